Background: an optimization exercise with open tools, aiming at small area. Do not read the settings as production practice.
Where RTL was checked, it was by simulation tests only, not by an equivalence proof against the original.
Runs are listed by start time; runs that overlapped did not see each other's results, and the first one shown may already differ from the original design.
Some runs may be left out. An edit can pass the tests and still lose a function that they never use.
The RTL of runs 4 to 6 was laid out without a check of its function.
No activity file was given, so power comes from the tool's default toggle rates.

**config.mk**
```make
export PLATFORM = sky130hd
export DESIGN_NAME = catTrap
export DESIGN_NICKNAME = catTrap
export VERILOG_FILES = /design/flow/design.v
export SDC_FILE = /design/flow/constraint.sdc
export NUM_CORES = 4
export LEC_CHECK = 0
export CAP_MARGIN = 20
export CORE_MARGIN = 2
export CORE_UTILIZATION = 30
export SLEW_MARGIN = 20
```
**constraint.sdc**
```tcl
create_clock -name core_clock -period 10.0 [get_ports {Clk}]
set_input_delay 2.0000 -clock core_clock [delete_from_list [all_inputs] [get_ports {Clk}]]
set_output_delay 2.0000 -clock core_clock [all_outputs]
set_load 0.01 [all_outputs]
```
**design.v**
```verilog
`timescale 1ns / 1ps
module catTrap(Clk, Reset, Down_b, hCount, vCount, rgb, bright, Block_col, Block_row);
	input	Clk, Reset, Down_b;
	input [7:0] Block_col, Block_row;
	reg btn_flag;
	integer i, j;
	reg [6:0] state;
	input [9:0] hCount, vCount;
	reg [83:0] board_map;    
	output reg [11:0] rgb;
	input bright;
	reg [1:0] cat_flag;
	reg [2:0] block_col;
  reg [2:0] block_row;
	reg [2:0] cat_col;
	reg [2:0] cat_row;
	localparam
		START =    7'b1000000,
		PLAY =   7'b0100000,
		GAMEOVER =   7'b0010000,
		GAMEWIN =  7'b0001000,
	WHITE = 12'b1111_1111_1111;
	parameter GRAY = 12'b1010_1010_1010;
	parameter BLACK = 12'b0000_0000_0000;
	parameter RED = 12'b1111_0000_0000;
	parameter ORANGE = 12'b1111_1000_0000;
	parameter GREEN = 12'b0000_1111_0000;
	wire [11:0] color [0:3];
	wire inbound;
	wire box00, box01, box02, box03, box04, box05, box06;
	wire box10, box11, box12, box13, box14, box15, box16;
	wire box20, box21, box22, box23, box24, box25, box26;
	wire box30, box31, box32, box33, box34, box35, box36;
	wire box40, box41, box42, box43, box44, box45, box46;
	wire box50, box51, box52, box53, box54, box55, box56;
	assign color[0] = WHITE;
	assign color[1] = GRAY;
	assign color[2] = ORANGE;
	assign color[3] = BLACK;
	always@ (*)
	begin
    	if(~bright )	 
			rgb = BLACK;
		else if (inbound)
		begin
			if(box00)
				rgb = color[board_map[70 +: 2]];
			else if (box01)
				rgb = color[board_map[72 +: 2]];
			else if (box02)
				rgb = color[board_map[74 +: 2]];
			else if (box03)
				rgb = color[board_map[76 +: 2]];
			else if (box04)
				rgb = color[board_map[78 +: 2]];
			else if (box05)
				rgb = color[board_map[80 +: 2]];
			else if (box06)
				rgb = color[board_map[82 +: 2]];
			else if (box10)
				rgb = color[board_map[56 +: 2]];
			else if (box11)
				rgb = color[board_map[58 +: 2]];
			else if (box12)
				rgb = color[board_map[60 +: 2]];
			else if (box13)
				rgb = color[board_map[62 +: 2]];
			else if (box14)
				rgb = color[board_map[64 +: 2]];
			else if (box15)
				rgb = color[board_map[66 +: 2]];
			else if (box16)
				rgb = color[board_map[68 +: 2]];
			else if (box20)
				rgb = color[board_map[42 +: 2]];
			else if (box21)
				rgb = color[board_map[44 +: 2]];
			else if (box22)
				rgb = color[board_map[46 +: 2]];
			else if (box23)
				rgb = color[board_map[48 +: 2]];
			else if (box24)
				rgb = color[board_map[50 +: 2]];
			else if (box25)
				rgb = color[board_map[52 +: 2]];
			else if (box26)
				rgb = color[board_map[54 +: 2]];
			else if (box30)
				rgb = color[board_map[28 +: 2]];
			else if (box31)
				rgb = color[board_map[30 +: 2]];
			else if (box32)
				rgb = color[board_map[32 +: 2]];
			else if (box33)
				rgb = color[board_map[34 +: 2]];
			else if (box34)
				rgb = color[board_map[36 +: 2]];
			else if (box35)
				rgb = color[board_map[38 +: 2]];
			else if (box36)
				rgb = color[board_map[40 +: 2]];
			else if (box40)
				rgb = color[board_map[14 +: 2]];
			else if (box41)
				rgb = color[board_map[16 +: 2]];
			else if (box42)
				rgb = color[board_map[18 +: 2]];
			else if (box43)
				rgb = color[board_map[20 +: 2]];
			else if (box44)
				rgb = color[board_map[22 +: 2]];
			else if (box45)
				rgb = color[board_map[24 +: 2]];
			else if (box46)
				rgb = color[board_map[26 +: 2]];
			else if (box50)
				rgb = color[board_map[0 +: 2]];
			else if (box51)
				rgb = color[board_map[2 +: 2]];
			else if (box52)
				rgb = color[board_map[4 +: 2]];
			else if (box53)
				rgb = color[board_map[6 +: 2]];
			else if (box54)
				rgb = color[board_map[8 +: 2]];
			else if (box55)
				rgb = color[board_map[10 +: 2]];
			else if (box56)
				rgb = color[board_map[12 +: 2]];
			else
				rgb = 12'b0000_0111_1111;
		end
		else
		begin
			if (state == GAMEOVER)
				rgb = RED;
			else if (state == GAMEWIN)
				rgb = GREEN;
			else if (state == START)
			     rgb = ORANGE;
			else
				rgb = 12'b1010_1111_1111;
	     end
	end
	assign inbound = ((hCount >= 190)&&(hCount <= 550)&&(vCount >= 140)&&(vCount <= 450));
	assign box00 = ((hCount >= 200)&&(hCount <= 250)&&(vCount >= 150)&&(vCount <= 200));
	assign box01 = ((hCount >= 250)&&(hCount <= 300)&&(vCount >= 150)&&(vCount <= 200));
	assign box02 = ((hCount >= 300)&&(hCount <= 350)&&(vCount >= 150)&&(vCount <= 200));
	assign box03 = ((hCount >= 350)&&(hCount <= 400)&&(vCount >= 150)&&(vCount <= 200));
	assign box04 = ((hCount >= 400)&&(hCount <= 450)&&(vCount >= 150)&&(vCount <= 200));
	assign box05 = ((hCount >= 450)&&(hCount <= 500)&&(vCount >= 150)&&(vCount <= 200));
	assign box06 = ((hCount >= 500)&&(hCount <= 550)&&(vCount >= 150)&&(vCount <= 200));
	assign box10 = ((hCount >= 200)&&(hCount <= 250)&&(vCount >= 200)&&(vCount <= 250));
	assign box11 = ((hCount >= 250)&&(hCount <= 300)&&(vCount >= 200)&&(vCount <= 250));
	assign box12 = ((hCount >= 300)&&(hCount <= 350)&&(vCount >= 200)&&(vCount <= 250));
	assign box13 = ((hCount >= 350)&&(hCount <= 400)&&(vCount >= 200)&&(vCount <= 250));
	assign box14 = ((hCount >= 400)&&(hCount <= 450)&&(vCount >= 200)&&(vCount <= 250));
	assign box15 = ((hCount >= 450)&&(hCount <= 500)&&(vCount >= 200)&&(vCount <= 250));
	assign box16 = ((hCount >= 500)&&(hCount <= 550)&&(vCount >= 200)&&(vCount <= 250));
	assign box20 = ((hCount >= 200)&&(hCount <= 250)&&(vCount >= 250)&&(vCount <= 300));
	assign box21 = ((hCount >= 250)&&(hCount <= 300)&&(vCount >= 250)&&(vCount <= 300));
	assign box22 = ((hCount >= 300)&&(hCount <= 350)&&(vCount >= 250)&&(vCount <= 300));
	assign box23 = ((hCount >= 350)&&(hCount <= 400)&&(vCount >= 250)&&(vCount <= 300));
	assign box24 = ((hCount >= 400)&&(hCount <= 450)&&(vCount >= 250)&&(vCount <= 300));
	assign box25 = ((hCount >= 450)&&(hCount <= 500)&&(vCount >= 250)&&(vCount <= 300));
	assign box26 = ((hCount >= 500)&&(hCount <= 550)&&(vCount >= 250)&&(vCount <= 300));
	assign box30 = ((hCount >= 200)&&(hCount <= 250)&&(vCount >= 300)&&(vCount <= 350));
	assign box31 = ((hCount >= 250)&&(hCount <= 300)&&(vCount >= 300)&&(vCount <= 350));
	assign box32 = ((hCount >= 300)&&(hCount <= 350)&&(vCount >= 300)&&(vCount <= 350));
	assign box33 = ((hCount >= 350)&&(hCount <= 400)&&(vCount >= 300)&&(vCount <= 350));
	assign box34 = ((hCount >= 400)&&(hCount <= 450)&&(vCount >= 300)&&(vCount <= 350));
	assign box35 = ((hCount >= 450)&&(hCount <= 500)&&(vCount >= 300)&&(vCount <= 350));
	assign box36 = ((hCount >= 500)&&(hCount <= 550)&&(vCount >= 300)&&(vCount <= 350));
	assign box40 = ((hCount >= 200)&&(hCount <= 250)&&(vCount >= 350)&&(vCount <= 400));
	assign box41 = ((hCount >= 250)&&(hCount <= 300)&&(vCount >= 350)&&(vCount <= 400));
	assign box42 = ((hCount >= 300)&&(hCount <= 350)&&(vCount >= 350)&&(vCount <= 400));
	assign box43 = ((hCount >= 350)&&(hCount <= 400)&&(vCount >= 350)&&(vCount <= 400));
	assign box44 = ((hCount >= 400)&&(hCount <= 450)&&(vCount >= 350)&&(vCount <= 400));
	assign box45 = ((hCount >= 450)&&(hCount <= 500)&&(vCount >= 350)&&(vCount <= 400));
	assign box46 = ((hCount >= 500)&&(hCount <= 550)&&(vCount >= 350)&&(vCount <= 400));
	assign box50 = ((hCount >= 200)&&(hCount <= 250)&&(vCount >= 400)&&(vCount <= 450));
	assign box51 = ((hCount >= 250)&&(hCount <= 300)&&(vCount >= 400)&&(vCount <= 450));
	assign box52 = ((hCount >= 300)&&(hCount <= 350)&&(vCount >= 400)&&(vCount <= 450));
	assign box53 = ((hCount >= 350)&&(hCount <= 400)&&(vCount >= 400)&&(vCount <= 450));
	assign box54 = ((hCount >= 400)&&(hCount <= 450)&&(vCount >= 400)&&(vCount <= 450));
	assign box55 = ((hCount >= 450)&&(hCount <= 500)&&(vCount >= 400)&&(vCount <= 450));
	assign box56 = ((hCount >= 500)&&(hCount <= 550)&&(vCount >= 400)&&(vCount <= 450));
	reg [83:0] next_map;
	reg [6:0] next_state;
	reg [2:0] next_cat_col;
	reg [2:0] next_cat_row;
	always @ (*)
	begin
		next_state = state;
		next_cat_col = cat_col;
		next_cat_row = cat_row;
		block_row = 3'b000;
		block_col = 3'b000;
		cat_flag = 1;
		for (i = 0; i < 6; i = i + 1)
			for (j = 0; j < 7; j = j + 1)
				next_map[2*((i)*7+(j)) +: 2] = board_map[2*((i)*7+(j)) +: 2];
			case(state)
				START:
				begin
						if (Down_b)
							begin
								 next_state = PLAY;
							end
				end
				PLAY:
				begin
	        if (Down_b)
	            begin
	            case(Block_row)
	               8'b00000000: block_row = 3'b000;
	               8'b00000001: block_row = 3'b001;
	               8'b00000010: block_row = 3'b010;
	               8'b00000100: block_row = 3'b011;
	               8'b00001000: block_row = 3'b100;
	               8'b00010000: block_row = 3'b101;
	               8'b00100000: block_row = 3'b110;
	               8'b01000000: block_row = 3'b111;
	               default: block_row = 3'b000;
	              endcase
	              case(Block_col)
	               8'b00000000: block_col = 3'b000;
	               8'b00000001: block_col = 3'b001;
	               8'b00000010: block_col = 3'b010;
	               8'b00000100: block_col = 3'b011;
	               8'b00001000: block_col = 3'b100;
	               8'b00010000: block_col = 3'b101;
	               8'b00100000: block_col = 3'b110;
	               8'b01000000: block_col = 3'b111;
	               default: block_col = 3'b000;
	              endcase
                    if ((block_row <= 3'd5)&&(block_col <= 3'd6))
                      next_map[2*((block_row)*7+(block_col)) +: 2] = 3;
                    cat_flag = 1;
                    if ((next_map[2*((next_cat_row+1)*7+(next_cat_col)) +: 2] != 3)&&(cat_flag==1))
                      begin
                        next_map[2*((next_cat_row+1)*7+(next_cat_col)) +: 2] = 2;
                        next_map[2*((next_cat_row)*7+(next_cat_col)) +: 2] = 0;
                        next_cat_row = next_cat_row + 1;
                        cat_flag = 0;
                      end
                    else if ((next_map[2*((next_cat_row)*7+(next_cat_col+1)) +: 2] != 3)&&(cat_flag==1))
                      begin
                        next_map[2*((next_cat_row)*7+(next_cat_col+1)) +: 2] = 2;
                        next_map[2*((next_cat_row)*7+(next_cat_col)) +: 2] = 0;
                        next_cat_col = next_cat_col + 1;
                        cat_flag = 0;
                      end
                    else if ((next_map[2*((next_cat_row-1)*7+(next_cat_col)) +: 2] != 3)&&(cat_flag==1))
                      begin
                        next_map[2*((next_cat_row-1)*7+(next_cat_col)) +: 2] = 2;
                        next_map[2*((next_cat_row)*7+(next_cat_col)) +: 2] = 0;
                        next_cat_row = next_cat_row - 1;
                        cat_flag = 0;
                      end
                    else if ((next_map[2*((next_cat_row)*7+(next_cat_col-1)) +: 2] != 3)&&(cat_flag==1))
                      begin
                        next_map[2*((next_cat_row)*7+(next_cat_col-1)) +: 2] = 2;
                        next_map[2*((next_cat_row)*7+(next_cat_col)) +: 2] = 0;
                        next_cat_col = next_cat_col - 1;
                        cat_flag = 0;
                      end
                    else
                      next_state = GAMEWIN;
	            end
								 if ((next_cat_row > 4)||(next_cat_col > 5)||(next_cat_col < 1)||(next_cat_row < 1))
									 next_state = GAMEOVER;
	           end
				GAMEOVER:
				begin
	      end
				GAMEWIN:
				begin
	      end
				default: ;
		  endcase
	end
	always @ (posedge Clk, posedge Reset)
	begin
		if(Reset)
		begin
			state <= START;
			cat_col <= 3'd3;
			cat_row <= 3'd3;
			for (i = 0; i < 6; i = i + 1)
				for (j = 0; j < 7; j = j + 1)
					board_map[2*((i)*7+(j)) +: 2] <= ((i + j) % 2 == 1) ? 2'd1 : 2'd0;
			board_map[48 +: 2] <= 2;  
		end
		else
		begin
			state <= next_state;
			cat_col <= next_cat_col;
			cat_row <= next_cat_row;
			for (i = 0; i < 6; i = i + 1)
				for (j = 0; j < 7; j = j + 1)
					board_map[2*((i)*7+(j)) +: 2] <= next_map[2*((i)*7+(j)) +: 2];
	   end 
    end
endmodule
```
**run.sh**
```bash
#!/bin/bash
# synth_recipe.tcl (not shown) runs the flow's synth.tcl, then flattens the netlist and writes it again
# the make line also repeats each setting of config.mk as NAME=value (left out here)
make -C /OpenROAD-flow-scripts/flow DESIGN_CONFIG=/design/flow/config.mk WORK_HOME=/design/flow/orfs CLKGATE_MAP_FILE= SYNTH_SCRIPT=/design/flow/synth_recipe.tcl finish
```
==> notes.md, run 1 <==
STATUS
--------------------------------------------------------------------------------------
Run status                                                    timing/DRC/antenna clean

FLOORPLANNING
--------------------------------------------------------------------------------------
Die height                                                                      234 um
Die outline area                                                           54,800 um^2
Core Area                                                                  52,400 um^2
Die width                                                                       234 um
Total number of placement rows                                                      84
Ports                                                                               52
Initial core utilization                                                         30.3%

CLOCKING
--------------------------------------------------------------------------------------
Clk buf depth                                                                        2
Library cell used as clock root buffer                                       clkbuf_16
Clock transition at the registers of the reported paths                        0.07 ns
# hold bufs at CTS                                                                   0
Clock latency at the later pin of the worst-skew pair                          0.40 ns
Number of buffers created by CTS                                                     9
Number of H-tree levels                                                              3
Postcts setup bufs                                                                   0
CTS tree                                                                          done
Number of clock sinks seen by CTS                                                   94
Resized cells post-CTS                                                               0

YOSYS
--------------------------------------------------------------------------------------
Flip-flop and latch count after synthesis                                           94
Share of the yosys chip area belonging to registers                              15.0%
Synthesized area per cell                                                    6.69 um^2
Number of synthesis warnings                                                         1
Number of distinct standard cells referenced by the synthesized netlist            107
Leading cell type by number of instances after synthesis                       a21oi_1
Synth top area share                                                             10.6%
Number of synthesized flops with an enable pin                                       0
Leading post-synthesis cells by instance count                            a21oi_1 (313), nand2_1 (277), nor2_1 (271)
Flip-flop cell with the highest count after synthesis                          dfrtp_1
Total standard cell area after synthesis                                   15,900 um^2
Gate Count Post-Synth                                                            2,371
Net count of the mapped netlist                                                  2,499
Most area-consuming cells after synthesis                                 dfrtp_1 (11%), a21oi_1 (9.9%), nand2_1 (6.6%), nor2_1 (6.4%), ha_1 (5.6%)
Async SR Flop Fraction                                                            100%
Synth area leader                                                              dfrtp_1

MIN PATH
--------------------------------------------------------------------------------------
Endpoint with the worst hold slack                                        board_map[30]$_DFFE_PP1P_
WHS Path Cells                                                                       2
Critical hold path startpoint                                             board_map[30]$_DFFE_PP1P_
Hold/Removal Path Class                                                   flop to flop

GRT
--------------------------------------------------------------------------------------
Number of global-route vias before repair                                       19,400
Global route overflow                                                                0
Wire length of the first global-routing pass                                137,000 um
Number of antenna violations at the first check in global routing                    1
Largest net degree at the start of global routing                                   62
Overall routing resource usage                                                   34.4%

FINAL LAYOUT
--------------------------------------------------------------------------------------
Multi-input combinational cell area                                        12,600 um^2
Design Area, Final                                                         17,900 um^2
Final cell utilization of the core                                               34.1%
Layout overhead on the synthesized area                                          12.5%
Layout Cells excl Fill                                                           3,090
Fraction of final layout cells sized beyond drive strength 1                     9.45%
Layout Nets                                                                      2,524
FILL cells                                                                       5,678
Area of all sequential standard cells                                        2390 um^2

DRT
--------------------------------------------------------------------------------------
Vias per inst                                                                     6.69
Routed length per instance                                                     31.0 um
Wire length after detailed routing                                           95,700 um
First-pass DRT Iterations                                                            6
DRC Markers                                                                          0
DR iter-0 viols                                                                  2,952
ANT nets after route                                                                 0
Via total after detailed routing                                                20,700

STA
--------------------------------------------------------------------------------------
Fin crit period                                                                9.36 ns
Period Utilization, post-route                                                   93.6%
Final Hold Viols                                                                     0
Slew at the pin with the worst max-slew slack                                  1.22 ns
Worst-case hold slack                                                         0.536 ns
Unrepaired setup endpoints after global routing                                  false
Setup total negative slack                                                        0 ns
Slew Limit Headroom                                                              18.3%
Clock skew                                                                   0.0109 ns
Final setup violation count                                                          0
Peak Freq                                                                      107 MHz
Max Transition Viols Final                                                           0

POWER
--------------------------------------------------------------------------------------
Static leakage                                                                 6.61 nW
Worst supply voltage drop on vdd                                             0.0618 mV
Power density cells                                                       53.0 nW/um^2

SETUP PATH
--------------------------------------------------------------------------------------
CP arrival                                                                     9.64 ns
Sort of element at the end of the critical path                                   flop
Nature of the critical path startpoint                                       input pin
Worst Reg-to-Reg Cells                                                              23
Critical R2R Capture                                                      board_map[78]$_DFFE_PP1P_
Category of the critical setup timing path                                input pin to flop
Data required time of the worst path                                          10.28 ns
Critical path fanouts, max                                                          17
Launching point of the worst reg2reg path                                 cat_row[0]$_DFFE_PP1P_
R2R Setup Slk                                                                  2.12 ns

PLACE
--------------------------------------------------------------------------------------
Count of port buffers added during placement                                        51
Global placement routability congestion                                           1.10
Total instance count after detailed placement                                    3,072
DPL Wire Length                                                              75,000 um
Total placed instance area                                                 17,500 um^2

RUN
--------------------------------------------------------------------------------------
Max-cap violation count                                                              0

## sequential cells by signal, summed over array words and instances (netlist names)
name       cells
cat_row        3
board_map     84
cat_col        3
state          4
## layer usage
metal	track usage [%]	wire, um	part of all wire, %	up-vias
met3	7.87	10200	11	286
met1	45.1	38900	41	10100
met5	0	0	0	-
li1	-	-	-	8962
met2	51.4	40100	42	1380
met4	20.0	6590	6.9	0
## metrics by stage
step | setup slack [ns] | power [mW]
detailed placement | 0.446 | 0.546
floorplan | 1.96 | 0.479
global route | 0.367 | 0.978
global placement | 0.504 | 0.545
finish | 0.639 | 0.947
CTS | 0.828 | 0.948
## cell type report
type / count / area share [%]
multi-input cells: 2064 / 70.5
flip-flops and latches: 94 / 13.4
repair buffers: 176 / 8.38
well taps: 688 / 4.82
clock buffers: 10 / 1.34
inverters: 51 / 1.09
clock inverters: 6 / 0.504
diodes: 1 / 0.0140
## placed cells by master (no fill, tap or decap), drive strengths merged, types with 10 or more instances in the layout
master,count
a21oi,314
nand2,279
nor2,274
o21ai,157
buf,125
nor3,120
nand3,102
ha,71
dfrtp,67
a31oi,65
inv,52
clkdlybuf4s50,51
o211ai,38
a211oi,36
o22ai,34
xnor2,33
nand2b,27
a21o,27
dfstp,27
nor4,26
and3,25
xor2,22
nand4,22
and2,21
nor2b,20
a221oi,19
a22oi,18
a311oi,18
or3,17
fa,17
mux2i,16
o21a,16
a2111oi,14
a32oi,12
o22a,11
or2,11
a21boi,11
o2111ai,10
clkbuf,10
## report_power, final
group	leakage, nW	switching [mW]	internal (mW)
clock network	0.159	0.177	0.227
logic	5.27	0.103	0.0596
registers	1.19	0	0.380
## cell families after synthesis
logic type | count (synthesis) | synth area share [%]
other | 1 | 0.0236
XOR/XNOR | 55 | 3.08
buffers and inverters | 213 | 5.96
AO/OA/AOI/OAI | 908 | 36.9
flip-flops | 94 | 15.0
multiplexers | 20 | 1.36
AND/OR/NAND/NOR | 992 | 29.9
adder cells (fa/ha/maj) | 88 | 7.74
## critical path, stage by stage
cell and delay (ns):
clkdlybuf4s50_1 0.51, or2_2 0.35, a211o_1 0.30, a211o_1 0.30, inv_1 0.20, fa_1 0.47, fa_1 0.52, fa_1 0.50
nand2b_1 0.18, a21oi_1 0.30, xnor2_2 0.22, nor3_1 0.11, buf_4 0.19, a31oi_1 0.49, nor4b_1 0.12, or4_1 0.48
or4_4 0.61, and2_2 0.35, nand2_1 0.23, nor2b_2 0.13, a222oi_1 0.70, a21oi_1 0.16, o22a_1 0.20
## worst max-delay path by stage
stage	endpoint	depth (start not counted)	startpoint
2_1_floorplan	state[4]$_DFFE_PP0P_	23	Block_row[3]
3_3_place_gp	board_map[47]$_DFFE_PP0P_	21	Block_row[5]
3_5_place_dp	board_map[47]$_DFFE_PP0P_	23	Block_row[5]
4_1_cts	board_map[47]$_DFFE_PP0P_	23	Block_row[5]
5_1_grt	board_map[47]$_DFFE_PP0P_	23	Block_row[6]
6_report	board_map[47]$_DFFE_PP0P_	23	Block_row[5]
==> run 2, diff against run 1 <==
==> design.v (replaced) <==
`timescale 1ns / 1ps
module catTrap(Clk, Reset, Down_b, hCount, vCount, rgb, bright, Block_col, Block_row);
	input	Clk, Reset, Down_b;
	input [7:0] Block_col, Block_row;
	input [9:0] hCount, vCount;
	input bright;
	output reg [11:0] rgb;
	localparam S_START = 2'd0, S_PLAY = 2'd1, S_LOST = 2'd2, S_WON = 2'd3;
	integer r, c, i;
	function gtk(input [9:0] x, input [9:0] K);
		reg g;
		begin
			g = 1'b0;
			for (i = 0; i < 10; i = i + 1)
				g = K[i] ? (x[i] & g) : (x[i] | g);
			gtk = g;
		end
	endfunction
	reg [1:0] state;
	reg [2:0] cr, cc;           
	reg [41:0] blk;             
	reg [41:0] vis_r;
	wire start = ~state[1] & ~state[0];
	wire go = ~state[1] & state[0] & Down_b;
	function is_vsq(input integer k);
		is_vsq = (k / 7 >= 1) && (k / 7 <= 4) && (k % 7 >= 1) && (k % 7 <= 5) && (((k / 7) + (k % 7)) % 2 == 1);
	endfunction
	wire [41:0] vis;
	genvar g;
	generate
		for (g = 0; g < 42; g = g + 1) begin : vmask
			if (is_vsq(g)) begin : v
				assign vis[g] = vis_r[g];
			end else begin : n
				assign vis[g] = 1'b0;
			end
		end
	endgenerate
	function [7:0] dec1h(input [7:0] code);
		reg [7:0] s;
		begin
			for (i = 1; i < 8; i = i + 1)
				s[i] = (code == (8'd1 << (i - 1)));
			s[0] = ~|s[7:1];
			dec1h = s;
		end
	endfunction
	wire [7:0] rsel = dec1h(Block_row);
	wire [7:0] csel = dec1h(Block_col);
	wire bvalid = go & ~rsel[6] & ~rsel[7] & ~csel[7];
	reg [5:0] crh;
	reg [6:0] cch;
	always @(*) begin
		for (r = 0; r < 6; r = r + 1) crh[r] = (cr == r);
		for (c = 0; c < 7; c = c + 1) cch[c] = (cc == c);
	end
	reg [6:0] colD, colU, colM;
	reg b_dn, b_up, b_rt, b_lt;
	always @(*) begin
		for (c = 0; c < 7; c = c + 1) begin
			colD[c] = 1'b0; colU[c] = 1'b0; colM[c] = 1'b0;
			for (r = 1; r < 5; r = r + 1) begin
				colD[c] = colD[c] | (crh[r] & blk[(r+1)*7+c]);
				colU[c] = colU[c] | (crh[r] & blk[(r-1)*7+c]);
				colM[c] = colM[c] | (crh[r] & blk[r*7+c]);
			end
		end
		b_dn = 1'b0; b_up = 1'b0; b_rt = 1'b0; b_lt = 1'b0;
		for (c = 1; c < 6; c = c + 1) begin
			b_dn = b_dn | (cch[c] & colD[c]);
			b_up = b_up | (cch[c] & colU[c]);
			b_rt = b_rt | (cch[c] & colM[c+1]);
			b_lt = b_lt | (cch[c] & colM[c-1]);
		end
	end
	reg m_r0, m_rp, m_rm, m_c0, m_cp, m_cm;
	always @(*) begin
		m_r0 = 1'b0; m_rp = 1'b0; m_rm = 1'b0;
		for (r = 1; r < 5; r = r + 1) begin
			m_r0 = m_r0 | (crh[r] & rsel[r]);
			m_rp = m_rp | (crh[r] & rsel[r+1]);
			m_rm = m_rm | (crh[r] & rsel[r-1]);
		end
		m_c0 = 1'b0; m_cp = 1'b0; m_cm = 1'b0;
		for (c = 1; c < 6; c = c + 1) begin
			m_c0 = m_c0 | (cch[c] & csel[c]);
			m_cp = m_cp | (cch[c] & csel[c+1]);
			m_cm = m_cm | (cch[c] & csel[c-1]);
		end
	end
	wire n_dn = b_dn | (bvalid & m_rp & m_c0);
	wire n_rt = b_rt | (bvalid & m_r0 & m_cp);
	wire n_up = b_up | (bvalid & m_rm & m_c0);
	wire n_lt = b_lt | (bvalid & m_r0 & m_cm);
	wire trapped = n_dn & n_rt & n_up & n_lt;
	wire moved = go & ~trapped;
	wire mv_dn = ~n_dn;
	wire mv_rt = n_dn & ~n_rt;
	wire mv_up = n_dn & n_rt & ~n_up;
	wire mv_lt = n_dn & n_rt & n_up & ~n_lt;
	reg [2:0] ncr, ncc;
	always @(*) begin
		case (cr)
			3'd1: ncr = mv_dn ? 3'd2 : mv_up ? 3'd0 : 3'd1;
			3'd2: ncr = mv_dn ? 3'd3 : mv_up ? 3'd1 : 3'd2;
			3'd3: ncr = mv_dn ? 3'd4 : mv_up ? 3'd2 : 3'd3;
			3'd4: ncr = mv_dn ? 3'd5 : mv_up ? 3'd3 : 3'd4;
			default: ncr = cr;
		endcase
		case (cc)
			3'd1: ncc = mv_rt ? 3'd2 : mv_lt ? 3'd0 : 3'd1;
			3'd2: ncc = mv_rt ? 3'd3 : mv_lt ? 3'd1 : 3'd2;
			3'd3: ncc = mv_rt ? 3'd4 : mv_lt ? 3'd2 : 3'd3;
			3'd4: ncc = mv_rt ? 3'd5 : mv_lt ? 3'd3 : 3'd4;
			3'd5: ncc = mv_rt ? 3'd6 : mv_lt ? 3'd4 : 3'd5;
			default: ncc = cc;
		endcase
	end
	wire edge_hit = (mv_dn & crh[4]) | (mv_up & crh[1]) | (mv_rt & cch[5]) | (mv_lt & cch[1]);
	reg [41:0] blk_n, vis_n;
	reg [5:0] rs, rk;
	reg [6:0] ck;
	always @(*) begin
		for (r = 0; r < 6; r = r + 1) begin
			rs[r] = bvalid & rsel[r];
			rk[r] = start | (moved & crh[r]);
		end
		for (c = 0; c < 7; c = c + 1)
			ck[c] = start | cch[c];
		for (r = 0; r < 6; r = r + 1)
			for (c = 0; c < 7; c = c + 1) begin
				blk_n[r*7+c] = (blk[r*7+c] | (rs[r] & csel[c])) & ~(rk[r] & ck[c]);
				vis_n[r*7+c] = (vis[r*7+c] & ~start) | (moved & crh[r] & cch[c]);
			end
	end
	always @(posedge Clk) begin
		blk <= blk_n;
		vis_r <= vis_n;
	end
	always @(posedge Clk, posedge Reset) begin
		if (Reset) begin
			state <= S_START;
			cr <= 3'd3;
			cc <= 3'd3;
		end else begin
			if (start) begin
				if (Down_b) state <= S_PLAY;
			end else if (go) begin
				if (moved) begin
					cr <= ncr;
					cc <= ncc;
					if (edge_hit) state <= S_LOST;
				end else
					state <= S_WON;
			end
		end
	end
	wire h_frame = gtk(hCount, 10'd189) & ~gtk(hCount, 10'd550);
	wire v_frame = gtk(vCount, 10'd139) & ~gtk(vCount, 10'd450);
	wire in_sq = gtk(hCount, 10'd199) & gtk(vCount, 10'd149);
	wire [6:0] hgt;
	wire [5:0] vgt;
	assign hgt[0] = 1'b0;
	assign hgt[1] = gtk(hCount, 10'd250);
	assign hgt[2] = gtk(hCount, 10'd300);
	assign hgt[3] = gtk(hCount, 10'd350);
	assign hgt[4] = gtk(hCount, 10'd400);
	assign hgt[5] = gtk(hCount, 10'd450);
	assign hgt[6] = gtk(hCount, 10'd500);
	assign vgt[0] = 1'b0;
	assign vgt[1] = gtk(vCount, 10'd200);
	assign vgt[2] = gtk(vCount, 10'd250);
	assign vgt[3] = gtk(vCount, 10'd300);
	assign vgt[4] = gtk(vCount, 10'd350);
	assign vgt[5] = gtk(vCount, 10'd400);
	reg [6:0] pch;
	reg [5:0] prh;
	always @(*) begin
		for (c = 0; c < 6; c = c + 1) pch[c] = ~hgt[c+1] & hgt[c] | (c == 0 && ~hgt[1]);
		pch[6] = hgt[6];
		for (r = 0; r < 5; r = r + 1) prh[5-r] = ~vgt[r+1] & vgt[r] | (r == 0 && ~vgt[1]);
		prh[0] = vgt[5];
	end
	reg p_blk, p_vis, p_odd;
	reg [6:0] pb_col, pv_col;
	always @(*) begin
		for (c = 0; c < 7; c = c + 1) begin
			pb_col[c] = 1'b0; pv_col[c] = 1'b0;
			for (r = 0; r < 6; r = r + 1) begin
				pb_col[c] = pb_col[c] | (prh[r] & blk[r*7+c]);
				pv_col[c] = pv_col[c] | (prh[r] & vis[r*7+c]);
			end
		end
		p_blk = 1'b0; p_vis = 1'b0;
		for (c = 0; c < 7; c = c + 1) begin
			p_blk = p_blk | (pch[c] & pb_col[c]);
			p_vis = p_vis | (pch[c] & pv_col[c]);
		end
		p_odd = (prh[1] | prh[3] | prh[5]) ^ (pch[1] | pch[3] | pch[5]);
	end
	wire p_cat = |(prh & crh) & |(pch & cch);
	always @(*) begin
		if (!bright)
			rgb = 12'h000;
		else if (h_frame && v_frame) begin
			if (!in_sq)
				rgb = 12'h07F;
			else if (p_blk & ~start)
				rgb = 12'h000;
			else if (p_cat)
				rgb = 12'hF80;
			else if (p_odd && !(p_vis & ~start))
				rgb = 12'hAAA;
			else
				rgb = 12'hFFF;
		end else begin
			case (state)
				S_LOST: rgb = 12'hF00;
				S_WON: rgb = 12'h0F0;
				S_START: rgb = 12'hF80;
				default: rgb = 12'hAFF;
			endcase
		end
	end
endmodule
--- a/config.mk
+++ b/config.mk
@@ -5,7 +5,9 @@
 export SDC_FILE = /design/flow/constraint.sdc
 export NUM_CORES = 4
 export LEC_CHECK = 0
+export ABC_AREA = 1
 export CAP_MARGIN = 20
 export CORE_MARGIN = 2
-export CORE_UTILIZATION = 30
+export CORE_UTILIZATION = 60
+export PLACE_DENSITY = 0.75
 export SLEW_MARGIN = 20
==> run 2 against run 1 <==
Against the previous run:
- still clean
- synthesized cell count shrank 62%
- combinational power decreased by 54%
- flip-flop and latch count decreased by 34
- wire length decreased by 80%
- worst setup slack improved by 2.3 ns
- critical endpoint is now rgb[10]
- largest cell class unchanged
- largest power group is now registers
==> notes.md, run 2 <==
DRT
-----------------------------------------------------------------------------------------------------------------
ANT nets after route                                                                                            0
Vias per inst                                                                                                6.25
First-pass DRT Iterations                                                                                       7
DRC Markers                                                                                                     0
Via total after detailed routing                                                                            6,561
Wire length after detailed routing                                                                      19,400 um
DR iter-0 viols                                                                                             1,018
Routed length per instance                                                                                18.5 um

STA
-----------------------------------------------------------------------------------------------------------------
Fin crit period                                                                                           7.05 ns
Peak Freq                                                                                                 142 MHz
Max Transition Viols Final                                                                                      0
Setup total negative slack                                                                                   0 ns
Worst-case hold slack                                                                                    0.500 ns
Slew at the pin with the worst max-slew slack                                                             1.07 ns
Final Hold Viols                                                                                                0
Clock skew                                                                                              0.0130 ns
Period Utilization, post-route                                                                              70.5%
Final setup violation count                                                                                     0
Smallest setup slack after layout                                                                         2.95 ns
Unrepaired setup endpoints after global routing                                                             false
Slew Limit Headroom                                                                                         28.2%

SETUP PATH
-----------------------------------------------------------------------------------------------------------------
Category of the critical setup timing path                                                           input pin to output port
Critical R2R Capture                                                                                 blk[41]$_DFF_P_
Cell-by-cell listing of the critical path                                                            clkdlybuf4s50_1 > nor2_1 > a21oi_1 > nand2_1 > nand2_1 > nand2_1 > nor2_1 > nor2_1 > nand2_1 > nand2_1 > nand2_1 > nor2_1 > nand2_1 > nand2_1 > nand2_1 > nand2_1 > nand2_1 > nor2_1 > clkdlybuf4s50_1
Most used cell, CP                                                                                        nand2_1
Launching point of the worst reg2reg path                                                            cr[2]$_DFFE_PP0P_
Critical path fanouts, max                                                                                     13
Data required time of the worst path                                                                      8.00 ns
Sort of element at the end of the critical path                                                       output port
Worst Reg-to-Reg Cells                                                                                         13
R2R Setup Slk                                                                                             5.88 ns
CP arrival                                                                                                5.05 ns
Cell with the largest stage delay on the worst path                                                  clkdlybuf4s50_1
Nature of the critical path startpoint                                                                  input pin
Delay of the slowest cell on the worst path                                                               0.57 ns

POWER
-----------------------------------------------------------------------------------------------------------------
Part of the power in the clock network                                                                      42.0%
Internal Dissipation                                                                                       387 uW
Switching share of power                                                                                    28.6%
Net load switching power                                                                                   155 uW
Sequential share of power                                                                                   44.1%
Static leakage                                                                                            2.95 nW
Power density cells                                                                                  93.9 nW/um^2
Worst supply voltage drop on vdd                                                                         0.118 mV
Total power draw                                                                                           542 uW
Combinational share of power                                                                                13.9%

FLOORPLANNING
-----------------------------------------------------------------------------------------------------------------
Core Area                                                                                               8220 um^2
Total number of placement rows                                                                                 33
Die outline area                                                                                        9220 um^2
Initial core utilization                                                                                    61.8%
Die height                                                                                                96.0 um
Ports                                                                                                          52
Die width                                                                                                 96.0 um

YOSYS
-----------------------------------------------------------------------------------------------------------------
Flip-flop cell with the highest count after synthesis                                                     dfxtp_1
Area share of xor/xnor cells in the synthesized design                                                     0.172%
Arithmetic-cell share of the synthesized area counting full adders, half adders and majority gates             0%
Number of distinct standard cells referenced by the synthesized netlist                                        39
Number of synthesis warnings                                                                                    1
Net count of the mapped netlist                                                                               945
Portion of netlist area occupied by mux cells                                                                  0%
Gate Count Post-Synth                                                                                         905
Most area-consuming cells after synthesis                                                            dfxtp_1 (20%), nand2_1 (18%), nand3_1 (10%), inv_1 (9.7%), o21ai_0 (8.9%)
Share of the yosys chip area belonging to registers                                                         24.5%
Async SR Flop Fraction                                                                                      13.3%
Leading post-synthesis cells by instance count                                                       nand2_1 (241), inv_1 (131), nor2_1 (118)
Leading cell type by number of instances after synthesis                                                  nand2_1
Synth area leader                                                                                         dfxtp_1
Area fraction in and, or, nand and nor cells after synthesis                                                41.4%
Number of synthesized flops with an enable pin                                                                  0
Synth top area share                                                                                        20.5%
Synthesized area per cell                                                                               5.61 um^2
Dominant combinational cell family by area after synthesis                                           simple AND/OR/NAND/NOR gates
Post-synthesis compound-gate area fraction                                                                  20.9%
Total standard cell area after synthesis                                                                5080 um^2
Flip-flop and latch count after synthesis                                                                      60

FINAL LAYOUT
-----------------------------------------------------------------------------------------------------------------
Total inserted antenna cells                                                                                    0
Layout Nets                                                                                                   980
Most frequent cells in the layout                                                                    nand2_1 (241), inv_1 (131), nor2_1 (118)
Most common cell after layout, fill and taps aside                                                        nand2_1
Design Area, Final                                                                                      5780 um^2
Number of flip-flops in the largest register                                                                   42
Final cell utilization of the core                                                                          70.3%
Largest register by flop count                                                                                blk
Layout Cells excl Fill                                                                                      1,050
Layout overhead on the synthesized area                                                                     13.7%
Fraction of final layout cells sized beyond drive strength 1                                                4.34%

CLOCKING
-----------------------------------------------------------------------------------------------------------------
Postcts setup bufs                                                                                              0
Number of clock sinks seen by CTS                                                                              60
Clock latency at the later pin of the worst-skew pair                                                     0.36 ns
# hold bufs at CTS                                                                                              0
Resized cells post-CTS                                                                                          0
Number of buffers created by CTS                                                                                9
Library cell used as clock root buffer                                                                   clkbuf_8
Clock transition at the registers of the reported paths                                                   0.07 ns
Clk buf depth                                                                                                   2
Number of H-tree levels                                                                                         3
CTS tree                                                                                                     done

MIN PATH
-----------------------------------------------------------------------------------------------------------------
Endpoint with the worst hold slack                                                                   vis_r[31]$_DFF_P_
Hold/Removal Path Class                                                                              flop to flop
Critical hold path startpoint                                                                        vis_r[31]$_DFF_P_
WHS Path Cells                                                                                                  2

RUN
-----------------------------------------------------------------------------------------------------------------
Max-cap violation count                                                                                         0

GRT
-----------------------------------------------------------------------------------------------------------------
Number of antenna violations at the first check in global routing                                               0
Overall routing resource usage                                                                              42.8%
Largest net degree at the start of global routing                                                              25
Wire length of the first global-routing pass                                                            29,700 um
Number of global-route vias before repair                                                                   6,030
Global route overflow                                                                                           0

PLACE
-----------------------------------------------------------------------------------------------------------------
Global placement routability congestion                                                                      1.16
Count of port buffers added during placement                                                                   51
Worst slack at placement                                                                                  3.01 ns
Total placed instance area                                                                              5580 um^2
Total instance count after detailed placement                                                               1,034
DPL Wire Length                                                                                         14,300 um

STATUS
-----------------------------------------------------------------------------------------------------------------
Run status                                                                               timing/DRC/antenna clean

[run 2: changes by cell type in the layout (fill, tap and decap cells not counted), sizes merged, moves of 36 or more]
cell and change:
dfrtp -63, ha -71, inv +84, a21oi -281
nor2 -153, a31oi -61, nor3 -108, dfxtp +52
o211ai -36, buf -124, o21ai -60, nand2 -36
a211oi -36
[run 2: power by group through the flow]
stage	registers [mW]	clock network, mW	logic [mW]
after CTS	0.239	0.225	0.0734
after detailed placement	0.245	0	0.0730
after global routing	0.239	0.233	0.0829
after floorplan	0.245	0	0.0403
after global placement	0.245	0	0.0704
final	0.239	0.228	0.0752
[run 2: cells by family after synthesis]
| logic type | after synthesis |
|---|---|
| compound gates | 182 |
| flops | 60 |
| xor+xnor | 1 |
| simple gates | 499 |
| buf+inv | 163 |
[run 2: layout make-up]
type | instances | area, um^2
repair buffers | 52 | 518
clock inverters | 5 | 61.3
flip-flops and latches | 60 | 1250
multi-input cells | 682 | 3180
fillers | 707 | 2440
clock buffers | 11 | 131
inverters | 135 | 507
well taps | 105 | 131
[run 2: worst max-delay path by stage]
stage / from / end / slack [ns]
finish: vCount[5] / rgb[10] / 2.95
global route: vCount[5] / rgb[10] / 2.66
CTS: vCount[5] / rgb[10] / 2.99
detailed placement: vCount[5] / rgb[10] / 3.01
global placement: vCount[5] / rgb[11] / 3.14
floorplan: vCount[4] / rgb[11] / 4.25
[run 2: critical path, delay by kind of cell]
| kind | cells | cell delay (ns) |
|---|---|---|
| compound gates | 1 | 0.11 |
| buf+inv | 2 | 1.04 |
| simple gates | 16 | 1.91 |
[run 2: layer usage]
layer | vias up | GRT usage [%] | share of wire, %
met5 | - | 0 | 0
met4 | 0 | 26.8 | 6.1
met2 | 566 | 65.5 | 43
li1 | 3007 | - | -
met3 | 140 | 12.5 | 15
met1 | 2848 | 52.6 | 37
==> run 3, diff against run 2 <==
==> flow/run.sh (new file) <==
#!/bin/bash
# The standard layout (standard.sh), with two changes:
#  - synthesis maps the logic with an area-oriented ABC script (flow/area.abc)
#    instead of ORFS's abc_area.script; everything else in the synthesis
#    script (synth_recipe.tcl) is unchanged, so the registers are the same;
#  - ports are buffered with sky130_fd_sc_hd__buf_1 cells.
set -euo pipefail
W=$(pwd)
export MY_ABC_SCRIPT=$W/flow/area.abc
{
  echo 'proc abc {args} {'
  echo '  set i [lsearch -exact $args -script]'
  echo '  if { $i >= 0 } { lset args [expr {$i + 1}] $::env(MY_ABC_SCRIPT) }'
  echo '  yosys abc {*}$args'
  echo '}'
  cat "$W/synth_recipe.tcl"
} > "$W/flow_synth.tcl"
bash "$W/standard.sh" SYNTH_SCRIPT="$W/flow_synth.tcl" \
  "BUFFER_PORTS_ARGS=-buffer_cell sky130_fd_sc_hd__buf_1" finish > "$W/standard.log" 2>&1
==> flow/area.abc (new file) <==
&get -n
&st
&dch -f
&nf -R 1000 -p -C 32 -F 10 -A 10
&put
==> standard.sh (new file) <==
#!/bin/bash
# synth_recipe.tcl (not shown) runs the flow's synth.tcl, then flattens the netlist and writes it again
# the make line also repeats each setting of config.mk as NAME=value (left out here)
make -C /OpenROAD-flow-scripts/flow DESIGN_CONFIG=/design/flow/config.mk WORK_HOME=/design/flow/orfs CLKGATE_MAP_FILE= SYNTH_SCRIPT=/design/flow/synth_recipe.tcl "${@:-finish}"
removed: run.sh
==> run 3 against run 2 <==
Against the previous run:
- still clean on timing, DRC and antenna
- register-to-register slack gained 0.09 ns
- first-iteration DRC count shrank 3.5%
- hold slack lost 0.027 ns
- synthesized cell count shrank 43%
- clock-buffer cell count shrank 1
- area after synthesis shrank 24%
- via count shrank 27%
- core utilization shrank 0.47 points
- critical path type unchanged
- largest power group unchanged
- highest routed layer unchanged
==> notes.md, run 3 <==
STA
-----------------------------------------------------------------------------------------------------------------
Setup total negative slack                                                                                   0 ns
Fin crit period                                                                                           7.20 ns
Slew at the pin with the worst max-slew slack                                                             1.07 ns
Final setup violation count                                                                                     0
Unrepaired setup endpoints after global routing                                                             false
Max Transition Viols Final                                                                                      0
Worst-case hold slack                                                                                    0.473 ns
Clock skew                                                                                              0.0123 ns
Peak Freq                                                                                                 139 MHz
Smallest setup slack after layout                                                                         2.80 ns
Slew Limit Headroom                                                                                         28.0%
Final Hold Viols                                                                                                0
Period Utilization, post-route                                                                              72.0%

YOSYS
-----------------------------------------------------------------------------------------------------------------
Share of the yosys chip area belonging to registers                                                         32.4%
Gate Count Post-Synth                                                                                         514
Leading post-synthesis cells by instance count                                                       a21oi_1 (121), nand2_1 (79), dfxtp_1 (52)
Area fraction in and, or, nand and nor cells after synthesis                                                24.5%
Post-synthesis compound-gate area fraction                                                                  40.4%
Most area-consuming cells after synthesis                                                            dfxtp_1 (27%), a21oi_1 (16%), a222oi_1 (9.9%), nand2_1 (7.7%), nor2_1 (3.8%)
Number of distinct standard cells referenced by the synthesized netlist                                        54
Number of synthesis warnings                                                                                    1
Total standard cell area after synthesis                                                                3850 um^2
Leading cell type by number of instances after synthesis                                                  a21oi_1
Area share of xor/xnor cells in the synthesized design                                                     0.682%
Synthesized area per cell                                                                               7.49 um^2
Flip-flop and latch count after synthesis                                                                      60
Dominant combinational cell family by area after synthesis                                           compound AO/OA/AOI/OAI gates
Net count of the mapped netlist                                                                               554
Portion of netlist area occupied by mux cells                                                                  0%
Synth area leader                                                                                         dfxtp_1
Number of synthesized flops with an enable pin                                                                  0
Async SR Flop Fraction                                                                                      13.3%
Arithmetic-cell share of the synthesized area counting full adders, half adders and majority gates             0%
Synth top area share                                                                                        27.0%
Flip-flop cell with the highest count after synthesis                                                     dfxtp_1

FINAL LAYOUT
-----------------------------------------------------------------------------------------------------------------
Fraction of final layout cells sized beyond drive strength 1                                                5.29%
Layout overhead on the synthesized area                                                                     13.8%
Area of all sequential standard cells                                                                   1250 um^2
FILL cells                                                                                                    552
Total inserted antenna cells                                                                                    0
Most frequent cells in the layout                                                                    a21oi_1 (121), nand2_1 (79), dfxtp_1 (52)
Largest register by flop count                                                                                blk
Number of flip-flops in the largest register                                                                   42
Multi-input combinational cell area                                                                     2530 um^2
Layout Nets                                                                                                   621
Most common cell after layout, fill and taps aside                                                        a21oi_1
Layout Cells excl Fill                                                                                        663

PLACE
-----------------------------------------------------------------------------------------------------------------
DPL Wire Length                                                                                           9560 um
Worst slack at placement                                                                                  2.91 ns
Global placement routability congestion                                                                     0.964
Total instance count after detailed placement                                                                 647
Count of port buffers added during placement                                                                   51

SETUP PATH
-----------------------------------------------------------------------------------------------------------------
CP arrival                                                                                                5.20 ns
Launching point of the worst reg2reg path                                                            cr[2]$_DFFE_PP0P_
Data required time of the worst path                                                                      8.00 ns
Sort of element at the end of the critical path                                                       output port
Startpoint of the most critical setup path                                                              vCount[7]
Delay of the slowest cell on the worst path                                                               0.52 ns
Critical path fanouts, max                                                                                     11
Nature of the critical path startpoint                                                                  input pin
Category of the critical setup timing path                                                           input pin to output port
Cell-by-cell listing of the critical path                                                            buf_1 > nand2_1 > o31a_1 > and2_0 > a222oi_1 > a21oi_1 > or4_1 > o21ai_0 > nand2_1 > nand3_1 > o211a_1 > nor2b_1 > buf_1
Cell with the largest stage delay on the worst path                                                         or4_1

GRT
-----------------------------------------------------------------------------------------------------------------
Wire length of the first global-routing pass                                                            21,500 um
Global route overflow                                                                                           0
Largest net degree at the start of global routing                                                              26
Number of global-route vias before repair                                                                   4,367
Overall routing resource usage                                                                              37.8%
Number of antenna violations at the first check in global routing                                               0

CLOCKING
-----------------------------------------------------------------------------------------------------------------
CTS tree                                                                                                     done
Clock latency at the later pin of the worst-skew pair                                                     0.36 ns
Library cell used as clock root buffer                                                                   clkbuf_8
Resized cells post-CTS                                                                                          0
Clk buf depth                                                                                                   2
Number of H-tree levels                                                                                         3
Clock transition at the registers of the reported paths                                                   0.08 ns
Number of buffers created by CTS                                                                                9
Number of clock sinks seen by CTS                                                                              60
Postcts setup bufs                                                                                              0
# hold bufs at CTS                                                                                              0

POWER
-----------------------------------------------------------------------------------------------------------------
Net load switching power                                                                                   149 uW
Switching share of power                                                                                    27.6%
Internal Dissipation                                                                                       392 uW
Combinational share of power                                                                                11.1%
Static leakage                                                                                            1.52 nW
Worst supply voltage drop on vdd                                                                         0.186 mV
Part of the power in the clock network                                                                      41.7%
Sequential share of power                                                                                   47.2%
Power density cells                                                                                   123 nW/um^2

DRT
-----------------------------------------------------------------------------------------------------------------
First-pass DRT Iterations                                                                                      11
Routed length per instance                                                                                20.2 um
DR iter-0 viols                                                                                               982
DRC Markers                                                                                                     0
Vias per inst                                                                                                7.22
Wire length after detailed routing                                                                      13,400 um
ANT nets after route                                                                                            0
Via total after detailed routing                                                                            4,784

FLOORPLANNING
-----------------------------------------------------------------------------------------------------------------
Die height                                                                                                84.1 um
Total number of placement rows                                                                                 29
Die outline area                                                                                        7080 um^2
Die width                                                                                                 84.1 um
Core Area                                                                                               6280 um^2
Initial core utilization                                                                                    61.4%
Ports                                                                                                          52

MIN PATH
-----------------------------------------------------------------------------------------------------------------
Hold/Removal Path Class                                                                              flop to flop
Critical hold path startpoint                                                                        vis_r[29]$_DFF_P_

RUN
-----------------------------------------------------------------------------------------------------------------
Max-cap violation count                                                                                         0

STATUS
-----------------------------------------------------------------------------------------------------------------
Run status                                                                               timing/DRC/antenna clean

==> run 3: cell families after synthesis <==
group / count (synthesis)
XOR/XNOR: 3
flip-flops: 60
AO/OA/AOI/OAI: 241
AND/OR/NAND/NOR: 194
buffers and inverters: 16
==> run 3: final timing paths <==
path	to	slack [ns]	depth (start not counted)
worst min register to register	vis_r[29]$_DFF_P_	0.47	2
worst max-delay path	rgb[2]	2.80	13
min in group asynchronous	state[0]$_DFFE_PP0P_	1.51	2
worst min-delay path	vis_r[29]$_DFF_P_	0.47	2
max in group asynchronous	cc[0]$_DFFE_PP1P_	8.25	2
worst max register to register	blk[30]$_DFF_P_	5.97	12
==> run 3: per-layer routing <==
layer / wire, um / share of wire, % / track usage [%] / up-vias
met5: 0 / 0 / 0 / -
met4: 584 / 4.4 / 24.2 / 0
met3: 1790 / 13 / 9.20 / 60
met2: 5790 / 43 / 56.4 / 371
met1: 5210 / 39 / 48.8 / 2170
li1: - / - / - / 2183
==> run 3: final cells by class <==
| type | instances | area share [%] |
|---|---|---|
| tap | 77 | 2.20 |
| sequential | 60 | 28.4 |
| clock inverter | 6 | 1.46 |
| clock buffer | 10 | 3.14 |
| timing repair buffer | 61 | 6.08 |
| multi-input combinational | 438 | 57.8 |
| inverter | 11 | 0.942 |
==> run 3: through the flow <==
| stage | utilization (%) | power [mW] | cell area, um^2 |
|---|---|---|---|
| floorplan | - | 0.296 | 3850 |
| global placement | 66.6 | 0.316 | 4180 |
| detailed placement | 66.6 | 0.319 | 4180 |
| CTS | 69.8 | 0.538 | 4380 |
| global route | 69.8 | 0.558 | 4380 |
| finish | 69.8 | 0.541 | 4380 |
==> run 3: power groups by stage <==
stage          sequential, mW  clock, mW  combinational (mW)
6_report                0.255      0.225              0.0599
5_1_grt                 0.256      0.235              0.0673
4_1_cts                 0.255      0.225              0.0586
3_5_place_dp            0.260          0              0.0584
3_3_place_gp            0.260          0              0.0561
2_1_floorplan           0.258          0              0.0379
==> run 3: critical path, delay by kind of cell <==
kind | cells | cell delay [ns]
AO/OA/AOI/OAI | 5 | 1.41
AND/OR/NAND/NOR | 6 | 1.38
buffers and inverters | 2 | 0.40
==> run 4, diff against run 3 <==
==> design.v (replaced) <==
`timescale 1ns / 1ps
module catTrap(Clk, Reset, Down_b, hCount, vCount, rgb, bright, Block_col, Block_row);
	input	Clk, Reset, Down_b;
	input [7:0] Block_col, Block_row;
	input [9:0] hCount, vCount;
	input bright;
	output reg [11:0] rgb;
	reg started;
	reg [2:0] cr, cc;
	reg [41:0] blk;
	reg [41:0] vis_r;
	wire [41:0] vis;
	function gtk(input [9:0] x, input [9:0] K);
		integer i;
		reg g;
		begin
			g = 1'b0;
			for (i = 0; i < 10; i = i + 1)
				g = K[i] ? (x[i] & g) : (x[i] | g);
			gtk = g;
		end
	endfunction
	function [7:0] dec1h(input [7:0] code);
		integer i;
		reg [7:0] s;
		begin
			for (i = 1; i < 8; i = i + 1)
				s[i] = (code == (8'd1 << (i - 1)));
			s[0] = ~|s[7:1];
			dec1h = s;
		end
	endfunction
	function is_vsq(input integer k);
		is_vsq = (k / 7 >= 1) && (k / 7 <= 4) && (k % 7 >= 1) && (k % 7 <= 5) && (((k / 7) + (k % 7)) % 2 == 1);
	endfunction
	wire [5:0] crh;
	wire [6:0] cch;
	genvar gr, gc;
	generate
		for (gr = 0; gr < 6; gr = gr + 1) begin : crdec
			assign crh[gr] = (cr == gr);
		end
		for (gc = 0; gc < 7; gc = gc + 1) begin : ccdec
			assign cch[gc] = (cc == gc);
		end
	endgenerate
	reg [5:0] rowC, rowL, rowR;
	reg b_dn, b_up, b_rt, b_lt;
	always @(*) begin : nbr
		integer r, c;
		for (r = 0; r < 6; r = r + 1) begin
			rowC[r] = 1'b0; rowL[r] = 1'b0; rowR[r] = 1'b0;
			for (c = 1; c < 6; c = c + 1) begin
				rowC[r] = rowC[r] | (cch[c] & blk[r*7+c]);
				rowL[r] = rowL[r] | (cch[c] & blk[r*7+c-1]);
				rowR[r] = rowR[r] | (cch[c] & blk[r*7+c+1]);
			end
		end
		b_dn = 1'b0; b_up = 1'b0; b_rt = 1'b0; b_lt = 1'b0;
		for (r = 1; r < 5; r = r + 1) begin
			b_dn = b_dn | (crh[r] & rowC[r+1]);
			b_up = b_up | (crh[r] & rowC[r-1]);
			b_rt = b_rt | (crh[r] & rowR[r]);
			b_lt = b_lt | (crh[r] & rowL[r]);
		end
	end
	wire on_edge = crh[0] | crh[5] | cch[0] | cch[6];
	wire trapped = b_dn & b_rt & b_up & b_lt;
	wire start = ~started;
	wire lost = started & on_edge;
	wire won = started & trapped;
	wire go = started & ~on_edge & ~trapped & Down_b;
	wire [7:0] rsel = dec1h(Block_row);
	wire [7:0] csel = dec1h(Block_col);
	wire bvalid = go & ~rsel[6] & ~rsel[7] & ~csel[7];
	reg m_r0, m_rp, m_rm, m_c0, m_cp, m_cm;
	always @(*) begin : match
		integer r, c;
		m_r0 = 1'b0; m_rp = 1'b0; m_rm = 1'b0;
		for (r = 1; r < 5; r = r + 1) begin
			m_r0 = m_r0 | (crh[r] & rsel[r]);
			m_rp = m_rp | (crh[r] & rsel[r+1]);
			m_rm = m_rm | (crh[r] & rsel[r-1]);
		end
		m_c0 = 1'b0; m_cp = 1'b0; m_cm = 1'b0;
		for (c = 1; c < 6; c = c + 1) begin
			m_c0 = m_c0 | (cch[c] & csel[c]);
			m_cp = m_cp | (cch[c] & csel[c+1]);
			m_cm = m_cm | (cch[c] & csel[c-1]);
		end
	end
	wire n_dn = b_dn | (bvalid & m_rp & m_c0);
	wire n_rt = b_rt | (bvalid & m_r0 & m_cp);
	wire n_up = b_up | (bvalid & m_rm & m_c0);
	wire n_lt = b_lt | (bvalid & m_r0 & m_cm);
	wire moved = go & ~(n_dn & n_rt & n_up & n_lt);
	wire mv_dn = ~n_dn;
	wire mv_rt = n_dn & ~n_rt;
	wire mv_up = n_dn & n_rt & ~n_up;
	wire mv_lt = n_dn & n_rt & n_up & ~n_lt;
	reg [2:0] ncr, ncc;
	always @(*) begin
		case (cr)
			3'd1: ncr = mv_dn ? 3'd2 : mv_up ? 3'd0 : 3'd1;
			3'd2: ncr = mv_dn ? 3'd3 : mv_up ? 3'd1 : 3'd2;
			3'd3: ncr = mv_dn ? 3'd4 : mv_up ? 3'd2 : 3'd3;
			3'd4: ncr = mv_dn ? 3'd5 : mv_up ? 3'd3 : 3'd4;
			default: ncr = cr;
		endcase
		case (cc)
			3'd1: ncc = mv_rt ? 3'd2 : mv_lt ? 3'd0 : 3'd1;
			3'd2: ncc = mv_rt ? 3'd3 : mv_lt ? 3'd1 : 3'd2;
			3'd3: ncc = mv_rt ? 3'd4 : mv_lt ? 3'd2 : 3'd3;
			3'd4: ncc = mv_rt ? 3'd5 : mv_lt ? 3'd3 : 3'd4;
			3'd5: ncc = mv_rt ? 3'd6 : mv_lt ? 3'd4 : 3'd5;
			default: ncc = cc;
		endcase
	end
	wire [5:0] rs, rk, mk;
	wire [6:0] ck;
	generate
		for (gr = 0; gr < 6; gr = gr + 1) begin : rowsig
			assign rs[gr] = bvalid & rsel[gr];
			assign mk[gr] = moved & crh[gr];
			assign rk[gr] = start | mk[gr];
		end
		for (gc = 0; gc < 7; gc = gc + 1) begin : colsig
			assign ck[gc] = start | cch[gc];
		end
		for (gr = 0; gr < 6; gr = gr + 1) begin : sqr
			for (gc = 0; gc < 7; gc = gc + 1) begin : sqc
				always @(posedge Clk)
					blk[gr*7+gc] <= (blk[gr*7+gc] | (rs[gr] & csel[gc])) & ~(rk[gr] & ck[gc]);
				if (is_vsq(gr*7+gc)) begin : v
					always @(posedge Clk)
						vis_r[gr*7+gc] <= (vis_r[gr*7+gc] & started) | (mk[gr] & cch[gc]);
					assign vis[gr*7+gc] = vis_r[gr*7+gc];
				end else begin : nv
					assign vis[gr*7+gc] = 1'b0;
				end
			end
		end
	endgenerate
	always @(posedge Clk, posedge Reset) begin
		if (Reset) begin
			started <= 1'b0;
			cr <= 3'd3;
			cc <= 3'd3;
		end else begin
			if (Down_b) started <= 1'b1;
			if (moved) begin
				cr <= ncr;
				cc <= ncc;
			end
		end
	end
	wire h_frame = gtk(hCount, 10'd189) & ~gtk(hCount, 10'd550);
	wire v_frame = gtk(vCount, 10'd139) & ~gtk(vCount, 10'd450);
	wire in_sq = gtk(hCount, 10'd199) & gtk(vCount, 10'd149);
	wire [6:0] hgt;
	wire [5:0] vgt;
	assign hgt[0] = 1'b1;
	assign hgt[1] = gtk(hCount, 10'd250);
	assign hgt[2] = gtk(hCount, 10'd300);
	assign hgt[3] = gtk(hCount, 10'd350);
	assign hgt[4] = gtk(hCount, 10'd400);
	assign hgt[5] = gtk(hCount, 10'd450);
	assign hgt[6] = gtk(hCount, 10'd500);
	assign vgt[0] = 1'b0;
	assign vgt[1] = gtk(vCount, 10'd200);
	assign vgt[2] = gtk(vCount, 10'd250);
	assign vgt[3] = gtk(vCount, 10'd300);
	assign vgt[4] = gtk(vCount, 10'd350);
	assign vgt[5] = gtk(vCount, 10'd400);
	wire [6:0] pch = {hgt[6], hgt[5:0] & ~hgt[6:1]};
	wire [5:0] prh = {~vgt[1], vgt[1] & ~vgt[2], vgt[2] & ~vgt[3], vgt[3] & ~vgt[4], vgt[4] & ~vgt[5], vgt[5]};
	reg p_blk, p_vis;
	reg [6:0] pb_col, pv_col;
	always @(*) begin : dmux
		integer r, c;
		for (c = 0; c < 7; c = c + 1) begin
			pb_col[c] = 1'b0; pv_col[c] = 1'b0;
			for (r = 0; r < 6; r = r + 1) begin
				pb_col[c] = pb_col[c] | (prh[r] & blk[r*7+c]);
				pv_col[c] = pv_col[c] | (prh[r] & vis[r*7+c]);
			end
		end
		p_blk = 1'b0; p_vis = 1'b0;
		for (c = 0; c < 7; c = c + 1) begin
			p_blk = p_blk | (pch[c] & pb_col[c]);
			p_vis = p_vis | (pch[c] & pv_col[c]);
		end
	end
	wire p_odd = (prh[1] | prh[3] | prh[5]) ^ (pch[1] | pch[3] | pch[5]);
	wire p_cat = |(prh & crh) & |(pch & cch);
	always @(*) begin
		if (!bright)
			rgb = 12'h000;
		else if (h_frame && v_frame) begin
			if (!in_sq)
				rgb = 12'h07F;
			else if (p_blk & started)
				rgb = 12'h000;
			else if (p_cat)
				rgb = 12'hF80;
			else if (p_odd && !(p_vis & started))
				rgb = 12'hAAA;
			else
				rgb = 12'hFFF;
		end else if (start)
			rgb = 12'hF80;
		else if (lost)
			rgb = 12'hF00;
		else if (won)
			rgb = 12'h0F0;
		else
			rgb = 12'hAFF;
	end
endmodule
--- a/config.mk
+++ b/config.mk
@@ -8,6 +8,9 @@
 export ABC_AREA = 1
 export CAP_MARGIN = 20
 export CORE_MARGIN = 2
-export CORE_UTILIZATION = 60
-export PLACE_DENSITY = 0.75
+export CORE_UTILIZATION = 40
+export CTS_BUF_LIST = sky130_fd_sc_hd__clkbuf_4
+export CTS_CLUSTER_DIAMETER = 60
+export CTS_CLUSTER_SIZE = 20
+export PLACE_DENSITY = 0.6
 export SLEW_MARGIN = 20
==> run 4 against run 3 <==
Against the previous run:
- still clean on timing, DRC and antenna
- total power shrank 10%
- non-clock buffer count shrank 5
- die area grew 47%
- critical path type unchanged
- largest cell class unchanged
==> notes.md, run 4 <==
STATUS
--------------------------------------------------------------------------------------
Run status                                                    timing/DRC/antenna clean

SETUP PATH
--------------------------------------------------------------------------------------
Cell-by-cell listing of the critical path                                 buf_1 > or3_1 > or4_1 > a31o_1 > nor3_2 > a222oi_1 > a21oi_1 > a2111oi_0 > a21boi_0 > nor2_1 > o21ai_0 > nor3_1 > buf_1
R2R Setup Slk                                                                  4.94 ns
Count of buffering cells on the critical path with inverters included                2
CP arrival                                                                     5.55 ns
Data required time of the worst path                                           8.00 ns
Most used cell, CP                                                               buf_1
Cell class contributing the biggest share of worst-path delay             simple AND/OR/NAND/NOR gates
Logic depth of the worst setup path including buffers                               13
Nature of the critical path startpoint                                       input pin
Delay of the slowest cell on the worst path                                    0.64 ns
Critical path fanouts, max                                                          11
Cell with the largest stage delay on the worst path                             nor3_2
Category of the critical setup timing path                                input pin to output port
Sort of element at the end of the critical path                            output port
Worst Reg-to-Reg Cells                                                              17

POWER
--------------------------------------------------------------------------------------
Internal Dissipation                                                            356 uW
Switching share of power                                                         26.8%
Combinational share of power                                                      9.9%
Power density cells                                                        111 nW/um^2
Sequential share of power                                                        49.5%
Part of the power in the clock network                                           40.6%
Worst supply voltage drop on vdd                                             0.0792 mV
Static leakage                                                                 1.55 nW
Net load switching power                                                        130 uW

YOSYS
--------------------------------------------------------------------------------------
Number of synthesis warnings                                                         1
Share of the yosys chip area belonging to registers                              31.7%
Flip-flop cell with the highest count after synthesis                          dfxtp_1
Number of distinct standard cells referenced by the synthesized netlist             50
Total standard cell area after synthesis                                     3850 um^2
Most area-consuming cells after synthesis                                 dfxtp_1 (27%), a222oi_1 (11%), a21oi_1 (8.8%), nand2_1 (8.2%), nor2b_1 (4.9%)
Leading post-synthesis cells by instance count                            nand2_1 (84), a21oi_1 (68), dfxtp_1 (52)
Async SR Flop Fraction                                                           11.9%
Net count of the mapped netlist                                                    543
Synth area leader                                                              dfxtp_1
Synthesized area per cell                                                    7.65 um^2
Gate Count Post-Synth                                                              503
Number of synthesized flops with an enable pin                                       0
Flip-flop and latch count after synthesis                                           59
Synth top area share                                                             27.0%
Leading cell type by number of instances after synthesis                       nand2_1

GRT
--------------------------------------------------------------------------------------
Met2 routing resource usage after global routing                                 41.3%
GR met3 Demand/Resource                                                          5.54%
Largest net degree at the start of global routing                                   49
Top Usage Layer GRT                                                               met2
Wire length of the first global-routing pass                                 21,400 um
Number of global-route vias before repair                                        4,131
Overall routing resource usage                                                   26.3%
Met1 GRT Util                                                                    34.7%
Global route overflow                                                                0
Number of antenna violations at the first check in global routing                    0

PLACE
--------------------------------------------------------------------------------------
Global placement routability congestion                                           1.03
DPL Wire Length                                                                9800 um
Count of port buffers added during placement                                        51

FINAL LAYOUT
--------------------------------------------------------------------------------------
Most frequent cells in the layout                                         nand2_1 (84), a21oi_1 (68), dfxtp_1 (52)
Largest register by flop count                                                     blk
Number of flip-flops in the largest register                                        42
Layout Nets                                                                        605
Fraction of final layout cells sized beyond drive strength 1                     4.74%
Layout overhead on the synthesized area                                          13.8%
Total inserted antenna cells                                                         0
Most common cell after layout, fill and taps aside                             nand2_1

CLOCKING
--------------------------------------------------------------------------------------
Clock latency at the later pin of the worst-skew pair                          0.42 ns
CTS tree                                                                          done
# hold bufs at CTS                                                                   0
Number of buffers created by CTS                                                     9
Clock transition at the registers of the reported paths                        0.09 ns
Number of clock sinks seen by CTS                                                   59
Number of H-tree levels                                                              3
Clk buf depth                                                                        2
Postcts setup bufs                                                                   0
Resized cells post-CTS                                                               0
Library cell used as clock root buffer                                        clkbuf_4

DRT
--------------------------------------------------------------------------------------
First-pass DRT Iterations                                                           13
Vias per inst                                                                     6.41
Routed length per instance                                                     19.1 um
Wire length after detailed routing                                           13,300 um
ANT nets after route                                                                 0
DRC Markers                                                                          0
DR iter-0 viols                                                                    884
Via total after detailed routing                                                 4,480

FLOORPLANNING
--------------------------------------------------------------------------------------
Core Area                                                                    9280 um^2
Total number of placement rows                                                      35
Ports                                                                               52
Die width                                                                       102 um
Die height                                                                      102 um
Initial core utilization                                                         41.5%
Die outline area                                                           10,400 um^2

RUN
--------------------------------------------------------------------------------------
Max-cap violation count                                                              0

STA
--------------------------------------------------------------------------------------
Final setup violation count                                                          0
Slew Limit Headroom                                                              24.8%
Setup total negative slack                                                        0 ns
Slew at the pin with the worst max-slew slack                                  1.12 ns
Period Utilization, post-route                                                   75.5%
Peak Freq                                                                      132 MHz
Worst-case hold slack                                                         0.464 ns
Max Transition Viols Final                                                           0
Fin crit period                                                                7.55 ns
Final Hold Viols                                                                     0
Clock skew                                                                   0.0207 ns
Unrepaired setup endpoints after global routing                                  false

MIN PATH
--------------------------------------------------------------------------------------
Hold/Removal Path Class                                                   flop to flop
WHS Path Cells                                                                       2

## run 4: changes by cell type after synthesis, sizes merged, moves of 6 or more
cell,change
clkinv,-6
a21oi,-53
o21ai,+7
o21a,+12
nor2b,+21
o22ai,-6
a22oi,+12
## run 4: power by group through the flow
stage          registers [mW]  clock network [mW]  logic, mW
2_1_floorplan           0.245                   0     0.0284
3_3_place_gp            0.246                   0     0.0454
3_5_place_dp            0.246                   0     0.0473
4_1_cts                 0.240               0.200     0.0475
5_1_grt                 0.241               0.209     0.0546
6_report                0.241               0.197     0.0482
## run 4: cells by family (layout without fill, tap and decap cells)
kind of cell / after synthesis / in the layout / share of synthesized area, %
AOI/OAI and AO/OA: 208 / 208 / 37.3
xor gates and xnor gates: 4 / 4 / 0.910
buffers and inverters: 10 / 77 / 1.46
DFF: 59 / 59 / 31.7
and+or+nand+nor: 222 / 222 / 28.6
## run 4: worst paths after layout
path                                   start                  end
hold / removal               vis[15]$_DFF_P_      vis[15]$_DFF_P_
hold reg to reg              vis[15]$_DFF_P_      vis[15]$_DFF_P_
setup reg to reg           cc[1]$_DFFE_PP1P_      blk[32]$_DFF_P_
max in group asynchronous              Reset    cr[1]$_DFFE_PP1P_
setup / recovery                   vCount[2]               rgb[2]
min in group asynchronous              Reset  started$_DFFE_PP0P_
## run 4: metal layers
| metal | wire length, um | part of all wire, % |
|---|---|---|
| met1 | 5780 | 43 |
| met2 | 5840 | 44 |
| met3 | 1270 | 9.5 |
| met4 | 457 | 3.4 |
| met5 | 0 | 0 |
## run 4: final cells by class
type / instances / area, um^2
Sequential cell: 59 / 1220
Timing Repair Buffer: 56 / 229
Multi-Input combinational cell: 434 / 2590
Inverter: 5 / 18.8
Tap cell: 129 / 161
Clock buffer: 9 / 67.6
Clock inverter: 7 / 92.6
Fill cell: 981 / 4900
## run 4: worst min-delay path, delay by kind of cell (launching register included)
| kind | cells | cell delay [ns] |
|---|---|---|
| AOI/OAI and AO/OA | 1 | 0.05 |
| DFF | 1 | 0.33 |
| and+or+nand+nor | 1 | 0.05 |
## run 4: stage by stage
stage	cell area (um^2)	std cells	setup slack (ns)	power, mW	utilization [%]
2_1_floorplan	3850	503	2.94	0.274	-
3_3_place_gp	4220	683	2.43	0.291	45.4
3_5_place_dp	4220	683	2.21	0.293	45.4
4_1_cts	4380	699	2.13	0.488	47.1
5_1_grt	4380	699	2.12	0.504	47.2
6_report	4380	699	2.45	0.486	47.2
==> run 5, diff against run 4 <==
--- a/config.mk
+++ b/config.mk
@@ -9,8 +9,5 @@
 export CAP_MARGIN = 20
 export CORE_MARGIN = 2
 export CORE_UTILIZATION = 40
-export CTS_BUF_LIST = sky130_fd_sc_hd__clkbuf_4
-export CTS_CLUSTER_DIAMETER = 60
-export CTS_CLUSTER_SIZE = 20
 export PLACE_DENSITY = 0.6
 export SLEW_MARGIN = 20
==> run 5 against run 4 <==
Against the previous run:
- via count up 0.94%
- critical path depth unchanged
- combinational power about the same
- die area stayed put
- area after synthesis unchanged
- global-route usage decreased by 0.057 points
- final area up 1.7%
- core utilization up 0.82 points
- flip-flop and latch count unchanged
- first-iteration DRC count is 8.5% lower
- clock power rose by 31%
- critical endpoint unchanged
- highest routed layer unchanged
==> notes.md, run 5 <==
FINAL LAYOUT
--------------------------------------------------------------------------------------
Design Area, Final                                                           4460 um^2
FILL cells                                                                         976
Most frequent cells in the layout                                         nand2_1 (84), a21oi_1 (68), dfxtp_1 (52)
Most common cell after layout, fill and taps aside                             nand2_1
Number of flip-flops in the largest register                                        42
Layout Cells excl Fill                                                             699
Fraction of final layout cells sized beyond drive strength 1                     5.09%
Multi-input combinational cell area                                          2590 um^2
Final cell utilization of the core                                               48.0%
Total inserted antenna cells                                                         0
Area of all sequential standard cells                                        1220 um^2
Layout overhead on the synthesized area                                          15.8%
Largest register by flop count                                                     blk
Layout Nets                                                                        605

CLOCKING
--------------------------------------------------------------------------------------
Clock transition at the registers of the reported paths                        0.07 ns
Number of buffers created by CTS                                                     9
Number of H-tree levels                                                              3
Number of clock sinks seen by CTS                                                   59
CTS tree                                                                          done
Library cell used as clock root buffer                                        clkbuf_8
Resized cells post-CTS                                                               0
Clk buf depth                                                                        2
Clock latency at the later pin of the worst-skew pair                          0.35 ns
Postcts setup bufs                                                                   0
# hold bufs at CTS                                                                   0

YOSYS
--------------------------------------------------------------------------------------
Number of distinct standard cells referenced by the synthesized netlist             50
Synthesized area per cell                                                    7.65 um^2
Flip-flop cell with the highest count after synthesis                          dfxtp_1
Synth top area share                                                             27.0%
Leading post-synthesis cells by instance count                            nand2_1 (84), a21oi_1 (68), dfxtp_1 (52)
Number of synthesis warnings                                                         1
Synth area leader                                                              dfxtp_1
Async SR Flop Fraction                                                           11.9%
Flip-flop and latch count after synthesis                                           59
Share of the yosys chip area belonging to registers                              31.7%
Number of synthesized flops with an enable pin                                       0
Leading cell type by number of instances after synthesis                       nand2_1
Most area-consuming cells after synthesis                                 dfxtp_1 (27%), a222oi_1 (11%), a21oi_1 (8.8%), nand2_1 (8.2%), nor2b_1 (4.9%)
Gate Count Post-Synth                                                              503
Total standard cell area after synthesis                                     3850 um^2
Net count of the mapped netlist                                                    543

POWER
--------------------------------------------------------------------------------------
Power density cells                                                        123 nW/um^2
Worst supply voltage drop on vdd                                             0.0822 mV
Sequential share of power                                                        43.9%
Internal Dissipation                                                            410 uW
Net load switching power                                                        137 uW
Switching share of power                                                         25.1%
Total power draw                                                                547 uW
Part of the power in the clock network                                           47.2%
Static leakage                                                                 1.59 nW
Combinational share of power                                                      8.8%

SETUP PATH
--------------------------------------------------------------------------------------
Delay of the slowest cell on the worst path                                    0.64 ns
Cell with the largest stage delay on the worst path                             nor3_2
Nature of the critical path startpoint                                       input pin
Category of the critical setup timing path                                input pin to output port
Cell-by-cell listing of the critical path                                 buf_1 > or3_1 > or4_1 > a31o_1 > nor3_2 > a222oi_1 > a21oi_1 > a2111oi_0 > a21boi_0 > nor2_1 > o21ai_0 > nor3_1 > buf_1
Sort of element at the end of the critical path                            output port
CP arrival                                                                     5.55 ns
Most used cell, CP                                                               buf_1
Critical path fanouts, max                                                          11
Data required time of the worst path                                           8.00 ns

STATUS
--------------------------------------------------------------------------------------
Run status                                                    timing/DRC/antenna clean

STA
--------------------------------------------------------------------------------------
Fin crit period                                                                7.55 ns
Slew Limit Headroom                                                              23.7%
Setup total negative slack                                                        0 ns
Worst-case hold slack                                                         0.463 ns
Clock skew                                                                   0.0123 ns
Slew at the pin with the worst max-slew slack                                  1.14 ns
Max Transition Viols Final                                                           0
Peak Freq                                                                      132 MHz
Unrepaired setup endpoints after global routing                                  false
Final Hold Viols                                                                     0
Final setup violation count                                                          0
Period Utilization, post-route                                                   75.5%
Smallest setup slack after layout                                              2.45 ns

FLOORPLANNING
--------------------------------------------------------------------------------------
Die outline area                                                           10,400 um^2
Die height                                                                      102 um
Ports                                                                               52
Die width                                                                       102 um
Initial core utilization                                                         41.5%
Total number of placement rows                                                      35
Core Area                                                                    9280 um^2

DRT
--------------------------------------------------------------------------------------
Wire length after detailed routing                                           13,400 um
Vias per inst                                                                     6.47
Routed length per instance                                                     19.2 um
Via total after detailed routing                                                 4,522
ANT nets after route                                                                 0
First-pass DRT Iterations                                                           11
DR iter-0 viols                                                                    809
DRC Markers                                                                          0

PLACE
--------------------------------------------------------------------------------------
Count of port buffers added during placement                                        51
Global placement routability congestion                                           1.03
Total instance count after detailed placement                                      683
Total placed instance area                                                   4220 um^2
Worst slack at placement                                                       2.21 ns
DPL Wire Length                                                                9800 um

GRT
--------------------------------------------------------------------------------------
Global route overflow                                                                0
Largest net degree at the start of global routing                                   49
Wire length of the first global-routing pass                                 21,400 um
Number of global-route vias before repair                                        4,137
Overall routing resource usage                                                   26.2%
Number of antenna violations at the first check in global routing                    0

MIN PATH
--------------------------------------------------------------------------------------
Hold/Removal Path Class                                                   flop to flop

RUN
--------------------------------------------------------------------------------------
Max-cap violation count                                                              0

-- run 5: cell types whose count changed in the layout (fill, tap and decap cells not counted), sizes merged --
cell / before / now
clkbuf: 9 / 11
clkinv: 9 / 7
-- run 5: layout make-up --
class                      instances  share of cell area (%)
clock buffer                      11                    3.40
clock inverter                     5                    1.91
inverter                           5                   0.421
multi-input combinational        434                    58.1
sequential                        59                    27.4
tap                              129                    3.62
timing repair buffer              56                    5.13
-- run 5: routing by layer --
layer / vias up / wire [um] / global-route usage (%)
met3: 49 / 1350 / 5.88
li1: 2118 / - / -
met2: 300 / 5770 / 41.9
met4: 0 / 472 / 10.5
met1: 2055 / 5830 / 34.3
met5: - / 0 / 0
-- run 5: worst max-delay path, delay by kind of cell --
kind	cells	cell delay, ns
and+or+nand+nor	5	1.66
buffers and inverters	2	0.28
AOI/OAI and AO/OA	6	1.62
-- run 5: logic make-up (layout without fill, tap and decap cells) --
kind of cell    Yosys count  in the layout  share of synthesized area [%]
xor+xnor                  4              4                          0.910
simple gates            222            222                           28.6
flops                    59             59                           31.7
compound gates          208            208                           37.3
buf+inv                  10             77                           1.46
-- run 5: worst paths after layout --
| check | from | to | slack (ns) | depth (start not counted) |
|---|---|---|---|---|
| max in group asynchronous | Reset | cr[1]$_DFFE_PP1P_ | 8.25 | 2 |
| min | vis[33]$_DFF_P_ | vis[33]$_DFF_P_ | 0.46 | 2 |
| min reg2reg | vis[33]$_DFF_P_ | vis[33]$_DFF_P_ | 0.46 | 2 |
| max reg2reg | cc[1]$_DFFE_PP1P_ | blk[32]$_DFF_P_ | 4.92 | 17 |
| min in group asynchronous | Reset | started$_DFFE_PP0P_ | 1.51 | 2 |
| max | vCount[2] | rgb[2] | 2.45 | 13 |
-- run 5: power by group through the flow --
stage               sequential (mW)  clock [mW]  combinational (mW)
floorplan                     0.245           0              0.0284
global placement              0.246           0              0.0454
detailed placement            0.246           0              0.0473
CTS                           0.240       0.261              0.0476
global route                  0.241       0.269              0.0546
finish                        0.241       0.258              0.0484
==> run 6, diff against run 5 <==
--- a/design.v
+++ b/design.v
@@ -6,6 +6,7 @@
 	input bright;
 	output reg [11:0] rgb;
 	reg started;
+	reg won;
 	reg [2:0] cr, cc;
 	reg [41:0] blk;
 	reg [41:0] vis_r;
@@ -33,66 +34,64 @@
 	function is_vsq(input integer k);
 		is_vsq = (k / 7 >= 1) && (k / 7 <= 4) && (k % 7 >= 1) && (k % 7 <= 5) && (((k / 7) + (k % 7)) % 2 == 1);
 	endfunction
+	assign crh[0] = cr[2] & cr[0];
+	assign crh[1] = cr[1] & ~cr[0];
+	assign crh[2] = cr[2] & ~cr[1];
+	assign crh[3] = ~cr[2] & ~cr[0];
+	assign crh[4] = cr[0] & ~cr[1];
+	assign crh[5] = cr[1] & ~cr[2];
 	wire [5:0] crh;
 	wire [6:0] cch;
 	genvar gr, gc;
 	generate
-		for (gr = 0; gr < 6; gr = gr + 1) begin : crdec
-			assign crh[gr] = (cr == gr);
-		end
 		for (gc = 0; gc < 7; gc = gc + 1) begin : ccdec
 			assign cch[gc] = (cc == gc);
 		end
 	endgenerate
-	reg [5:0] rowC, rowL, rowR;
+	wire [7:0] rsel = dec1h(Block_row);
+	wire [7:0] csel = dec1h(Block_col);
+	wire bvalid = go & ~rsel[6] & ~rsel[7] & ~csel[7];
+	wire [41:0] bs;
+	generate
+		for (gr = 0; gr < 6; gr = gr + 1) begin : bsr
+			for (gc = 0; gc < 7; gc = gc + 1) begin : bsc
+				assign bs[gr*7+gc] = blk[gr*7+gc] | (bvalid & rsel[gr] & csel[gc]);
+			end
+		end
+	endgenerate
+	reg [5:0] colv;
+	reg [6:0] rowv;
 	reg b_dn, b_up, b_rt, b_lt;
 	always @(*) begin : nbr
 		integer r, c;
 		for (r = 0; r < 6; r = r + 1) begin
-			rowC[r] = 1'b0; rowL[r] = 1'b0; rowR[r] = 1'b0;
-			for (c = 1; c < 6; c = c + 1) begin
-				rowC[r] = rowC[r] | (cch[c] & blk[r*7+c]);
-				rowL[r] = rowL[r] | (cch[c] & blk[r*7+c-1]);
-				rowR[r] = rowR[r] | (cch[c] & blk[r*7+c+1]);
-			end
+			colv[r] = 1'b0;
+			for (c = 1; c < 6; c = c + 1)
+				colv[r] = colv[r] | (cch[c] & bs[r*7+c]);
+		end
+		for (c = 0; c < 7; c = c + 1) begin
+			rowv[c] = 1'b0;
+			for (r = 1; r < 5; r = r + 1)
+				rowv[c] = rowv[c] | (crh[r] & bs[r*7+c]);
 		end
 		b_dn = 1'b0; b_up = 1'b0; b_rt = 1'b0; b_lt = 1'b0;
 		for (r = 1; r < 5; r = r + 1) begin
-			b_dn = b_dn | (crh[r] & rowC[r+1]);
-			b_up = b_up | (crh[r] & rowC[r-1]);
-			b_rt = b_rt | (crh[r] & rowR[r]);
-			b_lt = b_lt | (crh[r] & rowL[r]);
+			b_dn = b_dn | (crh[r] & colv[r+1]);
+			b_up = b_up | (crh[r] & colv[r-1]);
+		end
+		for (c = 1; c < 6; c = c + 1) begin
+			b_rt = b_rt | (cch[c] & rowv[c+1]);
+			b_lt = b_lt | (cch[c] & rowv[c-1]);
 		end
 	end
 	wire on_edge = crh[0] | crh[5] | cch[0] | cch[6];
-	wire trapped = b_dn & b_rt & b_up & b_lt;
 	wire start = ~started;
 	wire lost = started & on_edge;
-	wire won = started & trapped;
-	wire go = started & ~on_edge & ~trapped & Down_b;
-	wire [7:0] rsel = dec1h(Block_row);
-	wire [7:0] csel = dec1h(Block_col);
-	wire bvalid = go & ~rsel[6] & ~rsel[7] & ~csel[7];
-	reg m_r0, m_rp, m_rm, m_c0, m_cp, m_cm;
-	always @(*) begin : match
-		integer r, c;
-		m_r0 = 1'b0; m_rp = 1'b0; m_rm = 1'b0;
-		for (r = 1; r < 5; r = r + 1) begin
-			m_r0 = m_r0 | (crh[r] & rsel[r]);
-			m_rp = m_rp | (crh[r] & rsel[r+1]);
-			m_rm = m_rm | (crh[r] & rsel[r-1]);
-		end
-		m_c0 = 1'b0; m_cp = 1'b0; m_cm = 1'b0;
-		for (c = 1; c < 6; c = c + 1) begin
-			m_c0 = m_c0 | (cch[c] & csel[c]);
-			m_cp = m_cp | (cch[c] & csel[c+1]);
-			m_cm = m_cm | (cch[c] & csel[c-1]);
-		end
-	end
-	wire n_dn = b_dn | (bvalid & m_rp & m_c0);
-	wire n_rt = b_rt | (bvalid & m_r0 & m_cp);
-	wire n_up = b_up | (bvalid & m_rm & m_c0);
-	wire n_lt = b_lt | (bvalid & m_r0 & m_cm);
+	wire go = started & ~on_edge & ~won & Down_b;
+	wire n_dn = b_dn;
+	wire n_rt = b_rt;
+	wire n_up = b_up;
+	wire n_lt = b_lt;
 	wire moved = go & ~(n_dn & n_rt & n_up & n_lt);
 	wire mv_dn = ~n_dn;
 	wire mv_rt = n_dn & ~n_rt;
@@ -100,13 +99,7 @@
 	wire mv_lt = n_dn & n_rt & n_up & ~n_lt;
 	reg [2:0] ncr, ncc;
 	always @(*) begin
-		case (cr)
-			3'd1: ncr = mv_dn ? 3'd2 : mv_up ? 3'd0 : 3'd1;
-			3'd2: ncr = mv_dn ? 3'd3 : mv_up ? 3'd1 : 3'd2;
-			3'd3: ncr = mv_dn ? 3'd4 : mv_up ? 3'd2 : 3'd3;
-			3'd4: ncr = mv_dn ? 3'd5 : mv_up ? 3'd3 : 3'd4;
-			default: ncr = cr;
-		endcase
+		ncr = mv_dn ? {cr[1:0], ~cr[2]} : mv_up ? {~cr[0], cr[2:1]} : cr;
 		case (cc)
 			3'd1: ncc = mv_rt ? 3'd2 : mv_lt ? 3'd0 : 3'd1;
 			3'd2: ncc = mv_rt ? 3'd3 : mv_lt ? 3'd1 : 3'd2;
@@ -121,16 +114,16 @@
 	generate
 		for (gr = 0; gr < 6; gr = gr + 1) begin : rowsig
 			assign rs[gr] = bvalid & rsel[gr];
-			assign mk[gr] = moved & crh[gr];
+			assign mk[gr] = (gr == 0 || gr == 5) ? 1'b0 : moved & crh[gr];
 			assign rk[gr] = start | mk[gr];
 		end
 		for (gc = 0; gc < 7; gc = gc + 1) begin : colsig
-			assign ck[gc] = start | cch[gc];
+			assign ck[gc] = (gc == 0 || gc == 6) ? start : start | cch[gc];
 		end
 		for (gr = 0; gr < 6; gr = gr + 1) begin : sqr
 			for (gc = 0; gc < 7; gc = gc + 1) begin : sqc
 				always @(posedge Clk)
-					blk[gr*7+gc] <= (blk[gr*7+gc] | (rs[gr] & csel[gc])) & ~(rk[gr] & ck[gc]);
+					blk[gr*7+gc] <= bs[gr*7+gc] & ~(rk[gr] & ck[gc]);
 				if (is_vsq(gr*7+gc)) begin : v
 					always @(posedge Clk)
 						vis_r[gr*7+gc] <= (vis_r[gr*7+gc] & started) | (mk[gr] & cch[gc]);
@@ -144,10 +137,12 @@
 	always @(posedge Clk, posedge Reset) begin
 		if (Reset) begin
 			started <= 1'b0;
-			cr <= 3'd3;
+			won <= 1'b0;
+			cr <= 3'b000;
 			cc <= 3'd3;
 		end else begin
 			if (Down_b) started <= 1'b1;
+			if (go & ~moved) won <= 1'b1;
 			if (moved) begin
 				cr <= ncr;
 				cc <= ncc;
--- a/config.mk
+++ b/config.mk
@@ -9,5 +9,8 @@
 export CAP_MARGIN = 20
 export CORE_MARGIN = 2
 export CORE_UTILIZATION = 40
+export CTS_BUF_LIST = sky130_fd_sc_hd__clkbuf_4
+export CTS_CLUSTER_DIAMETER = 150
+export CTS_CLUSTER_SIZE = 30
 export PLACE_DENSITY = 0.6
 export SLEW_MARGIN = 20
==> run 6 against run 5 <==
Against the previous run:
- core utilization is 1.2 points lower
- clock power is 33% lower
- highest routed layer unchanged
- still clean
- hold slack better by 0.0088 ns
- largest cell class unchanged
==> notes.md, run 6 <==
YOSYS
--------------------------------------------------------------------------------------
Async SR Flop Fraction                                                           13.3%
Number of synthesized flops with an enable pin                                       0
Net count of the mapped netlist                                                    514
Synthesized area per cell                                                    7.68 um^2
Leading cell type by number of instances after synthesis                       a21oi_1
Leading post-synthesis cells by instance count                            a21oi_1 (73), nand2_1 (59), dfxtp_1 (52)
Gate Count Post-Synth                                                              474
Most area-consuming cells after synthesis                                 dfxtp_1 (29%), a21oi_1 (10%), nand2_1 (6.1%), a222oi_1 (4.7%), o22ai_1 (4.6%)
Flip-flop and latch count after synthesis                                           60
Number of distinct standard cells referenced by the synthesized netlist             50
Synth top area share                                                             28.6%
Flip-flop cell with the highest count after synthesis                          dfxtp_1
Share of the yosys chip area belonging to registers                              34.2%
Number of synthesis warnings                                                         1
Synth area leader                                                              dfxtp_1
Total standard cell area after synthesis                                     3640 um^2

FLOORPLANNING
--------------------------------------------------------------------------------------
Initial core utilization                                                         41.5%
Die outline area                                                             9880 um^2
Ports                                                                               52
Total number of placement rows                                                      34
Core Area                                                                    8760 um^2
Die height                                                                     99.4 um
Die width                                                                      99.4 um

FINAL LAYOUT
--------------------------------------------------------------------------------------
Layout Nets                                                                        576
Fraction of final layout cells sized beyond drive strength 1                     4.07%
Final cell utilization of the core                                               46.8%
Number of flip-flops in the largest register                                        42
Largest register by flop count                                                     blk
Layout Cells excl Fill                                                             649
Most frequent cells in the layout                                         a21oi_1 (73), nand2_1 (59), dfxtp_1 (52)
Total inserted antenna cells                                                         0
Most common cell after layout, fill and taps aside                             a21oi_1
FILL cells                                                                         899
Layout overhead on the synthesized area                                          12.7%

GRT
--------------------------------------------------------------------------------------
Largest net degree at the start of global routing                                   47
Number of antenna violations at the first check in global routing                    0
Wire length of the first global-routing pass                                 19,300 um
Overall routing resource usage                                                   24.7%
Global route overflow                                                                0
Number of global-route vias before repair                                        3,938

RUN
--------------------------------------------------------------------------------------
Max-cap violation count                                                              0

SETUP PATH
--------------------------------------------------------------------------------------
Data required time of the worst path                                           8.00 ns
Category of the critical setup timing path                                input pin to output port
Nature of the critical path startpoint                                       input pin
Critical path fanouts, max                                                          11
Worst Reg-to-Reg Cells                                                              20
Launching point of the worst reg2reg path                                 cc[0]$_DFFE_PP1P_
Sort of element at the end of the critical path                            output port
CP arrival                                                                     4.97 ns
Critical R2R Capture                                                      blk[31]$_DFF_P_
R2R Setup Slk                                                                  4.59 ns

CLOCKING
--------------------------------------------------------------------------------------
Postcts setup bufs                                                                   0
Resized cells post-CTS                                                               0
Clk buf depth                                                                        2
Number of buffers created by CTS                                                     9
Library cell used as clock root buffer                                        clkbuf_4
CTS tree                                                                          done
Number of clock sinks seen by CTS                                                   60
Clock transition at the registers of the reported paths                        0.11 ns
Clock latency at the later pin of the worst-skew pair                          0.43 ns
# hold bufs at CTS                                                                   0
Number of H-tree levels                                                              3

DRT
--------------------------------------------------------------------------------------
Routed length per instance                                                     18.9 um
DRC Markers                                                                          0
ANT nets after route                                                                 0
Total routed wire length on the met1 layer                                     5030 um
Max Used Layer                                                                    met4
Wire length after detailed routing                                           12,300 um
Via total after detailed routing                                                 4,326
Met2 WL post-DR                                                                5420 um
First-pass DRT Iterations                                                            6
Met3 wire len                                                                  1370 um
Vias per inst                                                                     6.67
DR iter-0 viols                                                                    654

STA
--------------------------------------------------------------------------------------
Clock skew                                                                   0.0176 ns
Unrepaired setup endpoints after global routing                                  false
Max Transition Viols Final                                                           0
Period Utilization, post-route                                                   69.7%
Peak Freq                                                                      143 MHz
Setup total negative slack                                                        0 ns
Fin crit period                                                                6.97 ns
Final Hold Viols                                                                     0
Final setup violation count                                                          0
Slew Limit Headroom                                                              29.9%
Slew at the pin with the worst max-slew slack                                  1.04 ns

PLACE
--------------------------------------------------------------------------------------
Total instance count after detailed placement                                      633
Count of port buffers added during placement                                        51
DPL Wire Length                                                                9010 um
Global placement routability congestion                                           1.01

POWER
--------------------------------------------------------------------------------------
Internal Dissipation                                                            334 uW
Power density cells                                                        113 nW/um^2
Part of the power in the clock network                                           37.1%
Net load switching power                                                        130 uW
Sequential share of power                                                        52.8%
Static leakage                                                                 1.48 nW
Switching share of power                                                         28.0%
Worst supply voltage drop on vdd                                             0.0787 mV
Combinational share of power                                                     10.2%

STATUS
--------------------------------------------------------------------------------------
Run status                                                    timing/DRC/antenna clean

MIN PATH
--------------------------------------------------------------------------------------
Critical hold path startpoint                                             vis[11]$_DFF_P_
Endpoint with the worst hold slack                                        vis[11]$_DFF_P_
Hold/Removal Path Class                                                   flop to flop
WHS Path Cells                                                                       2

[run 6: cells by family (layout without fill, tap and decap cells)]
group	after synthesis	after routing	synth area share, %
XOR/XNOR	1	1	0.241
multiplexers	4	4	1.20
flip-flops	60	60	34.2
AO/OA/AOI/OAI	201	201	35.4
buffers and inverters	12	79	1.75
AND/OR/NAND/NOR	196	196	27.2
[run 6: power groups by stage]
stage / Clock (mW) / Sequential, mW / Combinational, mW
final: 0.172 / 0.245 / 0.0472
after global routing: 0.183 / 0.245 / 0.0530
after CTS: 0.173 / 0.245 / 0.0466
after detailed placement: 0 / 0.250 / 0.0464
after global placement: 0 / 0.250 / 0.0447
after floorplan: 0 / 0.249 / 0.0276
[run 6: worst max-delay path, stage by stage]
cell and delay (ns):
buf_1 0.15, or3_1 0.44, a41o_1 0.37, nor2b_1 0.73
a222oi_1 0.20, a21oi_1 0.22, a21oi_1 0.06, nand3_1 0.13
nand2_1 0.08, nand2_1 0.09, nand2_1 0.05, nand2_1 0.09
a21oi_1 0.06, and2_0 0.16, buf_1 0.13
[run 6: worst max-delay path by stage]
| stage | startpoint | to | slack, ns |
|---|---|---|---|
| after floorplan | vCount[6] | rgb[2] | 3.54 |
| after global placement | vCount[6] | rgb[2] | 3.32 |
| after detailed placement | vCount[6] | rgb[0] | 3.13 |
| after CTS | vCount[6] | rgb[0] | 3.11 |
| after global routing | vCount[6] | rgb[0] | 2.81 |
| final | vCount[6] | rgb[0] | 3.03 |
[run 6: per-layer routing]
layer / GRT usage, % / vias up
li1: - / 1969
met1: 32.2 / 1997
met2: 38.5 / 307
met3: 7.24 / 53
met4: 9.69 / 0
met5: 0 / -
[run 6: stage by stage]
stage	worst slack [ns]	hold slack [ns]	power [mW]	area, um^2
after detailed placement	3.13	0.445	0.296	3970
after global placement	3.32	0.445	0.295	3970
after floorplan	3.54	0.429	0.277	3640
after global routing	2.81	0.513	0.481	4100
after CTS	3.11	0.473	0.464	4100
final	3.03	0.472	0.464	4100
[run 6: final cells by class]
type                    instances  area (um^2)  area share (%)
clock buffers                   9         67.6            1.65
clock inverters                 7         67.6            1.65
inverters                       7         26.3           0.641
multi-input cells             402         2330            56.9
flip-flops and latches         60         1240            30.3
well taps                     108          135            3.30
repair buffers                 56          229            5.58
==> run 7, diff against run 6 <==
--- a/design.v
+++ b/design.v
@@ -21,14 +21,14 @@
 			gtk = g;
 		end
 	endfunction
-	function [7:0] dec1h(input [7:0] code);
-		integer i;
-		reg [7:0] s;
+	function [7:0] dec1h(input [7:0] b);
+		reg m_lo, m_hi, multi;
 		begin
-			for (i = 1; i < 8; i = i + 1)
-				s[i] = (code == (8'd1 << (i - 1)));
-			s[0] = ~|s[7:1];
-			dec1h = s;
+			m_lo = (b[0] & b[1]) | (b[2] & b[3]) | ((b[0] | b[1]) & (b[2] | b[3]));
+			m_hi = (b[4] & b[5]) | (b[6] & b[7]) | ((b[4] | b[5]) & (b[6] | b[7]));
+			multi = m_lo | m_hi | (|b[3:0] & |b[7:4]);
+			dec1h[7:1] = b[6:0] & {7{~multi}};
+			dec1h[0] = ~|b[6:0] | multi;
 		end
 	endfunction
 	function is_vsq(input integer k);
@@ -51,28 +51,29 @@
 	wire [7:0] rsel = dec1h(Block_row);
 	wire [7:0] csel = dec1h(Block_col);
 	wire bvalid = go & ~rsel[6] & ~rsel[7] & ~csel[7];
-	wire [41:0] bs;
+	wire [5:0] rs;
+	wire [41:0] fr;       
 	generate
 		for (gr = 0; gr < 6; gr = gr + 1) begin : bsr
 			for (gc = 0; gc < 7; gc = gc + 1) begin : bsc
-				assign bs[gr*7+gc] = blk[gr*7+gc] | (bvalid & rsel[gr] & csel[gc]);
+				assign fr[gr*7+gc] = ~(blk[gr*7+gc] | (rs[gr] & csel[gc]));
 			end
 		end
 	endgenerate
 	reg [5:0] colv;
 	reg [6:0] rowv;
-	reg b_dn, b_up, b_rt, b_lt;
+	reg b_dn, b_up, b_rt, b_lt;    
 	always @(*) begin : nbr
 		integer r, c;
 		for (r = 0; r < 6; r = r + 1) begin
 			colv[r] = 1'b0;
 			for (c = 1; c < 6; c = c + 1)
-				colv[r] = colv[r] | (cch[c] & bs[r*7+c]);
+				colv[r] = colv[r] | (cch[c] & fr[r*7+c]);
 		end
 		for (c = 0; c < 7; c = c + 1) begin
 			rowv[c] = 1'b0;
 			for (r = 1; r < 5; r = r + 1)
-				rowv[c] = rowv[c] | (crh[r] & bs[r*7+c]);
+				rowv[c] = rowv[c] | (crh[r] & fr[r*7+c]);
 		end
 		b_dn = 1'b0; b_up = 1'b0; b_rt = 1'b0; b_lt = 1'b0;
 		for (r = 1; r < 5; r = r + 1) begin
@@ -88,10 +89,10 @@
 	wire start = ~started;
 	wire lost = started & on_edge;
 	wire go = started & ~on_edge & ~won & Down_b;
-	wire n_dn = b_dn;
-	wire n_rt = b_rt;
-	wire n_up = b_up;
-	wire n_lt = b_lt;
+	wire n_dn = ~b_dn;
+	wire n_rt = ~b_rt;
+	wire n_up = ~b_up;
+	wire n_lt = ~b_lt;
 	wire moved = go & ~(n_dn & n_rt & n_up & n_lt);
 	wire mv_dn = ~n_dn;
 	wire mv_rt = n_dn & ~n_rt;
@@ -109,7 +110,7 @@
 			default: ncc = cc;
 		endcase
 	end
-	wire [5:0] rs, rk, mk;
+	wire [5:0] rk, mk;
 	wire [6:0] ck;
 	generate
 		for (gr = 0; gr < 6; gr = gr + 1) begin : rowsig
@@ -123,7 +124,7 @@
 		for (gr = 0; gr < 6; gr = gr + 1) begin : sqr
 			for (gc = 0; gc < 7; gc = gc + 1) begin : sqc
 				always @(posedge Clk)
-					blk[gr*7+gc] <= bs[gr*7+gc] & ~(rk[gr] & ck[gc]);
+					blk[gr*7+gc] <= ~(fr[gr*7+gc] | (rk[gr] & ck[gc]));
 				if (is_vsq(gr*7+gc)) begin : v
 					always @(posedge Clk)
 						vis_r[gr*7+gc] <= (vis_r[gr*7+gc] & started) | (mk[gr] & cch[gc]);
--- a/config.mk
+++ b/config.mk
@@ -9,8 +9,5 @@
 export CAP_MARGIN = 20
 export CORE_MARGIN = 2
 export CORE_UTILIZATION = 40
-export CTS_BUF_LIST = sky130_fd_sc_hd__clkbuf_4
-export CTS_CLUSTER_DIAMETER = 150
-export CTS_CLUSTER_SIZE = 30
 export PLACE_DENSITY = 0.6
 export SLEW_MARGIN = 20
==> run 7 against run 6 <==
Against the previous run:
- register-to-register slack worse by 0.42 ns
- largest power group unchanged
- wire length is 2.1% higher
- synthesized cell count is 1.7% lower
- sequential share of layout area is 0.23 points lower
- first-iteration DRC count is 5.5% lower
- clock power is 31% higher
- hold slack worse by 0.0040 ns
- flip-flop and latch count stayed put
- via count is 4.3% lower
- clock-buffer cell count stayed put
- still clean on timing, DRC and antenna
- largest cell class unchanged
==> notes.md, run 7 <==
SETUP PATH
--------------------------------------------------------------------------------------
CP arrival                                                                     5.55 ns
Sort of element at the end of the critical path                            output port
Launching point of the worst reg2reg path                                 cc[0]$_DFFE_PP1P_
Worst Reg-to-Reg Cells                                                              20
Critical R2R Capture                                                      blk[19]$_DFF_P_
Nature of the critical path startpoint                                       input pin
Startpoint of the most critical setup path                                   vCount[6]
Data required time of the worst path                                           8.00 ns
Category of the critical setup timing path                                input pin to output port
Critical path fanouts, max                                                          11
R2R Setup Slk                                                                  4.17 ns
Critical path destination                                                       rgb[2]

STA
--------------------------------------------------------------------------------------
Final setup violation count                                                          0
Setup total negative slack                                                        0 ns
Max Transition Viols Final                                                           0
Peak Freq                                                                      132 MHz
Unrepaired setup endpoints after global routing                                  false
Fin crit period                                                                7.55 ns
Final Hold Viols                                                                     0
Worst-case hold slack                                                         0.468 ns
Period Utilization, post-route                                                   75.5%
Slew at the pin with the worst max-slew slack                                 0.983 ns
Clock skew                                                                   0.0146 ns
Slew Limit Headroom                                                              34.5%

DRT
--------------------------------------------------------------------------------------
DR iter-0 viols                                                                    618
Vias per inst                                                                     6.47
Routed length per instance                                                     19.6 um
Wire length after detailed routing                                           12,500 um
DRC Markers                                                                          0
First-pass DRT Iterations                                                           10
ANT nets after route                                                                 0
Via total after detailed routing                                                 4,142

GRT
--------------------------------------------------------------------------------------
Met1 GRT Util                                                                    36.8%
Number of global-route vias before repair                                        3,796
Global route overflow                                                                0
Wire length of the first global-routing pass                                 20,200 um
Met2 routing resource usage after global routing                                 38.9%
Top Usage Layer GRT                                                               met2
Number of antenna violations at the first check in global routing                    0
Largest net degree at the start of global routing                                   47
GR met3 Demand/Resource                                                          6.74%
Overall routing resource usage                                                   26.1%

FINAL LAYOUT
--------------------------------------------------------------------------------------
Fraction of final layout cells sized beyond drive strength 1                     4.32%
Layout overhead on the synthesized area                                          14.5%
Most common cell after layout, fill and taps aside                             a21oi_1
Largest register by flop count                                                     blk
Total inserted antenna cells                                                         0
Number of flip-flops in the largest register                                        42
Layout Nets                                                                        567
Most frequent cells in the layout                                         a21oi_1 (80), nand2_1 (60), dfxtp_1 (52)
Design Area, Final                                                           4130 um^2

FLOORPLANNING
--------------------------------------------------------------------------------------
Die outline area                                                             9800 um^2
Ports                                                                               52
Core Area                                                                    8720 um^2
Initial core utilization                                                         41.4%
Die width                                                                      99.0 um
Die height                                                                     99.0 um
Total number of placement rows                                                      34

MIN PATH
--------------------------------------------------------------------------------------
Hold/Removal Path Class                                                   flop to flop

CLOCKING
--------------------------------------------------------------------------------------
Number of clock sinks seen by CTS                                                   60
# hold bufs at CTS                                                                   0
Number of buffers created by CTS                                                     9
Library cell used as clock root buffer                                        clkbuf_8
Clock latency at the later pin of the worst-skew pair                          0.36 ns
Clk buf depth                                                                        2
Number of H-tree levels                                                              3
Clock transition at the registers of the reported paths                        0.07 ns
CTS tree                                                                          done
Resized cells post-CTS                                                               0
Postcts setup bufs                                                                   0

YOSYS
--------------------------------------------------------------------------------------
Synthesized area per cell                                                    7.74 um^2
Synth area leader                                                              dfxtp_1
Number of synthesis warnings                                                         1
Flip-flop and latch count after synthesis                                           60
Number of distinct standard cells referenced by the synthesized netlist             49
Number of synthesized flops with an enable pin                                       0
Total standard cell area after synthesis                                     3610 um^2
Most area-consuming cells after synthesis                                 dfxtp_1 (29%), a21oi_1 (11%), a222oi_1 (7.2%), nand2_1 (6.2%), nor2b_1 (5.5%)
Synth top area share                                                             28.8%
Async SR Flop Fraction                                                           13.3%
Leading post-synthesis cells by instance count                            a21oi_1 (80), nand2_1 (60), dfxtp_1 (52)
Gate Count Post-Synth                                                              466
Flip-flop cell with the highest count after synthesis                          dfxtp_1
Share of the yosys chip area belonging to registers                              34.5%
Net count of the mapped netlist                                                    506
Leading cell type by number of instances after synthesis                       a21oi_1

PLACE
--------------------------------------------------------------------------------------
Total placed instance area                                                   3930 um^2
DPL Wire Length                                                                9270 um
Global placement routability congestion                                          0.963
Count of port buffers added during placement                                        51

POWER
--------------------------------------------------------------------------------------
Static leakage                                                                 1.53 nW
Power density cells                                                        126 nW/um^2
Worst supply voltage drop on vdd                                             0.0507 mV

RUN
--------------------------------------------------------------------------------------
Max-cap violation count                                                              0

STATUS
--------------------------------------------------------------------------------------
Run status                                                    timing/DRC/antenna clean

==> run 7: how the worst min path moves through the flow <==
stage,from,depth (start not counted),slack [ns],endpoint
4_1_cts,vis[9]$_DFF_P_,2,0.47,vis[9]$_DFF_P_
3_5_place_dp,vis[9]$_DFF_P_,2,0.45,vis[9]$_DFF_P_
3_3_place_gp,vis[15]$_DFF_P_,2,0.44,vis[15]$_DFF_P_
2_1_floorplan,vis[17]$_DFF_P_,2,0.43,vis[17]$_DFF_P_
6_report,vis[9]$_DFF_P_,2,0.47,vis[9]$_DFF_P_
5_1_grt,vis[31]$_DFF_P_,2,0.50,vis[31]$_DFF_P_
==> run 7: layer usage <==
metal  part of all wire, %  up-vias
li1                      -     1939
met1                    44     1945
met2                    43      224
met3                    10       34
met4                   2.6        0
met5                     0        -
==> run 7: where the power goes <==
| group | switching (mW) | internal, mW | total, mW |
|---|---|---|---|
| clock network | 0.108 | 0.116 | 0.225 |
| registers | 0.00191 | 0.243 | 0.245 |
| logic | 0.0334 | 0.0158 | 0.0492 |
| total | 0.144 | 0.375 | 0.519 |
==> run 7: metrics by stage <==
| step | std cells | worst slack, ns | total power, mW | util (%) |
|---|---|---|---|---|
| 2_1_floorplan | 466 | 3.51 | 0.277 | - |
| 3_3_place_gp | 624 | 2.55 | 0.297 | 45.0 |
| 3_5_place_dp | 624 | 2.55 | 0.298 | 45.1 |
| 4_1_cts | 640 | 2.53 | 0.520 | 47.4 |
| 5_1_grt | 640 | 2.06 | 0.541 | 47.4 |
| 6_report | 640 | 2.45 | 0.519 | 47.4 |
==> run 7: cell type report <==
| class | count | area (um^2) |
|---|---|---|
| Sequential cell | 60 | 1240 |
| Fill cell | 929 | 4590 |
| Timing Repair Buffer | 55 | 221 |
| Multi-Input combinational cell | 394 | 2310 |
| Clock inverter | 7 | 75.1 |
| Inverter | 7 | 26.3 |
| Clock buffer | 9 | 124 |
| Tap cell | 108 | 135 |
==> run 7: worst max-delay path, stage by stage <==
cell       delay (ns)
buf_1            0.15
or3_1            0.44
a41o_1           0.42
nor2b_1          0.81
a222oi_1         0.18
a21oi_1          0.24
a2111oi_0        0.08
a21boi_0         0.49
nor2b_1          0.09
o21ai_0          0.36
nor3_1           0.13
buf_1            0.15
==> run 7: kinds of logic (layout without fill, tap and decap cells) <==
group	count (synthesis)	count (layout)	share of synthesized area (%)
AOI/OAI and AO/OA	201	201	36.7
xor gates and xnor gates	2	2	0.486
DFF	60	60	34.5
buffers and inverters	12	78	1.77
muxes	5	5	1.53
and+or+nand+nor	186	186	25.1
==> run 8, diff against run 7 <==
==> flow/run.sh (replaced) <==
#!/bin/bash
# The standard layout (standard.sh), with these changes:
#  - synthesis maps the logic with an area-oriented ABC script (flow/area.abc)
#    instead of ORFS's abc_area.script; everything else in the synthesis
#    script (synth_recipe.tcl) is unchanged, so the registers are the same;
#  - ports, and the outputs that share a driver, are buffered with
#    sky130_fd_sc_hd__buf_1 cells;
#  - clock tree: clkbuf_4 buffers, larger sink clusters, no dummy loads.
set -euo pipefail
W=$(pwd)
export MY_ABC_SCRIPT=$W/flow/area.abc
{
  echo 'proc abc {args} {'
  echo '  set i [lsearch -exact $args -script]'
  echo '  if { $i >= 0 } { lset args [expr {$i + 1}] $::env(MY_ABC_SCRIPT) }'
  echo '  yosys abc {*}$args'
  echo '}'
  cat "$W/synth_recipe.tcl"
} > "$W/flow_synth.tcl"
bash "$W/standard.sh" SYNTH_SCRIPT="$W/flow_synth.tcl" \
  "BUFFER_PORTS_ARGS=-buffer_cell sky130_fd_sc_hd__buf_1" \
  "MIN_BUF_CELL_AND_PORTS=sky130_fd_sc_hd__buf_1 A X" \
  "CTS_ARGS=-sink_clustering_enable -repair_clock_nets -dont_use_dummy_load -buf_list sky130_fd_sc_hd__clkbuf_4 -sink_clustering_size 15 -sink_clustering_max_diameter 300" \
  finish > "$W/standard.log" 2>&1
==> run 8 against run 7 <==
Against the previous run:
- clock power down 47%
- final area decreased by 2.9%
- area after synthesis down 0.52%
- cell count fell by 0.78%
- core utilization decreased by 1.4 points
- largest power group unchanged
- highest routed layer unchanged
==> notes.md, run 8 <==
FINAL LAYOUT
--------------------------------------------------------------------------------------
Design Area, Final                                                           4010 um^2
Layout overhead on the synthesized area                                          11.8%
Total inserted antenna cells                                                         0
Largest register by flop count                                                     blk
FILL cells                                                                         907
Layout Cells excl Fill                                                             635
Fraction of final layout cells sized beyond drive strength 1                     3.42%
Most frequent cells in the layout                                         a21oi_1 (80), nand2_1 (60), dfxtp_1 (52)
Number of flip-flops in the largest register                                        42
Most common cell after layout, fill and taps aside                             a21oi_1
Layout Nets                                                                        569

PLACE
--------------------------------------------------------------------------------------
Total placed instance area                                                   3940 um^2
Count of port buffers added during placement                                        51
Global placement routability congestion                                          0.983
Worst slack at placement                                                       2.65 ns
Total instance count after detailed placement                                      625
DPL Wire Length                                                                9200 um

SETUP PATH
--------------------------------------------------------------------------------------
Category of the critical setup timing path                                input pin to output port
Data required time of the worst path                                           8.00 ns
Critical path fanouts, max                                                          11
Launching point of the worst reg2reg path                                 cc[0]$_DFFE_PP1P_
Nature of the critical path startpoint                                       input pin
Cell with the largest stage delay on the worst path                            nor2b_1
Cell class contributing the biggest share of worst-path delay             compound AO/OA/AOI/OAI gates
CP arrival                                                                     5.49 ns
Critical R2R Capture                                                      blk[16]$_DFF_P_
Worst Reg-to-Reg Cells                                                              18
Count of buffering cells on the critical path with inverters included                2
Sort of element at the end of the critical path                            output port
Cell-by-cell listing of the critical path                                 buf_1 > or3_1 > a41o_1 > nor2b_1 > a222oi_1 > a21oi_1 > a2111oi_0 > a21boi_0 > nor2b_1 > o21ai_0 > nor3_1 > buf_1
Delay of the slowest cell on the worst path                                    0.83 ns
R2R Setup Slk                                                                  4.01 ns
Startpoint of the most critical setup path                                   vCount[6]

POWER
--------------------------------------------------------------------------------------
Combinational share of power                                                     11.8%
Power density cells                                                        103 nW/um^2
Static leakage                                                                 1.48 nW
Part of the power in the clock network                                           29.0%
Switching share of power                                                         27.3%
Net load switching power                                                        112 uW
Sequential share of power                                                        59.3%
Internal Dissipation                                                            300 uW
Worst supply voltage drop on vdd                                             0.0560 mV

STA
--------------------------------------------------------------------------------------
Setup total negative slack                                                        0 ns
Smallest setup slack after layout                                              2.51 ns
Clock skew                                                                   0.0418 ns
Final setup violation count                                                          0
Slew Limit Headroom                                                              33.8%
Period Utilization, post-route                                                   74.9%
Unrepaired setup endpoints after global routing                                  false
Max Transition Viols Final                                                           0
Slew at the pin with the worst max-slew slack                                 0.991 ns
Worst-case hold slack                                                         0.474 ns
Final Hold Viols                                                                     0
Peak Freq                                                                      133 MHz
Fin crit period                                                                7.49 ns

CLOCKING
--------------------------------------------------------------------------------------
# hold bufs at CTS                                                                   0
Library cell used as clock root buffer                                        clkbuf_4
Clk buf depth                                                                        2
Clock latency at the later pin of the worst-skew pair                          0.42 ns
Postcts setup bufs                                                                   0
Number of buffers created by CTS                                                     9
Resized cells post-CTS                                                               0
Number of clock sinks seen by CTS                                                   60
Clock transition at the registers of the reported paths                        0.11 ns
CTS tree                                                                          done
Number of H-tree levels                                                              3

DRT
--------------------------------------------------------------------------------------
DRC Markers                                                                          0
First-pass DRT Iterations                                                            8
Routed length per instance                                                     19.6 um
Vias per inst                                                                     6.55
Via total after detailed routing                                                 4,158
DR iter-0 viols                                                                    444
Wire length after detailed routing                                           12,500 um
ANT nets after route                                                                 0

FLOORPLANNING
--------------------------------------------------------------------------------------
Die outline area                                                             9750 um^2
Die height                                                                     98.7 um
Initial core utilization                                                         41.2%
Die width                                                                      98.7 um
Ports                                                                               52
Core Area                                                                    8720 um^2
Total number of placement rows                                                      34

YOSYS
--------------------------------------------------------------------------------------
Number of distinct standard cells referenced by the synthesized netlist             49
Most area-consuming cells after synthesis                                 dfxtp_1 (29%), a21oi_1 (11%), a222oi_1 (7.2%), nand2_1 (6.3%), nor2b_1 (5.6%)
Flip-flop and latch count after synthesis                                           60
Synthesized area per cell                                                    7.70 um^2
Net count of the mapped netlist                                                    506
Share of the yosys chip area belonging to registers                              34.6%
Gate Count Post-Synth                                                              466
Leading post-synthesis cells by instance count                            a21oi_1 (80), nand2_1 (60), dfxtp_1 (52)
Synth top area share                                                             29.0%
Total standard cell area after synthesis                                     3590 um^2
Async SR Flop Fraction                                                           13.3%
Flip-flop cell with the highest count after synthesis                          dfxtp_1
Number of synthesized flops with an enable pin                                       0
Number of synthesis warnings                                                         1
Leading cell type by number of instances after synthesis                       a21oi_1
Synth area leader                                                              dfxtp_1

STATUS
--------------------------------------------------------------------------------------
Run status                                                    timing/DRC/antenna clean

MIN PATH
--------------------------------------------------------------------------------------
Hold/Removal Path Class                                                   flop to flop
WHS Path Cells                                                                       2
Critical hold path startpoint                                             vis[15]$_DFF_P_
Endpoint with the worst hold slack                                        vis[15]$_DFF_P_

GRT
--------------------------------------------------------------------------------------
Overall routing resource usage                                                   25.5%
Largest net degree at the start of global routing                                   46
Number of global-route vias before repair                                        3,782
Number of antenna violations at the first check in global routing                    0
Global route overflow                                                                0
Wire length of the first global-routing pass                                 19,600 um

RUN
--------------------------------------------------------------------------------------
Max-cap violation count                                                              0

[run 8: changes by cell type in the layout (fill, tap and decap cells not counted), sizes merged]
cell | previous run | this run
bufinv | 1 | 0
buf | 55 | 56
clkinvlp | 1 | 0
inv | 2 | 0
clkbuf | 9 | 10
clkinv | 10 | 7
[run 8: layer usage]
layer | global-route usage (%) | part of all wire [%] | vias to the layer above
met5 | 0 | 0 | -
met4 | 9.27 | 2.9 | 0
met3 | 6.38 | 9.0 | 34
met2 | 40.8 | 46 | 202
met1 | 33.5 | 43 | 1977
li1 | - | - | 1945
[run 8: stage by stage]
| step | power, mW | util (%) |
|---|---|---|
| global placement | 0.297 | 45.1 |
| detailed placement | 0.298 | 45.2 |
| CTS | 0.415 | 46.0 |
| floorplan | 0.276 | - |
| finish | 0.413 | 46.0 |
| global route | 0.431 | 46.0 |
[run 8: area by class of cell]
cell class / count / area, um^2 / share of cell area (%)
Timing Repair Buffer: 57 / 234 / 5.83
Sequential cell: 60 / 1240 / 31.0
Multi-Input combinational cell: 394 / 2310 / 57.5
Tap cell: 108 / 135 / 3.37
Clock buffer: 9 / 67.6 / 1.68
Inverter: 7 / 26.3 / 0.655
[run 8: worst min-delay path, delay by kind of cell (launching register included)]
kind	cells	cell delay [ns]
DFF	1	0.35
AOI/OAI and AO/OA	1	0.05
and+or+nand+nor	1	0.05
[run 8: cells by family (layout without fill, tap and decap cells)]
logic type | Yosys count | in the layout | synth area share (%)
simple gates | 186 | 186 | 25.2
buf+inv | 12 | 73 | 1.25
mux | 5 | 5 | 1.53
flops | 60 | 60 | 34.6
compound gates | 201 | 201 | 36.9
xor+xnor | 2 | 2 | 0.488
[run 8: worst max-delay path by stage]
stage             end  slack (ns)  cells past startpoint
6_report       rgb[2]        2.51                     12
5_1_grt        rgb[0]        2.27                     12
4_1_cts        rgb[2]        2.62                     12
3_5_place_dp   rgb[2]        2.65                     12
3_3_place_gp   rgb[2]        2.69                     12
2_1_floorplan  rgb[2]        3.53                     11
[run 8: power by group through the flow]
stage	combinational (mW)	sequential (mW)	clock, mW
finish	0.0486	0.245	0.120
global route	0.0546	0.245	0.132
CTS	0.0482	0.244	0.122
detailed placement	0.0480	0.250	0
global placement	0.0470	0.250	0
floorplan	0.0265	0.249	0
==> run 9, diff against run 8 <==
--- a/flow/run.sh
+++ b/flow/run.sh
@@ -20,5 +20,5 @@
 bash "$W/standard.sh" SYNTH_SCRIPT="$W/flow_synth.tcl" \
   "BUFFER_PORTS_ARGS=-buffer_cell sky130_fd_sc_hd__buf_1" \
   "MIN_BUF_CELL_AND_PORTS=sky130_fd_sc_hd__buf_1 A X" \
-  "CTS_ARGS=-sink_clustering_enable -repair_clock_nets -dont_use_dummy_load -buf_list sky130_fd_sc_hd__clkbuf_4 -sink_clustering_size 15 -sink_clustering_max_diameter 300" \
+  "CTS_ARGS=-sink_clustering_enable -repair_clock_nets -dont_use_dummy_load -buf_list sky130_fd_sc_hd__clkbuf_4 -sink_clustering_size 30 -sink_clustering_max_diameter 150" \
   finish > "$W/standard.log" 2>&1
==> run 9 against run 8 <==
Against the previous run:
- global-route usage unchanged
- critical endpoint unchanged
- clock-buffer cell count unchanged
- critical path depth unchanged
- largest cell class unchanged
- still clean
- core utilization unchanged
==> notes.md, run 9 <==
DRT
--------------------------------------------------------------------------------------
DRC Markers                                                                          0
ANT nets after route                                                                 0
DR iter-0 viols                                                                    444
Met3 wire len                                                                  1120 um
First-pass DRT Iterations                                                            8
Vias per inst                                                                     6.55
Max Used Layer                                                                    met4
Via total after detailed routing                                                 4,158
Total routed wire length on the met1 layer                                     5300 um
Met2 WL post-DR                                                                5680 um
Wire length after detailed routing                                           12,500 um
Routed length per instance                                                     19.6 um

FINAL LAYOUT
--------------------------------------------------------------------------------------
Total inserted antenna cells                                                         0
Number of flip-flops in the largest register                                        42
Largest register by flop count                                                     blk
Layout overhead on the synthesized area                                          11.8%
Final cell utilization of the core                                               46.0%
Most frequent cells in the layout                                         a21oi_1 (80), nand2_1 (60), dfxtp_1 (52)
Layout Nets                                                                        569
Most common cell after layout, fill and taps aside                             a21oi_1
Fraction of final layout cells sized beyond drive strength 1                     3.42%

GRT
--------------------------------------------------------------------------------------
Number of global-route vias before repair                                        3,782
Largest net degree at the start of global routing                                   46
Wire length of the first global-routing pass                                 19,600 um
Number of antenna violations at the first check in global routing                    0
Overall routing resource usage                                                   25.5%
Global route overflow                                                                0

STA
--------------------------------------------------------------------------------------
Setup total negative slack                                                        0 ns
Worst-case hold slack                                                         0.474 ns
Unrepaired setup endpoints after global routing                                  false
Fin crit period                                                                7.49 ns
Slew Limit Headroom                                                              33.8%
Final setup violation count                                                          0
Final Hold Viols                                                                     0
Clock skew                                                                   0.0418 ns
Slew at the pin with the worst max-slew slack                                 0.991 ns
Smallest setup slack after layout                                              2.51 ns
Peak Freq                                                                      133 MHz
Max Transition Viols Final                                                           0
Period Utilization, post-route                                                   74.9%

CLOCKING
--------------------------------------------------------------------------------------
Clock latency at the later pin of the worst-skew pair                          0.42 ns
Postcts setup bufs                                                                   0
Number of H-tree levels                                                              3
CTS tree                                                                          done
Library cell used as clock root buffer                                        clkbuf_4
Number of clock sinks seen by CTS                                                   60
Number of buffers created by CTS                                                     9
# hold bufs at CTS                                                                   0
Clk buf depth                                                                        2
Resized cells post-CTS                                                               0
Clock transition at the registers of the reported paths                        0.11 ns

POWER
--------------------------------------------------------------------------------------
Worst supply voltage drop on vdd                                             0.0560 mV
Power density cells                                                        103 nW/um^2
Net load switching power                                                        112 uW
Switching share of power                                                         27.3%
Static leakage                                                                 1.48 nW
Part of the power in the clock network                                           29.0%
Combinational share of power                                                     11.8%
Sequential share of power                                                        59.3%
Internal Dissipation                                                            300 uW

YOSYS
--------------------------------------------------------------------------------------
Synthesized area per cell                                                    7.70 um^2
Flip-flop and latch count after synthesis                                           60
Share of the yosys chip area belonging to registers                              34.6%
Number of distinct standard cells referenced by the synthesized netlist             49
Total standard cell area after synthesis                                     3590 um^2
Flip-flop cell with the highest count after synthesis                          dfxtp_1
Leading cell type by number of instances after synthesis                       a21oi_1
Gate Count Post-Synth                                                              466
Synth top area share                                                             29.0%
Async SR Flop Fraction                                                           13.3%
Net count of the mapped netlist                                                    506
Number of synthesized flops with an enable pin                                       0
Most area-consuming cells after synthesis                                 dfxtp_1 (29%), a21oi_1 (11%), a222oi_1 (7.2%), nand2_1 (6.3%), nor2b_1 (5.6%)
Leading post-synthesis cells by instance count                            a21oi_1 (80), nand2_1 (60), dfxtp_1 (52)
Number of synthesis warnings                                                         1
Synth area leader                                                              dfxtp_1

PLACE
--------------------------------------------------------------------------------------
Count of port buffers added during placement                                        51
DPL Wire Length                                                                9200 um
Global placement routability congestion                                          0.983
Worst slack at placement                                                       2.65 ns

FLOORPLANNING
--------------------------------------------------------------------------------------
Die outline area                                                             9750 um^2
Total number of placement rows                                                      34
Initial core utilization                                                         41.2%
Die width                                                                      98.7 um
Ports                                                                               52
Core Area                                                                    8720 um^2
Die height                                                                     98.7 um

SETUP PATH
--------------------------------------------------------------------------------------
Cell with the largest stage delay on the worst path                            nor2b_1
Cell-by-cell listing of the critical path                                 buf_1 > or3_1 > a41o_1 > nor2b_1 > a222oi_1 > a21oi_1 > a2111oi_0 > a21boi_0 > nor2b_1 > o21ai_0 > nor3_1 > buf_1
CP arrival                                                                     5.49 ns
Nature of the critical path startpoint                                       input pin
Delay of the slowest cell on the worst path                                    0.83 ns
Sort of element at the end of the critical path                            output port
Category of the critical setup timing path                                input pin to output port
Data required time of the worst path                                           8.00 ns
Critical path fanouts, max                                                          11

RUN
--------------------------------------------------------------------------------------
Max-cap violation count                                                              0

STATUS
--------------------------------------------------------------------------------------
Run status                                                    timing/DRC/antenna clean

MIN PATH
--------------------------------------------------------------------------------------
Hold/Removal Path Class                                                   flop to flop

==> run 9: cell counts after synthesis <==
Identical to the previous run, type by type.
==> run 9: critical path, delay by kind of cell <==
| family | cells | cell delay, ns |
|---|---|---|
| compound gates | 6 | 1.71 |
| simple gates | 4 | 1.48 |
| buf+inv | 2 | 0.30 |
==> run 9: worst paths after layout <==
path,startpoint,to,slack (ns),cells past startpoint
worst max-delay path,vCount[6],rgb[2],2.51,12
min in group asynchronous,Reset,started$_DFFE_PP0P_,1.44,2
worst max register to register,cc[0]$_DFFE_PP1P_,blk[16]$_DFF_P_,4.01,18
max in group asynchronous,Reset,cc[1]$_DFFE_PP1P_,8.30,2
worst min-delay path,vis[15]$_DFF_P_,vis[15]$_DFF_P_,0.47,2
worst min register to register,vis[15]$_DFF_P_,vis[15]$_DFF_P_,0.47,2
==> run 9: stage by stage <==
stage	instance area, um^2	power (mW)	std cells
finish	4010	0.413	635
global route	4010	0.431	635
CTS	4010	0.415	634
detailed placement	3940	0.298	625
global placement	3940	0.297	625
floorplan	3590	0.276	466
==> run 9: cell type report <==
type / count / area, um^2
fillers: 907 / 4710
multi-input cells: 394 / 2310
flip-flops and latches: 60 / 1240
repair buffers: 57 / 234
well taps: 108 / 135
clock buffers: 9 / 67.6
inverters: 7 / 26.3
==> run 9: power by group through the flow <==
stage / combinational, mW / sequential [mW] / clock [mW]
floorplan: 0.0265 / 0.249 / 0
global placement: 0.0470 / 0.250 / 0
detailed placement: 0.0480 / 0.250 / 0
CTS: 0.0482 / 0.244 / 0.122
global route: 0.0546 / 0.245 / 0.132
finish: 0.0486 / 0.245 / 0.120
==> run 9: cells by family (layout without fill, tap and decap cells) <==
family | Yosys count | count (layout) | synth area share [%]
AOI/OAI and AO/OA | 201 | 201 | 36.9
xor gates and xnor gates | 2 | 2 | 0.488
buffers and inverters | 12 | 73 | 1.25
DFF | 60 | 60 | 34.6
muxes | 5 | 5 | 1.53
and+or+nand+nor | 186 | 186 | 25.2
==> run 9: layer usage <==
layer	up-vias	track usage [%]
met5	-	0
met4	0	9.27
met3	34	6.38
met2	202	40.8
met1	1977	33.5
li1	1945	-
==> run 10, diff against run 9 <==
--- a/config.mk
+++ b/config.mk
@@ -9,5 +9,6 @@
 export CAP_MARGIN = 20
 export CORE_MARGIN = 2
 export CORE_UTILIZATION = 40
+export GPL_TIMING_DRIVEN = 0
 export PLACE_DENSITY = 0.6
 export SLEW_MARGIN = 20
==> run 10 against run 9 <==
Against the previous run:
- register-to-register slack better by 0.04 ns
- final area down 0.56%
- critical endpoint unchanged
- via count down 1.4%
- combinational power up 2%
- hold slack worse by 0.013 ns
- flip-flop and latch count unchanged
- still clean on timing, DRC and antenna
- largest cell class unchanged
==> notes.md, run 10 <==
STATUS
-----------------------------------------------------------------------------------------------------------------
Run status                                                                               timing/DRC/antenna clean

STA
-----------------------------------------------------------------------------------------------------------------
Slew Limit Headroom                                                                                         24.9%
Unrepaired setup endpoints after global routing                                                             false
Fin crit period                                                                                           7.74 ns
Worst-case hold slack                                                                                    0.462 ns
Clock skew                                                                                              0.0328 ns
Setup total negative slack                                                                                   0 ns
Max Transition Viols Final                                                                                      0
Final setup violation count                                                                                     0
Period Utilization, post-route                                                                              77.4%
Slew at the pin with the worst max-slew slack                                                             1.13 ns
Final Hold Viols                                                                                                0
Peak Freq                                                                                                 129 MHz

FINAL LAYOUT
-----------------------------------------------------------------------------------------------------------------
Number of flip-flops in the largest register                                                                   42
Largest register by flop count                                                                                blk
Design Area, Final                                                                                      3990 um^2
Fraction of final layout cells sized beyond drive strength 1                                                2.47%
Most common cell after layout, fill and taps aside                                                        a21oi_1
Final cell utilization of the core                                                                          45.8%
Layout overhead on the synthesized area                                                                     11.2%
Total inserted antenna cells                                                                                    0
Most frequent cells in the layout                                                                    a21oi_1 (80), nand2_1 (60), buf_1 (56)
Layout Nets                                                                                                   568

DRT
-----------------------------------------------------------------------------------------------------------------
First-pass DRT Iterations                                                                                       6
DR iter-0 viols                                                                                               416
DRC Markers                                                                                                     0
Vias per inst                                                                                                6.47
ANT nets after route                                                                                            0
Routed length per instance                                                                                18.8 um
Via total after detailed routing                                                                            4,101
Wire length after detailed routing                                                                      11,900 um

SETUP PATH
-----------------------------------------------------------------------------------------------------------------
Data required time of the worst path                                                                      8.00 ns
Cell-by-cell listing of the critical path                                                            buf_1 > or3_1 > a41o_1 > nor2b_1 > a222oi_1 > a21oi_1 > a2111oi_0 > a21boi_0 > nor2b_1 > o21ai_0 > nor3_1 > buf_1 > buf_1
Sort of element at the end of the critical path                                                       output port
Critical path fanouts, max                                                                                     11
Most used cell, CP                                                                                          buf_1
Cell with the largest stage delay on the worst path                                                       nor2b_1
Delay of the slowest cell on the worst path                                                               0.91 ns
Count of buffering cells on the critical path with inverters included                                           3
Category of the critical setup timing path                                                           input pin to output port
Cell class contributing the biggest share of worst-path delay                                        compound AO/OA/AOI/OAI gates
CP arrival                                                                                                5.74 ns
Nature of the critical path startpoint                                                                  input pin

CLOCKING
-----------------------------------------------------------------------------------------------------------------
# hold bufs at CTS                                                                                              0
Clock latency at the later pin of the worst-skew pair                                                     0.40 ns
Number of buffers created by CTS                                                                                9
Clock transition at the registers of the reported paths                                                   0.06 ns
Library cell used as clock root buffer                                                                   clkbuf_4
Number of H-tree levels                                                                                         3
Postcts setup bufs                                                                                              0
CTS tree                                                                                                     done
Clk buf depth                                                                                                   2
Number of clock sinks seen by CTS                                                                              60
Resized cells post-CTS                                                                                          0

YOSYS
-----------------------------------------------------------------------------------------------------------------
Net count of the mapped netlist                                                                               506
Post-synthesis compound-gate area fraction                                                                  36.9%
Area share of xor/xnor cells in the synthesized design                                                     0.488%
Number of synthesized flops with an enable pin                                                                  0
Synth area leader                                                                                         dfxtp_1
Leading post-synthesis cells by instance count                                                       a21oi_1 (80), nand2_1 (60), dfxtp_1 (52)
Gate Count Post-Synth                                                                                         466
Area fraction in and, or, nand and nor cells after synthesis                                                25.2%
Synthesized area per cell                                                                               7.70 um^2
Total standard cell area after synthesis                                                                3590 um^2
Number of distinct standard cells referenced by the synthesized netlist                                        49
Share of the yosys chip area belonging to registers                                                         34.6%
Portion of netlist area occupied by mux cells                                                               1.53%
Number of synthesis warnings                                                                                    1
Most area-consuming cells after synthesis                                                            dfxtp_1 (29%), a21oi_1 (11%), a222oi_1 (7.2%), nand2_1 (6.3%), nor2b_1 (5.6%)
Dominant combinational cell family by area after synthesis                                           compound AO/OA/AOI/OAI gates
Leading cell type by number of instances after synthesis                                                  a21oi_1
Synth top area share                                                                                        29.0%
Flip-flop cell with the highest count after synthesis                                                     dfxtp_1
Async SR Flop Fraction                                                                                      13.3%
Arithmetic-cell share of the synthesized area counting full adders, half adders and majority gates             0%
Flip-flop and latch count after synthesis                                                                      60

PLACE
-----------------------------------------------------------------------------------------------------------------
Count of port buffers added during placement                                                                   51
Global placement routability congestion                                                                      1.03
Total placed instance area                                                                              3920 um^2
DPL Wire Length                                                                                           8880 um

GRT
-----------------------------------------------------------------------------------------------------------------
Number of global-route vias before repair                                                                   3,728
Global route overflow                                                                                           0
Number of antenna violations at the first check in global routing                                               0
Largest net degree at the start of global routing                                                              47
Wire length of the first global-routing pass                                                            18,900 um
Overall routing resource usage                                                                              24.2%

FLOORPLANNING
-----------------------------------------------------------------------------------------------------------------
Die width                                                                                                 98.7 um
Die height                                                                                                98.7 um
Total number of placement rows                                                                                 34
Initial core utilization                                                                                    41.2%
Die outline area                                                                                        9750 um^2
Ports                                                                                                          52
Core Area                                                                                               8720 um^2

POWER
-----------------------------------------------------------------------------------------------------------------
Worst supply voltage drop on vdd                                                                        0.0525 mV
Power density cells                                                                                   103 nW/um^2
Static leakage                                                                                            1.45 nW
Total power draw                                                                                           411 uW

MIN PATH
-----------------------------------------------------------------------------------------------------------------
Hold/Removal Path Class                                                                              flop to flop

RUN
-----------------------------------------------------------------------------------------------------------------
Max-cap violation count                                                                                         0

==> run 10: path summary, 6_finish.rpt <==
| path | start | to | slack (ns) | cells after the start |
|---|---|---|---|---|
| min in group asynchronous | Reset | cr[2]$_DFFE_PP0P_ | 1.47 | 2 |
| max reg2reg | cc[0]$_DFFE_PP1P_ | blk[32]$_DFF_P_ | 4.05 | 20 |
| max | vCount[6] | rgb[2] | 2.26 | 13 |
| min reg2reg | vis[25]$_DFF_P_ | vis[25]$_DFF_P_ | 0.46 | 2 |
| min | vis[25]$_DFF_P_ | vis[25]$_DFF_P_ | 0.46 | 2 |
| max in group asynchronous | Reset | cc[0]$_DFFE_PP1P_ | 8.29 | 2 |
==> run 10: kinds of logic (layout without fill, tap and decap cells) <==
group | after synthesis | after routing
AOI/OAI and AO/OA | 201 | 201
and+or+nand+nor | 186 | 186
DFF | 60 | 60
buffers and inverters | 12 | 72
muxes | 5 | 5
xor gates and xnor gates | 2 | 2
==> run 10: metrics by stage <==
| stage | instances | setup WS (ns) |
|---|---|---|
| global placement | 625 | 2.39 |
| floorplan | 466 | 3.53 |
| global route | 634 | 2.05 |
| finish | 634 | 2.26 |
| CTS | 634 | 2.35 |
| detailed placement | 625 | 2.36 |
==> run 10: layout make-up <==
cell class	count	area (um^2)
buffer	5	18.8
clock buffer	9	67.6
fill	900	4730
inverter	7	26.3
multi-input combinational	394	2310
sequential	60	1240
tap	108	135
timing repair buffer	51	191
==> run 10: worst min-delay path: cells and delay by family, from the launching register on <==
family             cells  cell delay, ns
AOI/OAI and AO/OA      1            0.05
DFF                    1            0.33
and+or+nand+nor        1            0.05
==> run 10: routing by layer <==
layer | GRT usage (%) | wire [um] | part of all wire (%) | up-vias
met3 | 5.89 | 873 | 7.3 | 28
met4 | 7.59 | 253 | 2.1 | 0
met1 | 33.4 | 5390 | 45 | 1948
met2 | 37.6 | 5380 | 45 | 185
met5 | 0 | 0 | 0 | -
li1 | - | - | - | 1940
==> run 10: power by group <==
group	internal (mW)	switching (mW)	leakage, nW
logic	0.0162	0.0336	0.891
clock network	0.0417	0.0748	0.0414
registers	0.243	0.00168	0.521
==> run 11, diff against run 10 <==
--- a/design.v
+++ b/design.v
@@ -11,13 +11,14 @@
 	reg [41:0] blk;
 	reg [41:0] vis_r;
 	wire [41:0] vis;
-	function gtk(input [9:0] x, input [9:0] K);
+	function gtk(input [9:0] x, input [9:0] K, input [9:0] M);
 		integer i;
 		reg g;
 		begin
 			g = 1'b0;
 			for (i = 0; i < 10; i = i + 1)
-				g = K[i] ? (x[i] & g) : (x[i] | g);
+				if (M[i])
+					g = K[i] ? (x[i] & g) : (x[i] | g);
 			gtk = g;
 		end
 	endfunction
@@ -150,24 +151,24 @@
 			end
 		end
 	end
-	wire h_frame = gtk(hCount, 10'd189) & ~gtk(hCount, 10'd550);
-	wire v_frame = gtk(vCount, 10'd139) & ~gtk(vCount, 10'd450);
-	wire in_sq = gtk(hCount, 10'd199) & gtk(vCount, 10'd149);
+	wire h_frame = gtk(hCount, 10'd189, 10'b1111111110) & ~gtk(hCount, 10'd550, 10'b1111111111);
+	wire v_frame = gtk(vCount, 10'd139, 10'b0111111100) & ~gtk(vCount, 10'd450, 10'b1111111111);
+	wire in_sq = gtk(hCount, 10'd199, 10'b1101111000) & gtk(vCount, 10'd149, 10'b0101111110);
 	wire [6:0] hgt;
 	wire [5:0] vgt;
 	assign hgt[0] = 1'b1;
-	assign hgt[1] = gtk(hCount, 10'd250);
-	assign hgt[2] = gtk(hCount, 10'd300);
-	assign hgt[3] = gtk(hCount, 10'd350);
-	assign hgt[4] = gtk(hCount, 10'd400);
-	assign hgt[5] = gtk(hCount, 10'd450);
-	assign hgt[6] = gtk(hCount, 10'd500);
+	assign hgt[1] = gtk(hCount, 10'd250, 10'b1100111111);
+	assign hgt[2] = gtk(hCount, 10'd300, 10'b1111111111);
+	assign hgt[3] = gtk(hCount, 10'd350, 10'b1111111111);
+	assign hgt[4] = gtk(hCount, 10'd400, 10'b1111111111);
+	assign hgt[5] = gtk(hCount, 10'd450, 10'b1111111111);
+	assign hgt[6] = gtk(hCount, 10'd500, 10'b1111111111);
 	assign vgt[0] = 1'b0;
-	assign vgt[1] = gtk(vCount, 10'd200);
-	assign vgt[2] = gtk(vCount, 10'd250);
-	assign vgt[3] = gtk(vCount, 10'd300);
-	assign vgt[4] = gtk(vCount, 10'd350);
-	assign vgt[5] = gtk(vCount, 10'd400);
+	assign vgt[1] = gtk(vCount, 10'd200, 10'b0101111111);
+	assign vgt[2] = gtk(vCount, 10'd250, 10'b0101111111);
+	assign vgt[3] = gtk(vCount, 10'd300, 10'b0111111111);
+	assign vgt[4] = gtk(vCount, 10'd350, 10'b0111111111);
+	assign vgt[5] = gtk(vCount, 10'd400, 10'b0111111111);
 	wire [6:0] pch = {hgt[6], hgt[5:0] & ~hgt[6:1]};
 	wire [5:0] prh = {~vgt[1], vgt[1] & ~vgt[2], vgt[2] & ~vgt[3], vgt[3] & ~vgt[4], vgt[4] & ~vgt[5], vgt[5]};
 	reg p_blk, p_vis;
==> run 11 against run 10 <==
Against the previous run:
- global-route usage shrank 0.26 points
- clock-buffer cell count unchanged
- clock skew down 0.0021 ns
- hold slack gained 0.0053 ns
- wire length fell by 0.82%
- sequential share of layout area about the same
- final area fell by 0.16%
- synthesized cell count increased by 0.43%
- combinational power is 3% higher
- sequential power barely moved
- fmax shrank 5.9%
- critical endpoint unchanged
- largest cell class unchanged
==> notes.md, run 11 <==
STATUS
--------------------------------------------------------------------------------------
Run status                                                    timing/DRC/antenna clean

FINAL LAYOUT
--------------------------------------------------------------------------------------
Most common cell after layout, fill and taps aside                             a21oi_1
Most frequent cells in the layout                                         a21oi_1 (76), nand2_1 (64), buf_1 (56)
Layout overhead on the synthesized area                                          11.2%
Number of flip-flops in the largest register                                        42
Total inserted antenna cells                                                         0
Largest register by flop count                                                     blk
Fraction of final layout cells sized beyond drive strength 1                     2.46%
Design Area, Final                                                           3980 um^2
Layout Nets                                                                        570

GRT
--------------------------------------------------------------------------------------
Number of antenna violations at the first check in global routing                    0
Largest net degree at the start of global routing                                   47
Global route overflow                                                                0
Overall routing resource usage                                                   24.0%
Wire length of the first global-routing pass                                 18,600 um
Number of global-route vias before repair                                        3,766

SETUP PATH
--------------------------------------------------------------------------------------
Critical path fanouts, max                                                          11
Category of the critical setup timing path                                input pin to output port
Cell-by-cell listing of the critical path                                 buf_1 > or3_1 > a211o_1 > a21oi_1 > nor2b_1 > a222oi_1 > a31oi_1 > a2111oi_0 > a21boi_0 > nor2_1 > o21ai_0 > a21oi_1 > nor2b_1 > buf_1 > buf_1
CP arrival                                                                     6.23 ns
Delay of the slowest cell on the worst path                                    0.82 ns
Sort of element at the end of the critical path                            output port
Most used cell, CP                                                               buf_1
Nature of the critical path startpoint                                       input pin
Cell with the largest stage delay on the worst path                            a21oi_1
Data required time of the worst path                                           8.00 ns
Cell class contributing the biggest share of worst-path delay             compound AO/OA/AOI/OAI gates
Count of buffering cells on the critical path with inverters included                3

DRT
--------------------------------------------------------------------------------------
DR iter-0 viols                                                                    408
Vias per inst                                                                     6.43
First-pass DRT Iterations                                                           10
Routed length per instance                                                     18.5 um
DRC Markers                                                                          0
ANT nets after route                                                                 0
Via total after detailed routing                                                 4,089
Wire length after detailed routing                                           11,800 um

YOSYS
--------------------------------------------------------------------------------------
Most area-consuming cells after synthesis                                 dfxtp_1 (29%), a21oi_1 (11%), nand2_1 (6.7%), nor2b_1 (6.6%), a222oi_1 (5.9%)
Total standard cell area after synthesis                                     3580 um^2
Net count of the mapped netlist                                                    508
Synthesized area per cell                                                    7.66 um^2
Flip-flop cell with the highest count after synthesis                          dfxtp_1
Share of the yosys chip area belonging to registers                              34.7%
Number of synthesized flops with an enable pin                                       0
Async SR Flop Fraction                                                           13.3%
Number of synthesis warnings                                                         1
Synth area leader                                                              dfxtp_1
Synth top area share                                                             29.1%
Flip-flop and latch count after synthesis                                           60
Leading cell type by number of instances after synthesis                       a21oi_1
Leading post-synthesis cells by instance count                            a21oi_1 (76), nand2_1 (64), dfxtp_1 (52)
Gate Count Post-Synth                                                              468
Number of distinct standard cells referenced by the synthesized netlist             48

FLOORPLANNING
--------------------------------------------------------------------------------------
Die height                                                                     98.7 um
Die outline area                                                             9730 um^2
Core Area                                                                    8720 um^2
Initial core utilization                                                         41.1%
Ports                                                                               52
Total number of placement rows                                                      34
Die width                                                                      98.7 um

STA
--------------------------------------------------------------------------------------
Period Utilization, post-route                                                   82.3%
Unrepaired setup endpoints after global routing                                  false
Fin crit period                                                                8.23 ns
Slew at the pin with the worst max-slew slack                                  1.19 ns
Final setup violation count                                                          0
Peak Freq                                                                      122 MHz
Clock skew                                                                   0.0307 ns
Final Hold Viols                                                                     0
Setup total negative slack                                                        0 ns
Max Transition Viols Final                                                           0
Slew Limit Headroom                                                              20.3%

POWER
--------------------------------------------------------------------------------------
Net load switching power                                                        117 uW
Internal Dissipation                                                            302 uW
Sequential share of power                                                        58.4%
Power density cells                                                        105 nW/um^2
Combinational share of power                                                     12.3%
Static leakage                                                                 1.46 nW
Worst supply voltage drop on vdd                                             0.0403 mV
Switching share of power                                                         27.8%
Part of the power in the clock network                                           29.3%

MIN PATH
--------------------------------------------------------------------------------------
Hold/Removal Path Class                                                   flop to flop

PLACE
--------------------------------------------------------------------------------------
Total placed instance area                                                   3920 um^2
Global placement routability congestion                                          0.927
DPL Wire Length                                                                8580 um
Count of port buffers added during placement                                        51

CLOCKING
--------------------------------------------------------------------------------------
CTS tree                                                                          done
Library cell used as clock root buffer                                        clkbuf_4
# hold bufs at CTS                                                                   0
Number of buffers created by CTS                                                     9
Number of clock sinks seen by CTS                                                   60
Postcts setup bufs                                                                   0
Clock latency at the later pin of the worst-skew pair                          0.41 ns
Number of H-tree levels                                                              3
Resized cells post-CTS                                                               0
Clock transition at the registers of the reported paths                        0.08 ns
Clk buf depth                                                                        2

RUN
--------------------------------------------------------------------------------------
Max-cap violation count                                                              0

run 11: layout make-up:
type / instances / area, um^2
Fill cell: 906 / 4740
Multi-Input combinational cell: 397 / 2300
Tap cell: 108 / 135
Clock buffer: 9 / 67.6
Sequential cell: 60 / 1240
Timing Repair Buffer: 51 / 191
Inverter: 6 / 22.5
Buffer: 5 / 18.8
run 11: worst min-delay path, cell delays in order (launching register included):
cell and delay [ns]:
dfxtp_1 0.33, nand2_1 0.05, o21ai_0 0.05
run 11: power groups by stage:
stage / sequential, mW / combinational, mW / clock, mW
finish: 0.244 / 0.0515 / 0.123
CTS: 0.244 / 0.0509 / 0.125
global route: 0.245 / 0.0572 / 0.134
floorplan: 0.249 / 0.0283 / 0
detailed placement: 0.250 / 0.0507 / 0
global placement: 0.250 / 0.0499 / 0
run 11: logic make-up (layout without fill, tap and decap cells):
| family | after synthesis | count (layout) | share of synthesized area [%] |
|---|---|---|---|
| and+or+nand+nor | 192 | 192 | 25.9 |
| xor gates and xnor gates | 2 | 2 | 0.489 |
| AOI/OAI and AO/OA | 199 | 199 | 36.5 |
| buffers and inverters | 11 | 71 | 1.15 |
| DFF | 60 | 60 | 34.7 |
| muxes | 4 | 4 | 1.19 |
run 11: final timing paths:
check	from	cells past startpoint	slack, ns	endpoint
setup / recovery	vCount[2]	15	1.77	rgb[2]
hold / removal	vis[23]$_DFF_P_	2	0.47	vis[23]$_DFF_P_
setup reg to reg	cc[0]$_DFFE_PP1P_	18	4.16	blk[24]$_DFF_P_
hold reg to reg	vis[23]$_DFF_P_	2	0.47	vis[23]$_DFF_P_
max in group asynchronous	Reset	2	8.29	cc[0]$_DFFE_PP1P_
min in group asynchronous	Reset	2	1.45	started$_DFFE_PP0P_
run 11: routing by layer:
layer,vias to the layer above,part of all wire (%),wire [um],GRT usage [%]
met1,1924,43,5080,31.5
met2,211,46,5440,38.2
li1,1923,-,-,-
met5,-,0,0,0
met3,31,8.3,974,5.74
met4,0,2.6,301,9.17
run 11: per-stage QoR:
step / total power [mW] / hold slack [ns] / worst slack, ns / instances / util (%)
floorplan: 0.278 / 0.429 / 2.71 / 468 / -
detailed placement: 0.300 / 0.447 / 1.86 / 627 / 44.9
CTS: 0.420 / 0.467 / 1.85 / 636 / 45.7
global placement: 0.299 / 0.440 / 1.83 / 627 / 44.8
global route: 0.436 / 0.497 / 1.40 / 636 / 45.7
finish: 0.418 / 0.467 / 1.77 / 636 / 45.7
==> run 12, diff against run 11 <==
--- a/flow/run.sh
+++ b/flow/run.sh
@@ -19,6 +19,6 @@
 } > "$W/flow_synth.tcl"
 bash "$W/standard.sh" SYNTH_SCRIPT="$W/flow_synth.tcl" \
   "BUFFER_PORTS_ARGS=-buffer_cell sky130_fd_sc_hd__buf_1" \
-  "MIN_BUF_CELL_AND_PORTS=sky130_fd_sc_hd__buf_1 A X" \
+  "MIN_BUF_CELL_AND_PORTS=sky130_fd_sc_hd__buf_1 A X" SYNTH_INSBUF=0 \
   "CTS_ARGS=-sink_clustering_enable -repair_clock_nets -dont_use_dummy_load -buf_list sky130_fd_sc_hd__clkbuf_4 -sink_clustering_size 30 -sink_clustering_max_diameter 150" \
   finish > "$W/standard.log" 2>&1
==> run 12 against run 11 <==
Against the previous run:
- via count shrank 0.81%
- core utilization about the same
- total power down 1.1%
- register-to-register slack gained 0.07 ns
- clock power decreased by 3%
- critical endpoint is now rgb[0]
- highest routed layer unchanged
==> notes.md, run 12 <==
STATUS
-----------------------------------------------------------------------------------------------------------------
Run status                                                                               timing/DRC/antenna clean

CLOCKING
-----------------------------------------------------------------------------------------------------------------
Number of H-tree levels                                                                                         3
# hold bufs at CTS                                                                                              0
Clk buf depth                                                                                                   2
CTS tree                                                                                                     done
Postcts setup bufs                                                                                              0
Number of buffers created by CTS                                                                                9
Number of clock sinks seen by CTS                                                                              60
Resized cells post-CTS                                                                                          0
Clock transition at the registers of the reported paths                                                   0.07 ns
Clock latency at the later pin of the worst-skew pair                                                     0.40 ns
Library cell used as clock root buffer                                                                   clkbuf_4

DRT
-----------------------------------------------------------------------------------------------------------------
DR iter-0 viols                                                                                               456
Routed length per instance                                                                                18.4 um
First-pass DRT Iterations                                                                                       6
Via total after detailed routing                                                                            4,056
Vias per inst                                                                                                6.43
Wire length after detailed routing                                                                      11,600 um
ANT nets after route                                                                                            0
DRC Markers                                                                                                     0

STA
-----------------------------------------------------------------------------------------------------------------
Setup total negative slack                                                                                   0 ns
Clock skew                                                                                              0.0249 ns
Slew Limit Headroom                                                                                         25.5%
Final Hold Viols                                                                                                0
Period Utilization, post-route                                                                              82.9%
Smallest setup slack after layout                                                                         1.71 ns
Unrepaired setup endpoints after global routing                                                             false
Peak Freq                                                                                                 121 MHz
Fin crit period                                                                                           8.29 ns
Final setup violation count                                                                                     0
Max Transition Viols Final                                                                                      0
Slew at the pin with the worst max-slew slack                                                             1.12 ns

POWER
-----------------------------------------------------------------------------------------------------------------
Power density cells                                                                                   104 nW/um^2
Static leakage                                                                                            1.45 nW
Total power draw                                                                                           414 uW
Worst supply voltage drop on vdd                                                                        0.0423 mV

YOSYS
-----------------------------------------------------------------------------------------------------------------
Most area-consuming cells after synthesis                                                            dfxtp_1 (29%), a21oi_1 (11%), nand2_1 (6.7%), nor2b_1 (6.7%), a222oi_1 (5.9%)
Synth top area share                                                                                        29.2%
Share of the yosys chip area belonging to registers                                                         34.9%
Gate Count Post-Synth                                                                                         463
Area share of xor/xnor cells in the synthesized design                                                     0.491%
Number of synthesis warnings                                                                                    1
Portion of netlist area occupied by mux cells                                                               1.19%
Dominant combinational cell family by area after synthesis                                           compound AO/OA/AOI/OAI gates
Arithmetic-cell share of the synthesized area counting full adders, half adders and majority gates             0%
Number of distinct standard cells referenced by the synthesized netlist                                        47
Post-synthesis compound-gate area fraction                                                                  36.7%
Async SR Flop Fraction                                                                                      13.3%
Flip-flop and latch count after synthesis                                                                      60
Number of synthesized flops with an enable pin                                                                  0
Net count of the mapped netlist                                                                               503
Flip-flop cell with the highest count after synthesis                                                     dfxtp_1
Leading post-synthesis cells by instance count                                                       a21oi_1 (76), nand2_1 (64), dfxtp_1 (52)
Leading cell type by number of instances after synthesis                                                  a21oi_1
Area fraction in and, or, nand and nor cells after synthesis                                                26.1%
Synth area leader                                                                                         dfxtp_1
Total standard cell area after synthesis                                                                3560 um^2
Synthesized area per cell                                                                               7.70 um^2

SETUP PATH
-----------------------------------------------------------------------------------------------------------------
CP arrival                                                                                                6.29 ns
Category of the critical setup timing path                                                           input pin to output port
Data required time of the worst path                                                                      8.00 ns
Critical path fanouts, max                                                                                     11
Cell-by-cell listing of the critical path                                                            buf_1 > or3_1 > a211o_1 > a21oi_1 > nor2b_1 > a222oi_1 > a31oi_1 > a2111oi_0 > a21boi_0 > nor2_1 > o21ai_0 > a21oi_1 > nor2b_1 > buf_1
Cell with the largest stage delay on the worst path                                                       a21oi_1
Nature of the critical path startpoint                                                                  input pin
Delay of the slowest cell on the worst path                                                               0.84 ns
Sort of element at the end of the critical path                                                       output port

FLOORPLANNING
-----------------------------------------------------------------------------------------------------------------
Die width                                                                                                 98.4 um
Die outline area                                                                                        9680 um^2
Ports                                                                                                          52
Die height                                                                                                98.4 um
Core Area                                                                                               8680 um^2
Total number of placement rows                                                                                 34
Initial core utilization                                                                                    41.1%

FINAL LAYOUT
-----------------------------------------------------------------------------------------------------------------
Layout Nets                                                                                                   565
Fraction of final layout cells sized beyond drive strength 1                                                2.49%
Layout overhead on the synthesized area                                                                     11.2%
Most frequent cells in the layout                                                                    a21oi_1 (76), nand2_1 (64), dfxtp_1 (52)
Largest register by flop count                                                                                blk
Number of flip-flops in the largest register                                                                   42
Final cell utilization of the core                                                                          45.7%
Total inserted antenna cells                                                                                    0
Most common cell after layout, fill and taps aside                                                        a21oi_1

GRT
-----------------------------------------------------------------------------------------------------------------
Overall routing resource usage                                                                              23.7%
Met2 routing resource usage after global routing                                                            38.4%
Largest net degree at the start of global routing                                                              47
Global route overflow                                                                                           0
Number of global-route vias before repair                                                                   3,743
GR met3 Demand/Resource                                                                                     6.16%
Met1 GRT Util                                                                                               30.6%
Number of antenna violations at the first check in global routing                                               0
Wire length of the first global-routing pass                                                            18,500 um
Top Usage Layer GRT                                                                                          met2

MIN PATH
-----------------------------------------------------------------------------------------------------------------
Hold/Removal Path Class                                                                              flop to flop

RUN
-----------------------------------------------------------------------------------------------------------------
Max-cap violation count                                                                                         0

PLACE
-----------------------------------------------------------------------------------------------------------------
Count of port buffers added during placement                                                                   51
Worst slack at placement                                                                                  1.81 ns
Global placement routability congestion                                                                     0.966
DPL Wire Length                                                                                           8540 um

[run 12: cell count changes in the layout (fill, tap and decap cells not counted), sizes merged]
cell,delta
buf,-5
[run 12: cells by family after synthesis]
group | after synthesis
mux | 4
simple gates | 192
buf+inv | 6
flops | 60
xor+xnor | 2
compound gates | 199
[run 12: power by group]
part	internal, mW	switching (mW)	leakage, nW
clock	0.0417	0.0770	0.0414
combinational	0.0172	0.0338	0.891
sequential	0.243	0.00167	0.521
total	0.302	0.112	1.45
[run 12: metrics by stage]
| stage | area (um^2) | cells | hold slack, ns |
|---|---|---|---|
| 2_1_floorplan | 3560 | 463 | 0.429 |
| 3_3_place_gp | 3890 | 622 | 0.439 |
| 3_5_place_dp | 3900 | 622 | 0.445 |
| 4_1_cts | 3970 | 631 | 0.466 |
| 5_1_grt | 3970 | 631 | 0.506 |
| 6_report | 3970 | 631 | 0.469 |
[run 12: critical path, delay by kind of cell]
| kind | cells | cell delay, ns |
|---|---|---|
| buf+inv | 2 | 0.30 |
| simple gates | 4 | 1.20 |
| compound gates | 8 | 2.78 |
[run 12: final cells by class]
class / instances / area, um^2
Clock buffer: 9 / 67.6
Multi-Input combinational cell: 397 / 2300
Fill cell: 925 / 4710
Tap cell: 108 / 135
Inverter: 6 / 22.5
Timing Repair Buffer: 51 / 191
Sequential cell: 60 / 1240
[run 12: worst paths after layout]
path | to | slack (ns) | depth (start not counted) | start
worst max-delay path | rgb[0] | 1.71 | 14 | vCount[2]
worst min-delay path | vis[15]$_DFF_P_ | 0.47 | 2 | vis[15]$_DFF_P_
worst max register to register | blk[25]$_DFF_P_ | 4.23 | 18 | cc[0]$_DFFE_PP1P_
worst min register to register | vis[15]$_DFF_P_ | 0.47 | 2 | vis[15]$_DFF_P_
max in group asynchronous | cc[1]$_DFFE_PP1P_ | 8.28 | 2 | Reset
min in group asynchronous | won$_DFFE_PP0P_ | 1.45 | 2 | Reset
[run 12: per-layer routing]
metal	part of all wire [%]	wire (um)
met2	46	5360
met4	2.5	287
met3	9.3	1080
met5	0	0
met1	42	4890
==> run 13, diff against run 12 <==
--- a/flow/run.sh
+++ b/flow/run.sh
@@ -20,5 +20,5 @@
 bash "$W/standard.sh" SYNTH_SCRIPT="$W/flow_synth.tcl" \
   "BUFFER_PORTS_ARGS=-buffer_cell sky130_fd_sc_hd__buf_1" \
   "MIN_BUF_CELL_AND_PORTS=sky130_fd_sc_hd__buf_1 A X" SYNTH_INSBUF=0 \
-  "CTS_ARGS=-sink_clustering_enable -repair_clock_nets -dont_use_dummy_load -buf_list sky130_fd_sc_hd__clkbuf_4 -sink_clustering_size 30 -sink_clustering_max_diameter 150" \
+  "CTS_ARGS=-repair_clock_nets -dont_use_dummy_load -buf_list sky130_fd_sc_hd__clkbuf_4 -sink_clustering_size 30 -sink_clustering_max_diameter 150" \
   finish > "$W/standard.log" 2>&1
==> run 13 against run 12 <==
Against the previous run:
- via count is the same
- critical path type unchanged
- non-clock buffer count is the same
- flip-flop and latch count is the same
- cell count is the same
==> notes.md, run 13 <==
SETUP PATH
--------------------------------------------------------------------------------------
Critical R2R Capture                                                      blk[25]$_DFF_P_
Category of the critical setup timing path                                input pin to output port
Delay of the slowest cell on the worst path                                    0.84 ns
Launching point of the worst reg2reg path                                 cc[0]$_DFFE_PP1P_
Nature of the critical path startpoint                                       input pin
Count of buffering cells on the critical path with inverters included                2
Critical path fanouts, max                                                          11
CP arrival                                                                     6.29 ns
Cell class contributing the biggest share of worst-path delay             compound AO/OA/AOI/OAI gates
Logic depth of the worst setup path including buffers                               14
Worst Reg-to-Reg Cells                                                              18
Data required time of the worst path                                           8.00 ns
Cell-by-cell listing of the critical path                                 buf_1 > or3_1 > a211o_1 > a21oi_1 > nor2b_1 > a222oi_1 > a31oi_1 > a2111oi_0 > a21boi_0 > nor2_1 > o21ai_0 > a21oi_1 > nor2b_1 > buf_1
Sort of element at the end of the critical path                            output port
Cell with the largest stage delay on the worst path                            a21oi_1
R2R Setup Slk                                                                  4.23 ns

GRT
--------------------------------------------------------------------------------------
Wire length of the first global-routing pass                                 18,500 um
Global route overflow                                                                0
Number of antenna violations at the first check in global routing                    0
Number of global-route vias before repair                                        3,743
Overall routing resource usage                                                   23.7%
Largest net degree at the start of global routing                                   47

YOSYS
--------------------------------------------------------------------------------------
Number of synthesized flops with an enable pin                                       0
Flip-flop and latch count after synthesis                                           60
Share of the yosys chip area belonging to registers                              34.9%
Most area-consuming cells after synthesis                                 dfxtp_1 (29%), a21oi_1 (11%), nand2_1 (6.7%), nor2b_1 (6.7%), a222oi_1 (5.9%)
Leading post-synthesis cells by instance count                            a21oi_1 (76), nand2_1 (64), dfxtp_1 (52)
Synthesized area per cell                                                    7.70 um^2
Number of synthesis warnings                                                         1
Async SR Flop Fraction                                                           13.3%
Number of distinct standard cells referenced by the synthesized netlist             47
Synth area leader                                                              dfxtp_1
Flip-flop cell with the highest count after synthesis                          dfxtp_1
Synth top area share                                                             29.2%
Total standard cell area after synthesis                                     3560 um^2
Leading cell type by number of instances after synthesis                       a21oi_1
Gate Count Post-Synth                                                              463
Net count of the mapped netlist                                                    503

MIN PATH
--------------------------------------------------------------------------------------
Endpoint with the worst hold slack                                        vis[15]$_DFF_P_
Critical hold path startpoint                                             vis[15]$_DFF_P_
Hold/Removal Path Class                                                   flop to flop
WHS Path Cells                                                                       2

DRT
--------------------------------------------------------------------------------------
Routed length per instance                                                     18.4 um
Wire length after detailed routing                                           11,600 um
DR iter-0 viols                                                                    456
First-pass DRT Iterations                                                            6
Vias per inst                                                                     6.43
ANT nets after route                                                                 0
Via total after detailed routing                                                 4,056
DRC Markers                                                                          0

POWER
--------------------------------------------------------------------------------------
Net load switching power                                                        112 uW
Combinational share of power                                                     12.3%
Internal Dissipation                                                            302 uW
Total power draw                                                                414 uW
Static leakage                                                                 1.45 nW
Sequential share of power                                                        59.0%
Switching share of power                                                         27.2%
Power density cells                                                        104 nW/um^2
Worst supply voltage drop on vdd                                             0.0423 mV
Part of the power in the clock network                                           28.7%

CLOCKING
--------------------------------------------------------------------------------------
Library cell used as clock root buffer                                        clkbuf_4
Number of clock sinks seen by CTS                                                   60
Number of buffers created by CTS                                                     9
Clock transition at the registers of the reported paths                        0.07 ns
Number of H-tree levels                                                              3
Clk buf depth                                                                        2
CTS tree                                                                          done
Clock latency at the later pin of the worst-skew pair                          0.40 ns
# hold bufs at CTS                                                                   0
Postcts setup bufs                                                                   0
Resized cells post-CTS                                                               0

FLOORPLANNING
--------------------------------------------------------------------------------------
Die width                                                                      98.4 um
Die outline area                                                             9680 um^2
Core Area                                                                    8680 um^2
Ports                                                                               52
Total number of placement rows                                                      34
Initial core utilization                                                         41.1%
Die height                                                                     98.4 um

RUN
--------------------------------------------------------------------------------------
Max-cap violation count                                                              0

PLACE
--------------------------------------------------------------------------------------
Count of port buffers added during placement                                        51
DPL Wire Length                                                                8540 um
Global placement routability congestion                                          0.966
Worst slack at placement                                                       1.81 ns

STA
--------------------------------------------------------------------------------------
Setup total negative slack                                                        0 ns
Slew Limit Headroom                                                              25.5%
Unrepaired setup endpoints after global routing                                  false
Period Utilization, post-route                                                   82.9%
Fin crit period                                                                8.29 ns
Final Hold Viols                                                                     0
Final setup violation count                                                          0
Clock skew                                                                   0.0249 ns
Smallest setup slack after layout                                              1.71 ns
Slew at the pin with the worst max-slew slack                                  1.12 ns
Peak Freq                                                                      121 MHz
Max Transition Viols Final                                                           0
Worst-case hold slack                                                         0.469 ns

FINAL LAYOUT
--------------------------------------------------------------------------------------
Most frequent cells in the layout                                         a21oi_1 (76), nand2_1 (64), dfxtp_1 (52)
Largest register by flop count                                                     blk
Layout Nets                                                                        565
Final cell utilization of the core                                               45.7%
Fraction of final layout cells sized beyond drive strength 1                     2.49%
Layout overhead on the synthesized area                                          11.2%
Most common cell after layout, fill and taps aside                             a21oi_1
Total inserted antenna cells                                                         0
Number of flip-flops in the largest register                                        42

STATUS
--------------------------------------------------------------------------------------
Run status                                                    timing/DRC/antenna clean

run 13: cell counts after synthesis:
Identical to the previous run, type by type.
run 13: final cells by class:
class | count | area [um^2]
fill | 925 | 4710
multi-input combinational | 397 | 2300
sequential | 60 | 1240
timing repair buffer | 51 | 191
tap | 108 | 135
clock buffer | 9 | 67.6
inverter | 6 | 22.5
run 13: cell families (layout without fill, tap and decap cells):
group	after synthesis	count (layout)	synth area share [%]
AO/OA/AOI/OAI	199	199	36.7
XOR/XNOR	2	2	0.491
buffers and inverters	6	66	0.632
flip-flops	60	60	34.9
multiplexers	4	4	1.19
AND/OR/NAND/NOR	192	192	26.1
run 13: worst max path at each step:
| stage | startpoint | endpoint |
|---|---|---|
| after floorplan | vCount[2] | rgb[0] |
| after global placement | vCount[2] | rgb[0] |
| after detailed placement | vCount[2] | rgb[0] |
| after CTS | vCount[2] | rgb[0] |
| after global routing | vCount[2] | rgb[0] |
| final | vCount[2] | rgb[0] |
run 13: stage by stage:
stage	instances	area [um^2]
2_1_floorplan	463	3560
3_3_place_gp	622	3890
3_5_place_dp	622	3900
4_1_cts	631	3970
5_1_grt	631	3970
6_report	631	3970
run 13: worst reg2reg max path, cell delays in order (launching register included):
cell      delay (ns)
dfstp_2         0.67
nor3_1          0.11
a211oi_1        0.24
o21ai_0         0.15
nand2b_1        0.20
nor2_1          0.17
nand2_1         0.20
a211oi_1        0.43
and3_1          0.48
a21oi_1         0.20
a221oi_1        0.34
o211ai_1        0.17
a222oi_1        0.57
a21boi_0        0.61
nand4_1         0.25
nor2b_1         0.31
nand2_1         0.18
nand2_1         0.17
a21boi_0        0.26
run 13: power by group through the flow:
stage | registers, mW | clock network, mW | logic, mW
2_1_floorplan | 0.249 | 0 | 0.0278
4_1_cts | 0.244 | 0.121 | 0.0503
3_5_place_dp | 0.250 | 0 | 0.0500
6_report | 0.244 | 0.119 | 0.0509
3_3_place_gp | 0.250 | 0 | 0.0491
5_1_grt | 0.245 | 0.131 | 0.0567
run 13: per-layer routing:
metal  GRT usage [%]  part of all wire (%)
met5               0                     0
met1            30.6                    42
met2            38.4                    46
met4            8.64                   2.5
met3            6.16                   9.3
==> run 14, diff against run 13 <==
--- a/design.v
+++ b/design.v
@@ -172,20 +172,20 @@
 	wire [6:0] pch = {hgt[6], hgt[5:0] & ~hgt[6:1]};
 	wire [5:0] prh = {~vgt[1], vgt[1] & ~vgt[2], vgt[2] & ~vgt[3], vgt[3] & ~vgt[4], vgt[4] & ~vgt[5], vgt[5]};
 	reg p_blk, p_vis;
-	reg [6:0] pb_col, pv_col;
+	reg [5:0] pb_row, pv_row;
 	always @(*) begin : dmux
 		integer r, c;
-		for (c = 0; c < 7; c = c + 1) begin
-			pb_col[c] = 1'b0; pv_col[c] = 1'b0;
-			for (r = 0; r < 6; r = r + 1) begin
-				pb_col[c] = pb_col[c] | (prh[r] & blk[r*7+c]);
-				pv_col[c] = pv_col[c] | (prh[r] & vis[r*7+c]);
+		for (r = 0; r < 6; r = r + 1) begin
+			pb_row[r] = 1'b0; pv_row[r] = 1'b0;
+			for (c = 0; c < 7; c = c + 1) begin
+				pb_row[r] = pb_row[r] | (pch[c] & blk[r*7+c]);
+				pv_row[r] = pv_row[r] | (pch[c] & vis[r*7+c]);
 			end
 		end
 		p_blk = 1'b0; p_vis = 1'b0;
-		for (c = 0; c < 7; c = c + 1) begin
-			p_blk = p_blk | (pch[c] & pb_col[c]);
-			p_vis = p_vis | (pch[c] & pv_col[c]);
+		for (r = 0; r < 6; r = r + 1) begin
+			p_blk = p_blk | (prh[r] & pb_row[r]);
+			p_vis = p_vis | (prh[r] & pv_row[r]);
 		end
 	end
 	wire p_odd = (prh[1] | prh[3] | prh[5]) ^ (pch[1] | pch[3] | pch[5]);
==> run.sh (new file) <==
#!/bin/bash
# synth_recipe.tcl (not shown) runs the flow's synth.tcl, then flattens the netlist and writes it again
# the make line also repeats each setting of config.mk as NAME=value (left out here)
make -C /OpenROAD-flow-scripts/flow DESIGN_CONFIG=/design/flow/config.mk WORK_HOME=/design/flow/orfs CLKGATE_MAP_FILE= SYNTH_SCRIPT=/design/flow/synth_recipe.tcl finish
removed: flow/run.sh
removed: flow/area.abc
removed: standard.sh
==> run 14 against run 13 <==
Against the previous run:
- register-to-register slack improved by 2.1 ns
- combinational power grew 93%
- area after synthesis rose by 27%
- fmax grew 6.1%
- sequential share of layout area decreased by 8.9 points
- critical path depth rose by 4
- first-iteration DRC count increased by 14%
- critical endpoint is now rgb[2]
- largest power group is now clock
- highest routed layer unchanged
==> notes.md, run 14 <==
STA
--------------------------------------------------------------------------------------
Max Transition Viols Final                                                           0
Slew at the pin with the worst max-slew slack                                  1.02 ns
Period Utilization, post-route                                                   78.2%
Slew Limit Headroom                                                              31.5%
Peak Freq                                                                      128 MHz
Final Hold Viols                                                                     0
Fin crit period                                                                7.82 ns
Clock skew                                                                  0.00561 ns
Final setup violation count                                                          0
Setup total negative slack                                                        0 ns
Worst-case hold slack                                                         0.449 ns
Unrepaired setup endpoints after global routing                                  false

CLOCKING
--------------------------------------------------------------------------------------
CTS tree                                                                          done
Number of clock sinks seen by CTS                                                   60
Clock latency at the later pin of the worst-skew pair                          0.34 ns
Postcts setup bufs                                                                   0
Clock transition at the registers of the reported paths                        0.06 ns
Library cell used as clock root buffer                                       clkbuf_16
Clk buf depth                                                                        2
# hold bufs at CTS                                                                   0
Number of buffers created by CTS                                                     9
Resized cells post-CTS                                                               0
Number of H-tree levels                                                              3

FINAL LAYOUT
--------------------------------------------------------------------------------------
FILL cells                                                                       1,189
Most frequent cells in the layout                                         nand2_1 (143), inv_1 (126), nand3_1 (123)
Number of flip-flops in the largest register                                        42
Most common cell after layout, fill and taps aside                             nand2_1
Final cell utilization of the core                                               50.5%
Total inserted antenna cells                                                         0
Layout Cells excl Fill                                                             962
Fraction of final layout cells sized beyond drive strength 1                     6.81%
Largest register by flop count                                                     blk
Layout Nets                                                                        857
Layout overhead on the synthesized area                                          22.2%

YOSYS
--------------------------------------------------------------------------------------
Gate Count Post-Synth                                                              755
Share of the yosys chip area belonging to registers                              27.5%
Number of synthesized flops with an enable pin                                       0
Number of distinct standard cells referenced by the synthesized netlist             42
Flip-flop and latch count after synthesis                                           60
Net count of the mapped netlist                                                    795
Most area-consuming cells after synthesis                                 dfxtp_1 (23%), nand3_1 (14%), nand2_1 (12%), inv_1 (10%), a21oi_1 (7.6%)
Async SR Flop Fraction                                                           13.3%
Synth top area share                                                             23.1%
Synthesized area per cell                                                    5.98 um^2
Leading post-synthesis cells by instance count                            nand2_1 (143), inv_1 (126), nand3_1 (123)
Leading cell type by number of instances after synthesis                       nand2_1
Number of synthesis warnings                                                         1
Synth area leader                                                              dfxtp_1
Total standard cell area after synthesis                                     4520 um^2
Flip-flop cell with the highest count after synthesis                          dfxtp_1

FLOORPLANNING
--------------------------------------------------------------------------------------
Die outline area                                                           12,200 um^2
Total number of placement rows                                                      38
Ports                                                                               52
Die width                                                                       110 um
Initial core utilization                                                         41.3%
Die height                                                                      110 um
Core Area                                                                  10,900 um^2

SETUP PATH
--------------------------------------------------------------------------------------
Most used cell, CP                                                             nand2_1
R2R Setup Slk                                                                  6.37 ns
Cell with the largest stage delay on the worst path                       clkdlybuf4s50_1
Critical path fanouts, max                                                          10
Startpoint of the most critical setup path                                   hCount[9]
Launching point of the worst reg2reg path                                 cc[0]$_DFFE_PP1P_
Delay of the slowest cell on the worst path                                    0.52 ns
Cell-by-cell listing of the critical path                                 clkdlybuf4s50_1 > nor2_1 > inv_1 > a21oi_1 > inv_1 > nand2_1 > o221ai_1 > o21ai_0 > nand2_1 > nor2_1 > nand2_1 > nand2_1 > nand2_1 > nand2_1 > nand2_1 > nor2_1 > buf_4 > clkdlybuf4s50_1
Nature of the critical path startpoint                                       input pin
Data required time of the worst path                                           8.00 ns
Sort of element at the end of the critical path                            output port
Category of the critical setup timing path                                input pin to output port
CP arrival                                                                     5.82 ns

POWER
--------------------------------------------------------------------------------------
Total power draw                                                                691 uW
Worst supply voltage drop on vdd                                             0.0730 mV
Power density cells                                                        125 nW/um^2
Static leakage                                                                 2.64 nW

PLACE
--------------------------------------------------------------------------------------
Count of port buffers added during placement                                        51
Total instance count after detailed placement                                      946
DPL Wire Length                                                              12,800 um
Global placement routability congestion                                           1.01

DRT
--------------------------------------------------------------------------------------
Wire length after detailed routing                                           16,600 um
Routed length per instance                                                     17.2 um
Via total after detailed routing                                                 5,414
ANT nets after route                                                                 0
First-pass DRT Iterations                                                            5
Vias per inst                                                                     5.63
DRC Markers                                                                          0
DR iter-0 viols                                                                    521

GRT
--------------------------------------------------------------------------------------
Largest net degree at the start of global routing                                   12
Number of global-route vias before repair                                        5,007
Overall routing resource usage                                                   28.2%
Wire length of the first global-routing pass                                 25,600 um
Number of antenna violations at the first check in global routing                    1
Global route overflow                                                                0

MIN PATH
--------------------------------------------------------------------------------------
Critical hold path startpoint                                             vis[9]$_DFF_P_
Hold/Removal Path Class                                                   flop to flop

STATUS
--------------------------------------------------------------------------------------
Run status                                                    timing/DRC/antenna clean

RUN
--------------------------------------------------------------------------------------
Max-cap violation count                                                              0

run 14: cell types whose count changed in the layout (fill, tap and decap cells not counted), moves of 38 or more:
cell,change
inv_1,+126
clkdlybuf4s50_1,+51
nand3_1,+117
nor2b_1,-38
buf_1,-51
nor2_1,+42
nand2_1,+79
run 14: logic make-up (layout without fill, tap and decap cells):
kind of cell    Yosys count  after routing  share of synthesized area (%)
xor+xnor                  1              1                          0.194
simple gates            387            387                           39.4
flops                    60             60                           27.5
buf+inv                 157            224                           14.1
compound gates          150            150                           18.8
run 14: routing by layer:
metal	global-route usage, %	vias to the layer above	wire length (um)
li1	-	2626	-
met1	37.3	2492	7260
met2	45.6	261	7430
met3	5.70	35	1460
met4	10.0	0	433
met5	0	-	0
run 14: layout make-up:
type,count,area [um^2],area share [%]
Multi-Input combinational cell,538,2640,47.8
Clock buffer,10,229,4.15
Inverter,135,507,9.18
Timing Repair Buffer,51,510,9.25
Tap cell,140,175,3.17
Buffer,22,129,2.34
Clock inverter,6,88.8,1.61
Sequential cell,60,1240,22.5
run 14: final timing paths:
path,end,depth (start not counted)
hold reg to reg,vis[9]$_DFF_P_,2
max in group asynchronous,cc[1]$_DFFE_PP1P_,2
setup / recovery,rgb[2],18
setup reg to reg,vis[29]$_DFF_P_,18
min in group asynchronous,cr[2]$_DFFE_PP0P_,2
hold / removal,vis[9]$_DFF_P_,2
run 14: per-stage QoR:
stage               instance area [um^2]  setup WS, ns
floorplan                           4520          4.11
global placement                    5200          2.30
detailed placement                  5200          2.29
CTS                                 5520          2.29
global route                        5520          1.82
finish                              5520          2.18
run 14: where the power goes:
group	switching (mW)	internal [mW]	total [mW]
clock network	0.117	0.218	0.335
logic	0.0562	0.0421	0.0983
registers	0.00455	0.253	0.257
run 14: critical path, delay by kind of cell:
family | cells | cell delay, ns
AND/OR/NAND/NOR | 10 | 1.46
buffers and inverters | 5 | 1.42
AO/OA/AOI/OAI | 3 | 0.95
==> run 15, diff against run 14 <==
==> flow/run.sh (new file) <==
#!/bin/bash
# The standard layout (standard.sh), with these changes:
#  - synthesis maps the logic with an area-oriented ABC script (flow/area.abc)
#    instead of ORFS's abc_area.script; everything else in the synthesis
#    script (synth_recipe.tcl) is unchanged, so the registers are the same;
#  - ports, and the outputs that share a driver, are buffered with
#    sky130_fd_sc_hd__buf_1 cells;
#  - clock tree: clkbuf_4 buffers, larger sink clusters, no dummy loads.
set -euo pipefail
W=$(pwd)
export MY_ABC_SCRIPT=$W/flow/area.abc
{
  echo 'proc abc {args} {'
  echo '  set i [lsearch -exact $args -script]'
  echo '  if { $i >= 0 } { lset args [expr {$i + 1}] $::env(MY_ABC_SCRIPT) }'
  echo '  yosys abc {*}$args'
  echo '}'
  cat "$W/synth_recipe.tcl"
} > "$W/flow_synth.tcl"
bash "$W/standard.sh" SYNTH_SCRIPT="$W/flow_synth.tcl" \
  "BUFFER_PORTS_ARGS=-buffer_cell sky130_fd_sc_hd__buf_1" \
  "MIN_BUF_CELL_AND_PORTS=sky130_fd_sc_hd__buf_1 A X" SYNTH_INSBUF=0 \
  "CTS_ARGS=-sink_clustering_enable -repair_clock_nets -dont_use_dummy_load -buf_list sky130_fd_sc_hd__clkbuf_4 -sink_clustering_size 30 -sink_clustering_max_diameter 150" \
  finish > "$W/standard.log" 2>&1
==> flow/area.abc (new file) <==
&get -n
&st
&dch -f
&nf -R 1000 -p -C 32 -F 10 -A 10
&put
==> standard.sh (new file) <==
#!/bin/bash
# synth_recipe.tcl (not shown) runs the flow's synth.tcl, then flattens the netlist and writes it again
# the make line also repeats each setting of config.mk as NAME=value (left out here)
make -C /OpenROAD-flow-scripts/flow DESIGN_CONFIG=/design/flow/config.mk WORK_HOME=/design/flow/orfs CLKGATE_MAP_FILE= SYNTH_SCRIPT=/design/flow/synth_recipe.tcl "${@:-finish}"
removed: run.sh
==> run 15 against run 14 <==
Against the previous run:
- non-clock buffer count is 22 lower
- largest cell class unchanged
- final area decreased by 29%
- clock-buffer cell count shrank 1
- critical path depth down 3
- global-route usage decreased by 3.6 points
==> notes.md, run 15 <==
STATUS
--------------------------------------------------------------------------------------
Run status                                                    timing/DRC/antenna clean

DRT
--------------------------------------------------------------------------------------
Wire length after detailed routing                                           11,700 um
DRC Markers                                                                          0
Via total after detailed routing                                                 4,008
Met2 WL post-DR                                                                5330 um
Vias per inst                                                                     6.38
Max Used Layer                                                                    met4
Routed length per instance                                                     18.6 um
Total routed wire length on the met1 layer                                     5100 um
ANT nets after route                                                                 0
DR iter-0 viols                                                                    628
First-pass DRT Iterations                                                           10
Met3 wire len                                                                  1070 um

YOSYS
--------------------------------------------------------------------------------------
Leading post-synthesis cells by instance count                            a21oi_1 (81), nand2_1 (68), dfxtp_1 (52)
Synth top area share                                                             29.4%
Total standard cell area after synthesis                                     3540 um^2
Synth area leader                                                              dfxtp_1
Share of the yosys chip area belonging to registers                              35.1%
Flip-flop and latch count after synthesis                                           60
Async SR Flop Fraction                                                           13.3%
Gate Count Post-Synth                                                              460
Number of distinct standard cells referenced by the synthesized netlist             45
Flip-flop cell with the highest count after synthesis                          dfxtp_1
Net count of the mapped netlist                                                    500
Most area-consuming cells after synthesis                                 dfxtp_1 (29%), a21oi_1 (11%), a222oi_1 (8.2%), nand2_1 (7.2%), nor2b_1 (6.2%)
Number of synthesis warnings                                                         1
Synthesized area per cell                                                    7.69 um^2
Leading cell type by number of instances after synthesis                       a21oi_1
Number of synthesized flops with an enable pin                                       0

FLOORPLANNING
--------------------------------------------------------------------------------------
Initial core utilization                                                         41.0%
Die outline area                                                             9610 um^2
Die height                                                                     98.1 um
Ports                                                                               52
Total number of placement rows                                                      34
Core Area                                                                    8640 um^2
Die width                                                                      98.1 um

STA
--------------------------------------------------------------------------------------
Clock skew                                                                   0.0384 ns
Max Transition Viols Final                                                           0
Slew at the pin with the worst max-slew slack                                  1.01 ns
Fin crit period                                                                7.66 ns
Smallest setup slack after layout                                              2.34 ns
Worst-case hold slack                                                         0.469 ns
Final setup violation count                                                          0
Unrepaired setup endpoints after global routing                                  false
Period Utilization, post-route                                                   76.6%
Setup total negative slack                                                        0 ns
Slew Limit Headroom                                                              32.7%
Peak Freq                                                                      131 MHz
Final Hold Viols                                                                     0

POWER
--------------------------------------------------------------------------------------
Power density cells                                                        106 nW/um^2
Worst supply voltage drop on vdd                                             0.0555 mV
Static leakage                                                                 1.40 nW

FINAL LAYOUT
--------------------------------------------------------------------------------------
FILL cells                                                                         893
Layout overhead on the synthesized area                                          11.5%
Most frequent cells in the layout                                         a21oi_1 (81), nand2_1 (68), dfxtp_1 (52)
Layout Nets                                                                        562
Total inserted antenna cells                                                         0
Layout Cells excl Fill                                                             628
Largest register by flop count                                                     blk
Design Area, Final                                                           3940 um^2
Most common cell after layout, fill and taps aside                             a21oi_1
Fraction of final layout cells sized beyond drive strength 1                     2.69%
Number of flip-flops in the largest register                                        42

CLOCKING
--------------------------------------------------------------------------------------
Number of buffers created by CTS                                                     9
Number of H-tree levels                                                              3
CTS tree                                                                          done
Clk buf depth                                                                        2
Clock transition at the registers of the reported paths                        0.08 ns
# hold bufs at CTS                                                                   0
Number of clock sinks seen by CTS                                                   60
Resized cells post-CTS                                                               0
Library cell used as clock root buffer                                        clkbuf_4
Postcts setup bufs                                                                   0
Clock latency at the later pin of the worst-skew pair                          0.43 ns

SETUP PATH
--------------------------------------------------------------------------------------
CP arrival                                                                     5.66 ns
Cell-by-cell listing of the critical path                                 buf_1 > o21ai_0 > a21oi_1 > or3_1 > a21oi_1 > nor2b_1 > a222oi_1 > a31oi_1 > a2111oi_0 > a21boi_0 > nor2_1 > o21ai_0 > a21oi_1 > nor2b_1 > buf_1
Category of the critical setup timing path                                input pin to output port
Nature of the critical path startpoint                                       input pin
Sort of element at the end of the critical path                            output port
Critical path fanouts, max                                                          10
Data required time of the worst path                                           8.00 ns
Count of buffering cells on the critical path with inverters included                2
Launching point of the worst reg2reg path                                 cc[0]$_DFFE_PP1P_
Cell class contributing the biggest share of worst-path delay             compound AO/OA/AOI/OAI gates
Cell with the largest stage delay on the worst path                            nor2b_1
Delay of the slowest cell on the worst path                                    0.75 ns
Startpoint of the most critical setup path                                   hCount[1]
Most used cell, CP                                                             a21oi_1

PLACE
--------------------------------------------------------------------------------------
DPL Wire Length                                                                8730 um
Worst slack at placement                                                       2.41 ns
Count of port buffers added during placement                                        51
Global placement routability congestion                                          0.974
Total placed instance area                                                   3880 um^2
Total instance count after detailed placement                                      619

GRT
--------------------------------------------------------------------------------------
Global route overflow                                                                0
Number of global-route vias before repair                                        3,745
Overall routing resource usage                                                   24.6%
Largest net degree at the start of global routing                                   47
Number of antenna violations at the first check in global routing                    0
Wire length of the first global-routing pass                                 18,900 um

MIN PATH
--------------------------------------------------------------------------------------
Hold/Removal Path Class                                                   flop to flop
Critical hold path startpoint                                             vis[29]$_DFF_P_

RUN
--------------------------------------------------------------------------------------
Max-cap violation count                                                              0

-- run 15: cell types whose count changed after synthesis, moves of 11 or more --
cell | before | now
a21oi_1 | 69 | 81
a222oi_1 | 0 | 29
and2_0 | 0 | 11
clkbuf_1 | 12 | 0
inv_1 | 126 | 0
nand2_1 | 143 | 68
nand3_1 | 123 | 6
nor2_1 | 77 | 28
nor2b_1 | 0 | 35
o21ai_1 | 17 | 0
o221ai_1 | 12 | 1
-- run 15: cell families after synthesis --
logic type      count (synthesis)  share of synthesized area, %
compound gates                193                          35.5
xor+xnor                        2                         0.495
buf+inv                         7                         0.743
flops                          60                          35.1
mux                             4                          1.20
simple gates                  194                          26.9
-- run 15: power breakdown --
group / switching (mW) / internal (mW) / total, mW
combinational: 0.0326 / 0.0166 / 0.0491
clock: 0.0809 / 0.0417 / 0.123
sequential: 0.00175 / 0.243 / 0.244
-- run 15: metal layers --
layer	up-vias	GRT usage, %
met5	-	0
met4	0	8.12
met2	204	39.0
met3	21	5.37
li1	1914	-
met1	1869	33.3
-- run 15: tightest hold or removal path, stage by stage, from the launching register on --
cell     delay [ns]
dfxtp_1        0.34
nand2_1        0.05
o21ai_0        0.05
-- run 15: cell type report --
cell class / count / area, um^2 / area share [%]
inverter: 7 / 26.3 / 0.666
timing repair buffer: 51 / 191 / 4.85
multi-input combinational: 393 / 2280 / 57.8
tap: 108 / 135 / 3.43
sequential: 60 / 1240 / 31.6
clock buffer: 9 / 67.6 / 1.71
-- run 15: per-stage QoR --
stage	power, mW	util [%]
after floorplan	0.275	-
after global placement	0.297	44.8
after detailed placement	0.298	44.9
after CTS	0.417	45.7
after global routing	0.434	45.7
final	0.416	45.7
-- run 15: worst paths after layout --
| check | endpoint | slack [ns] | depth (start not counted) |
|---|---|---|---|
| max in group asynchronous | cc[1]$_DFFE_PP1P_ | 8.29 | 2 |
| min in group asynchronous | cc[2]$_DFFE_PP0P_ | 1.46 | 2 |
| max reg2reg | blk[30]$_DFF_P_ | 4.65 | 19 |
| max | rgb[2] | 2.34 | 15 |
| min | vis[29]$_DFF_P_ | 0.47 | 2 |
| min reg2reg | vis[29]$_DFF_P_ | 0.47 | 2 |
==> run 16, diff against run 15 <==
--- a/design.v
+++ b/design.v
@@ -5,7 +5,7 @@
 	input [9:0] hCount, vCount;
 	input bright;
 	output reg [11:0] rgb;
-	reg started;
+	reg start;              
 	reg won;
 	reg [2:0] cr, cc;
 	reg [41:0] blk;
@@ -87,7 +87,7 @@
 		end
 	end
 	wire on_edge = crh[0] | crh[5] | cch[0] | cch[6];
-	wire start = ~started;
+	wire started = ~start;
 	wire lost = started & on_edge;
 	wire go = started & ~on_edge & ~won & Down_b;
 	wire n_dn = ~b_dn;
@@ -138,12 +138,12 @@
 	endgenerate
 	always @(posedge Clk, posedge Reset) begin
 		if (Reset) begin
-			started <= 1'b0;
+			start <= 1'b1;
 			won <= 1'b0;
 			cr <= 3'b000;
 			cc <= 3'd3;
 		end else begin
-			if (Down_b) started <= 1'b1;
+			if (Down_b) start <= 1'b0;
 			if (go & ~moved) won <= 1'b1;
 			if (moved) begin
 				cr <= ncr;
==> run 16 against run 15 <==
Against the previous run:
- clock skew fell by 0.012 ns
- die area decreased by 1.8%
- non-clock buffer count unchanged
- clock-buffer cell count is the same
- area after synthesis decreased by 1.8%
- hold slack better by 0.0023 ns
- sequential share of layout area rose by 0.56 points
- global-route usage shrank 0.20 points
- synthesized cell count fell by 2.0%
- largest power group unchanged
==> notes.md, run 16 <==
CLOCKING
-----------------------------------------------------------------------------------------------------------------
Number of clock sinks seen by CTS                                                                              60
Number of H-tree levels                                                                                         3
Clock transition at the registers of the reported paths                                                   0.09 ns
Clock latency at the later pin of the worst-skew pair                                                     0.41 ns
Library cell used as clock root buffer                                                                   clkbuf_4
# hold bufs at CTS                                                                                              0
Clk buf depth                                                                                                   2
CTS tree                                                                                                     done
Number of buffers created by CTS                                                                                9
Resized cells post-CTS                                                                                          0
Postcts setup bufs                                                                                              0

YOSYS
-----------------------------------------------------------------------------------------------------------------
Flip-flop and latch count after synthesis                                                                      60
Synthesized area per cell                                                                               7.70 um^2
Gate Count Post-Synth                                                                                         451
Most area-consuming cells after synthesis                                                            dfxtp_1 (30%), a21oi_1 (12%), a222oi_1 (8.4%), nand2_1 (6.3%), nor2_1 (5.7%)
Share of the yosys chip area belonging to registers                                                         35.8%
Number of synthesized flops with an enable pin                                                                  0
Arithmetic-cell share of the synthesized area counting full adders, half adders and majority gates             0%
Area fraction in and, or, nand and nor cells after synthesis                                                24.9%
Dominant combinational cell family by area after synthesis                                           compound AO/OA/AOI/OAI gates
Area share of xor/xnor cells in the synthesized design                                                     0.504%
Number of distinct standard cells referenced by the synthesized netlist                                        45
Net count of the mapped netlist                                                                               491
Flip-flop cell with the highest count after synthesis                                                     dfxtp_1
Number of synthesis warnings                                                                                    1
Synth top area share                                                                                        30.0%
Leading cell type by number of instances after synthesis                                                  a21oi_1
Synth area leader                                                                                         dfxtp_1
Leading post-synthesis cells by instance count                                                       a21oi_1 (81), nand2_1 (58), nor2_1 (53)
Total standard cell area after synthesis                                                                3470 um^2
Async SR Flop Fraction                                                                                      13.3%
Post-synthesis compound-gate area fraction                                                                  36.8%
Portion of netlist area occupied by mux cells                                                               1.22%

DRT
-----------------------------------------------------------------------------------------------------------------
Vias per inst                                                                                                6.62
DRC Markers                                                                                                     0
Wire length after detailed routing                                                                      12,000 um
Routed length per instance                                                                                19.5 um
DR iter-0 viols                                                                                               582
First-pass DRT Iterations                                                                                       9
ANT nets after route                                                                                            0
Via total after detailed routing                                                                            4,079

FINAL LAYOUT
-----------------------------------------------------------------------------------------------------------------
Fraction of final layout cells sized beyond drive strength 1                                                2.74%
Final cell utilization of the core                                                                          46.7%
Total inserted antenna cells                                                                                    0
Layout Cells excl Fill                                                                                        616
Number of flip-flops in the largest register                                                                   42
Layout Nets                                                                                                   553
Largest register by flop count                                                                                blk
Layout overhead on the synthesized area                                                                     11.6%
Most frequent cells in the layout                                                                    a21oi_1 (81), nand2_1 (58), nor2_1 (53)
Most common cell after layout, fill and taps aside                                                        a21oi_1

POWER
-----------------------------------------------------------------------------------------------------------------
Worst supply voltage drop on vdd                                                                        0.0628 mV
Power density cells                                                                                   104 nW/um^2
Static leakage                                                                                            1.40 nW

PLACE
-----------------------------------------------------------------------------------------------------------------
Count of port buffers added during placement                                                                   51
Global placement routability congestion                                                                     0.970
Worst slack at placement                                                                                  2.62 ns
DPL Wire Length                                                                                           8710 um
Total instance count after detailed placement                                                                 607

STA
-----------------------------------------------------------------------------------------------------------------
Setup total negative slack                                                                                   0 ns
Slew at the pin with the worst max-slew slack                                                             1.10 ns
Clock skew                                                                                              0.0264 ns
Slew Limit Headroom                                                                                         26.8%
Period Utilization, post-route                                                                              75.8%
Max Transition Viols Final                                                                                      0
Unrepaired setup endpoints after global routing                                                             false
Smallest setup slack after layout                                                                         2.42 ns
Fin crit period                                                                                           7.58 ns
Final setup violation count                                                                                     0
Worst-case hold slack                                                                                    0.471 ns
Final Hold Viols                                                                                                0
Peak Freq                                                                                                 132 MHz

FLOORPLANNING
-----------------------------------------------------------------------------------------------------------------
Initial core utilization                                                                                    41.9%
Total number of placement rows                                                                                 33
Core Area                                                                                               8300 um^2
Die width                                                                                                 97.2 um
Ports                                                                                                          52
Die outline area                                                                                        9440 um^2
Die height                                                                                                97.2 um

MIN PATH
-----------------------------------------------------------------------------------------------------------------
WHS Path Cells                                                                                                  1
Hold/Removal Path Class                                                                              flop to flop

GRT
-----------------------------------------------------------------------------------------------------------------
Global route overflow                                                                                           0
Number of antenna violations at the first check in global routing                                               0
Overall routing resource usage                                                                              24.4%
Number of global-route vias before repair                                                                   3,656
Largest net degree at the start of global routing                                                              28
Wire length of the first global-routing pass                                                            18,400 um

STATUS
-----------------------------------------------------------------------------------------------------------------
Run status                                                                               timing/DRC/antenna clean

SETUP PATH
-----------------------------------------------------------------------------------------------------------------
Cell-by-cell listing of the critical path                                                            buf_1 > o21ai_0 > a21oi_1 > or3_1 > a21oi_1 > nor2b_1 > a222oi_1 > a31oi_1 > a2111oi_0 > a21oi_1 > nor2_1 > o21ai_0 > nor3_1 > buf_1
Data required time of the worst path                                                                      8.00 ns
CP arrival                                                                                                5.58 ns
Sort of element at the end of the critical path                                                       output port
Worst Reg-to-Reg Cells                                                                                         17
Nature of the critical path startpoint                                                                  input pin
Most used cell, CP                                                                                        a21oi_1
Category of the critical setup timing path                                                           input pin to output port
Delay of the slowest cell on the worst path                                                               0.87 ns
Cell with the largest stage delay on the worst path                                                       nor2b_1
Critical path fanouts, max                                                                                     10

RUN
-----------------------------------------------------------------------------------------------------------------
Max-cap violation count                                                                                         0

## run 16: path summary, 6_finish.rpt
kind / endpoint / start / slack (ns)
max in group asynchronous: start$_DFFE_PP1P_ / Reset / 8.29
min in group asynchronous: cc[2]$_DFFE_PP0P_ / Reset / 1.45
worst min register to register: vis[15]$_DFF_P_ / vis[15]$_DFF_P_ / 0.47
worst min-delay path: vis[15]$_DFF_P_ / vis[15]$_DFF_P_ / 0.47
worst max-delay path: rgb[0] / hCount[1] / 2.42
worst max register to register: blk[18]$_DFF_P_ / cc[0]$_DFFE_PP1P_ / 4.63
## run 16: cell families (layout without fill, tap and decap cells)
group	Yosys count	after routing
AO/OA/AOI/OAI	191	191
buffers and inverters	7	67
XOR/XNOR	2	2
AND/OR/NAND/NOR	187	187
flip-flops	60	60
multiplexers	4	4
## run 16: critical path, delay by kind of cell
kind	cells	cell delay, ns
AOI/OAI and AO/OA	8	1.93
buffers and inverters	2	0.26
and+or+nand+nor	4	1.38
## run 16: report_power, final
part | internal, mW | total, mW | switching, mW
combinational | 0.0142 | 0.0447 | 0.0305
clock | 0.0417 | 0.121 | 0.0789
sequential | 0.239 | 0.239 | 0.0000000000000000759
## run 16: area by class of cell
cell class                      count  area [um^2]
Multi-Input combinational cell    384         2210
Tap cell                          105          131
Sequential cell                    60         1240
Clock buffer                        9         67.6
Inverter                            7         26.3
Timing Repair Buffer               51          191
Fill cell                         867         4420
## run 16: routing by layer
metal | global-route usage, % | wire length, um
met1 | 32.0 | 4940
met2 | 37.8 | 5400
met3 | 7.34 | 1350
met4 | 9.32 | 308
met5 | 0 | 0
## run 16: through the flow
step	power [mW]	area, um^2
floorplan	0.267	3470
global placement	0.287	3800
detailed placement	0.288	3810
CTS	0.405	3870
global route	0.419	3870
finish	0.405	3870
==> run 17, diff against run 16 <==
--- a/design.v
+++ b/design.v
@@ -35,20 +35,24 @@
 	function is_vsq(input integer k);
 		is_vsq = (k / 7 >= 1) && (k / 7 <= 4) && (k % 7 >= 1) && (k % 7 <= 5) && (((k / 7) + (k % 7)) % 2 == 1);
 	endfunction
+	wire [5:0] crh;
+	wire [6:0] cch;
+	genvar gr, gc;
 	assign crh[0] = cr[2] & cr[0];
 	assign crh[1] = cr[1] & ~cr[0];
 	assign crh[2] = cr[2] & ~cr[1];
 	assign crh[3] = ~cr[2] & ~cr[0];
 	assign crh[4] = cr[0] & ~cr[1];
 	assign crh[5] = cr[1] & ~cr[2];
-	wire [5:0] crh;
-	wire [6:0] cch;
-	genvar gr, gc;
 	generate
 		for (gc = 0; gc < 7; gc = gc + 1) begin : ccdec
 			assign cch[gc] = (cc == gc);
 		end
 	endgenerate
+	wire on_edge = crh[0] | crh[5] | cch[0] | cch[6];
+	wire started = ~start;
+	wire lost = started & on_edge;
+	wire go = started & ~on_edge & ~won & Down_b;
 	wire [7:0] rsel = dec1h(Block_row);
 	wire [7:0] csel = dec1h(Block_col);
 	wire bvalid = go & ~rsel[6] & ~rsel[7] & ~csel[7];
@@ -86,10 +90,6 @@
 			b_lt = b_lt | (cch[c] & rowv[c-1]);
 		end
 	end
-	wire on_edge = crh[0] | crh[5] | cch[0] | cch[6];
-	wire started = ~start;
-	wire lost = started & on_edge;
-	wire go = started & ~on_edge & ~won & Down_b;
 	wire n_dn = ~b_dn;
 	wire n_rt = ~b_rt;
 	wire n_up = ~b_up;
==> run 17 against run 16 <==
Against the previous run:
- area after synthesis unchanged
- still clean
- highest routed layer unchanged
- core utilization unchanged
- sequential power about the same
- worst setup slack unchanged
- flip-flop and latch count unchanged
- synthesized cell count unchanged
- combinational power about the same
- total power unchanged
==> notes.md, run 17 <==
STA
--------------------------------------------------------------------------------------
Fin crit period                                                                7.58 ns
Setup total negative slack                                                        0 ns
Unrepaired setup endpoints after global routing                                  false
Peak Freq                                                                      132 MHz
Final Hold Viols                                                                     0
Slew at the pin with the worst max-slew slack                                  1.10 ns
Slew Limit Headroom                                                              26.8%
Clock skew                                                                   0.0264 ns
Period Utilization, post-route                                                   75.8%
Max Transition Viols Final                                                           0
Final setup violation count                                                          0

SETUP PATH
--------------------------------------------------------------------------------------
Critical path fanouts, max                                                          10
Sort of element at the end of the critical path                            output port
Nature of the critical path startpoint                                       input pin
Category of the critical setup timing path                                input pin to output port
Data required time of the worst path                                           8.00 ns
CP arrival                                                                     5.58 ns

FLOORPLANNING
--------------------------------------------------------------------------------------
Ports                                                                               52
Die outline area                                                             9440 um^2
Die height                                                                     97.2 um
Initial core utilization                                                         41.9%
Die width                                                                      97.2 um
Core Area                                                                    8300 um^2
Total number of placement rows                                                      33

FINAL LAYOUT
--------------------------------------------------------------------------------------
Number of flip-flops in the largest register                                        42
Fraction of final layout cells sized beyond drive strength 1                     2.74%
Most common cell after layout, fill and taps aside                             a21oi_1
Final cell utilization of the core                                               46.7%
Layout Nets                                                                        553
Most frequent cells in the layout                                         a21oi_1 (81), nand2_1 (58), nor2_1 (53)
Largest register by flop count                                                     blk
FILL cells                                                                         867
Layout overhead on the synthesized area                                          11.6%
Total inserted antenna cells                                                         0

CLOCKING
--------------------------------------------------------------------------------------
CTS tree                                                                          done
Postcts setup bufs                                                                   0
Number of buffers created by CTS                                                     9
# hold bufs at CTS                                                                   0
Clock transition at the registers of the reported paths                        0.09 ns
Number of H-tree levels                                                              3
Number of clock sinks seen by CTS                                                   60
Library cell used as clock root buffer                                        clkbuf_4
Clock latency at the later pin of the worst-skew pair                          0.41 ns
Resized cells post-CTS                                                               0
Clk buf depth                                                                        2

DRT
--------------------------------------------------------------------------------------
Wire length after detailed routing                                           12,000 um
DRC Markers                                                                          0
Routed length per instance                                                     19.5 um
ANT nets after route                                                                 0
Vias per inst                                                                     6.62
Via total after detailed routing                                                 4,079
DR iter-0 viols                                                                    582
First-pass DRT Iterations                                                            9

GRT
--------------------------------------------------------------------------------------
Overall routing resource usage                                                   24.4%
Largest net degree at the start of global routing                                   28
Global route overflow                                                                0
Wire length of the first global-routing pass                                 18,400 um
Number of global-route vias before repair                                        3,656
Number of antenna violations at the first check in global routing                    0

YOSYS
--------------------------------------------------------------------------------------
Synth top area share                                                             30.0%
Leading cell type by number of instances after synthesis                       a21oi_1
Number of distinct standard cells referenced by the synthesized netlist             45
Most area-consuming cells after synthesis                                 dfxtp_1 (30%), a21oi_1 (12%), a222oi_1 (8.4%), nand2_1 (6.3%), nor2_1 (5.7%)
Async SR Flop Fraction                                                           13.3%
Flip-flop and latch count after synthesis                                           60
Share of the yosys chip area belonging to registers                              35.8%
Number of synthesis warnings                                                         1
Total standard cell area after synthesis                                     3470 um^2
Flip-flop cell with the highest count after synthesis                          dfxtp_1
Synth area leader                                                              dfxtp_1
Synthesized area per cell                                                    7.70 um^2
Net count of the mapped netlist                                                    491
Leading post-synthesis cells by instance count                            a21oi_1 (81), nand2_1 (58), nor2_1 (53)
Number of synthesized flops with an enable pin                                       0
Gate Count Post-Synth                                                              451

PLACE
--------------------------------------------------------------------------------------
Global placement routability congestion                                          0.970
DPL Wire Length                                                                8710 um
Count of port buffers added during placement                                        51

POWER
--------------------------------------------------------------------------------------
Static leakage                                                                 1.40 nW
Worst supply voltage drop on vdd                                             0.0628 mV
Power density cells                                                        104 nW/um^2

STATUS
--------------------------------------------------------------------------------------
Run status                                                    timing/DRC/antenna clean

MIN PATH
--------------------------------------------------------------------------------------
Hold/Removal Path Class                                                   flop to flop

RUN
--------------------------------------------------------------------------------------
Max-cap violation count                                                              0

[run 17: cell counts in the layout (fill, tap and decap cells not counted)]
No cell type changed its count.
[run 17: through the flow]
step                      setup slack, ns  std cells  hold slack [ns]  power [mW]  instance area, um^2
after floorplan                      3.55        451            0.430       0.267                 3470
after global placement               2.60        607            0.442       0.287                 3800
after detailed placement             2.62        607            0.451       0.288                 3810
after CTS                            2.59        616            0.471       0.405                 3870
after global routing                 2.19        616            0.483       0.419                 3870
final                                2.42        616            0.471       0.405                 3870
[run 17: path summary, 6_finish.rpt]
kind                                   start           endpoint  slack, ns  depth (start not counted)
min in group asynchronous              Reset  cc[2]$_DFFE_PP0P_       1.45                          2
max                                hCount[1]             rgb[0]       2.42                         14
max reg2reg                cc[0]$_DFFE_PP1P_    blk[18]$_DFF_P_       4.63                         17
max in group asynchronous              Reset  start$_DFFE_PP1P_       8.29                          2
min reg2reg                  vis[15]$_DFF_P_    vis[15]$_DFF_P_       0.47                          1
min                          vis[15]$_DFF_P_    vis[15]$_DFF_P_       0.47                          1
[run 17: final cells by class]
| type | instances | area [um^2] | share of cell area, % |
|---|---|---|---|
| Multi-Input combinational cell | 384 | 2210 | 57.1 |
| Sequential cell | 60 | 1240 | 32.1 |
| Tap cell | 105 | 131 | 3.39 |
| Inverter | 7 | 26.3 | 0.678 |
| Timing Repair Buffer | 51 | 191 | 4.94 |
| Clock buffer | 9 | 67.6 | 1.74 |
[run 17: worst max-delay path, stage by stage]
cell	delay, ns
buf_1	0.11
o21ai_0	0.26
a21oi_1	0.10
or3_1	0.32
a21oi_1	0.21
nor2b_1	0.87
a222oi_1	0.37
a31oi_1	0.25
a2111oi_0	0.09
a21oi_1	0.32
nor2_1	0.06
o21ai_0	0.33
nor3_1	0.13
buf_1	0.15
[run 17: cells by family after synthesis]
logic type | count (synthesis) | synth area share, %
AOI/OAI and AO/OA | 191 | 36.8
and+or+nand+nor | 187 | 24.9
muxes | 4 | 1.22
buffers and inverters | 7 | 0.757
xor gates and xnor gates | 2 | 0.504
DFF | 60 | 35.8
[run 17: where the power goes]
part,switching [mW],internal [mW],leakage [nW]
Sequential,0.0000000000000000759,0.239,0.519
Combinational,0.0305,0.0142,0.839
Clock,0.0789,0.0417,0.0414
[run 17: routing by layer]
layer,vias up,wire length [um],track usage [%],part of all wire (%)
met5,-,0,0,0
met4,0,308,9.32,2.6
met3,33,1350,7.34,11
met2,232,5400,37.8,45
met1,1916,4940,32.0,41
li1,1898,-,-,-

[separate check: timing with driven ports]
The results above use ideal ports. As a check the final layouts listed here were re-extracted and re-timed, cells and wires unchanged.
Step 1: set_driving_cell puts a clkbuf_16 on Clk and a buf_2 on each other input, an assumption about the parent block.
Step 2 times the ports against the registers' clock, not the clock port: input delays grow and output delays shrink by t, the midpoint of the rising clock arrivals with the driver on.
a / b / c = ideal ports / drivers / drivers and shift; a / b = the first two.
| run | t (ns) | setup slack, ns | worst setup path at the end | clock arrival spread, ns |
|---|---|---|---|---|
| run 1 | 0.446 | 0.639 / 0.668 / 0.222 | input to register | 0.011 / 0.010 |
| run 2 | 0.394 | 2.955 / 2.933 / 2.933 | input to output | 0.013 / 0.013 |
| run 3 | 0.385 | 2.796 / 2.771 / 2.771 | input to output | 0.012 / 0.012 |
| run 4 | 0.435 | 2.450 / 2.429 / 2.429 | input to output | 0.021 / 0.020 |
| run 5 | 0.374 | 2.448 / 2.427 / 2.427 | input to output | 0.012 / 0.012 |
| run 6 | 0.450 | 3.025 / 3.006 / 3.006 | input to output | 0.018 / 0.017 |
| run 7 | 0.383 | 2.452 / 2.427 / 2.427 | input to output | 0.014 / 0.015 |
| run 8 | 0.424 | 2.507 / 2.485 / 2.485 | input to output | 0.042 / 0.042 |
| run 9 | 0.424 | 2.507 / 2.485 / 2.485 | input to output | 0.042 / 0.042 |
| run 10 | 0.414 | 2.261 / 2.239 / 2.239 | input to output | 0.033 / 0.033 |
| run 11 | 0.425 | 1.772 / 1.749 / 1.749 | input to output | 0.031 / 0.031 |
| run 12 | 0.420 | 1.708 / 1.687 / 1.687 | input to output | 0.025 / 0.025 |
| run 13 | 0.420 | 1.708 / 1.687 / 1.687 | input to output | 0.025 / 0.025 |
| run 14 | 0.380 | 2.183 / 2.158 / 2.158 | input to output | 0.005 / 0.006 |
| run 15 | 0.434 | 2.344 / 2.322 / 2.322 | input to output | 0.039 / 0.039 |
| run 16 | 0.431 | 2.416 / 2.393 / 2.393 | input to output | 0.026 / 0.026 |
| run 17 | 0.431 | 2.416 / 2.393 / 2.393 | input to output | 0.026 / 0.026 |
After both steps setup and hold are still met in every run listed. The setup slack of run 1, which loses most, moves by +0.029 ns with the drivers and by -0.417 ns with both steps.
